Source: an optimization exercise on an open RTL-to-GDS flow (aim: small area, a short achievable clock period and few clock cycles). Production flows keep margins and buffers that such runs may drop. At most, simulation tests tie the RTL to the original design; equivalence was not proved. Order is by start time. A run may have started before the one above it ended, and the first run may already hold edits. Some runs may be left out. An edit can pass the tests and still lose a function that they never use. Only the layout flow was run in runs 2 and 3; the RTL was not checked for function there. Power and IR drop assume default switching activity.

$ cat design/flow/run.sh
#!/bin/bash
# synth_recipe.tcl (not shown) runs the flow's synth.tcl, then flattens the netlist and writes it again
# the make line also repeats each setting of config.mk as NAME=value (left out here)
make -C /OpenROAD-flow-scripts/flow DESIGN_CONFIG=/design/flow/config.mk WORK_HOME=/design/flow/orfs CLKGATE_MAP_FILE= SYNTH_SCRIPT=/design/flow/synth_recipe.tcl finish
$ cat design/flow/config.mk
export PLATFORM = sky130hd
export DESIGN_NAME = TPU
export DESIGN_NICKNAME = TPU
export VERILOG_FILES = /design/flow/design.v
export SDC_FILE = /design/flow/constraint.sdc
export NUM_CORES = 4
export LEC_CHECK = 0
export CAP_MARGIN = 20
export CORE_MARGIN = 2
export CORE_UTILIZATION = 40
export SLEW_MARGIN = 20
$ cat design/flow/constraint.sdc
create_clock -name core_clock -period 10.0 [get_ports {clk}]
set_input_delay 2.0000 -clock core_clock [delete_from_list [all_inputs] [get_ports {clk}]]
set_output_delay 2.0000 -clock core_clock [all_outputs]
set_load 0.01 [all_outputs]
$ cat design/flow/design.v
module PE (
    input  wire        clk,
    input  wire        rst_n,
    input  wire        clr_acc,    
    input  wire        vld,        
    input  wire [7:0]  a_in,
    input  wire [8:0]  b_in,
    output reg  [7:0]  a_out,
    output reg  [8:0]  b_out,
    output reg signed [31:0] acc
  );
  wire signed [17:0] prod = $signed(a_in) * $signed(b_in);
  always @(posedge clk or negedge rst_n)
  begin
    if (!rst_n)
    begin
      a_out <= 0;
      b_out <= 0;
      acc <= 0;
    end
    else
    begin
      a_out <= a_in;
      b_out <= b_in;
      if (clr_acc)
        acc <= 0;
      else if (vld)
        acc <= acc + $signed(prod);
    end
  end
endmodule
module systolic_array_4x4 (
  input  wire        clk,
  input  wire        rst_n,
  input  wire        start,        
  input  wire        vld,          
  input  wire [31:0] a_bus,        
  input  wire [35:0] b_bus,        
  output wire [511:0] c_bus
  );
  wire [7:0] a_r0_t0, a_r0_t1, a_r0_t2, a_r0_t3, a_r0_t4;
  wire [7:0] a_r1_t0, a_r1_t1, a_r1_t2, a_r1_t3, a_r1_t4;
  wire [7:0] a_r2_t0, a_r2_t1, a_r2_t2, a_r2_t3, a_r2_t4;
  wire [7:0] a_r3_t0, a_r3_t1, a_r3_t2, a_r3_t3, a_r3_t4;
  reg [7:0] a1_d0;
  reg [7:0] a2_d1, a2_d2;
  reg [7:0] a3_d1, a3_d2, a3_d3;
  always @(posedge clk or negedge rst_n)
  begin
    if (!rst_n)
    begin
      a1_d0 <= 8'd0;
      a2_d1 <= 8'd0;
      a2_d2 <= 8'd0;
      a3_d1 <= 8'd0;
      a3_d2 <= 8'd0;
      a3_d3 <= 8'd0;
    end
    else if (start)
    begin
      a1_d0 <= 8'd0;
      a2_d1 <= 8'd0;
      a2_d2 <= 8'd0;
      a3_d1 <= 8'd0;
      a3_d2 <= 8'd0;
      a3_d3 <= 8'd0;
    end
    else if (vld)
    begin
      a1_d0 <= a_bus[23:16];                  
      a2_d1 <= a_bus[15:8 ];
      a2_d2 <= a2_d1;  
      a3_d1 <= a_bus[7 :0 ];
      a3_d2 <= a3_d1;
      a3_d3 <= a3_d2;  
    end
  end
  assign a_r0_t0 = a_bus[31:24];  
  assign a_r1_t0 = a1_d0;
  assign a_r2_t0 = a2_d2;
  assign a_r3_t0 = a3_d3;
  wire [8:0] b_t0_c0, b_t1_c0, b_t2_c0, b_t3_c0, b_t4_c0;
  wire [8:0] b_t0_c1, b_t1_c1, b_t2_c1, b_t3_c1, b_t4_c1;
  wire [8:0] b_t0_c2, b_t1_c2, b_t2_c2, b_t3_c2, b_t4_c2;
  wire [8:0] b_t0_c3, b_t1_c3, b_t2_c3, b_t3_c3, b_t4_c3;
  reg [8:0] b1_d0;
  reg [8:0] b2_d1, b2_d2;
  reg [8:0] b3_d1, b3_d2, b3_d3;
  always @(posedge clk or negedge rst_n)
  begin
    if (!rst_n)
    begin
      b1_d0 <= 9'd0;
      b2_d1 <= 9'd0;
      b2_d2 <= 9'd0;
      b3_d1 <= 9'd0;
      b3_d2 <= 9'd0;
      b3_d3 <= 9'd0;
    end
    else if (start)
    begin
      b1_d0 <= 9'd0;
      b2_d1 <= 9'd0;
      b2_d2 <= 9'd0;
      b3_d1 <= 9'd0;
      b3_d2 <= 9'd0;
      b3_d3 <= 9'd0;
    end
    else if (vld)
    begin
      b1_d0 <= b_bus[26:18];                  
      b2_d1 <= b_bus[17:9 ];
      b2_d2 <= b2_d1;  
      b3_d1 <= b_bus[8 :0 ];
      b3_d2 <= b3_d1;
      b3_d3 <= b3_d2;  
    end
  end
  assign b_t0_c0 = b_bus[35:27];  
  assign b_t0_c1 = b1_d0;
  assign b_t0_c2 = b2_d2;
  assign b_t0_c3 = b3_d3;
  wire [31:0] c00, c01, c02, c03;
  wire [31:0] c10, c11, c12, c13;
  wire [31:0] c20, c21, c22, c23;
  wire [31:0] c30, c31, c32, c33;
  PE pe00 (.clk(clk), .rst_n(rst_n), .clr_acc(start), .vld(vld),
           .a_in(a_r0_t0), .b_in(b_t0_c0), .a_out(a_r0_t1), .b_out(b_t1_c0), .acc(c00));
  PE pe01 (.clk(clk), .rst_n(rst_n), .clr_acc(start), .vld(vld),
           .a_in(a_r0_t1), .b_in(b_t0_c1), .a_out(a_r0_t2), .b_out(b_t1_c1), .acc(c01));
  PE pe02 (.clk(clk), .rst_n(rst_n), .clr_acc(start), .vld(vld),
           .a_in(a_r0_t2), .b_in(b_t0_c2), .a_out(a_r0_t3), .b_out(b_t1_c2), .acc(c02));
  PE pe03 (.clk(clk), .rst_n(rst_n), .clr_acc(start), .vld(vld),
           .a_in(a_r0_t3), .b_in(b_t0_c3), .a_out(a_r0_t4), .b_out(b_t1_c3), .acc(c03));
  PE pe10 (.clk(clk), .rst_n(rst_n), .clr_acc(start), .vld(vld),
           .a_in(a_r1_t0), .b_in(b_t1_c0), .a_out(a_r1_t1), .b_out(b_t2_c0), .acc(c10));
  PE pe11 (.clk(clk), .rst_n(rst_n), .clr_acc(start), .vld(vld),
           .a_in(a_r1_t1), .b_in(b_t1_c1), .a_out(a_r1_t2), .b_out(b_t2_c1), .acc(c11));
  PE pe12 (.clk(clk), .rst_n(rst_n), .clr_acc(start), .vld(vld),
           .a_in(a_r1_t2), .b_in(b_t1_c2), .a_out(a_r1_t3), .b_out(b_t2_c2), .acc(c12));
  PE pe13 (.clk(clk), .rst_n(rst_n), .clr_acc(start), .vld(vld),
           .a_in(a_r1_t3), .b_in(b_t1_c3), .a_out(a_r1_t4), .b_out(b_t2_c3), .acc(c13));
  PE pe20 (.clk(clk), .rst_n(rst_n), .clr_acc(start), .vld(vld),
           .a_in(a_r2_t0), .b_in(b_t2_c0), .a_out(a_r2_t1), .b_out(b_t3_c0), .acc(c20));
  PE pe21 (.clk(clk), .rst_n(rst_n), .clr_acc(start), .vld(vld),
           .a_in(a_r2_t1), .b_in(b_t2_c1), .a_out(a_r2_t2), .b_out(b_t3_c1), .acc(c21));
  PE pe22 (.clk(clk), .rst_n(rst_n), .clr_acc(start), .vld(vld),
           .a_in(a_r2_t2), .b_in(b_t2_c2), .a_out(a_r2_t3), .b_out(b_t3_c2), .acc(c22));
  PE pe23 (.clk(clk), .rst_n(rst_n), .clr_acc(start), .vld(vld),
           .a_in(a_r2_t3), .b_in(b_t2_c3), .a_out(a_r2_t4), .b_out(b_t3_c3), .acc(c23));
  PE pe30 (.clk(clk), .rst_n(rst_n), .clr_acc(start), .vld(vld),
           .a_in(a_r3_t0), .b_in(b_t3_c0), .a_out(a_r3_t1), .b_out(b_t4_c0), .acc(c30));
  PE pe31 (.clk(clk), .rst_n(rst_n), .clr_acc(start), .vld(vld),
           .a_in(a_r3_t1), .b_in(b_t3_c1), .a_out(a_r3_t2), .b_out(b_t4_c1), .acc(c31));
  PE pe32 (.clk(clk), .rst_n(rst_n), .clr_acc(start), .vld(vld),
           .a_in(a_r3_t2), .b_in(b_t3_c2), .a_out(a_r3_t3), .b_out(b_t4_c2), .acc(c32));
  PE pe33 (.clk(clk), .rst_n(rst_n), .clr_acc(start), .vld(vld),
           .a_in(a_r3_t3), .b_in(b_t3_c3), .a_out(a_r3_t4), .b_out(b_t4_c3), .acc(c33));
  assign c_bus = { c33, c32, c31, c30,
                   c23, c22, c21, c20,
                   c13, c12, c11, c10,
                   c03, c02, c01, c00 };
endmodule
module TPU(
    input         clk,
    input         rst_n,
    input         in_valid,
    input  [15:0] K,
    input  [7:0]  M,
    input  [7:0]  N,
    output reg    busy,
    output        A_wr_en,
    output [15:0] A_index,
    output [31:0] A_data_in,
    input  [31:0] A_data_out,
    output        B_wr_en,
    output [15:0] B_index0,
    output [15:0] B_index1,
    output [31:0] B_data_in,
    input  [31:0] B_data_out0,
    input  [31:0] B_data_out1,
    output        C_wr_en,
    output [15:0] C_index,
    output [127:0] C_data_in,
    input  [127:0] C_data_out
  );
  reg         c_wr_en_r;
  reg  [15:0] a_idx_r, b_idx_r0, b_idx_r1, c_idx_r;
  reg  [127:0] c_din_r;
  assign A_wr_en   = 1'b0;
  assign B_wr_en   = 1'b0;
  assign A_data_in = 32'd0;
  assign B_data_in = 32'd0;
  assign A_index   = a_idx_r;
  assign B_index0  = b_idx_r0;
  assign B_index1  = b_idx_r1;
  assign C_wr_en   = c_wr_en_r;
  assign C_index   = c_idx_r;
  assign C_data_in = c_din_r;
  localparam S_IDLE  = 4'd0;
  localparam S_RD0   = 4'd1;  
  localparam S_LD0   = 4'd2;  
  localparam S_RUN   = 4'd3;  
  localparam S_FLUSH = 4'd4;  
  localparam S_WR    = 4'd5;  
  reg [3:0] state, state_nxt;
  reg [7:0] M_tot, N_tot;
  reg [15:0] K_tot;      
  reg [7:0] blkM, blkN;               
  reg [7:0] ib, jb;                   
  reg [7:0] m_q, n_q, n_q2;
  reg [15:0] k_q;
  reg        has_second_block;
  reg        start_pending;
  reg [7:0]  M_req, N_req;
  reg [15:0] K_req;
  reg        in_valid_d;
  wire       idle        = (state == S_IDLE);
  wire [7:0] M_sane      = (M==0)?8'd1:M;
  wire [7:0] N_sane      = (N==0)?8'd1:N;
  wire [15:0] K_sane     = (K==0)?16'd1:K;
  wire       start_pulse = in_valid && !in_valid_d;
  wire       start_fire_live = idle && in_valid;
  wire       start_fire_pend = idle && !in_valid && start_pending;
  wire       start_fire  = start_fire_live || start_fire_pend;
  wire       use_pending = start_fire_pend;
  wire [7:0] start_M     = use_pending ? M_req : M_sane;
  wire [7:0] start_N     = use_pending ? N_req : N_sane;
  wire [15:0] start_K    = use_pending ? K_req : K_sane;
  reg [31:0] a_word_cur, b_word_cur0, b_word_cur1;
  function [7:0] pick8;
    input [31:0] w;
    input [1:0] idx;
    begin
      case (idx)
        2'd0:
          pick8 = w[31:24];
        2'd1:
          pick8 = w[23:16];
        2'd2:
          pick8 = w[15:8 ];
        default:
          pick8 = w[7:0];
      endcase
    end
  endfunction
  function [8:0] pick8_signed;
    input [31:0] w;
    input [1:0] idx;
    reg [7:0] val;
    begin
      case (idx)
        2'd0:
          val = w[31:24];
        2'd1:
          val = w[23:16];
        2'd2:
          val = w[15:8 ];
        default:
          val = w[7:0];
      endcase
      pick8_signed = {val[7], val};
    end
  endfunction
  wire       sa_start = (state == S_LD0);
  wire       sa_vld   = (state == S_RUN) || (state == S_FLUSH);
  reg  [7:0] sa_a0, sa_a1, sa_a2, sa_a3;
  reg  [8:0] sa0_b0, sa0_b1, sa0_b2, sa0_b3;
  reg  [8:0] sa1_b0, sa1_b1, sa1_b2, sa1_b3;
  wire [31:0] c00_0, c01_0, c02_0, c03_0;
  wire [31:0] c10_0, c11_0, c12_0, c13_0;
  wire [31:0] c20_0, c21_0, c22_0, c23_0;
  wire [31:0] c30_0, c31_0, c32_0, c33_0;
  wire [31:0] c00_1, c01_1, c02_1, c03_1;
  wire [31:0] c10_1, c11_1, c12_1, c13_1;
  wire [31:0] c20_1, c21_1, c22_1, c23_1;
  wire [31:0] c30_1, c31_1, c32_1, c33_1;
  wire [31:0]  sa_a_bus = { sa_a0, sa_a1, sa_a2, sa_a3 };
  wire [35:0]  sa_b_bus0 = { sa0_b0, sa0_b1, sa0_b2, sa0_b3 };
  wire [35:0]  sa_b_bus1 = { sa1_b0, sa1_b1, sa1_b2, sa1_b3 };
  wire [511:0] sa_c_bus0;
  wire [511:0] sa_c_bus1;
  systolic_array_4x4 SA4_0 (
                         .clk  (clk),
                         .rst_n(rst_n),
                         .start(sa_start),
                         .vld  (sa_vld),
                         .a_bus(sa_a_bus),
                         .b_bus(sa_b_bus0),
                         .c_bus(sa_c_bus0)
                       );
  systolic_array_4x4 SA4_1 (
                         .clk  (clk),
                         .rst_n(rst_n),
                         .start(sa_start),
                         .vld  (sa_vld),
                         .a_bus(sa_a_bus),
                         .b_bus(sa_b_bus1),
                         .c_bus(sa_c_bus1)
                       );
  assign c00_0 = sa_c_bus0[ 31:  0];
  assign c01_0 = sa_c_bus0[ 63: 32];
  assign c02_0 = sa_c_bus0[ 95: 64];
  assign c03_0 = sa_c_bus0[127: 96];
  assign c10_0 = sa_c_bus0[159:128];
  assign c11_0 = sa_c_bus0[191:160];
  assign c12_0 = sa_c_bus0[223:192];
  assign c13_0 = sa_c_bus0[255:224];
  assign c20_0 = sa_c_bus0[287:256];
  assign c21_0 = sa_c_bus0[319:288];
  assign c22_0 = sa_c_bus0[351:320];
  assign c23_0 = sa_c_bus0[383:352];
  assign c30_0 = sa_c_bus0[415:384];
  assign c31_0 = sa_c_bus0[447:416];
  assign c32_0 = sa_c_bus0[479:448];
  assign c33_0 = sa_c_bus0[511:480];
  assign c00_1 = sa_c_bus1[ 31:  0];
  assign c01_1 = sa_c_bus1[ 63: 32];
  assign c02_1 = sa_c_bus1[ 95: 64];
  assign c03_1 = sa_c_bus1[127: 96];
  assign c10_1 = sa_c_bus1[159:128];
  assign c11_1 = sa_c_bus1[191:160];
  assign c12_1 = sa_c_bus1[223:192];
  assign c13_1 = sa_c_bus1[255:224];
  assign c20_1 = sa_c_bus1[287:256];
  assign c21_1 = sa_c_bus1[319:288];
  assign c22_1 = sa_c_bus1[351:320];
  assign c23_1 = sa_c_bus1[383:352];
  assign c30_1 = sa_c_bus1[415:384];
  assign c31_1 = sa_c_bus1[447:416];
  assign c32_1 = sa_c_bus1[479:448];
  assign c33_1 = sa_c_bus1[511:480];
  reg [15:0] k_cnt;                    
  reg [2:0] flush_cnt, flush_need;    
  reg [1:0] row_cnt;                  
  reg       write_half;
  wire      row_write_done = (!has_second_block) || write_half;
  always @*
  begin
    sa_a0 = 8'd0;
    sa_a1 = 8'd0;
    sa_a2 = 8'd0;
    sa_a3 = 8'd0;
    sa0_b0 = 9'd0;
    sa0_b1 = 9'd0;
    sa0_b2 = 9'd0;
    sa0_b3 = 9'd0;
    sa1_b0 = 9'd0;
    sa1_b1 = 9'd0;
    sa1_b2 = 9'd0;
    sa1_b3 = 9'd0;
    if (state == S_RUN)
    begin
      if (0 < m_q)
        sa_a0 = pick8(a_word_cur, 2'd0);
      if (1 < m_q)
        sa_a1 = pick8(a_word_cur, 2'd1);
      if (2 < m_q)
        sa_a2 = pick8(a_word_cur, 2'd2);
      if (3 < m_q)
        sa_a3 = pick8(a_word_cur, 2'd3);
      if (0 < n_q)
        sa0_b0 = pick8_signed(b_word_cur0, 2'd0);
      if (1 < n_q)
        sa0_b1 = pick8_signed(b_word_cur0, 2'd1);
      if (2 < n_q)
        sa0_b2 = pick8_signed(b_word_cur0, 2'd2);
      if (3 < n_q)
        sa0_b3 = pick8_signed(b_word_cur0, 2'd3);
      if (0 < n_q2)
        sa1_b0 = pick8_signed(b_word_cur1, 2'd0);
      if (1 < n_q2)
        sa1_b1 = pick8_signed(b_word_cur1, 2'd1);
      if (2 < n_q2)
        sa1_b2 = pick8_signed(b_word_cur1, 2'd2);
      if (3 < n_q2)
        sa1_b3 = pick8_signed(b_word_cur1, 2'd3);
    end
  end
  reg [127:0] c_din_pack0;
  reg [127:0] c_din_pack1;
  always @*
  begin
    case (row_cnt)
      2'd0:
        c_din_pack0 = { (n_q>0)?c00_0:32'd0, (n_q>1)?c01_0:32'd0,
                        (n_q>2)?c02_0:32'd0, (n_q>3)?c03_0:32'd0 };
      2'd1:
        c_din_pack0 = { (n_q>0)?c10_0:32'd0, (n_q>1)?c11_0:32'd0,
                        (n_q>2)?c12_0:32'd0, (n_q>3)?c13_0:32'd0 };
      2'd2:
        c_din_pack0 = { (n_q>0)?c20_0:32'd0, (n_q>1)?c21_0:32'd0,
                        (n_q>2)?c22_0:32'd0, (n_q>3)?c23_0:32'd0 };
      default:
        c_din_pack0 = { (n_q>0)?c30_0:32'd0, (n_q>1)?c31_0:32'd0,
                        (n_q>2)?c32_0:32'd0, (n_q>3)?c33_0:32'd0 };
    endcase
  end
  always @*
  begin
    case (row_cnt)
      2'd0:
        c_din_pack1 = { (n_q2>0)?c00_1:32'd0, (n_q2>1)?c01_1:32'd0,
                        (n_q2>2)?c02_1:32'd0, (n_q2>3)?c03_1:32'd0 };
      2'd1:
        c_din_pack1 = { (n_q2>0)?c10_1:32'd0, (n_q2>1)?c11_1:32'd0,
                        (n_q2>2)?c12_1:32'd0, (n_q2>3)?c13_1:32'd0 };
      2'd2:
        c_din_pack1 = { (n_q2>0)?c20_1:32'd0, (n_q2>1)?c21_1:32'd0,
                        (n_q2>2)?c22_1:32'd0, (n_q2>3)?c23_1:32'd0 };
      default:
        c_din_pack1 = { (n_q2>0)?c30_1:32'd0, (n_q2>1)?c31_1:32'd0,
                        (n_q2>2)?c32_1:32'd0, (n_q2>3)?c33_1:32'd0 };
    endcase
  end
  always @*
  begin
    state_nxt = state;
    case (state)
      S_IDLE :
        state_nxt = (in_valid || start_pending) ? S_RD0 : S_IDLE;
      S_RD0  :
        state_nxt = S_LD0;
      S_LD0  :
        state_nxt = S_RUN;
      S_RUN  :
        state_nxt = (k_cnt == k_q-1) ? S_FLUSH : S_RUN;
      S_FLUSH:
        state_nxt = (flush_need == 0) ? S_WR
                    : ((flush_cnt + 3'd1) >= flush_need) ? S_WR : S_FLUSH;
      S_WR   : begin
        if (!row_write_done) begin
          state_nxt = S_WR;
        end else if (row_cnt == m_q-1) begin
          if (jb + (has_second_block ? 8'd2 : 8'd1) < blkN)
            state_nxt = S_RD0;   
          else if (ib + 8'd1 < blkM)
            state_nxt = S_RD0;   
          else
            state_nxt = S_IDLE;  
        end else begin
          state_nxt = S_WR;
        end
      end
      default:
        state_nxt = S_IDLE;
    endcase
  end
  always @(posedge clk or negedge rst_n)
  begin
    if (!rst_n)
    begin
      state <= S_IDLE;
      busy  <= 1'b0;
      a_idx_r <= 16'd0;
      b_idx_r0 <= 16'd0;
      b_idx_r1 <= 16'd0;
      c_idx_r <= 16'd0;
      c_wr_en_r <= 1'b0;
      c_din_r <= 128'd0;
      M_tot <= 0;
      N_tot <= 0;
      K_tot <= 0;
      blkM  <= 0;
      blkN  <= 0;
      ib <= 0;
      jb <= 0;
      m_q <= 0;
      n_q <= 0;
      n_q2 <= 0;
      has_second_block <= 1'b0;
      k_q <= 0;
      a_word_cur <= 32'd0;
      b_word_cur0 <= 32'd0;
      b_word_cur1 <= 32'd0;
      start_pending <= 1'b0;
      in_valid_d <= 1'b0;
      M_req <= 8'd0;
      N_req <= 8'd0;
      K_req <= 8'd0;
      k_cnt <= 0;
      flush_cnt <= 0;
      flush_need <= 0;
      row_cnt <= 0;
      write_half <= 1'b0;
      c_wr_en_r <= 1'b0;
    end
    else
    begin
      state <= state_nxt;
      c_wr_en_r <= 1'b0;
      in_valid_d <= in_valid;
      if (start_pulse && !idle)
      begin
        start_pending <= 1'b1;
        M_req <= M_sane;
        N_req <= N_sane;
        K_req <= K_sane;
      end
      else if (start_fire_pend)
      begin
        start_pending <= 1'b0;
      end
      case (state)
        S_IDLE:
        begin
          if (in_valid || start_pending)
            busy <= 1'b1;
          else
            busy <= 1'b0;
          if (start_fire)
          begin
            M_tot <= start_M;
            N_tot <= start_N;
            K_tot <= start_K;
            k_q   <= start_K;
            blkM  <= (start_M + 8'd3) >> 2;  
            blkN  <= (start_N + 8'd3) >> 2;  
            ib <= 8'd0;
            jb <= 8'd0;
          end
        end
        S_RD0:
        begin
          begin : _tile_sizes
            reg [8:0] M9, N9, start_row, start_col0, start_col1;
            reg [8:0] remM, remN0, remN1;
            reg [7:0] m_q_next, n_q_next, n_q2_next, max_n_q;
            reg       second_block;
            M9        = {1'b0, M_tot};
            N9        = {1'b0, N_tot};
            start_row = ({1'b0, ib} << 2);    
            start_col0 = ({1'b0, jb} << 2);    
            start_col1 = ({1'b0, (jb + 8'd1)} << 2);   
            remM      = (M9 > start_row) ? (M9 - start_row) : 9'd0;
            remN0     = (N9 > start_col0) ? (N9 - start_col0) : 9'd0;
            remN1     = (N9 > start_col1) ? (N9 - start_col1) : 9'd0;
            m_q_next  = (remM > 9'd4) ? 8'd4 : remM[7:0];
            n_q_next  = (remN0 > 9'd4) ? 8'd4 : remN0[7:0];
            second_block = (jb + 8'd1 < blkN);
            n_q2_next = second_block ? ((remN1 > 9'd4) ? 8'd4 : remN1[7:0]) : 8'd0;
            max_n_q   = (n_q2_next > n_q_next) ? n_q2_next : n_q_next;
            m_q       <= m_q_next;
            n_q       <= n_q_next;
            n_q2      <= n_q2_next;
            has_second_block <= second_block;
            flush_cnt <= 3'd0;
            flush_need <= (m_q_next - 8'd1) + (max_n_q - 8'd1);
          end
          k_cnt   <= 8'd0;
          row_cnt <= 2'd0;
          write_half <= 1'b0;
          begin : _ab_base
            reg [15:0] a_blk_base;
            reg [15:0] b_blk_base0;
            reg [15:0] b_blk_base1;
            reg        second_block;
            a_blk_base = {8'd0, ib} * {8'd0, K_tot};
            b_blk_base0 = {8'd0, jb} * {8'd0, K_tot};
            second_block = (jb + 8'd1 < blkN);
            if (second_block)
              b_blk_base1 = {8'd0, (jb + 8'd1)} * {8'd0, K_tot};
            else
              b_blk_base1 = b_blk_base0;
            a_idx_r   <= a_blk_base;
            b_idx_r0  <= b_blk_base0;
            b_idx_r1  <= b_blk_base1;
          end
        end
        S_LD0:
        begin
          a_word_cur <= A_data_out;   
          b_word_cur0 <= B_data_out0;
          if (has_second_block)
            b_word_cur1 <= B_data_out1;
          else
            b_word_cur1 <= 32'd0;
          if (k_q > 8'd1)
          begin
            a_idx_r <= a_idx_r + 16'd1;  
            b_idx_r0 <= b_idx_r0 + 16'd1;
            if (has_second_block)
              b_idx_r1 <= b_idx_r1 + 16'd1;
          end
        end
        S_RUN:
        begin
          if (k_cnt < k_q-1)
          begin
            a_word_cur <= A_data_out;   
            b_word_cur0 <= B_data_out0;
            if (has_second_block)
              b_word_cur1 <= B_data_out1;
            else
              b_word_cur1 <= 32'd0;
          end
          if (k_cnt + 8'd1 < k_q-1)
          begin
            a_idx_r <= a_idx_r + 16'd1;
            b_idx_r0 <= b_idx_r0 + 16'd1;
            if (has_second_block)
              b_idx_r1 <= b_idx_r1 + 16'd1;
          end
          if (k_cnt != k_q-1)
            k_cnt <= k_cnt + 8'd1;
        end
        S_FLUSH:
        begin
          if (flush_need != 0 && flush_cnt < flush_need)
            flush_cnt <= flush_cnt + 3'd1;
        end
        S_WR:
        begin
          c_wr_en_r <= 1'b1;
          begin : _cidx
            reg [15:0] ib4, row_glb;
            reg [15:0] n_blocks;   
            reg [1:0]  row_for_idx;
            reg [7:0]  col_block;
            row_for_idx = row_cnt;
            ib4          = ({8'd0, ib} << 2);                   
            row_glb      = ib4 + {14'd0, row_for_idx};          
            n_blocks     = ({8'd0, N_tot} + 8'd3) >> 2;         
            col_block    = jb + ((has_second_block && write_half) ? 8'd1 : 8'd0);
            c_idx_r      <= row_glb * n_blocks + {14'd0, 2'd0, col_block};   
          end
          if (has_second_block && write_half)
            c_din_r   <= c_din_pack1;
          else
            c_din_r   <= c_din_pack0;
          c_wr_en_r <= 1'b1;
          if (has_second_block && !write_half) begin
            write_half <= 1'b1;
          end else begin
            write_half <= 1'b0;
            if (row_cnt != (m_q-1))
            begin
              row_cnt <= row_cnt + 2'd1;
            end
            else
            begin
              if (jb + (has_second_block ? 8'd2 : 8'd1) < blkN)
              begin
                jb <= jb + (has_second_block ? 8'd2 : 8'd1);          
              end
              else if (ib + 8'd1 < blkM)
              begin
                ib <= ib + 8'd1;          
                jb <= 8'd0;
              end
              row_cnt <= 2'd0;
            end
          end
        end
      endcase
    end
  end
endmodule
==> results of run 1 <==
routing by layer:
layer	GRT usage	up-vias
met2	0.369	4460
li1	-	88200
met1	0.306	99000
met3	0.0318	981
met5	0	-
met4	0.0761	20
critical path, delay by kind of cell, from the launching register on:
family	cells	cell delay, ns
buffers and inverters	4	0.42
DFF	1	0.37
adders and majority gates	7	2.59
and+or+nand+nor	6	2.47
xor gates and xnor gates	1	0.18
AOI/OAI and AO/OA	9	2.47
stage by stage:
stage / cell area (um2) / setup slack [ns]
after floorplan: 267000 / 0.352
after global placement: 280000 / 1.48
after detailed placement: 280000 / 1.48
after CTS: 290000 / 1.37
after global routing: 290000 / 0.884
final: 290000 / 1.34
Yosys cell counts, types with 131 or more instances:
| library cell | n |
|---|---|
| clkbuf_1 | 835 |
| a21oi_1 | 864 |
| a22o_1 | 360 |
| a221oi_1 | 144 |
| nor3_1 | 163 |
| o21ai_0 | 1629 |
| xnor2_1 | 661 |
| inv_1 | 6178 |
| and2_1 | 997 |
| nand2b_1 | 386 |
| nor2_1 | 886 |
| nand3_1 | 423 |
| o21a_1 | 131 |
| dfrtp_1 | 1893 |
| a21o_1 | 386 |
| nand2_1 | 2696 |
| xor2_1 | 470 |
| a222oi_1 | 256 |
| ha_1 | 2452 |
| fa_1 | 4582 |
worst max-delay path by stage:
stage,endpoint,cells after the start
2_1_floorplan,SA4_0.pe00.acc[25],24
6_report,SA4_0.pe00.acc[24],27
3_3_place_gp,SA4_0.pe00.acc[24],27
4_1_cts,SA4_0.pe00.acc[24],27
5_1_grt,SA4_0.pe00.acc[24],27
3_5_place_dp,SA4_0.pe00.acc[24],27
cell type report:
| class | count | area (um2) |
|---|---|---|
| Clock inverter | 125 | 1820 |
| Antenna cell | 16 | 40.0 |
| Sequential cell | 1893 | 47400 |
| Timing Repair Buffer | 663 | 6140 |
| Tap cell | 8879 | 11100 |
| Multi-Input combinational cell | 19000 | 192000 |
| Clock buffer | 356 | 7720 |
| Inverter | 6181 | 23200 |
| Fill cell | 64000 | 373000 |
kinds of logic after synthesis:
| logic type | count (synthesis) |
|---|---|
| buffers and inverters | 7150 |
| adders and majority gates | 7034 |
| and+or+nand+nor | 6017 |
| AOI/OAI and AO/OA | 4631 |
| DFF | 1893 |
| xor gates and xnor gates | 1131 |
| muxes | 94 |
| other | 2 |
==> key figures, run 1 <==
Clock tree
  • Post-CTS Resized: 0
  • Clock Pin Slew Worst Setup and Hold Paths: 0.06 ns
  • CTS root buf: clkbuf_16
  • Setup bufs post-CTS: 0
  • H-tree depth: 5
  • Num CTS Buffers: 271
  • CTS Sinks: 1,893
  • Clock buffer depth: 4
  • Hold Buf Count CTS: 0
  • Worst-skew pair later-pin latency: 1.01 ns
  • TritonCTS clock tree: yes

Setup path
  • Kind of critical path: register to register
  • Worst Path Required: 10.81 ns
  • R2R depth: 27
  • Crit-path slowest cell: o21ai_0
  • CP endpoint kind: register
  • Worst Setup SP: m_q[7]
  • Crit Reg-Reg Startpoint: m_q[7]
  • Reg-to-reg slack, setup: 1.34 ns
  • Crit path launch type: register
  • Worst path max stage delay: 0.59 ns
  • Crit path max fanout: 20
  • Reg2Reg Capture Point: SA4_0.pe00.acc[24]
  • Arr. time, crit path: 9.47 ns

Outcome
  • Status: complete, no violations

Finish
  • Commonest non-fill, non-tap cell in the layout: inv_1
  • Syn-to-layout area delta: 8.79%
  • Max reg flops: 128
  • Final core utilization: 0.437
  • Non-Filler Instances: 37,100
  • Layout cells sized above 1: 0.0340
  • Nets@finish: 35,300
  • Most frequent cells in the layout: inv_1 (6,170), fa_1 (4,576), nand2_1 (2,682)
  • Top reg by flops: c_din_r

Synth
  • Mean post-synth cell area: 9.53 um2
  • Netlist Area Pre-Place: 266,000 um2
  • Compound-cell area share of the yosys netlist: 0.114
  • Area leader, netlist: fa_1
  • Sequential fraction of the synthesis area: 0.178
  • Yosys top cell area share: 0.344
  • Yosys warning count: 3
  • XOR/XNOR share of the synthesized area: 0.0372
  • Dominant cells by area after synthesis: fa_1 (34%), dfrtp_1 (18%), ha_1 (12%), inv_1 (8.7%), nand2_1 (3.8%)
  • Synth Area in Simple Gates: 0.106
  • Main synth FF type: dfrtp_1
  • Netlist cell types: 100
  • Synthesized flop and latch total: 1,893
  • Largest family of logic cells by synthesized area: adder cells
  • Post-synthesis mux area share: 0.00372
  • Async SR Flop Fraction: 1.00
  • Synth Area in Adders: 0.459
  • Synth Instances: 28,000
  • EDFF count, synth: 0

Routing
  • Post-route ant nets: 0
  • DRT Pass-1 Iters: 8
  • Top routing layer in use: met5
  • Wirelength per Cell: 20.0 um
  • Routed metal-1 wire length: 323 mm
  • Drt drc: 0
  • Vias: 193,000
  • Avg Vias per Cell: 5.20
  • Wire length on met3: 41.5 mm
  • Post-Route WL: 743 mm
  • Met2 routed WL: 347 mm
  • 1st-iter DRT viols: 12,700

Timing
  • Setup TNS: 0 ns
  • Final period utilization: 0.866
  • Worst-margin pin slew: 1.25 ns
  • Post-Route Skew: 0.0936 ns
  • Fin. Hold Viols: 0
  • Unrepaired setup endpoints after global routing: no
  • Final setup vio count: 0
  • Hold WS: 0.365 ns
  • Final min period: 8.66 ns
  • Slew headroom: 0.164
  • FMAX: 0.115 GHz
  • Final Slew Violations: 0

Hold path
  • Hold WC Path Type: register to register
  • Hold path endpoint: SA4_1.pe30.a_out[3]
  • Hold wc startpoint: SA4_1.a3_d3[3]
  • Hold Path Depth: 0

Global routing
  • Largest net degree at the start of global routing: 193
  • Grt ovf: 0
  • Global-route wire length before repair: 1190 mm
  • Initial antenna violation count: 49
  • GR Util All Layers: 0.225
  • Vias in the first global route: 206,000

Placement
  • IO Port Bufs: 324
  • Dpl cells: 36,600
  • Placer congestion estimate: 0.906
  • HPWL after detailed placement: 592 mm

Die
  • Cell Rows: 299
  • Starting Density: 0.402
  • CORE AREA: 663,000 um2
  • Chip height: 820 um
  • Chip width: 820 um
  • Die area: 673,000 um2
  • # IOs: 519

Job
  • Max-cap viol count: 0
Testbench counts, summed over its fixed seeds: cycles 638,763.
Power of run 1 is not shown: the default activity estimate is doubtful for this run.
==> run 2: changes to the inputs <==
==> design/flow/design.v (replaced) <==
module PE (
    input  wire        clk,
    input  wire        first,      
    input  wire [7:0]  a,
    input  wire [7:0]  b,
    output reg  [31:0] acc
  );
  reg signed [15:0] prod;
  always @(posedge clk)
  begin
    prod <= $signed(a) * $signed(b);
    acc  <= (first ? 32'd0 : acc) + {{16{prod[15]}}, prod};
  end
endmodule
module systolic_array_4x8 (
  input  wire         clk,
  input  wire         first,
  input  wire [31:0]  a_bus,    
  input  wire [63:0]  b_bus,    
  input  wire [2:0]   wsel,     
  output reg  [127:0] c_row
  );
  wire [31:0] acc [0:31];
  genvar r, c;
  generate
    for (r = 0; r < 4; r = r + 1) begin : g_row
      for (c = 0; c < 8; c = c + 1) begin : g_col
        PE pe (.clk(clk), .first(first),
               .a(a_bus[31-8*r -: 8]), .b(b_bus[63-8*c -: 8]),
               .acc(acc[r*8+c]));
      end
    end
  endgenerate
  always @*
  begin
    c_row = { acc[{wsel, 2'd0}], acc[{wsel, 2'd1}], acc[{wsel, 2'd2}], acc[{wsel, 2'd3}] };
  end
endmodule
module TPU(
    input         clk,
    input         rst_n,
    input         in_valid,
    input  [15:0] K,
    input  [7:0]  M,
    input  [7:0]  N,
    output reg    busy,
    output        A_wr_en,
    output [15:0] A_index,
    output [31:0] A_data_in,
    input  [31:0] A_data_out,
    output        B_wr_en,
    output [15:0] B_index0,
    output [15:0] B_index1,
    output [31:0] B_data_in,
    input  [31:0] B_data_out0,
    input  [31:0] B_data_out1,
    output        C_wr_en,
    output [15:0] C_index,
    output [127:0] C_data_in,
    input  [127:0] C_data_out
  );
  assign A_wr_en   = 1'b0;
  assign B_wr_en   = 1'b0;
  assign A_data_in = 32'd0;
  assign B_data_in = 32'd0;
  wire [7:0]  M_s = {M[7:1], M[0] | ~|M[7:1]};
  wire [7:0]  N_s = {N[7:1], N[0] | ~|N[7:1]};
  wire [15:0] K_s = {K[15:1], K[0] | ~|K[15:1]};
  reg [7:0]  Mr, Nr;
  reg [15:0] Kr;
  reg [7:0]  blkN;         
  reg [15:0] Kp1, K1m;     
  reg        run;          
  reg [15:0] krem;         
  reg [2:0]  bub;          
  reg        tfirst;       
  reg        jfirst;       
  reg        newcol;       
  reg [7:0]  i_rm, i_cn;   
  reg [15:0] a_idx, b_idx0, b_idx1;
  reg        v0, f0, l0;
  reg [7:0]  mask0;
  assign A_index  = a_idx;
  assign B_index0 = b_idx0;
  assign B_index1 = b_idx1;
  wire [2:0] i_mq1 = (i_rm >= 8'd4) ? 3'd3 : (i_rm[2:0] - 3'd1);    
  wire       i_h2  = (i_cn > 8'd4);
  wire [2:0] i_w1  = i_h2 ? {i_mq1[1:0], 1'b1} : i_mq1;              
  wire [7:0] i_mask;
  genvar gi;
  generate
    for (gi = 0; gi < 8; gi = gi + 1) begin : g_mask
      assign i_mask[7-gi] = (i_cn > gi);
    end
  endgenerate
  wire        slot    = run && (bub == 3'd0);
  wire        lastk   = (krem == 16'd1);
  wire [15:0] b_step  = tfirst ? (newcol ? Kp1 : K1m) : 16'd1;
  always @(posedge clk)
  begin
    if (slot)
    begin
      if (jfirst)
      begin
        a_idx  <= 16'd0;
        b_idx0 <= 16'd0;
        b_idx1 <= Kr;
      end
      else
      begin
        a_idx  <= (tfirst && newcol) ? 16'd0 : a_idx + 16'd1;
        b_idx0 <= b_idx0 + b_step;
        b_idx1 <= b_idx1 + b_step;
      end
      mask0 <= i_mask;
    end
  end
  always @(posedge clk or negedge rst_n)
  begin
    if (!rst_n)
    begin
      run <= 1'b0;
      krem <= 16'd0;
      bub <= 3'd0;
      tfirst <= 1'b0;
      jfirst <= 1'b0;
      newcol <= 1'b0;
      i_rm <= 8'd0;
      i_cn <= 8'd0;
      v0 <= 1'b0;
      f0 <= 1'b0;
      l0 <= 1'b0;
    end
    else
    begin
      v0 <= slot;
      f0 <= slot && tfirst;
      l0 <= slot && lastk;
      if (in_valid && !busy)
      begin
        run    <= 1'b1;
        krem   <= K_s;
        bub    <= 3'd0;
        tfirst <= 1'b1;
        jfirst <= 1'b1;
        newcol <= 1'b1;
        i_rm   <= M_s;
        i_cn   <= N_s;
      end
      else if (run)
      begin
        if (bub != 3'd0)
          bub <= bub - 3'd1;
        else
        begin
          tfirst <= 1'b0;
          jfirst <= 1'b0;
          if (lastk)
          begin
            krem   <= Kr;
            tfirst <= 1'b1;
            bub    <= i_w1;
            if (i_rm > 8'd4)
            begin
              i_rm   <= i_rm - 8'd4;
              newcol <= 1'b0;
            end
            else
            begin
              i_rm   <= Mr;
              i_cn   <= i_cn - 8'd8;
              newcol <= 1'b1;
              if (i_cn <= 8'd8)
                run <= 1'b0;
            end
          end
          else
            krem <= krem - 16'd1;
        end
      end
    end
  end
  reg [31:0] a_reg;
  reg [63:0] b_reg;
  reg        f1, l1, f2, l2;
  integer j;
  always @(posedge clk)
  begin
    a_reg <= A_data_out;
    for (j = 0; j < 4; j = j + 1)
    begin
      b_reg[63-8*j -: 8] <= (v0 && mask0[7-j]) ? B_data_out0[31-8*j -: 8] : 8'd0;
      b_reg[31-8*j -: 8] <= (v0 && mask0[3-j]) ? B_data_out1[31-8*j -: 8] : 8'd0;
    end
  end
  always @(posedge clk or negedge rst_n)
  begin
    if (!rst_n)
    begin
      f1 <= 1'b0;
      l1 <= 1'b0;
      f2 <= 1'b0;
      l2 <= 1'b0;
    end
    else
    begin
      f1 <= f0;
      l1 <= l0;
      f2 <= f1;
      l2 <= l1;
    end
  end
  reg  [2:0]   wsel;
  wire [127:0] c_row;
  systolic_array_4x8 SA (
    .clk  (clk),
    .first(f2),
    .a_bus(a_reg),
    .b_bus(b_reg),
    .wsel (wsel),
    .c_row(c_row)
  );
  reg         w_act;        
  reg  [1:0]  w_r;
  reg         w_h;
  reg  [15:0] w_ptr;        
  reg  [7:0]  w_colbase;    
  reg  [7:0]  w_rm, w_cn;
  reg         fin;
  reg         c_wr_en_r;
  reg  [15:0] c_idx_r;
  reg  [127:0] c_din_r;
  assign C_wr_en   = c_wr_en_r;
  assign C_index   = c_idx_r;
  assign C_data_in = c_din_r;
  wire w_h2     = (w_cn > 8'd4);
  wire w_rowend = !w_h2 || w_h;
  wire w_last_r = (w_r == 2'd3) || ((w_rm <= 8'd4) && ({6'd0, w_r} + 8'd1 == w_rm));
  always @*
    wsel = {w_r, w_h};
  always @(posedge clk)
  begin
    c_din_r <= c_row;
    c_idx_r <= w_ptr + {15'd0, w_h};
  end
  always @(posedge clk or negedge rst_n)
  begin
    if (!rst_n)
    begin
      busy <= 1'b0;
      Mr <= 8'd0;
      Nr <= 8'd0;
      Kr <= 16'd0;
      blkN <= 8'd0;
      Kp1 <= 16'd0;
      K1m <= 16'd0;
      w_act <= 1'b0;
      w_r <= 2'd0;
      w_h <= 1'b0;
      w_ptr <= 16'd0;
      w_colbase <= 8'd0;
      w_rm <= 8'd0;
      w_cn <= 8'd0;
      fin <= 1'b0;
      c_wr_en_r <= 1'b0;
    end
    else
    begin
      blkN <= (Nr + 8'd3) >> 2;
      Kp1  <= Kr + 16'd1;
      K1m  <= 16'd1 - Kr;
      c_wr_en_r <= w_act;
      fin <= 1'b0;
      if (in_valid && !busy)
      begin
        busy <= 1'b1;
        Mr <= M_s;
        Nr <= N_s;
        Kr <= K_s;
        w_ptr <= 16'd0;
        w_colbase <= 8'd0;
        w_rm <= M_s;
        w_cn <= N_s;
      end
      else if (fin)
        busy <= 1'b0;
      if (w_act)
      begin
        if (!w_rowend)
          w_h <= 1'b1;
        else
        begin
          w_h <= 1'b0;
          if (!w_last_r)
          begin
            w_r   <= w_r + 2'd1;
            w_ptr <= w_ptr + {8'd0, blkN};
          end
          else
          begin
            w_act <= 1'b0;
            if (w_rm > 8'd4)
            begin
              w_rm  <= w_rm - 8'd4;
              w_ptr <= w_ptr + {8'd0, blkN};
            end
            else
            begin
              w_rm <= Mr;
              w_cn <= w_cn - 8'd8;
              w_colbase <= w_colbase + 8'd2;
              w_ptr <= {8'd0, w_colbase} + 16'd2;
              if (w_cn <= 8'd8)
                fin <= 1'b1;
            end
          end
        end
      end
      if (l2)
      begin
        w_act <= 1'b1;
        w_r   <= 2'd0;
        w_h   <= 1'b0;
      end
    end
  end
endmodule
==> run 2 against run 1 <==
  * Design area is 28% lower
  * Fmax is 38% higher
  * Area after synthesis shrank 29%
  * Worst setup slack better by 2.4 ns
  * Count of clock-buffer cells in the layout up 4
  * Critical path depth down 8
  * Global-route usage rose by 0.11 points
  * Wire length decreased by 26%
  * Hold slack worse by 0.022 ns
  * Clock skew fell by 0.019 ns
  * Sequential cell count rose by 101
  * Sequential share of layout area rose by 3.5 points
==> key figures, run 2 <==
Synth
  • Most instantiated cells after synthesis: inv_1 (3,086), ha_1 (1,976), fa_1 (1,795)
  • Synthesized flop and latch total: 1,994 (+5.3%)
  • Main synth FF type: dfxtp_1
  • Netlist Area Pre-Place: 190,000 um2 (-29%)
  • Sequential fraction of the synthesis area: 0.217 (+0.0394)
  • Async SR Flop Fraction: 0.0812 (-0.919)
  • Mean post-synth cell area: 8.91 um2 (-6.5%)
  • EDFF count, synth: 56 (+56)
  • Area leader, netlist: fa_1
  • Netlist cell types: 103 (+3.0%)
  • Top-count cell post-synth: inv_1
  • Yosys top cell area share: 0.189 (-0.155)
  • Synth Instances: 21,300 (-24%)
  • Yosys warning count: 3 (unchanged)
  • Dominant cells by area after synthesis: fa_1 (19%), dfxtp_1 (19%), ha_1 (13%), inv_1 (6.1%), xnor2_1 (5.4%)

Finish
  • Layout cells sized above 1: 0.0433 (+0.00926)
  • Commonest non-fill, non-tap cell in the layout: inv_1
  • Most frequent cells in the layout: inv_1 (3,083), ha_1 (1,976), fa_1 (1,795)
  • Nets@finish: 25,300 (-28%)
  • # fillers: 46,300 (-28%)
  • Non-Filler Instances: 27,800 (-25%)
  • Syn-to-layout area delta: 9.67%
  • Top reg by flops: SA.g_row.g_col.pe.acc
  • Biggest regs: SA.g_row.g_col.pe.acc (1024), SA.g_row.g_col.pe.prod (512), c_din_r (128)
  • Max reg flops: 1,024 (+700%)

Timing
  • Final setup vio count: 0 (unchanged)
  • Setup TNS: 0 ns (unchanged)
  • Fin. Hold Viols: 0 (unchanged)
  • Worst-margin pin slew: 1.13 ns (-0.126 ns)
  • Final Slew Violations: 0 (unchanged)
  • Unrepaired setup endpoints after global routing: no
  • Final period utilization: 0.630 (-0.236)
  • Final min period: 6.30 ns (-2.36 ns)
  • Post-Route Skew: 0.0744 ns (-0.0193 ns)
  • Setup WS post-layout: 3.70 ns (+2.36 ns)
  • Slew headroom: 0.249 (+0.0842)
  • Hold WS: 0.343 ns (-0.0223 ns)
  • FMAX: 0.159 GHz (+38%)

Clock tree
  • H-tree depth: 5 (unchanged)
  • CTS Sinks: 1,994 (+5.3%)
  • Hold Buf Count CTS: 0 (unchanged)
  • Setup bufs post-CTS: 0 (unchanged)
  • Num CTS Buffers: 266 (-1.8%)
  • Clock buffer depth: 4 (unchanged)
  • Worst-skew pair later-pin latency: 0.98 ns (-0.03 ns)
  • Clock Pin Slew Worst Setup and Hold Paths: 0.06 ns (about the same)
  • CTS root buf: clkbuf_16
  • Post-CTS Resized: 0 (unchanged)
  • TritonCTS clock tree: yes

Power
  • Clk pwr share: 0.196
  • Net switching power: 0.0215 W
  • Sequential Power Share: 0.274
  • P per Cell Area: 244 nW/um2
  • Internal: 0.0294 W
  • P_leak: 101 nW
  • Combinational power share: 0.530
  • Design Power: 0.0509 W
  • Sw Ratio: 0.422
  • VDD IR max: 0.149 mV

Routing
  • Vias: 143,000 (-26%)
  • DRT Pass-1 Iters: 7 (-1)
  • Drt drc: 0 (unchanged)
  • Avg Vias per Cell: 5.16 (-0.67%)
  • 1st-iter DRT viols: 9,176 (-28%)
  • Post-route ant nets: 0 (unchanged)
  • Wirelength per Cell: 19.8 um (-1.2%)
  • Post-Route WL: 549 mm (-26%)

Setup path
  • CP endpoint: SA.g_row[0].g_col[3].pe.prod[15]
  • Kind of critical path: register to register
  • Reg-to-reg slack, setup: 3.70 ns (+2.36 ns)
  • Crit path buf inv count: 5 (+1)
  • Worst path max stage delay: 0.82 ns (+0.23 ns)
  • Crit Reg-Reg Startpoint: a_reg[28]
  • Arr. time, crit path: 7.07 ns (-2.40 ns)
  • Worst Setup SP: a_reg[28]
  • Worst path top cell family by delay: adder cells
  • R2R depth: 19 (-30%)
  • Logic depth of the worst setup path including buffers: 19 (-30%)
  • Worst Path Required: 10.78 ns (-0.03 ns)
  • Crit path launch type: register
  • Crit-path slowest cell: dfxtp_4
  • Crit path max fanout: 40 (+100%)
  • Reg2Reg Capture Point: SA.g_row[0].g_col[3].pe.prod[15]
  • Cell Chain, Critical Path: buf_4 -> nand2_1 -> fa_1 -> fa_1 -> inv_1 -> fa_1 -> inv_1 -> fa_1 -> inv_1 -> ha_1 -> inv_1 -> o21ai_0 -> a21oi_1 -> o21ai_0 -> a21oi_1 -> o21ai_0 -> nor4_1 -> nor3_1 -> xnor2_1
  • CP endpoint kind: register

Placement
  • Pre-CTS setup slack: 3.80 ns (+2.32 ns)
  • Placer congestion estimate: 0.905 (-0.18%)
  • HPWL after detailed placement: 413 mm (-30%)
  • IO Port Bufs: 324 (unchanged)
  • Dpl cells: 27,300 (-26%)

Global routing
  • Vias in the first global route: 142,000 (-31%)
  • Global-route wire length before repair: 843 mm (-29%)
  • Initial antenna violation count: 105 (+110%)
  • GR Util All Layers: 0.226 (+0.00108)
  • Grt ovf: 0 (unchanged)
  • Largest net degree at the start of global routing: 181 (-6.2%)

Die
  • Starting Density: 0.401 (-0.000530)
  • CORE AREA: 474,000 um2 (-29%)
  • Chip width: 693 um (-15%)
  • Cell Rows: 253 (-15%)
  • Chip height: 693 um (-15%)
  • # IOs: 519 (unchanged)
  • Die area: 481,000 um2 (-29%)

Outcome
  • Status: complete, no violations

Job
  • Max-cap viol count: 0 (unchanged)

Hold path
  • Hold Path Depth: 0 (unchanged)
  • Hold WC Path Type: register to register
[run 2: worst min path at each step]
| stage | start | to | slack (ns) |
|---|---|---|---|
| 6_report | f0 | f1 | 0.34 |
| 5_1_grt | f0 | f1 | 0.35 |
| 4_1_cts | f0 | f1 | 0.34 |
| 3_5_place_dp | f1 | f2 | 0.34 |
| 3_3_place_gp | f0 | f1 | 0.33 |
| 2_1_floorplan | f0 | f1 | 0.33 |
[run 2: cell type report]
| type | count | area, um2 | area share |
|---|---|---|---|
| antenna | 24 | 60.1 | 0.000288 |
| timing repair buffer | 474 | 4470 | 0.0214 |
| sequential | 1994 | 41400 | 0.199 |
| tap | 6247 | 7820 | 0.0375 |
| inverter | 3088 | 11600 | 0.0556 |
| clock inverter | 119 | 1490 | 0.00714 |
| clock buffer | 360 | 7520 | 0.0361 |
| multi-input combinational | 15500 | 134000 | 0.643 |
[run 2: stage by stage]
stage	utilization	cell area (um2)
after detailed placement	0.421	199000
after global routing	0.440	208000
after floorplan	-	190000
final	0.440	208000
after CTS	0.440	208000
after global placement	0.421	199000
[run 2: cell families after synthesis]
logic type | after synthesis | share of synthesized area
AOI/OAI and AO/OA | 3670 | 0.123
muxes | 295 | 0.0234
DFF | 1994 | 0.217
adders and majority gates | 3771 | 0.319
xor gates and xnor gates | 1471 | 0.0678
buffers and inverters | 3950 | 0.0794
other | 1 | 0.0000197
and+or+nand+nor | 6186 | 0.170
[run 2: layer usage]
layer | vias up | global-route usage | share of wire
li1 | 69400 | - | -
met1 | 69800 | 0.309 | 0.46
met2 | 3289 | 0.367 | 0.45
met3 | 760 | 0.0358 | 0.058
met4 | 78 | 0.0662 | 0.033
met5 | - | 0 | 0.00090
[run 2: power groups by stage]
stage               registers, W  logic, W  clock network (W)
finish                    0.0139    0.0270            0.00996
global route              0.0142    0.0303             0.0105
CTS                       0.0140    0.0269             0.0102
detailed placement        0.0141    0.0267                  0
global placement          0.0141    0.0263                  0
floorplan                 0.0127    0.0209                  0
==> run 3: changes to the inputs <==
--- a/design/flow/design.v
+++ b/design/flow/design.v
@@ -2,12 +2,288 @@
     input  wire        clk,
-    input  wire        first,      
+    input  wire        first,
     input  wire [7:0]  a,
     input  wire [7:0]  b,
-    output reg  [31:0] acc
+    output reg  [15:0] S,
+    output reg  [15:0] C,
+    output reg  [15:0] H,
+    output reg  [1:0]  Q
   );
-  reg signed [15:0] prod;
+  wire pp_0_0 = (a[0] & b[0]);
+  wire pp_0_1 = (a[0] & b[1]);
+  wire pp_0_2 = (a[0] & b[2]);
+  wire pp_0_3 = (a[0] & b[3]);
+  wire pp_0_4 = (a[0] & b[4]);
+  wire pp_0_5 = (a[0] & b[5]);
+  wire pp_0_6 = (a[0] & b[6]);
+  wire pp_0_7 = ~(a[0] & b[7]);
+  wire pp_1_0 = (a[1] & b[0]);
+  wire pp_1_1 = (a[1] & b[1]);
+  wire pp_1_2 = (a[1] & b[2]);
+  wire pp_1_3 = (a[1] & b[3]);
+  wire pp_1_4 = (a[1] & b[4]);
+  wire pp_1_5 = (a[1] & b[5]);
+  wire pp_1_6 = (a[1] & b[6]);
+  wire pp_1_7 = ~(a[1] & b[7]);
+  wire pp_2_0 = (a[2] & b[0]);
+  wire pp_2_1 = (a[2] & b[1]);
+  wire pp_2_2 = (a[2] & b[2]);
+  wire pp_2_3 = (a[2] & b[3]);
+  wire pp_2_4 = (a[2] & b[4]);
+  wire pp_2_5 = (a[2] & b[5]);
+  wire pp_2_6 = (a[2] & b[6]);
+  wire pp_2_7 = ~(a[2] & b[7]);
+  wire pp_3_0 = (a[3] & b[0]);
+  wire pp_3_1 = (a[3] & b[1]);
+  wire pp_3_2 = (a[3] & b[2]);
+  wire pp_3_3 = (a[3] & b[3]);
+  wire pp_3_4 = (a[3] & b[4]);
+  wire pp_3_5 = (a[3] & b[5]);
+  wire pp_3_6 = (a[3] & b[6]);
+  wire pp_3_7 = ~(a[3] & b[7]);
+  wire pp_4_0 = (a[4] & b[0]);
+  wire pp_4_1 = (a[4] & b[1]);
+  wire pp_4_2 = (a[4] & b[2]);
+  wire pp_4_3 = (a[4] & b[3]);
+  wire pp_4_4 = (a[4] & b[4]);
+  wire pp_4_5 = (a[4] & b[5]);
+  wire pp_4_6 = (a[4] & b[6]);
+  wire pp_4_7 = ~(a[4] & b[7]);
+  wire pp_5_0 = (a[5] & b[0]);
+  wire pp_5_1 = (a[5] & b[1]);
+  wire pp_5_2 = (a[5] & b[2]);
+  wire pp_5_3 = (a[5] & b[3]);
+  wire pp_5_4 = (a[5] & b[4]);
+  wire pp_5_5 = (a[5] & b[5]);
+  wire pp_5_6 = (a[5] & b[6]);
+  wire pp_5_7 = ~(a[5] & b[7]);
+  wire pp_6_0 = (a[6] & b[0]);
+  wire pp_6_1 = (a[6] & b[1]);
+  wire pp_6_2 = (a[6] & b[2]);
+  wire pp_6_3 = (a[6] & b[3]);
+  wire pp_6_4 = (a[6] & b[4]);
+  wire pp_6_5 = (a[6] & b[5]);
+  wire pp_6_6 = (a[6] & b[6]);
+  wire pp_6_7 = ~(a[6] & b[7]);
+  wire pp_7_0 = ~(a[7] & b[0]);
+  wire pp_7_1 = ~(a[7] & b[1]);
+  wire pp_7_2 = ~(a[7] & b[2]);
+  wire pp_7_3 = ~(a[7] & b[3]);
+  wire pp_7_4 = ~(a[7] & b[4]);
+  wire pp_7_5 = ~(a[7] & b[5]);
+  wire pp_7_6 = ~(a[7] & b[6]);
+  wire pp_7_7 = (a[7] & b[7]);
+  wire sg_0 = S[0] & ~first;
+  wire cg_0 = C[0] & ~first;
+  wire sg_1 = S[1] & ~first;
+  wire cg_1 = C[1] & ~first;
+  wire sg_2 = S[2] & ~first;
+  wire cg_2 = C[2] & ~first;
+  wire sg_3 = S[3] & ~first;
+  wire cg_3 = C[3] & ~first;
+  wire sg_4 = S[4] & ~first;
+  wire cg_4 = C[4] & ~first;
+  wire sg_5 = S[5] & ~first;
+  wire cg_5 = C[5] & ~first;
+  wire sg_6 = S[6] & ~first;
+  wire cg_6 = C[6] & ~first;
+  wire sg_7 = S[7] & ~first;
+  wire cg_7 = C[7] & ~first;
+  wire sg_8 = S[8] & ~first;
+  wire cg_8 = C[8] & ~first;
+  wire sg_9 = S[9] & ~first;
+  wire cg_9 = C[9] & ~first;
+  wire sg_10 = S[10] & ~first;
+  wire cg_10 = C[10] & ~first;
+  wire sg_11 = S[11] & ~first;
+  wire cg_11 = C[11] & ~first;
+  wire sg_12 = S[12] & ~first;
+  wire cg_12 = C[12] & ~first;
+  wire sg_13 = S[13] & ~first;
+  wire cg_13 = C[13] & ~first;
+  wire sg_14 = S[14] & ~first;
+  wire cg_14 = C[14] & ~first;
+  wire sg_15 = S[15] & ~first;
+  wire cg_15 = C[15] & ~first;
+  wire hs_1 = pp_0_7 ^ pp_1_6;
+  wire hc_1 = pp_0_7 & pp_1_6;
+  wire fs_2 = pp_1_7 ^ pp_2_6 ^ pp_3_5;
+  wire fc_2 = (pp_1_7 & pp_2_6) | (pp_1_7 & pp_3_5) | (pp_2_6 & pp_3_5);
+  wire hs_3 = pp_0_4 ^ pp_1_3;
+  wire hc_3 = pp_0_4 & pp_1_3;
+  wire fs_4 = pp_0_5 ^ pp_1_4 ^ pp_2_3;
+  wire fc_4 = (pp_0_5 & pp_1_4) | (pp_0_5 & pp_2_3) | (pp_1_4 & pp_2_3);
+  wire hs_5 = pp_3_2 ^ pp_4_1;
+  wire hc_5 = pp_3_2 & pp_4_1;
+  wire fs_6 = pp_0_6 ^ pp_1_5 ^ pp_2_4;
+  wire fc_6 = (pp_0_6 & pp_1_5) | (pp_0_6 & pp_2_4) | (pp_1_5 & pp_2_4);
+  wire fs_7 = pp_3_3 ^ pp_4_2 ^ pp_5_1;
+  wire fc_7 = (pp_3_3 & pp_4_2) | (pp_3_3 & pp_5_1) | (pp_4_2 & pp_5_1);
+  wire hs_8 = pp_6_0 ^ sg_6;
+  wire hc_8 = pp_6_0 & sg_6;
+  wire fs_9 = hs_1 ^ pp_2_5 ^ pp_3_4;
+  wire fc_9 = (hs_1 & pp_2_5) | (hs_1 & pp_3_4) | (pp_2_5 & pp_3_4);
+  wire fs_10 = pp_4_3 ^ pp_5_2 ^ pp_6_1;
+  wire fc_10 = (pp_4_3 & pp_5_2) | (pp_4_3 & pp_6_1) | (pp_5_2 & pp_6_1);
+  wire fs_11 = pp_7_0 ^ sg_7 ^ cg_7;
+  wire fc_11 = (pp_7_0 & sg_7) | (pp_7_0 & cg_7) | (sg_7 & cg_7);
+  wire fs_12 = fs_2 ^ pp_4_4 ^ pp_5_3;
+  wire fc_12 = (fs_2 & pp_4_4) | (fs_2 & pp_5_3) | (pp_4_4 & pp_5_3);
+  wire fs_13 = pp_6_2 ^ pp_7_1 ^ 1'b1;
+  wire fc_13 = (pp_6_2 & pp_7_1) | (pp_6_2 & 1'b1) | (pp_7_1 & 1'b1);
+  wire fs_14 = sg_8 ^ cg_8 ^ hc_1;
+  wire fc_14 = (sg_8 & cg_8) | (sg_8 & hc_1) | (cg_8 & hc_1);
+  wire fs_15 = pp_2_7 ^ pp_3_6 ^ pp_4_5;
+  wire fc_15 = (pp_2_7 & pp_3_6) | (pp_2_7 & pp_4_5) | (pp_3_6 & pp_4_5);
+  wire fs_16 = pp_5_4 ^ pp_6_3 ^ pp_7_2;
+  wire fc_16 = (pp_5_4 & pp_6_3) | (pp_5_4 & pp_7_2) | (pp_6_3 & pp_7_2);
+  wire fs_17 = sg_9 ^ cg_9 ^ fc_2;
+  wire fc_17 = (sg_9 & cg_9) | (sg_9 & fc_2) | (cg_9 & fc_2);
+  wire fs_18 = pp_3_7 ^ pp_4_6 ^ pp_5_5;
+  wire fc_18 = (pp_3_7 & pp_4_6) | (pp_3_7 & pp_5_5) | (pp_4_6 & pp_5_5);
+  wire fs_19 = pp_6_4 ^ pp_7_3 ^ sg_10;
+  wire fc_19 = (pp_6_4 & pp_7_3) | (pp_6_4 & sg_10) | (pp_7_3 & sg_10);
+  wire fs_20 = pp_4_7 ^ pp_5_6 ^ pp_6_5;
+  wire fc_20 = (pp_4_7 & pp_5_6) | (pp_4_7 & pp_6_5) | (pp_5_6 & pp_6_5);
+  wire hs_21 = pp_0_2 ^ pp_1_1;
+  wire hc_21 = pp_0_2 & pp_1_1;
+  wire fs_22 = pp_0_3 ^ pp_1_2 ^ pp_2_1;
+  wire fc_22 = (pp_0_3 & pp_1_2) | (pp_0_3 & pp_2_1) | (pp_1_2 & pp_2_1);
+  wire hs_23 = pp_3_0 ^ sg_3;
+  wire hc_23 = pp_3_0 & sg_3;
+  wire fs_24 = hs_3 ^ pp_2_2 ^ pp_3_1;
+  wire fc_24 = (hs_3 & pp_2_2) | (hs_3 & pp_3_1) | (pp_2_2 & pp_3_1);
+  wire fs_25 = pp_4_0 ^ sg_4 ^ cg_4;
+  wire fc_25 = (pp_4_0 & sg_4) | (pp_4_0 & cg_4) | (sg_4 & cg_4);
+  wire fs_26 = fs_4 ^ hs_5 ^ pp_5_0;
+  wire fc_26 = (fs_4 & hs_5) | (fs_4 & pp_5_0) | (hs_5 & pp_5_0);
+  wire fs_27 = sg_5 ^ cg_5 ^ hc_3;
+  wire fc_27 = (sg_5 & cg_5) | (sg_5 & hc_3) | (cg_5 & hc_3);
+  wire fs_28 = fs_6 ^ fs_7 ^ hs_8;
+  wire fc_28 = (fs_6 & fs_7) | (fs_6 & hs_8) | (fs_7 & hs_8);
+  wire fs_29 = cg_6 ^ fc_4 ^ hc_5;
+  wire fc_29 = (cg_6 & fc_4) | (cg_6 & hc_5) | (fc_4 & hc_5);
+  wire fs_30 = fs_9 ^ fs_10 ^ fs_11;
+  wire fc_30 = (fs_9 & fs_10) | (fs_9 & fs_11) | (fs_10 & fs_11);
+  wire fs_31 = fc_6 ^ fc_7 ^ hc_8;
+  wire fc_31 = (fc_6 & fc_7) | (fc_6 & hc_8) | (fc_7 & hc_8);
+  wire fs_32 = fs_12 ^ fs_13 ^ fs_14;
+  wire fc_32 = (fs_12 & fs_13) | (fs_12 & fs_14) | (fs_13 & fs_14);
+  wire fs_33 = fc_9 ^ fc_10 ^ fc_11;
+  wire fc_33 = (fc_9 & fc_10) | (fc_9 & fc_11) | (fc_10 & fc_11);
+  wire fs_34 = fs_15 ^ fs_16 ^ fs_17;
+  wire fc_34 = (fs_15 & fs_16) | (fs_15 & fs_17) | (fs_16 & fs_17);
+  wire fs_35 = fc_12 ^ fc_13 ^ fc_14;
+  wire fc_35 = (fc_12 & fc_13) | (fc_12 & fc_14) | (fc_13 & fc_14);
+  wire fs_36 = fs_18 ^ fs_19 ^ cg_10;
+  wire fc_36 = (fs_18 & fs_19) | (fs_18 & cg_10) | (fs_19 & cg_10);
+  wire fs_37 = fc_15 ^ fc_16 ^ fc_17;
+  wire fc_37 = (fc_15 & fc_16) | (fc_15 & fc_17) | (fc_16 & fc_17);
+  wire fs_38 = fs_20 ^ pp_7_4 ^ sg_11;
+  wire fc_38 = (fs_20 & pp_7_4) | (fs_20 & sg_11) | (pp_7_4 & sg_11);
+  wire fs_39 = cg_11 ^ fc_18 ^ fc_19;
+  wire fc_39 = (cg_11 & fc_18) | (cg_11 & fc_19) | (fc_18 & fc_19);
+  wire fs_40 = pp_5_7 ^ pp_6_6 ^ pp_7_5;
+  wire fc_40 = (pp_5_7 & pp_6_6) | (pp_5_7 & pp_7_5) | (pp_6_6 & pp_7_5);
+  wire fs_41 = sg_12 ^ cg_12 ^ fc_20;
+  wire fc_41 = (sg_12 & cg_12) | (sg_12 & fc_20) | (cg_12 & fc_20);
+  wire fs_42 = pp_6_7 ^ pp_7_6 ^ sg_13;
+  wire fc_42 = (pp_6_7 & pp_7_6) | (pp_6_7 & sg_13) | (pp_7_6 & sg_13);
+  wire hs_43 = pp_0_1 ^ pp_1_0;
+  wire hc_43 = pp_0_1 & pp_1_0;
+  wire fs_44 = hs_21 ^ pp_2_0 ^ sg_2;
+  wire fc_44 = (hs_21 & pp_2_0) | (hs_21 & sg_2) | (pp_2_0 & sg_2);
+  wire fs_45 = fs_22 ^ hs_23 ^ cg_3;
+  wire fc_45 = (fs_22 & hs_23) | (fs_22 & cg_3) | (hs_23 & cg_3);
+  wire fs_46 = fs_24 ^ fs_25 ^ fc_22;
+  wire fc_46 = (fs_24 & fs_25) | (fs_24 & fc_22) | (fs_25 & fc_22);
+  wire fs_47 = fs_26 ^ fs_27 ^ fc_24;
+  wire fc_47 = (fs_26 & fs_27) | (fs_26 & fc_24) | (fs_27 & fc_24);
+  wire fs_48 = fs_28 ^ fs_29 ^ fc_26;
+  wire fc_48 = (fs_28 & fs_29) | (fs_28 & fc_26) | (fs_29 & fc_26);
+  wire fs_49 = fs_30 ^ fs_31 ^ fc_28;
+  wire fc_49 = (fs_30 & fs_31) | (fs_30 & fc_28) | (fs_31 & fc_28);
+  wire fs_50 = fs_32 ^ fs_33 ^ fc_30;
+  wire fc_50 = (fs_32 & fs_33) | (fs_32 & fc_30) | (fs_33 & fc_30);
+  wire fs_51 = fs_34 ^ fs_35 ^ fc_32;
+  wire fc_51 = (fs_34 & fs_35) | (fs_34 & fc_32) | (fs_35 & fc_32);
+  wire fs_52 = fs_36 ^ fs_37 ^ fc_34;
+  wire fc_52 = (fs_36 & fs_37) | (fs_36 & fc_34) | (fs_37 & fc_34);
+  wire fs_53 = fs_38 ^ fs_39 ^ fc_36;
+  wire fc_53 = (fs_38 & fs_39) | (fs_38 & fc_36) | (fs_39 & fc_36);
+  wire fs_54 = fs_40 ^ fs_41 ^ fc_38;
+  wire fc_54 = (fs_40 & fs_41) | (fs_40 & fc_38) | (fs_41 & fc_38);
+  wire fs_55 = fs_42 ^ cg_13 ^ fc_40;
+  wire fc_55 = (fs_42 & cg_13) | (fs_42 & fc_40) | (cg_13 & fc_40);
+  wire fs_56 = pp_7_7 ^ sg_14 ^ cg_14;
+  wire fc_56 = (pp_7_7 & sg_14) | (pp_7_7 & cg_14) | (sg_14 & cg_14);
+  wire hs_57 = 1'b1 ^ sg_15;
+  wire hc_57 = 1'b1 & sg_15;
+  wire hs_58 = pp_0_0 ^ sg_0;
+  wire hc_58 = pp_0_0 & sg_0;
+  wire fs_59 = hs_43 ^ sg_1 ^ cg_1;
+  wire fc_59 = (hs_43 & sg_1) | (hs_43 & cg_1) | (sg_1 & cg_1);
+  wire fs_60 = fs_44 ^ cg_2 ^ hc_43;
+  wire fc_60 = (fs_44 & cg_2) | (fs_44 & hc_43) | (cg_2 & hc_43);
+  wire fs_61 = fs_45 ^ hc_21 ^ fc_44;
+  wire fc_61 = (fs_45 & hc_21) | (fs_45 & fc_44) | (hc_21 & fc_44);
+  wire fs_62 = fs_46 ^ hc_23 ^ fc_45;
+  wire fc_62 = (fs_46 & hc_23) | (fs_46 & fc_45) | (hc_23 & fc_45);
+  wire fs_63 = fs_47 ^ fc_25 ^ fc_46;
+  wire fc_63 = (fs_47 & fc_25) | (fs_47 & fc_46) | (fc_25 & fc_46);
+  wire fs_64 = fs_48 ^ fc_27 ^ fc_47;
+  wire fc_64 = (fs_48 & fc_27) | (fs_48 & fc_47) | (fc_27 & fc_47);
+  wire fs_65 = fs_49 ^ fc_29 ^ fc_48;
+  wire fc_65 = (fs_49 & fc_29) | (fs_49 & fc_48) | (fc_29 & fc_48);
+  wire fs_66 = fs_50 ^ fc_31 ^ fc_49;
+  wire fc_66 = (fs_50 & fc_31) | (fs_50 & fc_49) | (fc_31 & fc_49);
+  wire fs_67 = fs_51 ^ fc_33 ^ fc_50;
+  wire fc_67 = (fs_51 & fc_33) | (fs_51 & fc_50) | (fc_33 & fc_50);
+  wire fs_68 = fs_52 ^ fc_35 ^ fc_51;
+  wire fc_68 = (fs_52 & fc_35) | (fs_52 & fc_51) | (fc_35 & fc_51);
+  wire fs_69 = fs_53 ^ fc_37 ^ fc_52;
+  wire fc_69 = (fs_53 & fc_37) | (fs_53 & fc_52) | (fc_37 & fc_52);
+  wire fs_70 = fs_54 ^ fc_39 ^ fc_53;
+  wire fc_70 = (fs_54 & fc_39) | (fs_54 & fc_53) | (fc_39 & fc_53);
+  wire fs_71 = fs_55 ^ fc_41 ^ fc_54;
+  wire fc_71 = (fs_55 & fc_41) | (fs_55 & fc_54) | (fc_41 & fc_54);
+  wire fs_72 = fs_56 ^ fc_42 ^ fc_55;
+  wire fc_72 = (fs_56 & fc_42) | (fs_56 & fc_55) | (fc_42 & fc_55);
+  wire fs_73 = hs_57 ^ cg_15 ^ fc_56;
+  wire fc_73 = (hs_57 & cg_15) | (hs_57 & fc_56) | (cg_15 & fc_56);
   always @(posedge clk)
   begin
-    prod <= $signed(a) * $signed(b);
-    acc  <= (first ? 32'd0 : acc) + {{16{prod[15]}}, prod};
+    S[0] <= hs_58;
+    C[0] <= cg_0;
+    S[1] <= fs_59;
+    C[1] <= hc_58;
+    S[2] <= fs_60;
+    C[2] <= fc_59;
+    S[3] <= fs_61;
+    C[3] <= fc_60;
+    S[4] <= fs_62;
+    C[4] <= fc_61;
+    S[5] <= fs_63;
+    C[5] <= fc_62;
+    S[6] <= fs_64;
+    C[6] <= fc_63;
+    S[7] <= fs_65;
+    C[7] <= fc_64;
+    S[8] <= fs_66;
+    C[8] <= fc_65;
+    S[9] <= fs_67;
+    C[9] <= fc_66;
+    S[10] <= fs_68;
+    C[10] <= fc_67;
+    S[11] <= fs_69;
+    C[11] <= fc_68;
+    S[12] <= fs_70;
+    C[12] <= fc_69;
+    S[13] <= fs_71;
+    C[13] <= fc_70;
+    S[14] <= fs_72;
+    C[14] <= fc_71;
+    S[15] <= fs_73;
+    C[15] <= fc_72;
+    Q <= {fc_73, hc_57};
+    H <= first ? 16'd0 : H + {15'd0, Q[0]} + {15'd0, Q[1]} - 16'd1;
   end
@@ -22,3 +298,6 @@
   );
-  wire [31:0] acc [0:31];
+  wire [15:0] S [0:31];
+  wire [15:0] C [0:31];
+  wire [15:0] H [0:31];
+  wire [1:0]  Q [0:31];
   genvar r, c;
@@ -29,3 +308,3 @@
                .a(a_bus[31-8*r -: 8]), .b(b_bus[63-8*c -: 8]),
-               .acc(acc[r*8+c]));
+               .S(S[r*8+c]), .C(C[r*8+c]), .H(H[r*8+c]), .Q(Q[r*8+c]));
       end
@@ -33,5 +312,14 @@
   endgenerate
+  integer j;
+  reg [4:0]  n;
+  reg [15:0] hq;
   always @*
   begin
-    c_row = { acc[{wsel, 2'd0}], acc[{wsel, 2'd1}], acc[{wsel, 2'd2}], acc[{wsel, 2'd3}] };
+    c_row = 128'd0;
+    for (j = 0; j < 4; j = j + 1)
+    begin
+      n  = {wsel, j[1:0]};
+      hq = {15'd0, Q[n][0]} + {15'd0, Q[n][1]} - 16'd1;
+      c_row[127-32*j -: 32] = {H[n], S[n]} + {16'd0, C[n]} + {hq, 16'd0};
+    end
   end
@@ -184,3 +472,3 @@
   reg [63:0] b_reg;
-  reg        f1, l1, f2, l2;
+  reg        f1, l1;
   integer j;
@@ -201,4 +489,2 @@
       l1 <= 1'b0;
-      f2 <= 1'b0;
-      l2 <= 1'b0;
     end
@@ -208,4 +494,2 @@
       l1 <= l0;
-      f2 <= f1;
-      l2 <= l1;
     end
@@ -216,3 +500,3 @@
     .clk  (clk),
-    .first(f2),
+    .first(f1),
     .a_bus(a_reg),
@@ -318,3 +602,3 @@
       end
-      if (l2)
+      if (l1)
       begin
==> run 3 against run 2 <==
  * Hold slack gained 0.0047 ns
  * Global-route usage grew 2.2 points
  * Count of clock-buffer cells in the layout grew 15
==> key figures, run 3 <==
Placement
  • Pre-CTS setup slack: 2.97 ns (-0.827 ns)
  • HPWL after detailed placement: 354 mm (-14%)
  • IO Port Bufs: 324 (unchanged)
  • Placer congestion estimate: 0.888 (-1.8%)

Hold path
  • Hold WC Path Type: register to register

Clock tree
  • Clock Pin Slew Worst Setup and Hold Paths: 0.06 ns (about the same)
  • CTS root buf: clkbuf_16
  • Clock buffer depth: 4 (unchanged)
  • CTS Sinks: 2,056 (+3.1%)
  • Hold Buf Count CTS: 0 (unchanged)
  • H-tree depth: 5 (unchanged)
  • Worst-skew pair later-pin latency: 0.95 ns (-0.03 ns)
  • Setup bufs post-CTS: 0 (unchanged)
  • TritonCTS clock tree: yes
  • Num CTS Buffers: 274 (+3.0%)
  • Post-CTS Resized: 0 (unchanged)

Routing
  • Post-Route WL: 505 mm (-8.0%)
  • DRT Pass-1 Iters: 6 (-1)
  • Post-route ant nets: 0 (unchanged)
  • 1st-iter DRT viols: 8,646 (-5.8%)
  • Drt drc: 0 (unchanged)
  • Vias: 118,000 (-18%)
  • Wirelength per Cell: 22.5 um (+14%)
  • Avg Vias per Cell: 5.24 (+1.6%)

Timing
  • Final min period: 7.32 ns (+1.02 ns)
  • FMAX: 0.137 GHz (-14%)
  • Unrepaired setup endpoints after global routing: no
  • Slew headroom: 0.156 (-0.0929)
  • Fin. Hold Viols: 0 (unchanged)
  • Setup TNS: 0 ns (unchanged)
  • Final setup vio count: 0 (unchanged)
  • Post-Route Skew: 0.0691 ns (-0.00521 ns)
  • Hold WS: 0.347 ns (+0.00469 ns)
  • Worst-margin pin slew: 1.26 ns (+0.130 ns)
  • Setup WS post-layout: 2.68 ns (-1.02 ns)
  • Final period utilization: 0.732 (+0.102)
  • Final Slew Violations: 0 (unchanged)

Setup path
  • Crit path launch type: register
  • Arr. time, crit path: 8.14 ns (+1.07 ns)
  • Worst path max stage delay: 1.00 ns (+0.18 ns)
  • Crit-path slowest cell: a311oi_1
  • Cell Chain, Critical Path: nand2_1 -> nor2_4 -> buf_4 -> a22oi_1 -> o21ai_0 -> o22ai_1 -> ha_1 -> inv_1 -> ha_1 -> nand2_1 -> nor2_1 -> o211ai_1 -> a311oi_1 -> o21ai_1 -> a311oi_2 -> a211o_1 -> a21oi_1 -> xnor2_1
  • Kind of critical path: register to register
  • Crit path max fanout: 31 (-23%)
  • CP endpoint kind: register
  • Worst Path Required: 10.82 ns (+0.04 ns)

Die
  • CORE AREA: 402,000 um2 (-15%)
  • Cell Rows: 233 (-7.9%)
  • Starting Density: 0.401 (about the same)
  • # IOs: 519 (unchanged)
  • Die area: 408,000 um2 (-15%)
  • Chip width: 639 um (-7.9%)
  • Chip height: 639 um (-7.9%)

Synth
  • Netlist cell types: 91 (-12%)
  • Sequential fraction of the synthesis area: 0.264 (+0.0468)
  • Area leader, netlist: fa_1
  • Main synth FF type: dfxtp_1
  • Most instantiated cells after synthesis: inv_1 (2,410), fa_1 (2,055), dfxtp_1 (1,840)
  • Synth Instances: 17,100 (-20%)
  • Top-count cell post-synth: inv_1
  • Yosys top cell area share: 0.255 (+0.0664)
  • Synthesized flop and latch total: 2,056 (+3.1%)
  • Async SR Flop Fraction: 0.0778 (-0.00342)
  • Netlist Area Pre-Place: 161,000 um2 (-15%)
  • Mean post-synth cell area: 9.43 um2 (+5.9%)
  • Yosys warning count: 3 (unchanged)
  • Dominant cells by area after synthesis: fa_1 (26%), dfxtp_1 (23%), ha_1 (7.6%), inv_1 (5.6%), and2_1 (5.1%)
  • EDFF count, synth: 56 (unchanged)

Outcome
  • Status: complete, no violations

Global routing
  • Global route hottest layer: met2
  • Grt ovf: 0 (unchanged)
  • Vias in the first global route: 122,000 (-14%)
  • Global-route wire length before repair: 766 mm (-9.1%)
  • GR Util All Layers: 0.248 (+0.0221)
  • Met3 Resource Use GR: 0.0504 (+0.0147)
  • Grt met1 use: 0.333 (+0.0237)
  • Largest net degree at the start of global routing: 209 (+15%)
  • Initial antenna violation count: 52 (-50%)
  • Met2 usage: 0.390 (+0.0230)

Finish
  • Syn-to-layout area delta: 10.8%
  • Sequential cell area: 42,700 um2 (+3.0%)
  • # fillers: 38,600 (-17%)
  • Area of the multi-input gates: 106,000 um2 (-21%)
  • Final core utilization: 0.444 (+0.00425)
  • Nets@finish: 20,300 (-20%)
  • Layout cells sized above 1: 0.0556 (+0.0123)
  • Commonest non-fill, non-tap cell in the layout: inv_1
  • Most frequent cells in the layout: inv_1 (2,408), fa_1 (2,055), dfxtp_1 (1,777)
  • Biggest regs: SA.g_row.g_col.pe.C (512), SA.g_row.g_col.pe.H (512), SA.g_row.g_col.pe.S (512)

Power
  • P_leak: 82.2 nW (-18%)
  • VDD IR max: 0.163 mV (+9.0%)
  • Design Power: 0.0599 W (+18%)
  • P per Cell Area: 336 nW/um2 (+38%)

Job
  • Max-cap viol count: 0 (unchanged)
[run 3: metal layers]
layer | routed length, um | part of all wire
met3 | 39300 | 0.078
met1 | 216000 | 0.43
met2 | 226000 | 0.45
met4 | 23400 | 0.046
met5 | 234 | 0.00046
[run 3: final timing paths]
check	startpoint	endpoint	slack [ns]	depth (start not counted)
worst max register to register	w_r[0]	c_din_r[95]	2.68	18
worst min-delay path	l0	l1	0.35	0
worst max-delay path	w_r[0]	c_din_r[95]	2.68	18
min in group asynchronous	rst_n	Mr[5]	1.13	1
worst min register to register	l0	l1	0.35	0
max in group asynchronous	rst_n	w_h	7.38	2
[run 3: power by group]
part | total, W | switching [W] | internal (W)
sequential | 0.0151 | 0.00277 | 0.0124
clock | 0.0103 | 0.00420 | 0.00607
combinational | 0.0345 | 0.0191 | 0.0154
total | 0.0599 | 0.0261 | 0.0338
[run 3: cells by family (layout without fill, tap and decap cells)]
group | count (synthesis) | count (layout) | synth area share
multiplexers | 322 | 322 | 0.0261
other | 1 | 102 | 0.0000233
XOR/XNOR | 543 | 543 | 0.0295
AND/OR/NAND/NOR | 5521 | 5521 | 0.178
buffers and inverters | 3371 | 3401 | 0.0803
flip-flops | 2056 | 2056 | 0.264
adder cells (fa/ha/maj) | 3039 | 3039 | 0.332
AO/OA/AOI/OAI | 2218 | 2218 | 0.0901
[run 3: layout make-up]
class	instances	share of cell area
timing repair buffer	506	0.0266
multi-input combinational	11700	0.594
sequential	2056	0.239
clock buffer	375	0.0444
inverter	2412	0.0508
clock inverter	108	0.00717
tap	5287	0.0371
antenna	36	0.000505
[run 3: critical path, delay by kind of cell, from the launching register on]
| kind | cells | cell delay (ns) |
|---|---|---|
| AOI/OAI and AO/OA | 9 | 2.74 |
| adders and majority gates | 2 | 0.63 |
| and+or+nand+nor | 4 | 2.02 |
| DFF | 1 | 0.85 |
| xor gates and xnor gates | 1 | 0.12 |
| buffers and inverters | 2 | 0.76 |
[run 3: metrics by stage]
step | area, um2 | std cells
after floorplan | 161000 | 17100
after global placement | 169000 | 22000
after detailed placement | 169000 | 22000
after CTS | 178000 | 22500
after global routing | 178000 | 22500
final | 178000 | 22500
==> run 4: changes to the inputs <==
--- a/design/flow/design.v
+++ b/design/flow/design.v
@@ -312,4 +312,17 @@
   endgenerate
+  reg [15:0] rS [0:3];
+  reg [15:0] rC [0:3];
+  reg [15:0] rH [0:3];
+  reg [1:0]  rQ [0:3];
   integer j;
-  reg [4:0]  n;
+  always @(posedge clk)
+  begin
+    for (j = 0; j < 4; j = j + 1)
+    begin
+      rS[j] <= S[{wsel, j[1:0]}];
+      rC[j] <= C[{wsel, j[1:0]}];
+      rH[j] <= H[{wsel, j[1:0]}];
+      rQ[j] <= Q[{wsel, j[1:0]}];
+    end
+  end
   reg [15:0] hq;
@@ -320,5 +333,4 @@
     begin
-      n  = {wsel, j[1:0]};
-      hq = {15'd0, Q[n][0]} + {15'd0, Q[n][1]} - 16'd1;
-      c_row[127-32*j -: 32] = {H[n], S[n]} + {16'd0, C[n]} + {hq, 16'd0};
+      hq = {15'd0, rQ[j][0]} + {15'd0, rQ[j][1]} - 16'd1;
+      c_row[127-32*j -: 32] = {rH[j], rS[j]} + {16'd0, rC[j]} + {hq, 16'd0};
     end
@@ -506,2 +518,5 @@
   );
+  reg  [7:0]  t_rm, t_cn;   
+  reg  [15:0] t_base;       
+  reg  [7:0]  t_colbase;    
   reg         w_act;        
@@ -509,6 +524,9 @@
   reg         w_h;
+  reg  [2:0]  w_left;       
+  reg         w_H;          
+  reg         w_final;      
   reg  [15:0] w_ptr;        
-  reg  [7:0]  w_colbase;    
-  reg  [7:0]  w_rm, w_cn;
-  reg         fin;
+  reg         fin, fin_d;
+  reg         w_act_d;
+  reg  [15:0] w_idx_d;
   reg         c_wr_en_r;
@@ -519,5 +537,6 @@
   assign C_data_in = c_din_r;
-  wire w_h2     = (w_cn > 8'd4);
-  wire w_rowend = !w_h2 || w_h;
-  wire w_last_r = (w_r == 2'd3) || ((w_rm <= 8'd4) && ({6'd0, w_r} + 8'd1 == w_rm));
+  wire       t_lrb = (t_rm <= 8'd4);        
+  wire       t_lcp = (t_cn <= 8'd8);        
+  wire       t_H   = (t_cn > 8'd4);
+  wire [2:0] t_mq  = t_lrb ? t_rm[2:0] : 3'd4;
   always @*
@@ -527,3 +546,4 @@
     c_din_r <= c_row;
-    c_idx_r <= w_ptr + {15'd0, w_h};
+    w_idx_d <= w_ptr + {15'd0, w_h};
+    c_idx_r <= w_idx_d;
   end
@@ -540,2 +560,6 @@
       K1m <= 16'd0;
+      t_rm <= 8'd0;
+      t_cn <= 8'd0;
+      t_base <= 16'd0;
+      t_colbase <= 8'd0;
       w_act <= 1'b0;
@@ -543,7 +567,9 @@
       w_h <= 1'b0;
+      w_left <= 3'd0;
+      w_H <= 1'b0;
+      w_final <= 1'b0;
       w_ptr <= 16'd0;
-      w_colbase <= 8'd0;
-      w_rm <= 8'd0;
-      w_cn <= 8'd0;
       fin <= 1'b0;
+      fin_d <= 1'b0;
+      w_act_d <= 1'b0;
       c_wr_en_r <= 1'b0;
@@ -555,4 +581,6 @@
       K1m  <= 16'd1 - Kr;
-      c_wr_en_r <= w_act;
+      w_act_d <= w_act;
+      c_wr_en_r <= w_act_d;
       fin <= 1'b0;
+      fin_d <= fin;
       if (in_valid && !busy)
@@ -563,8 +591,8 @@
         Kr <= K_s;
-        w_ptr <= 16'd0;
-        w_colbase <= 8'd0;
-        w_rm <= M_s;
-        w_cn <= N_s;
+        t_rm <= M_s;
+        t_cn <= N_s;
+        t_base <= 16'd0;
+        t_colbase <= 8'd0;
       end
-      else if (fin)
+      else if (fin_d)
         busy <= 1'b0;
@@ -572,3 +600,10 @@
       begin
-        if (!w_rowend)
+        if (w_left == 3'd1)
+        begin
+          w_act <= 1'b0;
+          if (w_final)
+            fin <= 1'b1;
+        end
+        w_left <= w_left - 3'd1;
+        if (w_H && !w_h)
           w_h <= 1'b1;
@@ -576,26 +611,5 @@
         begin
-          w_h <= 1'b0;
-          if (!w_last_r)
-          begin
-            w_r   <= w_r + 2'd1;
-            w_ptr <= w_ptr + {8'd0, blkN};
-          end
-          else
-          begin
-            w_act <= 1'b0;
-            if (w_rm > 8'd4)
-            begin
-              w_rm  <= w_rm - 8'd4;
-              w_ptr <= w_ptr + {8'd0, blkN};
-            end
-            else
-            begin
-              w_rm <= Mr;
-              w_cn <= w_cn - 8'd8;
-              w_colbase <= w_colbase + 8'd2;
-              w_ptr <= {8'd0, w_colbase} + 16'd2;
-              if (w_cn <= 8'd8)
-                fin <= 1'b1;
-            end
-          end
+          w_h   <= 1'b0;
+          w_r   <= w_r + 2'd1;
+          w_ptr <= w_ptr + {8'd0, blkN};
         end
@@ -604,5 +618,21 @@
       begin
-        w_act <= 1'b1;
-        w_r   <= 2'd0;
-        w_h   <= 1'b0;
+        w_act   <= 1'b1;
+        w_r     <= 2'd0;
+        w_h     <= 1'b0;
+        w_left  <= t_H ? {t_mq[1:0], 1'b0} : t_mq;
+        w_H     <= t_H;
+        w_final <= t_lrb && t_lcp;
+        w_ptr   <= t_base;
+        if (t_lrb)
+        begin
+          t_rm      <= Mr;
+          t_cn      <= t_cn - 8'd8;
+          t_colbase <= t_colbase + 8'd2;
+          t_base    <= {8'd0, t_colbase} + 16'd2;
+        end
+        else
+        begin
+          t_rm   <= t_rm - 8'd4;
+          t_base <= t_base + {6'd0, blkN, 2'b00};
+        end
       end
==> run 4 against run 3 <==
  * Fmax is 54% higher
  * Design area is 3.4% higher
  * Area after synthesis is 3.1% higher
  * Utilization is 0.26 points higher
  * Clock skew is 0.014 ns lower
  * Non-clock buffer count is 4 lower
  * Via count is 2.3% higher
  * Hold slack worse by 0.023 ns
  * Synthesized cell count is 3.2% higher
  * Worst setup slack better by 2.6 ns
  * Critical endpoint is now SA.rC[2][10]
==> key figures, run 4 <==
Synth
  • Sequential fraction of the synthesis area: 0.286 (+0.0216)
  • Synth Instances: 17,600 (+3.2%)
  • Area leader, netlist: dfxtp_1
  • Netlist Area Pre-Place: 166,000 um2 (+3.1%)
  • EDFF count, synth: 56 (unchanged)
  • Yosys warning count: 11 (+8)
  • Yosys top cell area share: 0.248 (-0.00756)
  • Most instantiated cells after synthesis: inv_1 (2,609), dfxtp_1 (2,056), fa_1 (2,056)
  • Main synth FF type: dfxtp_1
  • Synthesized flop and latch total: 2,295 (+12%)
  • Async SR Flop Fraction: 0.0797 (+0.00192)
  • Top-count cell post-synth: inv_1
  • Dominant cells by area after synthesis: dfxtp_1 (25%), fa_1 (25%), ha_1 (7.5%), inv_1 (5.9%), and2_1 (4.4%)
  • Netlist cell types: 85 (-6.6%)
  • Mean post-synth cell area: 9.43 um2 (about the same)

Setup path
  • Worst Path Required: 10.84 ns (+0.02 ns)
  • Crit path launch type: register
  • CP endpoint kind: register
  • Worst path max stage delay: 0.71 ns (-0.29 ns)
  • Cell Chain, Critical Path: inv_8 -> buf_4 -> nand2_2 -> buf_4 -> nor2_4 -> buf_4 -> a22o_1 -> a221oi_1 -> a31oi_1
  • Crit path max fanout: 32 (+3.2%)
  • Crit-path slowest cell: buf_4
  • Arr. time, crit path: 5.58 ns (-2.56 ns)
  • R2R depth: 9 (-9)
  • Worst path most repeated cell: buf_4
  • Logic depth of the worst setup path including buffers: 9 (-9)
  • Crit path buf inv count: 4 (+2)
  • Crit Reg-Reg Startpoint: w_h
  • Reg2Reg Capture Point: SA.rC[2][10]
  • Kind of critical path: register to register
  • Reg-to-reg slack, setup: 5.26 ns (+2.57 ns)
  • Worst path top cell family by delay: buffers and inverters

Die
  • CORE AREA: 413,000 um2 (+2.8%)
  • Chip height: 648 um (+1.5%)
  • Die area: 420,000 um2 (+3.1%)
  • # IOs: 519 (unchanged)
  • Cell Rows: 236 (+1.3%)
  • Chip width: 648 um (+1.5%)
  • Starting Density: 0.402 (+0.00104)

Clock tree
  • Num CTS Buffers: 293 (+6.9%)
  • Hold Buf Count CTS: 0 (unchanged)
  • TritonCTS clock tree: yes
  • Clock Pin Slew Worst Setup and Hold Paths: 0.06 ns (about the same)
  • CTS Sinks: 2,295 (+12%)
  • H-tree depth: 5 (unchanged)
  • Worst-skew pair later-pin latency: 0.98 ns (+0.03 ns)
  • Setup bufs post-CTS: 0 (unchanged)
  • Post-CTS Resized: 0 (unchanged)
  • Clock buffer depth: 4 (unchanged)
  • CTS root buf: clkbuf_16

Timing
  • Slew headroom: 0.114 (-0.0418)
  • Setup TNS: 0 ns (unchanged)
  • Post-Route Skew: 0.0554 ns (-0.0137 ns)
  • Final min period: 4.74 ns (-2.57 ns)
  • Final setup vio count: 0 (unchanged)
  • Unrepaired setup endpoints after global routing: no
  • Worst-margin pin slew: 1.32 ns (+0.0623 ns)
  • Final period utilization: 0.474 (-0.257)
  • FMAX: 0.211 GHz (+54%)
  • Final Slew Violations: 0 (unchanged)
  • Fin. Hold Viols: 0 (unchanged)

Global routing
  • Vias in the first global route: 123,000 (+1.3%)
  • GR Util All Layers: 0.248 (about the same)
  • Initial antenna violation count: 52 (unchanged)
  • Largest net degree at the start of global routing: 218 (+4.3%)
  • Grt ovf: 0 (unchanged)
  • Global-route wire length before repair: 785 mm (+2.5%)

Routing
  • Avg Vias per Cell: 5.18 (-1.2%)
  • Post-route ant nets: 0 (unchanged)
  • Wirelength per Cell: 22.4 um (-0.37%)
  • Vias: 121,000 (+2.3%)
  • Post-Route WL: 521 mm (+3.1%)
  • Drt drc: 0 (unchanged)
  • 1st-iter DRT viols: 9,278 (+7.3%)
  • DRT Pass-1 Iters: 6 (unchanged)

Placement
  • Placer congestion estimate: 0.876 (-1.3%)
  • HPWL after detailed placement: 357 mm (+0.81%)
  • IO Port Bufs: 324 (unchanged)

Finish
  • Biggest regs: SA.g_row.g_col.pe.C (512), SA.g_row.g_col.pe.H (512), SA.g_row.g_col.pe.S (512)
  • Layout cells sized above 1: 0.0507 (-0.00485)
  • Nets@finish: 20,800 (+2.8%)
  • Syn-to-layout area delta: 11.1%
  • Most frequent cells in the layout: inv_1 (2,608), fa_1 (2,056), dfxtp_1 (2,005)
  • Final core utilization: 0.447 (+0.00259)
  • Commonest non-fill, non-tap cell in the layout: inv_1

Hold path
  • Hold wc startpoint: w_idx_d[2]
  • Hold Path Depth: 0 (unchanged)
  • Hold WC Path Type: register to register
  • Hold path endpoint: c_idx_r[2]

Outcome
  • Status: complete, no violations

Power
  • P per Cell Area: 336 nW/um2 (+0.11%)
  • P_leak: 83.8 nW (+1.9%)
  • VDD IR max: 0.141 mV (-13%)

Job
  • Max-cap viol count: 0 (unchanged)
-- run 4: how the worst max path moves through the flow --
stage | start | end | slack, ns
after floorplan | newcol | b_idx1[15] | 6.34
after global placement | w_h | SA.rC[2][10] | 5.44
after detailed placement | w_h | SA.rC[2][10] | 5.44
after CTS | w_h | SA.rC[2][10] | 5.42
after global routing | f1 | SA.g_row[0].g_col[0].pe.S[11] | 5.21
final | w_h | SA.rC[2][10] | 5.26
-- run 4: through the flow --
step	power (W)	hold slack (ns)	cell area, um2	cells	worst slack (ns)
global route	0.0684	0.331	185000	23300	5.21
detailed placement	0.0507	0.312	174000	22700	5.44
CTS	0.0624	0.320	184000	23200	5.42
global placement	0.0498	0.311	174000	22700	5.44
finish	0.0620	0.325	185000	23300	5.26
floorplan	0.0411	0.310	166000	17700	6.34
-- run 4: where the power goes --
part | internal, W | switching, W
Clock | 0.00669 | 0.00453
Sequential | 0.0137 | 0.00259
Combinational | 0.0150 | 0.0195
-- run 4: worst reg2reg max path: cells and delay by family, from the launching register on --
kind	cells	cell delay, ns
AO/OA/AOI/OAI	3	0.71
buffers and inverters	4	2.25
flip-flops	1	0.70
AND/OR/NAND/NOR	2	0.99
-- run 4: cell families after synthesis --
family                     Yosys count  share of synthesized area
AOI/OAI and AO/OA                 2299                     0.0886
xor gates and xnor gates           622                     0.0328
adders and majority gates         3051                      0.323
buffers and inverters             3577                     0.0824
DFF                               2295                      0.286
muxes                              298                     0.0215
other                                1                  0.0000226
and+or+nand+nor                   5471                      0.166
-- run 4: layout make-up --
class | instances | area [um2]
fill | 39700 | 229000
multi-input combinational | 11800 | 105000
sequential | 2295 | 47600
inverter | 2612 | 9820
clock buffer | 403 | 8530
tap | 5474 | 6850
timing repair buffer | 502 | 4720
clock inverter | 124 | 1520
antenna | 61 | 153
-- run 4: metal layers --
metal,wire length [um],GRT usage
met4,20600,0.0866
met3,44300,0.0554
met2,233000,0.391
met1,223000,0.334
met5,203,0
Testbench counts for the RTL of run 4, summed over its fixed seeds: cycles 577,824.
==> run 5: changes to the inputs <==
==> design/flow/design.v (replaced) <==
module PE (
    input  wire        clk,
    input  wire        first,
    input  wire [3:0]  one,    
    input  wire [3:0]  two,    
    input  wire [3:0]  neg,    
    input  wire [7:0]  b,
    output reg  [15:0] S,
    output reg  [15:0] C,
    output reg  [15:0] H,
    output reg  [1:0]  Q
  );
  wire pp_0_0 = (one[0] & b[0]) ^ neg[0];
  wire pp_0_1 = ((one[0] & b[1]) | (two[0] & b[0])) ^ neg[0];
  wire pp_0_2 = ((one[0] & b[2]) | (two[0] & b[1])) ^ neg[0];
  wire pp_0_3 = ((one[0] & b[3]) | (two[0] & b[2])) ^ neg[0];
  wire pp_0_4 = ((one[0] & b[4]) | (two[0] & b[3])) ^ neg[0];
  wire pp_0_5 = ((one[0] & b[5]) | (two[0] & b[4])) ^ neg[0];
  wire pp_0_6 = ((one[0] & b[6]) | (two[0] & b[5])) ^ neg[0];
  wire pp_0_7 = ((one[0] & b[7]) | (two[0] & b[6])) ^ neg[0];
  wire pp_0_8 = ~(((one[0] & b[7]) | (two[0] & b[7])) ^ neg[0]);
  wire pp_1_0 = (one[1] & b[0]) ^ neg[1];
  wire pp_1_1 = ((one[1] & b[1]) | (two[1] & b[0])) ^ neg[1];
  wire pp_1_2 = ((one[1] & b[2]) | (two[1] & b[1])) ^ neg[1];
  wire pp_1_3 = ((one[1] & b[3]) | (two[1] & b[2])) ^ neg[1];
  wire pp_1_4 = ((one[1] & b[4]) | (two[1] & b[3])) ^ neg[1];
  wire pp_1_5 = ((one[1] & b[5]) | (two[1] & b[4])) ^ neg[1];
  wire pp_1_6 = ((one[1] & b[6]) | (two[1] & b[5])) ^ neg[1];
  wire pp_1_7 = ((one[1] & b[7]) | (two[1] & b[6])) ^ neg[1];
  wire pp_1_8 = ~(((one[1] & b[7]) | (two[1] & b[7])) ^ neg[1]);
  wire pp_2_0 = (one[2] & b[0]) ^ neg[2];
  wire pp_2_1 = ((one[2] & b[1]) | (two[2] & b[0])) ^ neg[2];
  wire pp_2_2 = ((one[2] & b[2]) | (two[2] & b[1])) ^ neg[2];
  wire pp_2_3 = ((one[2] & b[3]) | (two[2] & b[2])) ^ neg[2];
  wire pp_2_4 = ((one[2] & b[4]) | (two[2] & b[3])) ^ neg[2];
  wire pp_2_5 = ((one[2] & b[5]) | (two[2] & b[4])) ^ neg[2];
  wire pp_2_6 = ((one[2] & b[6]) | (two[2] & b[5])) ^ neg[2];
  wire pp_2_7 = ((one[2] & b[7]) | (two[2] & b[6])) ^ neg[2];
  wire pp_2_8 = ~(((one[2] & b[7]) | (two[2] & b[7])) ^ neg[2]);
  wire pp_3_0 = (one[3] & b[0]) ^ neg[3];
  wire pp_3_1 = ((one[3] & b[1]) | (two[3] & b[0])) ^ neg[3];
  wire pp_3_2 = ((one[3] & b[2]) | (two[3] & b[1])) ^ neg[3];
  wire pp_3_3 = ((one[3] & b[3]) | (two[3] & b[2])) ^ neg[3];
  wire pp_3_4 = ((one[3] & b[4]) | (two[3] & b[3])) ^ neg[3];
  wire pp_3_5 = ((one[3] & b[5]) | (two[3] & b[4])) ^ neg[3];
  wire pp_3_6 = ((one[3] & b[6]) | (two[3] & b[5])) ^ neg[3];
  wire pp_3_7 = ((one[3] & b[7]) | (two[3] & b[6])) ^ neg[3];
  wire pp_3_8 = ~(((one[3] & b[7]) | (two[3] & b[7])) ^ neg[3]);
  wire sg_0 = S[0] & ~first;
  wire cg_0 = C[0] & ~first;
  wire sg_1 = S[1] & ~first;
  wire cg_1 = C[1] & ~first;
  wire sg_2 = S[2] & ~first;
  wire cg_2 = C[2] & ~first;
  wire sg_3 = S[3] & ~first;
  wire cg_3 = C[3] & ~first;
  wire sg_4 = S[4] & ~first;
  wire cg_4 = C[4] & ~first;
  wire sg_5 = S[5] & ~first;
  wire cg_5 = C[5] & ~first;
  wire sg_6 = S[6] & ~first;
  wire cg_6 = C[6] & ~first;
  wire sg_7 = S[7] & ~first;
  wire cg_7 = C[7] & ~first;
  wire sg_8 = S[8] & ~first;
  wire cg_8 = C[8] & ~first;
  wire sg_9 = S[9] & ~first;
  wire cg_9 = C[9] & ~first;
  wire sg_10 = S[10] & ~first;
  wire cg_10 = C[10] & ~first;
  wire sg_11 = S[11] & ~first;
  wire cg_11 = C[11] & ~first;
  wire sg_12 = S[12] & ~first;
  wire cg_12 = C[12] & ~first;
  wire sg_13 = S[13] & ~first;
  wire cg_13 = C[13] & ~first;
  wire sg_14 = S[14] & ~first;
  wire cg_14 = C[14] & ~first;
  wire sg_15 = S[15] & ~first;
  wire cg_15 = C[15] & ~first;
  wire hs_1 = pp_0_6 ^ pp_1_4;
  wire hc_1 = pp_0_6 & pp_1_4;
  wire hs_2 = pp_0_7 ^ pp_1_5;
  wire hc_2 = pp_0_7 & pp_1_5;
  wire fs_3 = pp_0_8 ^ pp_1_6 ^ pp_2_4;
  wire fc_3 = (pp_0_8 & pp_1_6) | (pp_0_8 & pp_2_4) | (pp_1_6 & pp_2_4);
  wire hs_4 = pp_1_7 ^ pp_2_5;
  wire hc_4 = pp_1_7 & pp_2_5;
  wire hs_5 = pp_0_2 ^ pp_1_0;
  wire hc_5 = pp_0_2 & pp_1_0;
  wire hs_6 = pp_0_3 ^ pp_1_1;
  wire hc_6 = pp_0_3 & pp_1_1;
  wire fs_7 = pp_0_4 ^ pp_1_2 ^ pp_2_0;
  wire fc_7 = (pp_0_4 & pp_1_2) | (pp_0_4 & pp_2_0) | (pp_1_2 & pp_2_0);
  wire hs_8 = neg[2] ^ sg_4;
  wire hc_8 = neg[2] & sg_4;
  wire fs_9 = pp_0_5 ^ pp_1_3 ^ pp_2_1;
  wire fc_9 = (pp_0_5 & pp_1_3) | (pp_0_5 & pp_2_1) | (pp_1_3 & pp_2_1);
  wire hs_10 = sg_5 ^ cg_5;
  wire hc_10 = sg_5 & cg_5;
  wire fs_11 = hs_1 ^ pp_2_2 ^ pp_3_0;
  wire fc_11 = (hs_1 & pp_2_2) | (hs_1 & pp_3_0) | (pp_2_2 & pp_3_0);
  wire fs_12 = neg[3] ^ sg_6 ^ cg_6;
  wire fc_12 = (neg[3] & sg_6) | (neg[3] & cg_6) | (sg_6 & cg_6);
  wire fs_13 = hs_2 ^ pp_2_3 ^ pp_3_1;
  wire fc_13 = (hs_2 & pp_2_3) | (hs_2 & pp_3_1) | (pp_2_3 & pp_3_1);
  wire fs_14 = sg_7 ^ cg_7 ^ hc_1;
  wire fc_14 = (sg_7 & cg_7) | (sg_7 & hc_1) | (cg_7 & hc_1);
  wire fs_15 = fs_3 ^ pp_3_2 ^ 1'b1;
  wire fc_15 = (fs_3 & pp_3_2) | (fs_3 & 1'b1) | (pp_3_2 & 1'b1);
  wire fs_16 = sg_8 ^ cg_8 ^ hc_2;
  wire fc_16 = (sg_8 & cg_8) | (sg_8 & hc_2) | (cg_8 & hc_2);
  wire fs_17 = hs_4 ^ pp_3_3 ^ 1'b1;
  wire fc_17 = (hs_4 & pp_3_3) | (hs_4 & 1'b1) | (pp_3_3 & 1'b1);
  wire fs_18 = sg_9 ^ cg_9 ^ fc_3;
  wire fc_18 = (sg_9 & cg_9) | (sg_9 & fc_3) | (cg_9 & fc_3);
  wire fs_19 = pp_1_8 ^ pp_2_6 ^ pp_3_4;
  wire fc_19 = (pp_1_8 & pp_2_6) | (pp_1_8 & pp_3_4) | (pp_2_6 & pp_3_4);
  wire fs_20 = sg_10 ^ cg_10 ^ hc_4;
  wire fc_20 = (sg_10 & cg_10) | (sg_10 & hc_4) | (cg_10 & hc_4);
  wire fs_21 = pp_2_7 ^ pp_3_5 ^ 1'b1;
  wire fc_21 = (pp_2_7 & pp_3_5) | (pp_2_7 & 1'b1) | (pp_3_5 & 1'b1);
  wire hs_22 = sg_11 ^ cg_11;
  wire hc_22 = sg_11 & cg_11;
  wire fs_23 = pp_2_8 ^ pp_3_6 ^ sg_12;
  wire fc_23 = (pp_2_8 & pp_3_6) | (pp_2_8 & sg_12) | (pp_3_6 & sg_12);
  wire hs_24 = pp_3_7 ^ 1'b1;
  wire hc_24 = pp_3_7 & 1'b1;
  wire hs_25 = pp_0_0 ^ neg[0];
  wire hc_25 = pp_0_0 & neg[0];
  wire hs_26 = pp_0_1 ^ sg_1;
  wire hc_26 = pp_0_1 & sg_1;
  wire fs_27 = hs_5 ^ neg[1] ^ sg_2;
  wire fc_27 = (hs_5 & neg[1]) | (hs_5 & sg_2) | (neg[1] & sg_2);
  wire fs_28 = hs_6 ^ sg_3 ^ cg_3;
  wire fc_28 = (hs_6 & sg_3) | (hs_6 & cg_3) | (sg_3 & cg_3);
  wire fs_29 = fs_7 ^ hs_8 ^ cg_4;
  wire fc_29 = (fs_7 & hs_8) | (fs_7 & cg_4) | (hs_8 & cg_4);
  wire fs_30 = fs_9 ^ hs_10 ^ fc_7;
  wire fc_30 = (fs_9 & hs_10) | (fs_9 & fc_7) | (hs_10 & fc_7);
  wire fs_31 = fs_11 ^ fs_12 ^ fc_9;
  wire fc_31 = (fs_11 & fs_12) | (fs_11 & fc_9) | (fs_12 & fc_9);
  wire fs_32 = fs_13 ^ fs_14 ^ fc_11;
  wire fc_32 = (fs_13 & fs_14) | (fs_13 & fc_11) | (fs_14 & fc_11);
  wire fs_33 = fs_15 ^ fs_16 ^ fc_13;
  wire fc_33 = (fs_15 & fs_16) | (fs_15 & fc_13) | (fs_16 & fc_13);
  wire fs_34 = fs_17 ^ fs_18 ^ fc_15;
  wire fc_34 = (fs_17 & fs_18) | (fs_17 & fc_15) | (fs_18 & fc_15);
  wire fs_35 = fs_19 ^ fs_20 ^ fc_17;
  wire fc_35 = (fs_19 & fs_20) | (fs_19 & fc_17) | (fs_20 & fc_17);
  wire fs_36 = fs_21 ^ hs_22 ^ fc_19;
  wire fc_36 = (fs_21 & hs_22) | (fs_21 & fc_19) | (hs_22 & fc_19);
  wire fs_37 = fs_23 ^ cg_12 ^ fc_21;
  wire fc_37 = (fs_23 & cg_12) | (fs_23 & fc_21) | (cg_12 & fc_21);
  wire fs_38 = hs_24 ^ sg_13 ^ cg_13;
  wire fc_38 = (hs_24 & sg_13) | (hs_24 & cg_13) | (sg_13 & cg_13);
  wire fs_39 = pp_3_8 ^ sg_14 ^ cg_14;
  wire fc_39 = (pp_3_8 & sg_14) | (pp_3_8 & cg_14) | (sg_14 & cg_14);
  wire hs_40 = 1'b1 ^ sg_15;
  wire hc_40 = 1'b1 & sg_15;
  wire hs_41 = hs_25 ^ sg_0;
  wire hc_41 = hs_25 & sg_0;
  wire fs_42 = hs_26 ^ cg_1 ^ hc_25;
  wire fc_42 = (hs_26 & cg_1) | (hs_26 & hc_25) | (cg_1 & hc_25);
  wire fs_43 = fs_27 ^ cg_2 ^ hc_26;
  wire fc_43 = (fs_27 & cg_2) | (fs_27 & hc_26) | (cg_2 & hc_26);
  wire fs_44 = fs_28 ^ hc_5 ^ fc_27;
  wire fc_44 = (fs_28 & hc_5) | (fs_28 & fc_27) | (hc_5 & fc_27);
  wire fs_45 = fs_29 ^ hc_6 ^ fc_28;
  wire fc_45 = (fs_29 & hc_6) | (fs_29 & fc_28) | (hc_6 & fc_28);
  wire fs_46 = fs_30 ^ hc_8 ^ fc_29;
  wire fc_46 = (fs_30 & hc_8) | (fs_30 & fc_29) | (hc_8 & fc_29);
  wire fs_47 = fs_31 ^ hc_10 ^ fc_30;
  wire fc_47 = (fs_31 & hc_10) | (fs_31 & fc_30) | (hc_10 & fc_30);
  wire fs_48 = fs_32 ^ fc_12 ^ fc_31;
  wire fc_48 = (fs_32 & fc_12) | (fs_32 & fc_31) | (fc_12 & fc_31);
  wire fs_49 = fs_33 ^ fc_14 ^ fc_32;
  wire fc_49 = (fs_33 & fc_14) | (fs_33 & fc_32) | (fc_14 & fc_32);
  wire fs_50 = fs_34 ^ fc_16 ^ fc_33;
  wire fc_50 = (fs_34 & fc_16) | (fs_34 & fc_33) | (fc_16 & fc_33);
  wire fs_51 = fs_35 ^ fc_18 ^ fc_34;
  wire fc_51 = (fs_35 & fc_18) | (fs_35 & fc_34) | (fc_18 & fc_34);
  wire fs_52 = fs_36 ^ fc_20 ^ fc_35;
  wire fc_52 = (fs_36 & fc_20) | (fs_36 & fc_35) | (fc_20 & fc_35);
  wire fs_53 = fs_37 ^ hc_22 ^ fc_36;
  wire fc_53 = (fs_37 & hc_22) | (fs_37 & fc_36) | (hc_22 & fc_36);
  wire fs_54 = fs_38 ^ fc_23 ^ fc_37;
  wire fc_54 = (fs_38 & fc_23) | (fs_38 & fc_37) | (fc_23 & fc_37);
  wire fs_55 = fs_39 ^ hc_24 ^ fc_38;
  wire fc_55 = (fs_39 & hc_24) | (fs_39 & fc_38) | (hc_24 & fc_38);
  wire fs_56 = hs_40 ^ cg_15 ^ fc_39;
  wire fc_56 = (hs_40 & cg_15) | (hs_40 & fc_39) | (cg_15 & fc_39);
  always @(posedge clk)
  begin
    S[0] <= hs_41;
    C[0] <= cg_0;
    S[1] <= fs_42;
    C[1] <= hc_41;
    S[2] <= fs_43;
    C[2] <= fc_42;
    S[3] <= fs_44;
    C[3] <= fc_43;
    S[4] <= fs_45;
    C[4] <= fc_44;
    S[5] <= fs_46;
    C[5] <= fc_45;
    S[6] <= fs_47;
    C[6] <= fc_46;
    S[7] <= fs_48;
    C[7] <= fc_47;
    S[8] <= fs_49;
    C[8] <= fc_48;
    S[9] <= fs_50;
    C[9] <= fc_49;
    S[10] <= fs_51;
    C[10] <= fc_50;
    S[11] <= fs_52;
    C[11] <= fc_51;
    S[12] <= fs_53;
    C[12] <= fc_52;
    S[13] <= fs_54;
    C[13] <= fc_53;
    S[14] <= fs_55;
    C[14] <= fc_54;
    S[15] <= fs_56;
    C[15] <= fc_55;
    Q <= {fc_56, hc_40};
    H <= first ? 16'd0 : H + {15'd0, Q[0]} + {15'd0, Q[1]} - 16'd1;
  end
endmodule
module systolic_array_4x8 (
  input  wire         clk,
  input  wire         first,
  input  wire [47:0]  a_enc,    
  input  wire [63:0]  b_bus,    
  input  wire [2:0]   wsel,     
  output reg  [127:0] c_row
  );
  wire [15:0] S [0:31];
  wire [15:0] C [0:31];
  wire [15:0] H [0:31];
  wire [1:0]  Q [0:31];
  genvar r, c;
  generate
    for (r = 0; r < 4; r = r + 1) begin : g_row
      for (c = 0; c < 8; c = c + 1) begin : g_col
        PE pe (.clk(clk), .first(first),
               .one(a_enc[47-12*r -: 4]), .two(a_enc[43-12*r -: 4]), .neg(a_enc[39-12*r -: 4]),
               .b(b_bus[63-8*c -: 8]),
               .S(S[r*8+c]), .C(C[r*8+c]), .H(H[r*8+c]), .Q(Q[r*8+c]));
      end
    end
  endgenerate
  reg [15:0] rS [0:3];
  reg [15:0] rC [0:3];
  reg [15:0] rH [0:3];
  reg [1:0]  rQ [0:3];
  integer j;
  always @(posedge clk)
  begin
    for (j = 0; j < 4; j = j + 1)
    begin
      rS[j] <= S[{wsel, j[1:0]}];
      rC[j] <= C[{wsel, j[1:0]}];
      rH[j] <= H[{wsel, j[1:0]}];
      rQ[j] <= Q[{wsel, j[1:0]}];
    end
  end
  reg [15:0] hq;
  always @*
  begin
    c_row = 128'd0;
    for (j = 0; j < 4; j = j + 1)
    begin
      hq = {15'd0, rQ[j][0]} + {15'd0, rQ[j][1]} - 16'd1;
      c_row[127-32*j -: 32] = {rH[j], rS[j]} + {16'd0, rC[j]} + {hq, 16'd0};
    end
  end
endmodule
module TPU(
    input         clk,
    input         rst_n,
    input         in_valid,
    input  [15:0] K,
    input  [7:0]  M,
    input  [7:0]  N,
    output reg    busy,
    output        A_wr_en,
    output [15:0] A_index,
    output [31:0] A_data_in,
    input  [31:0] A_data_out,
    output        B_wr_en,
    output [15:0] B_index0,
    output [15:0] B_index1,
    output [31:0] B_data_in,
    input  [31:0] B_data_out0,
    input  [31:0] B_data_out1,
    output        C_wr_en,
    output [15:0] C_index,
    output [127:0] C_data_in,
    input  [127:0] C_data_out
  );
  assign A_wr_en   = 1'b0;
  assign B_wr_en   = 1'b0;
  assign A_data_in = 32'd0;
  assign B_data_in = 32'd0;
  wire [7:0]  M_s = {M[7:1], M[0] | ~|M[7:1]};
  wire [7:0]  N_s = {N[7:1], N[0] | ~|N[7:1]};
  wire [15:0] K_s = {K[15:1], K[0] | ~|K[15:1]};
  reg [7:0]  Mr, Nr;
  reg [15:0] Kr;
  reg [7:0]  blkN;         
  reg [15:0] Kp1, K1m;     
  reg        run;          
  reg [15:0] krem;         
  reg [2:0]  bub;          
  reg        tfirst;       
  reg        jfirst;       
  reg        newcol;       
  reg [7:0]  i_rm, i_cn;   
  reg [15:0] a_idx, b_idx0, b_idx1;
  reg        v0, f0, l0;
  reg [7:0]  mask0;
  assign A_index  = a_idx;
  assign B_index0 = b_idx0;
  assign B_index1 = b_idx1;
  wire [2:0] i_mq1 = (i_rm >= 8'd4) ? 3'd3 : (i_rm[2:0] - 3'd1);    
  wire       i_h2  = (i_cn > 8'd4);
  wire [2:0] i_w1  = i_h2 ? {i_mq1[1:0], 1'b1} : i_mq1;              
  wire [7:0] i_mask;
  genvar gi;
  generate
    for (gi = 0; gi < 8; gi = gi + 1) begin : g_mask
      assign i_mask[7-gi] = (i_cn > gi);
    end
  endgenerate
  wire        slot    = run && (bub == 3'd0);
  wire        lastk   = (krem == 16'd1);
  wire [15:0] b_step  = tfirst ? (newcol ? Kp1 : K1m) : 16'd1;
  always @(posedge clk)
  begin
    if (slot)
    begin
      if (jfirst)
      begin
        a_idx  <= 16'd0;
        b_idx0 <= 16'd0;
        b_idx1 <= Kr;
      end
      else
      begin
        a_idx  <= (tfirst && newcol) ? 16'd0 : a_idx + 16'd1;
        b_idx0 <= b_idx0 + b_step;
        b_idx1 <= b_idx1 + b_step;
      end
      mask0 <= i_mask;
    end
  end
  always @(posedge clk or negedge rst_n)
  begin
    if (!rst_n)
    begin
      run <= 1'b0;
      krem <= 16'd0;
      bub <= 3'd0;
      tfirst <= 1'b0;
      jfirst <= 1'b0;
      newcol <= 1'b0;
      i_rm <= 8'd0;
      i_cn <= 8'd0;
      v0 <= 1'b0;
      f0 <= 1'b0;
      l0 <= 1'b0;
    end
    else
    begin
      v0 <= slot;
      f0 <= slot && tfirst;
      l0 <= slot && lastk;
      if (in_valid && !busy)
      begin
        run    <= 1'b1;
        krem   <= K_s;
        bub    <= 3'd0;
        tfirst <= 1'b1;
        jfirst <= 1'b1;
        newcol <= 1'b1;
        i_rm   <= M_s;
        i_cn   <= N_s;
      end
      else if (run)
      begin
        if (bub != 3'd0)
          bub <= bub - 3'd1;
        else
        begin
          tfirst <= 1'b0;
          jfirst <= 1'b0;
          if (lastk)
          begin
            krem   <= Kr;
            tfirst <= 1'b1;
            bub    <= i_w1;
            if (i_rm > 8'd4)
            begin
              i_rm   <= i_rm - 8'd4;
              newcol <= 1'b0;
            end
            else
            begin
              i_rm   <= Mr;
              i_cn   <= i_cn - 8'd8;
              newcol <= 1'b1;
              if (i_cn <= 8'd8)
                run <= 1'b0;
            end
          end
          else
            krem <= krem - 16'd1;
        end
      end
    end
  end
  reg [47:0] a_enc;        
  function [11:0] booth8;
    input [7:0] x;
    integer k;
    reg [8:0] y;
    begin
      y = {x, 1'b0};
      for (k = 0; k < 4; k = k + 1)
      begin
        booth8[8+k] = y[2*k+1] ^ y[2*k];
        booth8[4+k]  = (y[2*k+2] & ~y[2*k+1] & ~y[2*k]) | (~y[2*k+2] & y[2*k+1] & y[2*k]);
        booth8[k]    = y[2*k+2];
      end
    end
  endfunction
  reg [63:0] b_reg;
  reg        f1, l1;
  integer j;
  always @(posedge clk)
  begin
    for (j = 0; j < 4; j = j + 1)
      a_enc[47-12*j -: 12] <= booth8(A_data_out[31-8*j -: 8]);
    for (j = 0; j < 4; j = j + 1)
    begin
      b_reg[63-8*j -: 8] <= (v0 && mask0[7-j]) ? B_data_out0[31-8*j -: 8] : 8'd0;
      b_reg[31-8*j -: 8] <= (v0 && mask0[3-j]) ? B_data_out1[31-8*j -: 8] : 8'd0;
    end
  end
  always @(posedge clk or negedge rst_n)
  begin
    if (!rst_n)
    begin
      f1 <= 1'b0;
      l1 <= 1'b0;
    end
    else
    begin
      f1 <= f0;
      l1 <= l0;
    end
  end
  reg  [2:0]   wsel;
  wire [127:0] c_row;
  systolic_array_4x8 SA (
    .clk  (clk),
    .first(f1),
    .a_enc(a_enc),
    .b_bus(b_reg),
    .wsel (wsel),
    .c_row(c_row)
  );
  reg  [7:0]  t_rm, t_cn;   
  reg  [15:0] t_base;       
  reg  [7:0]  t_colbase;    
  reg         w_act;        
  reg  [1:0]  w_r;
  reg         w_h;
  reg  [2:0]  w_left;       
  reg         w_H;          
  reg         w_final;      
  reg  [15:0] w_ptr;        
  reg         fin, fin_d;
  reg         w_act_d;
  reg  [15:0] w_idx_d;
  reg         c_wr_en_r;
  reg  [15:0] c_idx_r;
  reg  [127:0] c_din_r;
  assign C_wr_en   = c_wr_en_r;
  assign C_index   = c_idx_r;
  assign C_data_in = c_din_r;
  wire       t_lrb = (t_rm <= 8'd4);        
  wire       t_lcp = (t_cn <= 8'd8);        
  wire       t_H   = (t_cn > 8'd4);
  wire [2:0] t_mq  = t_lrb ? t_rm[2:0] : 3'd4;
  always @*
    wsel = {w_r, w_h};
  always @(posedge clk)
  begin
    c_din_r <= c_row;
    w_idx_d <= w_ptr + {15'd0, w_h};
    c_idx_r <= w_idx_d;
  end
  always @(posedge clk or negedge rst_n)
  begin
    if (!rst_n)
    begin
      busy <= 1'b0;
      Mr <= 8'd0;
      Nr <= 8'd0;
      Kr <= 16'd0;
      blkN <= 8'd0;
      Kp1 <= 16'd0;
      K1m <= 16'd0;
      t_rm <= 8'd0;
      t_cn <= 8'd0;
      t_base <= 16'd0;
      t_colbase <= 8'd0;
      w_act <= 1'b0;
      w_r <= 2'd0;
      w_h <= 1'b0;
      w_left <= 3'd0;
      w_H <= 1'b0;
      w_final <= 1'b0;
      w_ptr <= 16'd0;
      fin <= 1'b0;
      fin_d <= 1'b0;
      w_act_d <= 1'b0;
      c_wr_en_r <= 1'b0;
    end
    else
    begin
      blkN <= (Nr + 8'd3) >> 2;
      Kp1  <= Kr + 16'd1;
      K1m  <= 16'd1 - Kr;
      w_act_d <= w_act;
      c_wr_en_r <= w_act_d;
      fin <= 1'b0;
      fin_d <= fin;
      if (in_valid && !busy)
      begin
        busy <= 1'b1;
        Mr <= M_s;
        Nr <= N_s;
        Kr <= K_s;
        t_rm <= M_s;
        t_cn <= N_s;
        t_base <= 16'd0;
        t_colbase <= 8'd0;
      end
      else if (fin_d)
        busy <= 1'b0;
      if (w_act)
      begin
        if (w_left == 3'd1)
        begin
          w_act <= 1'b0;
          if (w_final)
            fin <= 1'b1;
        end
        w_left <= w_left - 3'd1;
        if (w_H && !w_h)
          w_h <= 1'b1;
        else
        begin
          w_h   <= 1'b0;
          w_r   <= w_r + 2'd1;
          w_ptr <= w_ptr + {8'd0, blkN};
        end
      end
      if (l1)
      begin
        w_act   <= 1'b1;
        w_r     <= 2'd0;
        w_h     <= 1'b0;
        w_left  <= t_H ? {t_mq[1:0], 1'b0} : t_mq;
        w_H     <= t_H;
        w_final <= t_lrb && t_lcp;
        w_ptr   <= t_base;
        if (t_lrb)
        begin
          t_rm      <= Mr;
          t_cn      <= t_cn - 8'd8;
          t_colbase <= t_colbase + 8'd2;
          t_base    <= {8'd0, t_colbase} + 16'd2;
        end
        else
        begin
          t_rm   <= t_rm - 8'd4;
          t_base <= t_base + {6'd0, blkN, 2'b00};
        end
      end
    end
  end
endmodule
==> design/flow/flow/run.sh (new file) <==
#!/bin/bash
# Layout flow: the standard ORFS flow (standard synthesis unchanged), with
# timing repair (floorplan, CTS, global route) aiming for SETUP_MARGIN ns of
# setup slack at the design's clock period, so that the layout is repaired
# towards a shorter achieved period. Everything else is standard.sh.
set -euo pipefail
SETUP_MARGIN=6.4
bash standard.sh SETUP_SLACK_MARGIN=$SETUP_MARGIN finish > make_finish.log 2>&1
==> design/flow/standard.sh (new file) <==
#!/bin/bash
# synth_recipe.tcl (not shown) runs the flow's synth.tcl, then flattens the netlist and writes it again
# the make line also repeats each setting of config.mk as NAME=value (left out here)
make -C /OpenROAD-flow-scripts/flow DESIGN_CONFIG=/design/flow/config.mk WORK_HOME=/design/flow/orfs CLKGATE_MAP_FILE= SYNTH_SCRIPT=/design/flow/synth_recipe.tcl "${@:-finish}"
removed: design/flow/run.sh
==> run 5 against run 4 <==
  * Still clean on timing, DRC and antenna
  * Worst setup slack improved by 1.1 ns
  * Area after synthesis decreased by 2.5%
  * Synthesized cell count decreased by 1.5%
  * Critical endpoint is now B_index1[15]
  * Count of clock-buffer cells in the layout increased by 15
  * Via count increased by 3.3%
  * Non-clock buffer count increased by 148
  * Combinational power increased by 16%
  * Fmax increased by 31%
==> key figures, run 5 <==
Clock tree
  • Num CTS Buffers: 291 (-0.68%)
  • Clock Pin Slew Worst Setup and Hold Paths: 0.06 ns (about the same)
  • H-tree depth: 5 (unchanged)
  • CTS Sinks: 2,311 (+0.70%)
  • Clock buffer depth: 4 (unchanged)
  • Worst-skew pair later-pin latency: 0.96 ns (-0.02 ns)
  • TritonCTS clock tree: yes
  • CTS root buf: clkbuf_16

Timing
  • Setup TNS: 0 ns (unchanged)
  • Hold WS: 0.323 ns (-0.00162 ns)
  • Worst-margin pin slew: 1.20 ns (-0.123 ns)
  • Final Slew Violations: 0 (unchanged)
  • Slew headroom: 0.202 (+0.0882)
  • Setup WS post-layout: 6.38 ns (+1.13 ns)
  • Post-Route Skew: 0.0435 ns (-0.0119 ns)
  • Final period utilization: 0.362 (-0.113)
  • FMAX: 0.277 GHz (+31%)
  • Final min period: 3.62 ns (-1.13 ns)
  • Final setup vio count: 0 (unchanged)
  • Fin. Hold Viols: 0 (unchanged)
  • Unrepaired setup endpoints after global routing: yes

Routing
  • Avg Vias per Cell: 5.43 (+4.8%)
  • Wirelength per Cell: 24.0 um (+7.1%)
  • 1st-iter DRT viols: 11,000 (+19%)
  • Met2 routed WL: 240 mm (+3.0%)
  • Routed metal-1 wire length: 223 mm (+0.40%)
  • DRT Pass-1 Iters: 10 (+4)
  • Post-Route WL: 550 mm (+5.5%)
  • Vias: 125,000 (+3.3%)
  • Wire length on met3: 55.9 mm (+26%)
  • Top routing layer in use: met5
  • Drt drc: 0 (unchanged)
  • Post-route ant nets: 0 (unchanged)

Synth
  • Async SR Flop Fraction: 0.0792 (-0.000552)
  • EDFF count, synth: 56 (unchanged)
  • Post-synthesis mux area share: 0.0274 (+0.00599)
  • Main synth FF type: dfxtp_1
  • Synth Area in Simple Gates: 0.114 (-0.0525)
  • Yosys warning count: 11 (unchanged)
  • Dominant cells by area after synthesis: dfxtp_1 (26%), fa_1 (16%), ha_1 (8.7%), xnor2_1 (5.8%), inv_1 (5.7%)
  • Sequential fraction of the synthesis area: 0.295 (+0.00923)
  • Mean post-synth cell area: 9.34 um2 (-0.97%)
  • Yosys top cell area share: 0.256 (+0.00828)
  • Largest family of logic cells by synthesized area: adder cells
  • Synth Area in Adders: 0.250 (-0.0726)
  • Most instantiated cells after synthesis: inv_1 (2,449), dfxtp_1 (2,072), fa_1 (1,318)
  • Top-count cell post-synth: inv_1
  • Synthesized flop and latch total: 2,311 (+0.70%)
  • Compound-cell area share of the yosys netlist: 0.132 (+0.0438)
  • XOR/XNOR share of the synthesized area: 0.0977 (+0.0649)
  • Area leader, netlist: dfxtp_1
  • Netlist Area Pre-Place: 162,000 um2 (-2.5%)
  • Synth Instances: 17,300 (-1.5%)
  • Netlist cell types: 94 (+11%)

Finish
  • Post-route design area: 182,000 um2 (-1.4%)
  • Commonest non-fill, non-tap cell in the layout: inv_1
  • Syn-to-layout area delta: 12.4%
  • # fillers: 38,700 (-2.4%)
  • Area of the multi-input gates: 101,000 um2 (-3.9%)
  • Sequential cell area: 47,900 um2 (+0.74%)
  • Nets@finish: 20,000 (-4.0%)
  • Layout cells sized above 1: 0.0691 (+0.0184)
  • Biggest regs: SA.g_row.g_col.pe.C (512), SA.g_row.g_col.pe.H (512), SA.g_row.g_col.pe.S (512)
  • Most frequent cells in the layout: inv_1 (2,447), dfxtp_1 (2,015), fa_1 (1,318)

Placement
  • Pre-CTS setup slack: 5.11 ns (-0.328 ns)
  • Placer congestion estimate: 0.892 (+1.8%)
  • HPWL after detailed placement: 356 mm (-0.20%)
  • Placed Area: 170,000 um2 (-2.6%)
  • IO Port Bufs: 324 (unchanged)

Setup path
  • CP endpoint kind: output port
  • Reg-to-reg slack, setup: 6.41 ns (+1.15 ns)
  • Reg2Reg Capture Point: SA.rS[0][6]
  • Arr. time, crit path: 1.62 ns (-3.96 ns)
  • Cell Chain, Critical Path: buf_2
  • Crit Reg-Reg Startpoint: w_h
  • Worst path top cell family by delay: flip-flops
  • Kind of critical path: register to output port
  • Crit path max fanout: 2 (-94%)
  • Logic depth of the worst setup path including buffers: 1 (-8)
  • Crit path buf inv count: 1 (-3)
  • CP endpoint: B_index1[15]
  • Worst Path Required: 8.00 ns (-2.84 ns)
  • Worst path max stage delay: 0.48 ns (-0.23 ns)
  • R2R depth: 8 (-1)
  • Worst Setup SP: b_idx1[15]
  • Crit path launch type: register
  • Crit-path slowest cell: edfxtp_1

Power
  • P_leak: 81.0 nW (-3.3%)
  • Net switching power: 0.0303 W (+14%)
  • Sw Ratio: 0.443 (+0.0131)
  • Sequential Power Share: 0.253 (-0.009)
  • Internal: 0.0382 W (+7.9%)
  • P per Cell Area: 376 nW/um2 (+12%)
  • VDD IR max: 0.170 mV (+21%)
  • Combinational power share: 0.585 (+0.028)
  • Clk pwr share: 0.161 (-0.020)

Die
  • Die area: 410,000 um2 (-2.5%)
  • Starting Density: 0.402 (about the same)
  • Cell Rows: 233 (-1.3%)
  • # IOs: 519 (unchanged)
  • Chip width: 640 um (-1.2%)
  • Chip height: 640 um (-1.2%)
  • CORE AREA: 403,000 um2 (-2.5%)

Global routing
  • Largest net degree at the start of global routing: 96 (-56%)
  • GR Util All Layers: 0.263 (+0.0153)
  • Vias in the first global route: 125,000 (+1.7%)
  • Grt ovf: 0 (unchanged)
  • Global-route wire length before repair: 812 mm (+3.3%)
  • Initial antenna violation count: 73 (+40%)

Job
  • Max-cap viol count: 0 (unchanged)

Hold path
  • Hold WC Path Type: register to register

Outcome
  • Status: complete, no violations
## run 5: power by group through the flow
| stage | Sequential, W | Clock, W | Combinational [W] |
|---|---|---|---|
| finish | 0.0173 | 0.0111 | 0.0401 |
| global route | 0.0178 | 0.0116 | 0.0462 |
| CTS | 0.0173 | 0.0113 | 0.0399 |
| detailed placement | 0.0175 | 0 | 0.0395 |
| global placement | 0.0175 | 0 | 0.0385 |
| floorplan | 0.0164 | 0 | 0.0298 |
## run 5: metal layers
layer / GRT usage / vias up
li1: - / 56500
met1: 0.340 / 60900
met2: 0.410 / 5566
met3: 0.0722 / 1539
met4: 0.116 / 92
met5: 0 / -
## run 5: logic make-up after synthesis
logic type / after synthesis
adders and majority gates: 2448
DFF: 2311
AOI/OAI and AO/OA: 3148
buffers and inverters: 3532
other: 1
xor gates and xnor gates: 1807
and+or+nand+nor: 3757
muxes: 341
## run 5: per-stage QoR
step	util	cells	total power [W]
after global routing	0.452	22900	0.0756
after global placement	0.422	22300	0.0560
after detailed placement	0.422	22300	0.0571
final	0.452	22900	0.0685
after CTS	0.450	22900	0.0685
after floorplan	-	17400	0.0461
## run 5: cell type report
cell class / instances / share of cell area
repair buffers: 650 / 0.0376
clock inverters: 108 / 0.00706
flip-flops and latches: 2311 / 0.263
clock buffers: 418 / 0.0473
well taps: 5405 / 0.0372
inverters: 2451 / 0.0506
diodes: 26 / 0.000358
multi-input cells: 11600 / 0.556
## run 5: worst min-delay path by stage
stage / startpoint / end / slack [ns] / depth (start not counted)
after floorplan: w_idx_d[0] / c_idx_r[0] / 0.31 / 0
after global placement: w_idx_d[1] / c_idx_r[1] / 0.31 / 0
after detailed placement: w_idx_d[10] / c_idx_r[10] / 0.31 / 0
after CTS: w_idx_d[12] / c_idx_r[12] / 0.33 / 0
after global routing: w_idx_d[1] / c_idx_r[1] / 0.34 / 0
final: w_idx_d[1] / c_idx_r[1] / 0.32 / 0
## run 5: repair_timing
action / 4_1_cts / 5_1_grt
setup endpoints to repair: 1095 / 215
hold buffers: 0 / 0
resized for setup: 638 / 67
pin swaps: 9 / 2
gates cloned: 9 / 2
buffers inserted: 72 / 32
Testbench counts for the RTL of run 5, summed over its fixed seeds: cycles 577,824.
==> run 6: changes to the inputs <==
--- a/design/flow/design.v
+++ b/design/flow/design.v
@@ -227,3 +227,3 @@
     Q <= {fc_56, hc_40};
-    H <= first ? 16'd0 : H + {15'd0, Q[0]} + {15'd0, Q[1]} - 16'd1;
+    H <= first ? 16'd0 : H + {15'd0, Q[0]} + {15'd0, Q[1]};
   end
@@ -236,2 +236,3 @@
   input  wire [2:0]   wsel,     
+  input  wire [15:0]  wn,       
   output reg  [127:0] c_row
@@ -257,2 +258,3 @@
   reg [1:0]  rQ [0:3];
+  reg [15:0] rN;
   integer j;
@@ -260,2 +262,3 @@
   begin
+    rN <= wn;
     for (j = 0; j < 4; j = j + 1)
@@ -268,12 +271,10 @@
   end
-  reg [15:0] hq;
-  always @*
-  begin
-    c_row = 128'd0;
-    for (j = 0; j < 4; j = j + 1)
-    begin
-      hq = {15'd0, rQ[j][0]} + {15'd0, rQ[j][1]} - 16'd1;
-      c_row[127-32*j -: 32] = {rH[j], rS[j]} + {16'd0, rC[j]} + {hq, 16'd0};
+  genvar q;
+  generate
+    for (q = 0; q < 4; q = q + 1) begin : g_out
+      wire [15:0] hq = {15'd0, rQ[q][0]} + {15'd0, rQ[q][1]} - rN;
+      always @*
+        c_row[127-32*q -: 32] = {rH[q], rS[q]} + {16'd0, rC[q]} + {hq, 16'd0};
     end
-  end
+  endgenerate
 endmodule
@@ -465,2 +466,3 @@
   reg  [2:0]   wsel;
+  reg  [15:0]  w_n;         
   wire [127:0] c_row;
@@ -472,2 +474,3 @@
     .wsel (wsel),
+    .wn   (w_n),
     .c_row(c_row)
@@ -524,2 +527,3 @@
       w_left <= 3'd0;
+      w_n <= 16'd0;
       w_H <= 1'b0;
@@ -563,2 +567,3 @@
         w_left <= w_left - 3'd1;
+        w_n    <= w_n + 16'd1;
         if (w_H && !w_h)
@@ -578,2 +583,3 @@
         w_left  <= t_H ? {t_mq[1:0], 1'b0} : t_mq;
+        w_n     <= Kr;
         w_H     <= t_H;
--- a/design/flow/config.mk
+++ b/design/flow/config.mk
@@ -9,3 +9,3 @@
 export CORE_MARGIN = 2
-export CORE_UTILIZATION = 40
+export CORE_UTILIZATION = 60
 export SLEW_MARGIN = 20
==> run 6 against run 5 <==
  * Via count decreased by 4.7%
  * Design area decreased by 7.8%
  * Count of clock-buffer cells in the layout decreased by 18
  * First-iteration DRC count increased by 19%
  * Non-clock buffer count increased by 18
  * Cell count decreased by 17%
  * Utilization increased by 22 points
  * Critical path type is now register to register
  * Largest power group unchanged
  * Highest routed layer unchanged
==> key figures, run 6 <==
Outcome
  • Status: complete, no violations

Clock tree
  • Num CTS Buffers: 286 (-1.7%)
  • Worst-skew pair later-pin latency: 0.96 ns (about the same)
  • CTS Sinks: 2,343 (+1.4%)
  • CTS root buf: clkbuf_16
  • Clock buffer depth: 4 (unchanged)
  • TritonCTS clock tree: yes
  • Hold Buf Count CTS: 0 (unchanged)
  • Clock Pin Slew Worst Setup and Hold Paths: 0.06 ns (about the same)
  • H-tree depth: 5 (unchanged)

Routing
  • Wirelength per Cell: 28.5 um (+19%)
  • Post-Route WL: 542 mm (-1.3%)
  • 1st-iter DRT viols: 13,100 (+19%)
  • Drt drc: 0 (unchanged)
  • DRT Pass-1 Iters: 7 (-3)
  • Avg Vias per Cell: 6.23 (+15%)
  • Vias: 119,000 (-4.7%)
  • Post-route ant nets: 0 (unchanged)

Timing
  • Worst-margin pin slew: 1.21 ns (+0.0138 ns)
  • Unrepaired setup endpoints after global routing: yes
  • Hold WS: 0.326 ns (+0.00280 ns)
  • Fin. Hold Viols: 0 (unchanged)
  • Setup TNS: 0 ns (unchanged)
  • FMAX: 0.266 GHz (-3.8%)
  • Slew headroom: 0.193 (-0.00918)
  • Final setup vio count: 0 (unchanged)
  • Final min period: 3.76 ns (+0.143 ns)
  • Final period utilization: 0.376 (+0.0143)
  • Final Slew Violations: 0 (unchanged)
  • Post-Route Skew: 0.0715 ns (+0.0280 ns)

Setup path
  • Worst path most repeated cell: buf_6
  • Crit path buf inv count: 4 (+3)
  • Worst path max stage delay: 0.74 ns (+0.26 ns)
  • Crit path launch type: register
  • Cell Chain, Critical Path: buf_6 -> inv_8 -> buf_6 -> nor2_4 -> buf_6 -> a22o_1 -> a221oi_1 -> nor2_1
  • Arr. time, crit path: 4.54 ns (+2.92 ns)
  • Worst Path Required: 10.78 ns (+2.78 ns)
  • Kind of critical path: register to register
  • Worst path top cell family by delay: buffers and inverters
  • Reg-to-reg slack, setup: 6.24 ns (-0.17 ns)
  • CP endpoint kind: register
  • Crit path max fanout: 38 (+36)
  • Crit-path slowest cell: a221oi_1

Power
  • P per Cell Area: 328 nW/um2 (-13%)
  • VDD IR max: 0.219 mV (+29%)
  • P_leak: 71.0 nW (-12%)
  • Design Power: 0.0551 W (-20%)

Global routing
  • Global-route wire length before repair: 793 mm (-2.3%)
  • Met3 Resource Use GR: 0.132 (+0.0599)
  • GR Util All Layers: 0.417 (+0.154)
  • Largest net degree at the start of global routing: 218 (+130%)
  • Grt ovf: 0 (unchanged)
  • Initial antenna violation count: 35 (-52%)
  • Global route hottest layer: met2
  • Grt met1 use: 0.534 (+0.194)
  • Met2 usage: 0.615 (+0.205)
  • Vias in the first global route: 121,000 (-3.4%)

Synth
  • Netlist cell types: 95 (+1.1%)
  • Most instantiated cells after synthesis: dfxtp_1 (2,088), inv_1 (1,529), fa_1 (1,324)
  • Dominant cells by area after synthesis: dfxtp_1 (28%), fa_1 (18%), xnor2_1 (6.2%), ha_1 (5.5%), a22oi_1 (5.0%)
  • EDFF count, synth: 56 (unchanged)
  • Synthesized flop and latch total: 2,343 (+1.4%)
  • Main synth FF type: dfxtp_1
  • Area leader, netlist: dfxtp_1
  • Synth Instances: 15,600 (-10%)
  • Async SR Flop Fraction: 0.0849 (+0.00575)
  • Yosys top cell area share: 0.278 (+0.0220)
  • Sequential fraction of the synthesis area: 0.322 (+0.0276)
  • Netlist Area Pre-Place: 150,000 um2 (-7.2%)
  • Yosys warning count: 11 (unchanged)
  • Mean post-synth cell area: 9.64 um2 (+3.2%)
  • Top-count cell post-synth: dfxtp_1

Placement
  • IO Port Bufs: 324 (unchanged)
  • Placed Area: 156,000 um2 (-8.4%)
  • Placer congestion estimate: 0.953 (+6.8%)
  • HPWL after detailed placement: 358 mm (+0.64%)

Finish
  • Biggest regs: SA.g_row.g_col.pe.C (512), SA.g_row.g_col.pe.H (512), SA.g_row.g_col.pe.S (512)
  • Nets@finish: 17,700 (-11%)
  • Final core utilization: 0.674 (+0.222)
  • Most frequent cells in the layout: dfxtp_1 (2,001), inv_1 (1,522), fa_1 (1,321)
  • Commonest non-fill, non-tap cell in the layout: dfxtp_1
  • Syn-to-layout area delta: 11.6%
  • # fillers: 19,900 (-49%)
  • Layout cells sized above 1: 0.0827 (+0.0136)
  • Post-route design area: 168,000 um2 (-7.8%)

Die
  • # IOs: 519 (unchanged)
  • Chip width: 504 um (-21%)
  • Chip height: 504 um (-21%)
  • CORE AREA: 249,000 um2 (-38%)
  • Die area: 255,000 um2 (-38%)
  • Starting Density: 0.604 (+0.202)
  • Cell Rows: 183 (-21%)

Hold path
  • Hold WC Path Type: register to register

Job
  • Max-cap viol count: 0 (unchanged)
run 6: kinds of logic after synthesis:
logic type,after synthesis,synth area share
xor+xnor,1814,0.106
other cells,1,0.0000250
buf+inv,2663,0.0686
simple gates,3898,0.129
flops,2343,0.322
compound gates,2584,0.117
fa+ha+maj,1985,0.231
mux,311,0.0260
run 6: power breakdown:
part           switching, W  internal [W]
combinational        0.0157        0.0112
clock               0.00430       0.00638
sequential          0.00319        0.0143
run 6: metrics by stage:
| step | cells | setup WS (ns) |
|---|---|---|
| global route | 19000 | 6.24 |
| CTS | 19000 | 6.16 |
| detailed placement | 18400 | 5.18 |
| global placement | 18400 | 5.18 |
| floorplan | 15700 | 6.44 |
| finish | 19100 | 6.24 |
run 6: path summary, 6_finish.rpt:
path / start / to / cells past startpoint
setup reg to reg: w_h / SA.rS[2][9] / 8
setup / recovery: w_h / SA.rS[2][9] / 8
hold / removal: w_idx_d[14] / c_idx_r[14] / 0
min in group asynchronous: rst_n / w_n[4] / 1
hold reg to reg: w_idx_d[14] / c_idx_r[14] / 0
max in group asynchronous: rst_n / v0 / 3
run 6: what timing repair did:
item	in CTS	in global routing
cloned	3	2
pin swaps	21	49
resized for setup	697	156
hold endpoints to repair	0	0
setup buffers	79	33
endpoints found under the setup margin	1203	317
run 6: final cells by class:
| type | instances | area (um2) | area share |
|---|---|---|---|
| Inverter | 1534 | 5790 | 0.0345 |
| Multi-Input combinational cell | 10700 | 92800 | 0.553 |
| Antenna cell | 26 | 65.1 | 0.000388 |
| Sequential cell | 2343 | 48700 | 0.290 |
| Timing Repair Buffer | 668 | 6670 | 0.0398 |
| Tap cell | 3330 | 4170 | 0.0248 |
| Clock inverter | 98 | 1150 | 0.00689 |
| Clock buffer | 400 | 8360 | 0.0498 |
run 6: worst reg2reg max path, stage by stage, from the launching register on:
cell,delay [ns]
dfrtp_4,0.65
buf_6,0.30
inv_8,0.32
buf_6,0.50
nor2_4,0.17
buf_6,0.31
a22o_1,0.46
a221oi_1,0.74
nor2_1,0.17
run 6: metal layers:
layer  wire length [um]  up-vias  part of all wire
met2             231000     7289              0.43
met1             205000    58800              0.38
li1                   -    50900                 -
met3              67300     1789              0.12
met4              38400       18             0.071
met5                120        -           0.00022
Testbench counts for the RTL of run 6, summed over its fixed seeds: cycles 577,824.
==> run 7: changes to the inputs <==
--- a/design/flow/design.v
+++ b/design/flow/design.v
@@ -313,3 +313,2 @@
   reg [7:0]  blkN;         
-  reg [15:0] Kp1, K1m;     
   reg        run;          
@@ -339,3 +338,3 @@
   wire        lastk   = (krem == 16'd1);
-  wire [15:0] b_step  = tfirst ? (newcol ? Kp1 : K1m) : 16'd1;
+  wire [15:0] b_step  = tfirst ? (newcol ? Kr + 16'd1 : ~Kr + 16'd2) : 16'd1;
   always @(posedge clk)
@@ -359,2 +358,3 @@
   end
+  wire start = in_valid && !busy;
   always @(posedge clk or negedge rst_n)
@@ -364,9 +364,2 @@
       run <= 1'b0;
-      krem <= 16'd0;
-      bub <= 3'd0;
-      tfirst <= 1'b0;
-      jfirst <= 1'b0;
-      newcol <= 1'b0;
-      i_rm <= 8'd0;
-      i_cn <= 8'd0;
       v0 <= 1'b0;
@@ -380,43 +373,47 @@
       l0 <= slot && lastk;
-      if (in_valid && !busy)
-      begin
-        run    <= 1'b1;
-        krem   <= K_s;
-        bub    <= 3'd0;
-        tfirst <= 1'b1;
-        jfirst <= 1'b1;
-        newcol <= 1'b1;
-        i_rm   <= M_s;
-        i_cn   <= N_s;
-      end
-      else if (run)
+      if (start)
+        run <= 1'b1;
+      else if (slot && lastk && i_rm <= 8'd4 && i_cn <= 8'd8)
+        run <= 1'b0;
+    end
+  end
+  always @(posedge clk)
+  begin
+    if (start)
+    begin
+      krem   <= K_s;
+      bub    <= 3'd0;
+      tfirst <= 1'b1;
+      jfirst <= 1'b1;
+      newcol <= 1'b1;
+      i_rm   <= M_s;
+      i_cn   <= N_s;
+    end
+    else if (run)
+    begin
+      if (bub != 3'd0)
+        bub <= bub - 3'd1;
+      else
       begin
-        if (bub != 3'd0)
-          bub <= bub - 3'd1;
-        else
+        tfirst <= 1'b0;
+        jfirst <= 1'b0;
+        if (lastk)
         begin
-          tfirst <= 1'b0;
-          jfirst <= 1'b0;
-          if (lastk)
+          krem   <= Kr;
+          tfirst <= 1'b1;
+          bub    <= i_w1;
+          if (i_rm > 8'd4)
           begin
-            krem   <= Kr;
-            tfirst <= 1'b1;
-            bub    <= i_w1;
-            if (i_rm > 8'd4)
-            begin
-              i_rm   <= i_rm - 8'd4;
-              newcol <= 1'b0;
-            end
-            else
-            begin
-              i_rm   <= Mr;
-              i_cn   <= i_cn - 8'd8;
-              newcol <= 1'b1;
-              if (i_cn <= 8'd8)
-                run <= 1'b0;
-            end
+            i_rm   <= i_rm - 8'd4;
+            newcol <= 1'b0;
           end
           else
-            krem <= krem - 16'd1;
+          begin
+            i_rm   <= Mr;
+            i_cn   <= i_cn - 8'd8;
+            newcol <= 1'b1;
+          end
         end
+        else
+          krem <= krem - 16'd1;
       end
@@ -513,20 +510,3 @@
       busy <= 1'b0;
-      Mr <= 8'd0;
-      Nr <= 8'd0;
-      Kr <= 16'd0;
-      blkN <= 8'd0;
-      Kp1 <= 16'd0;
-      K1m <= 16'd0;
-      t_rm <= 8'd0;
-      t_cn <= 8'd0;
-      t_base <= 16'd0;
-      t_colbase <= 8'd0;
       w_act <= 1'b0;
-      w_r <= 2'd0;
-      w_h <= 1'b0;
-      w_left <= 3'd0;
-      w_n <= 16'd0;
-      w_H <= 1'b0;
-      w_final <= 1'b0;
-      w_ptr <= 16'd0;
       fin <= 1'b0;
@@ -538,63 +518,62 @@
     begin
-      blkN <= (Nr + 8'd3) >> 2;
-      Kp1  <= Kr + 16'd1;
-      K1m  <= 16'd1 - Kr;
       w_act_d <= w_act;
       c_wr_en_r <= w_act_d;
-      fin <= 1'b0;
+      fin <= w_act && (w_left == 3'd1) && w_final;
       fin_d <= fin;
-      if (in_valid && !busy)
-      begin
+      if (start)
         busy <= 1'b1;
-        Mr <= M_s;
-        Nr <= N_s;
-        Kr <= K_s;
-        t_rm <= M_s;
-        t_cn <= N_s;
-        t_base <= 16'd0;
-        t_colbase <= 8'd0;
-      end
       else if (fin_d)
         busy <= 1'b0;
-      if (w_act)
+      if (l1)
+        w_act <= 1'b1;
+      else if (w_act && (w_left == 3'd1))
+        w_act <= 1'b0;
+    end
+  end
+  always @(posedge clk)
+  begin
+    blkN <= (Nr + 8'd3) >> 2;
+    if (start)
+    begin
+      Mr <= M_s;
+      Nr <= N_s;
+      Kr <= K_s;
+      t_rm <= M_s;
+      t_cn <= N_s;
+      t_base <= 16'd0;
+      t_colbase <= 8'd0;
+    end
+    if (w_act)
+    begin
+      w_left <= w_left - 3'd1;
+      w_n    <= w_n + 16'd1;
+      if (w_H && !w_h)
+        w_h <= 1'b1;
+      else
       begin
-        if (w_left == 3'd1)
-        begin
-          w_act <= 1'b0;
-          if (w_final)
-            fin <= 1'b1;
-        end
-        w_left <= w_left - 3'd1;
-        w_n    <= w_n + 16'd1;
-        if (w_H && !w_h)
-          w_h <= 1'b1;
-        else
-        begin
-          w_h   <= 1'b0;
-          w_r   <= w_r + 2'd1;
-          w_ptr <= w_ptr + {8'd0, blkN};
-        end
+        w_h   <= 1'b0;
+        w_r   <= w_r + 2'd1;
+        w_ptr <= w_ptr + {8'd0, blkN};
       end
-      if (l1)
+    end
+    if (l1)
+    begin
+      w_r     <= 2'd0;
+      w_h     <= 1'b0;
+      w_left  <= t_H ? {t_mq[1:0], 1'b0} : t_mq;
+      w_n     <= Kr;
+      w_H     <= t_H;
+      w_final <= t_lrb && t_lcp;
+      w_ptr   <= t_base;
+      if (t_lrb)
       begin
-        w_act   <= 1'b1;
-        w_r     <= 2'd0;
-        w_h     <= 1'b0;
-        w_left  <= t_H ? {t_mq[1:0], 1'b0} : t_mq;
-        w_n     <= Kr;
-        w_H     <= t_H;
-        w_final <= t_lrb && t_lcp;
-        w_ptr   <= t_base;
-        if (t_lrb)
-        begin
-          t_rm      <= Mr;
-          t_cn      <= t_cn - 8'd8;
-          t_colbase <= t_colbase + 8'd2;
-          t_base    <= {8'd0, t_colbase} + 16'd2;
-        end
-        else
-        begin
-          t_rm   <= t_rm - 8'd4;
-          t_base <= t_base + {6'd0, blkN, 2'b00};
-        end
+        t_rm      <= Mr;
+        t_cn      <= t_cn - 8'd8;
+        t_colbase <= t_colbase + 8'd2;
+        t_base    <= {8'd0, t_colbase} + 16'd2;
+      end
+      else
+      begin
+        t_rm   <= t_rm - 8'd4;
+        t_base <= t_base + {6'd0, blkN, 2'b00};
       end
==> run 7 against run 6 <==
  * Total power down 8.8%
  * First-iteration DRC count grew 0.27%
  * Critical path type unchanged
  * Critical endpoint is now b_idx1[15]
  * Utilization up 0.49 points
  * Design area shrank 0.46%
  * Worst setup slack lost 0.016 ns
  * Register-to-register slack worse by 0.02 ns
  * Area after synthesis is 1.2% lower
  * Hold slack worse by 0.0061 ns
  * Clock power hardly changed
  * Critical path depth grew 10
  * Clock skew increased by 0.010 ns
  * Still clean
==> key figures, run 7 <==
Global routing
  • Initial antenna violation count: 48 (+37%)
  • Largest net degree at the start of global routing: 229 (+5.0%)
  • Grt ovf: 0 (unchanged)
  • Global-route wire length before repair: 779 mm (-1.8%)
  • GR Util All Layers: 0.420 (+0.00241)
  • Vias in the first global route: 120,000 (-0.93%)

Synth
  • Netlist cell types: 96 (+1.1%)
  • Main synth FF type: dfxtp_1
  • Most instantiated cells after synthesis: dfxtp_1 (2,115), inv_1 (1,574), fa_1 (1,324)
  • Netlist Area Pre-Place: 149,000 um2 (-1.2%)
  • Synth Instances: 15,200 (-2.5%)
  • Top-count cell post-synth: dfxtp_1
  • Yosys top cell area share: 0.285 (+0.00695)
  • EDFF count, synth: 185 (+230%)
  • Async SR Flop Fraction: 0.00519 (-0.0797)
  • Mean post-synth cell area: 9.77 um2 (+1.4%)
  • Yosys warning count: 11 (unchanged)
  • Dominant cells by area after synthesis: dfxtp_1 (29%), fa_1 (18%), xnor2_1 (6.2%), ha_1 (5.6%), a22oi_1 (4.7%)
  • Synthesized flop and latch total: 2,312 (-1.3%)
  • Area leader, netlist: dfxtp_1
  • Sequential fraction of the synthesis area: 0.324 (+0.00205)

Clock tree
  • CTS root buf: clkbuf_16
  • Worst-skew pair later-pin latency: 0.96 ns (about the same)
  • Hold Buf Count CTS: 0 (unchanged)
  • CTS Sinks: 2,312 (-1.3%)
  • TritonCTS clock tree: yes
  • H-tree depth: 5 (unchanged)
  • Num CTS Buffers: 282 (-1.4%)
  • Clock Pin Slew Worst Setup and Hold Paths: 0.06 ns (about the same)
  • Clock buffer depth: 4 (unchanged)

Die
  • Chip height: 502 um (-0.58%)
  • Die area: 252,000 um2 (-1.2%)
  • Starting Density: 0.604 (about the same)
  • # IOs: 519 (unchanged)
  • Cell Rows: 182 (-0.55%)
  • Chip width: 502 um (-0.58%)
  • CORE AREA: 246,000 um2 (-1.2%)

Setup path
  • Worst path most repeated cell: ha_1
  • Worst Path Required: 10.74 ns (-0.04 ns)
  • Kind of critical path: register to register
  • Arr. time, crit path: 4.51 ns (-0.03 ns)
  • Cell Chain, Critical Path: buf_6 -> ha_1 -> nand3_1 -> o21ai_1 -> xnor2_1 -> nor2_1 -> ha_1 -> buf_4 -> o21ai_2 -> o21bai_2 -> a21oi_4 -> o221ai_4 -> a211oi_2 -> o32ai_2 -> a311o_1 -> a31oi_2 -> nor4b_2 -> a311oi_1
  • CP endpoint kind: register
  • Crit path launch type: register
  • Crit Reg-Reg Startpoint: Kr[1]
  • Crit path buf inv count: 2 (-2)
  • Worst path top cell family by delay: compound AO/OA/AOI/OAI gates
  • Worst path max stage delay: 0.47 ns (-0.27 ns)
  • Crit path max fanout: 3 (-92%)
  • Worst Setup SP: Kr[1]
  • Crit-path slowest cell: edfxtp_1

Job
  • Max-cap viol count: 0 (unchanged)

Timing
  • Slew headroom: 0.0762 (-0.117)
  • Final setup vio count: 0 (unchanged)
  • Final Slew Violations: 0 (unchanged)
  • Fin. Hold Viols: 0 (unchanged)
  • Final period utilization: 0.377 (+0.00159)
  • FMAX: 0.265 GHz (-0.42%)
  • Final min period: 3.77 ns (+0.0159 ns)
  • Worst-margin pin slew: 1.39 ns (+0.175 ns)
  • Unrepaired setup endpoints after global routing: yes
  • Post-Route Skew: 0.0815 ns (+0.00999 ns)
  • Setup TNS: 0 ns (unchanged)

Power
  • P_leak: 72.4 nW (+2.0%)
  • Design Power: 0.0502 W (-8.8%)
  • VDD IR max: 0.199 mV (-9.1%)
  • P per Cell Area: 301 nW/um2 (-8.3%)

Routing
  • Avg Vias per Cell: 6.25 (+0.31%)
  • 1st-iter DRT viols: 13,200 (+0.27%)
  • Wirelength per Cell: 28.7 um (+0.90%)
  • DRT Pass-1 Iters: 10 (+3)
  • Drt drc: 0 (unchanged)
  • Post-route ant nets: 0 (unchanged)
  • Post-Route WL: 535 mm (-1.4%)
  • Vias: 116,000 (-2.0%)

Finish
  • Final core utilization: 0.679 (+0.00494)
  • Syn-to-layout area delta: 12.4%
  • Nets@finish: 17,400 (-1.8%)
  • Commonest non-fill, non-tap cell in the layout: dfxtp_1
  • Non-Filler Instances: 18,600 (-2.3%)
  • Biggest regs: SA.g_row.g_col.pe.C (512), SA.g_row.g_col.pe.H (512), SA.g_row.g_col.pe.S (512)
  • Most frequent cells in the layout: dfxtp_1 (2,022), inv_1 (1,562), fa_1 (1,319)
  • Layout cells sized above 1: 0.0935 (+0.0107)
  • # fillers: 19,300 (-2.8%)

Placement
  • Placer congestion estimate: 0.925 (-2.9%)
  • HPWL after detailed placement: 346 mm (-3.5%)
  • Dpl cells: 17,900 (-3.0%)
  • IO Port Bufs: 324 (unchanged)

Hold path
  • Hold wc startpoint: w_idx_d[4]
  • Hold WC Path Type: register to register

Outcome
  • Status: complete, no violations
run 7: timing repair:
action | CTS | global route
buffers inserted | 126 | 111
resized for setup | 621 | 239
cloned | 3 | 4
pin swaps | 61 | 101
endpoints found under the setup margin | 1110 | 315
run 7: power breakdown:
group	internal, W	total, W	switching (W)	leakage, nW
combinational	0.0101	0.0241	0.0140	48.4
clock	0.00632	0.0106	0.00424	4.56
sequential	0.0132	0.0156	0.00232	19.5
run 7: cell type report:
| cell class | count | area, um2 | area share |
|---|---|---|---|
| Clock inverter | 94 | 1240 | 0.00744 |
| Inverter | 1582 | 5970 | 0.0358 |
| Timing Repair Buffer | 775 | 7730 | 0.0463 |
| Sequential cell | 2312 | 48500 | 0.290 |
| Tap cell | 3220 | 4030 | 0.0241 |
| Clock buffer | 389 | 8090 | 0.0484 |
| Multi-Input combinational cell | 10200 | 91400 | 0.547 |
| Antenna cell | 24 | 60.1 | 0.000360 |
run 7: logic make-up (layout without fill, tap and decap cells):
kind of cell,Yosys count,count (layout),synth area share
flip-flops,2312,2312,0.324
multiplexers,314,314,0.0291
other,1,90,0.0000252
AO/OA/AOI/OAI,2311,2311,0.107
XOR/XNOR,1840,1840,0.109
AND/OR/NAND/NOR,3705,3706,0.125
adder cells (fa/ha/maj),1986,1986,0.234
buffers and inverters,2739,2840,0.0711
run 7: final timing paths:
kind / slack (ns) / to / depth (start not counted)
worst max-delay path: 6.23 / b_idx1[15] / 18
worst max register to register: 6.23 / b_idx1[15] / 18
max in group asynchronous: 8.01 / f1 / 1
min in group asynchronous: 1.48 / w_act_d / 1
worst min-delay path: 0.32 / c_idx_r[4] / 0
worst min register to register: 0.32 / c_idx_r[4] / 0
run 7: stage by stage:
stage	hold WS [ns]	area, um2	setup WS, ns
2_1_floorplan	0.310	149000	6.46
3_3_place_gp	0.316	153000	4.87
3_5_place_dp	0.312	153000	4.94
4_1_cts	0.323	165000	6.24
5_1_grt	0.330	167000	6.03
6_report	0.320	167000	6.23
run 7: layer usage:
layer	track usage	share of wire	vias up
li1	-	-	49600
met4	0.242	0.067	34
met3	0.133	0.13	1790
met2	0.629	0.43	7088
met1	0.535	0.37	57900
met5	0	0.00044	-
Testbench counts for the RTL of run 7, summed over its fixed seeds: cycles 577,824.
==> run 8: changes to the inputs <==
--- a/design/flow/design.v
+++ b/design/flow/design.v
@@ -274,5 +274,8 @@
     for (q = 0; q < 4; q = q + 1) begin : g_out
-      wire [15:0] hq = {15'd0, rQ[q][0]} + {15'd0, rQ[q][1]} - rN;
+      wire [1:0]  qv = {1'b0, rQ[q][0]} + {1'b0, rQ[q][1]} + 2'd1;
+      wire [15:0] nn = ~rN;
+      wire [15:0] hs = rH[q] ^ nn ^ {14'd0, qv};
+      wire [15:0] hc = (rH[q] & nn) | (rH[q] & {14'd0, qv}) | (nn & {14'd0, qv});
       always @*
-        c_row[127-32*q -: 32] = {rH[q], rS[q]} + {16'd0, rC[q]} + {hq, 16'd0};
+        c_row[127-32*q -: 32] = {hs, rS[q]} + {hc[14:0], 1'b0, rC[q]};
     end
@@ -313,2 +316,3 @@
   reg [7:0]  blkN;         
+  reg [15:0] Kp1, K1m;     
   reg        run;          
@@ -323,5 +327,5 @@
   reg [7:0]  mask0;
-  assign A_index  = a_idx;
-  assign B_index0 = b_idx0;
-  assign B_index1 = b_idx1;
+  assign A_index  = a_out;
+  assign B_index0 = b_out0;
+  assign B_index1 = b_out1;
   wire [2:0] i_mq1 = (i_rm >= 8'd4) ? 3'd3 : (i_rm[2:0] - 3'd1);    
@@ -338,21 +342,20 @@
   wire        lastk   = (krem == 16'd1);
-  wire [15:0] b_step  = tfirst ? (newcol ? Kr + 16'd1 : ~Kr + 16'd2) : 16'd1;
+  wire [15:0] b_step  = tfirst ? (newcol ? Kp1 : K1m) : 16'd1;
+  wire [15:0] a_st  = (jfirst || (tfirst && newcol)) ? 16'd0 : a_idx + 16'd1;
+  wire [15:0] b0_st = jfirst ? 16'd0 : b_idx0 + b_step;
+  wire [15:0] b1_st = jfirst ? Kr    : b_idx1 + b_step;
+  wire [15:0] a_nx  = slot ? a_st  : a_idx;
+  wire [15:0] b0_nx = slot ? b0_st : b_idx0;
+  wire [15:0] b1_nx = slot ? b1_st : b_idx1;
+  reg  [15:0] a_out, b_out0, b_out1;
   always @(posedge clk)
   begin
+    a_idx  <= a_nx;
+    b_idx0 <= b0_nx;
+    b_idx1 <= b1_nx;
+    a_out  <= a_st;
+    b_out0 <= b0_st;
+    b_out1 <= b1_st;
     if (slot)
-    begin
-      if (jfirst)
-      begin
-        a_idx  <= 16'd0;
-        b_idx0 <= 16'd0;
-        b_idx1 <= Kr;
-      end
-      else
-      begin
-        a_idx  <= (tfirst && newcol) ? 16'd0 : a_idx + 16'd1;
-        b_idx0 <= b_idx0 + b_step;
-        b_idx1 <= b_idx1 + b_step;
-      end
       mask0 <= i_mask;
-    end
   end
@@ -535,2 +538,4 @@
     blkN <= (Nr + 8'd3) >> 2;
+    Kp1  <= Kr + 16'd1;
+    K1m  <= 16'd1 - Kr;
     if (start)
==> run 8 against run 7 <==
  * First-iteration DRC count grew 3.0%
  * Critical endpoint is now c_din_r[83]
  * Total power is 3.2% higher
  * Critical path type unchanged
  * Largest power group unchanged
  * Global-route usage is 0.91 points higher
  * Sequential power barely moved
  * Design area increased by 1.4%
  * Highest routed layer unchanged
==> key figures, run 8 <==
Setup path
  • Crit path buf inv count: 0 (-2)
  • Crit path max fanout: 5 (+2)
  • Reg2Reg Capture Point: c_din_r[83]
  • Worst path max stage delay: 0.83 ns (+0.36 ns)
  • CP endpoint kind: register
  • Reg-to-reg slack, setup: 6.12 ns (-0.10 ns)
  • Worst path top cell family by delay: compound AO/OA/AOI/OAI gates
  • Crit-path slowest cell: nor2_1
  • Crit Reg-Reg Startpoint: SA.rC[1][1]
  • Kind of critical path: register to register
  • Arr. time, crit path: 4.63 ns (+0.12 ns)
  • Crit path launch type: register
  • Worst Path Required: 10.76 ns (+0.02 ns)
  • Cell Chain, Critical Path: ha_1 -> a211oi_1 -> nor4_1 -> nor2_1 -> a21boi_0 -> o21ai_0 -> a21oi_1 -> a21oi_1 -> o21ai_0 -> xor2_2
  • R2R depth: 10 (-8)

Synth
  • Mean post-synth cell area: 9.52 um2 (-2.5%)
  • Yosys warning count: 11 (unchanged)
  • Async SR Flop Fraction: 0.00502 (-0.000171)
  • EDFF count, synth: 185 (unchanged)
  • Netlist cell types: 75 (-22%)
  • Area leader, netlist: dfxtp_1
  • Main synth FF type: dfxtp_1
  • Top-count cell post-synth: dfxtp_1
  • Most instantiated cells after synthesis: dfxtp_1 (2,194), inv_1 (1,982), fa_1 (1,328)
  • Dominant cells by area after synthesis: dfxtp_1 (29%), fa_1 (18%), xnor2_1 (6.0%), ha_1 (5.7%), a22oi_1 (5.1%)
  • Synthesized flop and latch total: 2,391 (+3.4%)
  • Sequential fraction of the synthesis area: 0.328 (+0.00331)
  • Yosys top cell area share: 0.289 (+0.00417)
  • Netlist Area Pre-Place: 152,000 um2 (+2.2%)
  • Synth Instances: 15,900 (+4.9%)

Timing
  • FMAX: 0.258 GHz (-2.7%)
  • Final Slew Violations: 0 (unchanged)
  • Final min period: 3.88 ns (+0.103 ns)
  • Worst-margin pin slew: 1.42 ns (+0.0377 ns)
  • Setup TNS: 0 ns (unchanged)
  • Slew headroom: 0.0442 (-0.0320)
  • Post-Route Skew: 0.0708 ns (-0.0107 ns)
  • Final period utilization: 0.388 (+0.0103)
  • Unrepaired setup endpoints after global routing: yes
  • Setup WS post-layout: 6.12 ns (-0.103 ns)
  • Fin. Hold Viols: 0 (unchanged)
  • Final setup vio count: 0 (unchanged)

Power
  • Net switching power: 0.0220 W (+6.7%)
  • P per Cell Area: 306 nW/um2 (+1.8%)
  • Combinational power share: 0.493 (+0.013)
  • Clk pwr share: 0.201 (-0.009)
  • Sequential Power Share: 0.306 (-0.003)
  • P_leak: 75.3 nW (+4.0%)
  • Internal: 0.0299 W (+0.84%)
  • VDD IR max: 0.301 mV (+51%)
  • Sw Ratio: 0.423 (+0.0137)

Placement
  • IO Port Bufs: 324 (unchanged)
  • Placer congestion estimate: 0.968 (+4.6%)
  • HPWL after detailed placement: 368 mm (+6.3%)
  • Pre-CTS setup slack: 5.16 ns (+0.224 ns)

Hold path
  • Hold wc startpoint: w_idx_d[15]
  • Hold Path Depth: 0 (unchanged)
  • Hold path endpoint: c_idx_r[15]
  • Hold WC Path Type: register to register

Routing
  • Post-Route WL: 558 mm (+4.5%)
  • Drt drc: 0 (unchanged)
  • DRT Pass-1 Iters: 10 (unchanged)
  • Vias: 120,000 (+2.8%)
  • Post-route ant nets: 0 (unchanged)
  • 1st-iter DRT viols: 13,600 (+3.0%)
  • Wirelength per Cell: 28.6 um (-0.22%)
  • Avg Vias per Cell: 6.14 (-1.8%)

Die
  • CORE AREA: 252,000 um2 (+2.3%)
  • Starting Density: 0.603 (about the same)
  • Chip height: 507 um (+1.1%)
  • Cell Rows: 184 (+1.1%)
  • # IOs: 519 (unchanged)
  • Die area: 257,000 um2 (+2.2%)
  • Chip width: 507 um (+1.1%)

Clock tree
  • TritonCTS clock tree: yes
  • Worst-skew pair later-pin latency: 0.95 ns (about the same)
  • Hold Buf Count CTS: 0 (unchanged)
  • CTS root buf: clkbuf_16
  • CTS Sinks: 2,391 (+3.4%)
  • Clock buffer depth: 4 (unchanged)
  • Clock Pin Slew Worst Setup and Hold Paths: 0.06 ns (about the same)
  • Num CTS Buffers: 288 (+2.1%)
  • H-tree depth: 5 (unchanged)

Global routing
  • Global-route wire length before repair: 812 mm (+4.2%)
  • Initial antenna violation count: 59 (+23%)
  • Largest net degree at the start of global routing: 229 (unchanged)
  • GR Util All Layers: 0.429 (+0.00907)
  • Vias in the first global route: 122,000 (+1.8%)
  • Grt ovf: 0 (unchanged)

Finish
  • Biggest regs: SA.g_row.g_col.pe.C (512), SA.g_row.g_col.pe.H (512), SA.g_row.g_col.pe.S (512)
  • Syn-to-layout area delta: 11.5%
  • Nets@finish: 18,100 (+4.1%)
  • Layout cells sized above 1: 0.0727 (-0.0208)
  • Commonest non-fill, non-tap cell in the layout: dfxtp_1
  • Most frequent cells in the layout: dfxtp_1 (2,104), inv_1 (1,978), fa_1 (1,326)

Outcome
  • Status: complete, no violations

Job
  • Max-cap viol count: 0 (unchanged)
-- run 8: cell count changes in the layout (fill, tap and decap cells not counted), moves of 61 or more --
cell	delta
o21ai_0	+162
nand2_1	+96
a21oi_1	+81
xor2_1	-75
a22oi_1	+101
a22o_1	-69
dfxtp_1	+82
nor2b_1	-136
ha_1	+65
inv_1	+416
buf_4	-108
diode_2	+61
nand2b_1	+188
-- run 8: power groups by stage --
stage | registers [W] | clock network, W | logic (W)
6_report | 0.0159 | 0.0104 | 0.0256
5_1_grt | 0.0162 | 0.0108 | 0.0289
4_1_cts | 0.0158 | 0.0105 | 0.0251
3_5_place_dp | 0.0160 | 0 | 0.0245
3_3_place_gp | 0.0159 | 0 | 0.0234
2_1_floorplan | 0.0150 | 0 | 0.0166
-- run 8: cell families after synthesis --
kind of cell | after synthesis | share of synthesized area
simple gates | 3778 | 0.124
buf+inv | 3095 | 0.0781
compound gates | 2610 | 0.114
flops | 2391 | 0.328
fa+ha+maj | 2022 | 0.232
xor+xnor | 1751 | 0.101
mux | 300 | 0.0230
other cells | 1 | 0.0000247
-- run 8: layer usage --
metal / global-route usage / vias to the layer above / part of all wire
li1: - / 51500 / -
met1: 0.526 / 59100 / 0.36
met2: 0.638 / 7221 / 0.43
met3: 0.116 / 1909 / 0.11
met4: 0.342 / 10 / 0.094
met5: 0.00296 / - / 0.00045
-- run 8: final cells by class --
class / count / area [um2]
inverter: 1990 / 7510
tap: 3348 / 4190
clock buffer: 410 / 8300
sequential: 2391 / 50000
fill: 20200 / 82300
clock inverter: 79 / 838
timing repair buffer: 662 / 7260
antenna: 85 / 213
multi-input combinational: 10500 / 91000
-- run 8: repair_timing --
action / in CTS / in global routing
setup endpoints to repair: 1099 / 252
buffers inserted: 47 / 54
gates resized for setup: 588 / 85
pin swaps: 12 / 8
gates cloned: 8 / 4
-- run 8: worst register-to-register path, delay by kind of cell, from the launching register on --
| kind | cells | cell delay (ns) |
|---|---|---|
| DFF | 1 | 0.31 |
| xor gates and xnor gates | 1 | 0.59 |
| and+or+nand+nor | 2 | 0.96 |
| adders and majority gates | 1 | 0.32 |
| AOI/OAI and AO/OA | 6 | 1.53 |
-- run 8: stage by stage --
stage | instance area, um2 | power, W | utilization | hold WS, ns | instances
6_report | 169000 | 0.0519 | 0.673 | 0.323 | 19500
3_5_place_dp | 157000 | 0.0405 | 0.625 | 0.312 | 18800
4_1_cts | 168000 | 0.0514 | 0.668 | 0.323 | 19300
3_3_place_gp | 157000 | 0.0393 | 0.625 | 0.314 | 18800
2_1_floorplan | 152000 | 0.0317 | - | 0.310 | 16000
5_1_grt | 169000 | 0.0559 | 0.673 | 0.326 | 19500
-- run 8: worst max path at each step --
stage / depth (start not counted) / slack, ns / start / to
after floorplan: 13 / 6.41 / newcol / b_idx1[15]
after global routing: 10 / 6.15 / SA.rC[1][1] / c_din_r[83]
after global placement: 9 / 5.21 / a_enc[4] / SA.g_row[3].g_col[7].pe.S[8]
after detailed placement: 7 / 5.16 / w_r[0] / SA.rH[1][13]
after CTS: 10 / 6.38 / SA.rN[3] / c_din_r[94]
final: 10 / 6.12 / SA.rC[1][1] / c_din_r[83]
Testbench counts for the RTL of run 8, summed over its fixed seeds: cycles 577,824.
==> run 9: changes to the inputs <==
--- a/design/flow/design.v
+++ b/design/flow/design.v
@@ -278,4 +278,7 @@
       wire [15:0] hc = (rH[q] & nn) | (rH[q] & {14'd0, qv}) | (nn & {14'd0, qv});
+      wire [16:0] lo  = {1'b0, rS[q]} + {1'b0, rC[q]};
+      wire [15:0] hi0 = hs + {hc[14:0], 1'b0};
+      wire [15:0] hi1 = hs + {hc[14:0], 1'b1};
       always @*
-        c_row[127-32*q -: 32] = {hs, rS[q]} + {hc[14:0], 1'b0, rC[q]};
+        c_row[127-32*q -: 32] = {lo[16] ? hi1 : hi0, lo[15:0]};
     end
--- a/design/flow/flow/run.sh
+++ b/design/flow/flow/run.sh
@@ -6,3 +6,3 @@
 set -euo pipefail
-SETUP_MARGIN=6.4
+SETUP_MARGIN=6.5
 bash standard.sh SETUP_SLACK_MARGIN=$SETUP_MARGIN finish > make_finish.log 2>&1
==> run 9 against run 8 <==
  * Clock skew grew 0.029 ns
  * Count of clock-buffer cells in the layout shrank 6
  * Largest power group unchanged
  * Non-clock buffer count grew 30
  * Utilization grew 0.25 points
  * Clock power grew 8%
  * Total power grew 1.1%
==> key figures, run 9 <==
Synth
  • Most instantiated cells after synthesis: dfxtp_1 (2,194), inv_1 (2,000), fa_1 (1,336)
  • Area leader, netlist: dfxtp_1
  • EDFF count, synth: 185 (unchanged)
  • Main synth FF type: dfxtp_1
  • Async SR Flop Fraction: 0.00502 (unchanged)
  • Yosys top cell area share: 0.290 (+0.00120)
  • Synthesized flop and latch total: 2,391 (unchanged)
  • Top-count cell post-synth: dfxtp_1
  • Dominant cells by area after synthesis: dfxtp_1 (29%), fa_1 (18%), xnor2_1 (6.2%), ha_1 (5.7%), inv_1 (5.0%)
  • Yosys warning count: 11 (unchanged)
  • Sequential fraction of the synthesis area: 0.329 (+0.00136)
  • Netlist cell types: 91 (+21%)
  • Synth Instances: 15,600 (-2.2%)
  • Netlist Area Pre-Place: 151,000 um2 (-0.41%)
  • Mean post-synth cell area: 9.70 um2 (+1.9%)

Placement
  • Pre-CTS setup slack: 5.35 ns (+0.189 ns)
  • Placed Area: 157,000 um2 (-0.32%)
  • HPWL after detailed placement: 351 mm (-4.6%)
  • Placer congestion estimate: 0.942 (-2.6%)
  • IO Port Bufs: 324 (unchanged)

Finish
  • Biggest regs: SA.g_row.g_col.pe.C (512), SA.g_row.g_col.pe.H (512), SA.g_row.g_col.pe.S (512)
  • Most frequent cells in the layout: dfxtp_1 (2,112), inv_1 (1,993), fa_1 (1,327)
  • # fillers: 19,800 (-1.9%)
  • Commonest non-fill, non-tap cell in the layout: dfxtp_1
  • Layout cells sized above 1: 0.0919 (+0.0192)
  • Nets@finish: 17,900 (-1.5%)
  • Post-route design area: 169,000 um2 (about the same)
  • Syn-to-layout area delta: 12.0%

Setup path
  • CP endpoint kind: register
  • Worst path max stage delay: 0.70 ns (-0.13 ns)
  • Arr. time, crit path: 4.37 ns (-0.26 ns)
  • Worst Path Required: 10.79 ns (+0.03 ns)
  • Cell Chain, Critical Path: nand2_2 -> buf_4 -> nor2_4 -> buf_4 -> a22oi_1 -> a31oi_1
  • Crit path max fanout: 30 (+25)
  • Worst path most repeated cell: buf_4
  • Crit path buf inv count: 2 (+2)
  • Worst path top cell family by delay: buffers and inverters
  • Crit path launch type: register
  • Kind of critical path: register to register
  • Crit-path slowest cell: buf_4

Timing
  • Final setup vio count: 0 (unchanged)
  • Final period utilization: 0.358 (-0.0295)
  • Final Slew Violations: 0 (unchanged)
  • Setup TNS: 0 ns (unchanged)
  • FMAX: 0.279 GHz (+8.2%)
  • Setup WS post-layout: 6.42 ns (+0.295 ns)
  • Final min period: 3.58 ns (-0.295 ns)
  • Worst-margin pin slew: 1.23 ns (-0.193 ns)
  • Fin. Hold Viols: 0 (unchanged)
  • Slew headroom: 0.180 (+0.136)
  • Post-Route Skew: 0.0999 ns (+0.0291 ns)
  • Unrepaired setup endpoints after global routing: yes

Routing
  • Drt drc: 0 (unchanged)
  • Vias: 118,000 (-1.1%)
  • 1st-iter DRT viols: 12,500 (-7.7%)
  • Wirelength per Cell: 28.7 um (+0.12%)
  • Post-route ant nets: 0 (unchanged)
  • DRT Pass-1 Iters: 8 (-2)
  • Avg Vias per Cell: 6.17 (+0.46%)
  • Post-Route WL: 550 mm (-1.5%)

Global routing
  • Largest net degree at the start of global routing: 196 (-14%)
  • GR Util All Layers: 0.419 (-0.0101)
  • Grt ovf: 0 (unchanged)
  • Vias in the first global route: 122,000 (+0.17%)
  • Initial antenna violation count: 52 (-12%)
  • Global-route wire length before repair: 791 mm (-2.6%)

Power
  • P per Cell Area: 309 nW/um2 (+0.99%)
  • P_leak: 75.0 nW (-0.35%)
  • VDD IR max: 0.235 mV (-22%)

Clock tree
  • Hold Buf Count CTS: 0 (unchanged)
  • Clock Pin Slew Worst Setup and Hold Paths: 0.06 ns (about the same)
  • Clock buffer depth: 4 (unchanged)
  • CTS Sinks: 2,391 (unchanged)
  • Worst-skew pair later-pin latency: 1.01 ns (+0.06 ns)
  • Num CTS Buffers: 291 (+1.0%)
  • H-tree depth: 5 (unchanged)
  • TritonCTS clock tree: yes
  • CTS root buf: clkbuf_16

Die
  • Cell Rows: 184 (unchanged)
  • Chip width: 506 um (-0.21%)
  • Starting Density: 0.603 (-0.000832)
  • Die area: 256,000 um2 (-0.41%)
  • Chip height: 506 um (-0.21%)
  • # IOs: 519 (unchanged)
  • CORE AREA: 251,000 um2 (-0.27%)

Hold path
  • Hold WC Path Type: register to register

Job
  • Max-cap viol count: 0 (unchanged)

Outcome
  • Status: complete, no violations
==> run 9: cell types whose count changed after synthesis, sizes merged, moves of 39 or more <==
cell    change
nand2     -132
o221ai     +57
a221oi     -43
o21ai     -220
mux4       +49
mux2       +39
mux2i      -71
==> run 9: cell families (layout without fill, tap and decap cells) <==
family	after synthesis	in the layout	synth area share
muxes	317	317	0.0287
AOI/OAI and AO/OA	2353	2353	0.106
other	1	117	0.0000248
and+or+nand+nor	3646	3647	0.121
buffers and inverters	3077	3207	0.0780
xor gates and xnor gates	1775	1775	0.103
adders and majority gates	2030	2030	0.234
DFF	2391	2391	0.329
==> run 9: area by class of cell <==
class                           instances  area [um2]  area share
Multi-Input combinational cell      10200       90600       0.534
Sequential cell                      2391       50000       0.295
Clock buffer                          404        8360      0.0493
Inverter                             2007        7590      0.0448
Timing Repair Buffer                  692        6990      0.0413
Tap cell                             3348        4190      0.0247
Clock inverter                        104        1620     0.00955
Antenna cell                           51         128    0.000753
==> run 9: worst reg2reg max path: stages (launching register included) <==
cell,delay (ns)
dfxtp_4,0.68
nand2_2,0.30
buf_4,0.45
nor2_4,0.42
buf_4,0.70
a22oi_1,0.37
a31oi_1,0.49
==> run 9: final timing paths <==
kind	cells after the start	to	start	slack, ns
max in group asynchronous	1	f1	rst_n	8.11
worst max-delay path	6	SA.rQ[0][0]	w_r[1]	6.42
worst min-delay path	0	c_idx_r[1]	w_idx_d[1]	0.33
worst max register to register	6	SA.rQ[0][0]	w_r[1]	6.42
worst min register to register	0	c_idx_r[1]	w_idx_d[1]	0.33
min in group asynchronous	1	f1	rst_n	1.41
==> run 9: layer usage <==
metal,up-vias,track usage,share of wire
met5,-,0,0.00071
met4,46,0.265,0.073
met3,2037,0.139,0.13
met2,7400,0.624,0.43
met1,58500,0.524,0.37
li1,50400,-,-
==> run 9: report_power, final <==
group	internal [W]	switching (W)
Combinational	0.0104	0.0149
Sequential	0.0136	0.00236
Clock	0.00682	0.00442
==> run 9: per-stage QoR <==
| stage | utilization | hold slack, ns | power (W) | cells |
|---|---|---|---|---|
| after global placement | 0.625 | 0.312 | 0.0391 | 18500 |
| after CTS | 0.670 | 0.326 | 0.0519 | 19100 |
| final | 0.675 | 0.325 | 0.0524 | 19200 |
| after global routing | 0.675 | 0.334 | 0.0566 | 19100 |
| after detailed placement | 0.625 | 0.312 | 0.0403 | 18500 |
| after floorplan | - | 0.310 | 0.0317 | 15700 |
==> run 9: timing repair <==
action,4_1_cts,5_1_grt
setup endpoints to repair,1389,322
pin swaps,21,29
cloned,8,12
resized for setup,1064,116
buffers inserted,73,51
Testbench counts for the RTL of run 9, summed over its fixed seeds: cycles 577,824.
==> run 10: changes to the inputs <==
--- a/design/flow/flow/run.sh
+++ b/design/flow/flow/run.sh
@@ -6,3 +6,3 @@
 set -euo pipefail
-SETUP_MARGIN=6.5
+SETUP_MARGIN=6.4
 bash standard.sh SETUP_SLACK_MARGIN=$SETUP_MARGIN finish > make_finish.log 2>&1
==> run 10 against run 9 <==
  * Still clean on timing, DRC and antenna
  * Clock power is 5% lower
  * Area after synthesis stayed put
  * Fmax is 1.3% lower
  * Critical path depth is 1 higher
  * Non-clock buffer count is 73 lower
  * Hold slack worse by 0.0082 ns
  * Global-route usage is 0.94 points lower
  * Count of clock-buffer cells in the layout is 2 lower
  * Synthesized cell count stayed put
  * Utilization is 0.48 points lower
  * Critical path type unchanged
  * Critical endpoint is now SA.rS[3][10]
  * Largest cell class unchanged
==> key figures, run 10 <==
Clock tree
  • CTS root buf: clkbuf_16
  • Clock Pin Slew Worst Setup and Hold Paths: 0.06 ns (about the same)
  • Worst-skew pair later-pin latency: 0.95 ns (-0.06 ns)
  • Num CTS Buffers: 289 (-0.69%)
  • TritonCTS clock tree: yes
  • Clock buffer depth: 4 (unchanged)
  • CTS Sinks: 2,391 (unchanged)
  • H-tree depth: 5 (unchanged)

Routing
  • Post-Route WL: 532 mm (-3.4%)
  • DRT Pass-1 Iters: 9 (+1)
  • Post-route ant nets: 0 (unchanged)
  • Wirelength per Cell: 27.9 um (-2.9%)
  • Drt drc: 0 (unchanged)
  • Vias: 117,000 (-1.4%)
  • 1st-iter DRT viols: 12,800 (+2.2%)
  • Avg Vias per Cell: 6.12 (-0.87%)

Die
  • Starting Density: 0.603 (unchanged)
  • Chip width: 506 um (unchanged)
  • # IOs: 519 (unchanged)
  • Chip height: 506 um (unchanged)
  • Cell Rows: 184 (unchanged)
  • CORE AREA: 251,000 um2 (unchanged)
  • Die area: 256,000 um2 (unchanged)

Timing
  • Setup WS post-layout: 6.37 ns (-0.0454 ns)
  • Final min period: 3.63 ns (+0.0454 ns)
  • FMAX: 0.276 GHz (-1.3%)
  • Post-Route Skew: 0.0940 ns (-0.00592 ns)
  • Final period utilization: 0.363 (+0.00454)
  • Fin. Hold Viols: 0 (unchanged)
  • Final Slew Violations: 0 (unchanged)
  • Hold WS: 0.317 ns (-0.00821 ns)
  • Unrepaired setup endpoints after global routing: yes
  • Setup TNS: 0 ns (unchanged)
  • Final setup vio count: 0 (unchanged)
  • Worst-margin pin slew: 1.24 ns (+0.00781 ns)
  • Slew headroom: 0.175 (-0.00521)

Finish
  • Most frequent cells in the layout: dfxtp_1 (2,118), inv_1 (1,994), fa_1 (1,332)
  • Biggest regs: SA.g_row.g_col.pe.C (512), SA.g_row.g_col.pe.H (512), SA.g_row.g_col.pe.S (512)
  • Non-Filler Instances: 19,100 (-0.52%)
  • Sequential cell area: 50,000 um2 (about the same)
  • Final core utilization: 0.670 (-0.00479)
  • Syn-to-layout area delta: 11.3%
  • # fillers: 20,100 (+1.2%)
  • Commonest non-fill, non-tap cell in the layout: dfxtp_1
  • Area of the multi-input gates: 90,400 um2 (-0.21%)
  • Layout cells sized above 1: 0.0741 (-0.0178)
  • Nets@finish: 17,800 (-0.43%)

Setup path
  • Cell Chain, Critical Path: buf_4 -> buf_4 -> mux2_2 -> a221oi_1 -> a31oi_1 -> a221oi_1 -> nor2_1
  • Worst path max stage delay: 0.77 ns (+0.07 ns)
  • Arr. time, crit path: 4.41 ns (+0.04 ns)
  • Crit path max fanout: 28 (-6.7%)
  • CP endpoint kind: register
  • Crit path buf inv count: 2 (unchanged)
  • Crit-path slowest cell: dfxtp_4
  • Worst Path Required: 10.79 ns (about the same)
  • Crit path launch type: register
  • Worst path top cell family by delay: compound AO/OA/AOI/OAI gates
  • Reg-to-reg slack, setup: 6.37 ns (-0.05 ns)
  • Kind of critical path: register to register
  • R2R depth: 7 (+1)
  • Logic depth of the worst setup path including buffers: 7 (+1)

Placement
  • Dpl cells: 18,500 (-0.027%)
  • Placer congestion estimate: 0.938 (-0.52%)
  • HPWL after detailed placement: 346 mm (-1.4%)
  • Pre-CTS setup slack: 5.56 ns (+0.209 ns)
  • IO Port Bufs: 324 (unchanged)

Synth
  • Synthesized flop and latch total: 2,391 (unchanged)
  • Synth Instances: 15,600 (unchanged)
  • Main synth FF type: dfxtp_1
  • Async SR Flop Fraction: 0.00502 (unchanged)
  • Mean post-synth cell area: 9.70 um2 (unchanged)
  • EDFF count, synth: 185 (unchanged)
  • Yosys warning count: 11 (unchanged)
  • Dominant cells by area after synthesis: dfxtp_1 (29%), fa_1 (18%), xnor2_1 (6.2%), ha_1 (5.7%), inv_1 (5.0%)
  • Top-count cell post-synth: dfxtp_1
  • Netlist cell types: 91 (unchanged)
  • Netlist Area Pre-Place: 151,000 um2 (unchanged)
  • Area leader, netlist: dfxtp_1
  • Most instantiated cells after synthesis: dfxtp_1 (2,194), inv_1 (2,000), fa_1 (1,336)
  • Sequential fraction of the synthesis area: 0.329 (unchanged)
  • Yosys top cell area share: 0.290 (unchanged)

Power
  • VDD IR max: 0.217 mV (-7.6%)
  • P per Cell Area: 307 nW/um2 (-0.71%)
  • P_leak: 74.5 nW (-0.74%)

Hold path
  • Hold Path Depth: 0 (unchanged)
  • Hold WC Path Type: register to register

Global routing
  • Initial antenna violation count: 43 (-17%)
  • Global-route wire length before repair: 779 mm (-1.5%)
  • Grt ovf: 0 (unchanged)
  • Vias in the first global route: 121,000 (-0.98%)
  • GR Util All Layers: 0.409 (-0.00944)
  • Largest net degree at the start of global routing: 247 (+26%)

Outcome
  • Status: complete, no violations

Job
  • Max-cap viol count: 0 (unchanged)
[run 10: cell count changes in the layout (fill, tap and decap cells not counted), sizes merged, moves of 10 or more]
cell / change
buf: -245
clkdlybuf4s15: +15
bufinv: -17
clkinvlp: -17
dlygate4sd2: +169
clkinv: +17
clkbuf: -10
[run 10: final cells by class]
| cell class | count | share of cell area |
|---|---|---|
| Antenna cell | 42 | 0.000625 |
| Clock buffer | 402 | 0.0492 |
| Clock inverter | 90 | 0.00643 |
| Inverter | 2007 | 0.0450 |
| Multi-Input combinational cell | 10200 | 0.537 |
| Sequential cell | 2391 | 0.297 |
| Tap cell | 3348 | 0.0249 |
| Timing Repair Buffer | 619 | 0.0396 |
[run 10: per-layer routing]
layer / track usage / vias to the layer above / part of all wire / wire length, um
met1: 0.524 / 57700 / 0.38 / 201000
met2: 0.610 / 6925 / 0.43 / 228000
li1: - / 50200 / - / -
met4: 0.237 / 34 / 0.067 / 35900
met3: 0.130 / 1800 / 0.13 / 66700
met5: 0 / - / 0.00044 / 232
[run 10: logic make-up (layout without fill, tap and decap cells)]
kind of cell | Yosys count | after routing | share of synthesized area
flip-flops | 2391 | 2391 | 0.329
XOR/XNOR | 1775 | 1775 | 0.103
other | 1 | 108 | 0.0000248
buffers and inverters | 3077 | 3118 | 0.0780
multiplexers | 317 | 317 | 0.0287
AND/OR/NAND/NOR | 3646 | 3646 | 0.121
adder cells (fa/ha/maj) | 2030 | 2030 | 0.234
AO/OA/AOI/OAI | 2353 | 2353 | 0.106
[run 10: report_power, final]
| part | total (W) | leakage (nW) | internal (W) | switching [W] |
|---|---|---|---|---|
| logic | 0.0251 | 49.7 | 0.0103 | 0.0148 |
| clock network | 0.0106 | 4.62 | 0.00630 | 0.00433 |
| registers | 0.0159 | 20.2 | 0.0136 | 0.00234 |
| total | 0.0517 | 74.5 | 0.0302 | 0.0215 |
[run 10: stage by stage]
stage               total power [W]  instance area, um2
floorplan                    0.0317              151000
global placement             0.0391              157000
detailed placement           0.0403              157000
CTS                          0.0512              167000
global route                 0.0559              168000
finish                       0.0517              168000
[run 10: timing repair]
| action | 4_1_cts | 5_1_grt |
|---|---|---|
| gates resized for setup | 459 | 96 |
| endpoints found under the setup margin | 1167 | 224 |
| hold endpoints to repair | 0 | 0 |
| pin swaps | 11 | 16 |
| gates cloned | 3 | 4 |
| hold buffers | 0 | 0 |
| buffers inserted | 40 | 27 |
[run 10: final timing paths]
path	from	to
max reg2reg	w_r[1]	SA.rS[3][10]
max	w_r[1]	SA.rS[3][10]
max in group asynchronous	rst_n	f1
min reg2reg	w_idx_d[9]	c_idx_r[9]
min in group asynchronous	rst_n	c_wr_en_r
min	w_idx_d[9]	c_idx_r[9]
[run 10: worst register-to-register path, stage by stage, from the launching register on]
cell and delay, ns:
dfxtp_4 0.77, buf_4 0.65, buf_4 0.48, mux2_2 0.42
a221oi_1 0.33, a31oi_1 0.11, a221oi_1 0.62, nor2_1 0.11
==> run 11: changes to the inputs <==
--- a/design/flow/design.v
+++ b/design/flow/design.v
@@ -235,3 +235,3 @@
   input  wire [63:0]  b_bus,    
-  input  wire [2:0]   wsel,     
+  input  wire [7:0]   wsel,     
   input  wire [15:0]  wn,       
@@ -259,3 +259,24 @@
   reg [15:0] rN;
-  integer j;
+  integer j, m;
+  reg [15:0] pS [0:3];
+  reg [15:0] pC [0:3];
+  reg [15:0] pH [0:3];
+  reg [1:0]  pQ [0:3];
+  always @*
+  begin
+    for (j = 0; j < 4; j = j + 1)
+    begin
+      pS[j] = 16'd0;
+      pC[j] = 16'd0;
+      pH[j] = 16'd0;
+      pQ[j] = 2'd0;
+      for (m = 0; m < 8; m = m + 1)
+      begin
+        pS[j] = pS[j] | (S[4*m+j] & {16{wsel[m]}});
+        pC[j] = pC[j] | (C[4*m+j] & {16{wsel[m]}});
+        pH[j] = pH[j] | (H[4*m+j] & {16{wsel[m]}});
+        pQ[j] = pQ[j] | (Q[4*m+j] & {2{wsel[m]}});
+      end
+    end
+  end
   always @(posedge clk)
@@ -265,6 +286,6 @@
     begin
-      rS[j] <= S[{wsel, j[1:0]}];
-      rC[j] <= C[{wsel, j[1:0]}];
-      rH[j] <= H[{wsel, j[1:0]}];
-      rQ[j] <= Q[{wsel, j[1:0]}];
+      rS[j] <= pS[j];
+      rC[j] <= pC[j];
+      rH[j] <= pH[j];
+      rQ[j] <= pQ[j];
     end
@@ -468,3 +489,3 @@
   end
-  reg  [2:0]   wsel;
+  reg  [7:0]   wsel;        
   reg  [15:0]  w_n;         
@@ -503,4 +524,6 @@
   wire [2:0] t_mq  = t_lrb ? t_rm[2:0] : 3'd4;
-  always @*
-    wsel = {w_r, w_h};
+  wire       w_h_nx = l1 ? 1'b0 : (w_act ? (w_H && !w_h) : w_h);
+  wire [1:0] w_r_nx = l1 ? 2'd0 : ((w_act && !(w_H && !w_h)) ? w_r + 2'd1 : w_r);
+  always @(posedge clk)
+    wsel <= 8'd1 << {w_r_nx, w_h_nx};
   always @(posedge clk)
--- a/design/flow/flow/run.sh
+++ b/design/flow/flow/run.sh
@@ -6,3 +6,3 @@
 set -euo pipefail
-SETUP_MARGIN=6.4
+SETUP_MARGIN=6.5
 bash standard.sh SETUP_SLACK_MARGIN=$SETUP_MARGIN finish > make_finish.log 2>&1
==> run 11 against run 10 <==
  * Critical path type is now register to output port
  * Still clean
  * Sequential power about the same
  * Die area is 1.9% lower
  * Count of clock-buffer cells in the layout fell by 8
  * Largest power group unchanged
  * Non-clock buffer count down 40
==> key figures, run 11 <==
Routing
  • Wirelength per Cell: 26.6 um (-4.5%)
  • DRT Pass-1 Iters: 6 (-3)
  • Avg Vias per Cell: 6.14 (+0.43%)
  • Post-route ant nets: 0 (unchanged)
  • Vias: 114,000 (-2.7%)
  • 1st-iter DRT viols: 12,400 (-3.2%)
  • Post-Route WL: 492 mm (-7.5%)
  • Drt drc: 0 (unchanged)

Timing
  • FMAX: 0.282 GHz (+2.3%)
  • Final period utilization: 0.355 (-0.00815)
  • Final min period: 3.55 ns (-0.0815 ns)
  • Unrepaired setup endpoints after global routing: yes
  • Final setup vio count: 0 (unchanged)
  • Final Slew Violations: 0 (unchanged)
  • Setup WS post-layout: 6.45 ns (+0.0815 ns)
  • Post-Route Skew: 0.0927 ns (-0.00122 ns)
  • Slew headroom: 0.216 (+0.0419)
  • Setup TNS: 0 ns (unchanged)
  • Worst-margin pin slew: 1.18 ns (-0.0628 ns)
  • Fin. Hold Viols: 0 (unchanged)

Setup path
  • Worst path max stage delay: 0.44 ns (-0.33 ns)
  • Arr. time, crit path: 1.55 ns (-2.86 ns)
  • CP endpoint kind: output port
  • Worst Setup SP: c_wr_en_r
  • Kind of critical path: register to output port
  • Worst path top cell family by delay: flip-flops
  • Crit-path slowest cell: dfrtp_1
  • Worst Path Required: 8.00 ns (-2.79 ns)
  • Cell Chain, Critical Path: buf_2
  • Crit path max fanout: 1 (-96%)
  • Crit path buf inv count: 1 (-1)
  • Crit Reg-Reg Startpoint: a_enc[12]
  • Crit path launch type: register

Synth
  • Dominant cells by area after synthesis: dfxtp_1 (30%), fa_1 (18%), a22oi_1 (8.6%), xnor2_1 (6.1%), ha_1 (5.9%)
  • Top-count cell post-synth: dfxtp_1
  • Synthesized flop and latch total: 2,399 (+0.33%)
  • EDFF count, synth: 185 (unchanged)
  • XOR/XNOR share of the synthesized area: 0.104 (+0.00143)
  • Most instantiated cells after synthesis: dfxtp_1 (2,202), inv_1 (1,971), a22oi_1 (1,696)
  • Post-synthesis mux area share: 0.00279 (-0.0259)
  • Area leader, netlist: dfxtp_1
  • Netlist cell types: 94 (+3.3%)
  • Sequential fraction of the synthesis area: 0.337 (+0.00756)
  • Synth Instances: 15,200 (-2.7%)
  • Yosys top cell area share: 0.297 (+0.00680)
  • Main synth FF type: dfxtp_1
  • Yosys warning count: 19 (+8)
  • Netlist Area Pre-Place: 148,000 um2 (-1.9%)
  • Async SR Flop Fraction: 0.00500 (-0.0000167)
  • Synth Area in Adders: 0.239 (+0.00461)
  • Synth Area in Simple Gates: 0.124 (+0.00311)
  • Largest family of logic cells by synthesized area: adder cells
  • Compound-cell area share of the yosys netlist: 0.115 (+0.00893)
  • Mean post-synth cell area: 9.78 um2 (+0.78%)

Finish
  • Layout cells sized above 1: 0.0728 (-0.00127)
  • Nets@finish: 17,300 (-2.5%)
  • Biggest regs: SA.g_row.g_col.pe.C (512), SA.g_row.g_col.pe.H (512), SA.g_row.g_col.pe.S (512)
  • Syn-to-layout area delta: 10.9%
  • Most frequent cells in the layout: dfxtp_1 (2,086), inv_1 (1,967), a22oi_1 (1,696)
  • Commonest non-fill, non-tap cell in the layout: dfxtp_1
  • Final core utilization: 0.669 (-0.00184)
  • Post-route design area: 164,000 um2 (-2.3%)

Power
  • P per Cell Area: 305 nW/um2 (-0.71%)
  • P_leak: 71.8 nW (-3.6%)
  • Clk pwr share: 0.211 (+0.005)
  • Net switching power: 0.0206 W (-4.3%)
  • Combinational power share: 0.467 (-0.019)
  • Internal: 0.0296 W (-2.0%)
  • VDD IR max: 0.190 mV (-13%)
  • Sequential Power Share: 0.322 (+0.014)
  • Sw Ratio: 0.410 (-0.00581)

Global routing
  • Global-route wire length before repair: 730 mm (-6.3%)
  • Grt ovf: 0 (unchanged)
  • Vias in the first global route: 117,000 (-3.1%)
  • Largest net degree at the start of global routing: 232 (-6.1%)
  • Initial antenna violation count: 34 (-21%)
  • GR Util All Layers: 0.385 (-0.0243)

Clock tree
  • CTS root buf: clkbuf_16
  • Worst-skew pair later-pin latency: 0.96 ns (about the same)
  • Clock Pin Slew Worst Setup and Hold Paths: 0.06 ns (about the same)
  • TritonCTS clock tree: yes
  • Num CTS Buffers: 285 (-1.4%)
  • CTS Sinks: 2,399 (+0.33%)
  • H-tree depth: 5 (unchanged)
  • Clock buffer depth: 4 (unchanged)

Die
  • Chip width: 501 um (-0.96%)
  • Die area: 251,000 um2 (-1.9%)
  • CORE AREA: 246,000 um2 (-2.0%)
  • # IOs: 519 (unchanged)
  • Cell Rows: 182 (-1.1%)
  • Starting Density: 0.603 (about the same)
  • Chip height: 501 um (-0.96%)

Placement
  • Placed Area: 153,000 um2 (-2.3%)
  • IO Port Bufs: 324 (unchanged)
  • HPWL after detailed placement: 317 mm (-8.5%)
  • Pre-CTS setup slack: 5.47 ns (-0.0842 ns)
  • Placer congestion estimate: 0.951 (+1.5%)

Hold path
  • Hold WC Path Type: register to register
  • Hold wc startpoint: w_idx_d[10]

Job
  • Max-cap viol count: 0 (unchanged)

Outcome
  • Status: complete, no violations
-- run 11: logic make-up after synthesis --
logic type               count (synthesis)
AO/OA/AOI/OAI                         2407
other                                    1
multiplexers                            39
adder cells (fa/ha/maj)               2030
buffers and inverters                 3025
flip-flops                            2399
XOR/XNOR                              1765
AND/OR/NAND/NOR                       3504
-- run 11: what timing repair did --
| item | 4_1_cts | 5_1_grt |
|---|---|---|
| endpoints found under the setup margin | 1290 | 526 |
| cloned | 3 | 9 |
| hold buffers | 0 | 0 |
| resized for setup | 970 | 111 |
| hold endpoints to repair | 0 | 0 |
| pin swaps | 15 | 9 |
| setup buffers | 62 | 37 |
-- run 11: path summary, 6_finish.rpt --
path / to / slack, ns / cells past startpoint
max in group asynchronous: f1 / 8.02 / 1
min reg2reg: c_idx_r[10] / 0.33 / 0
min in group asynchronous: busy / 1.46 / 1
min: c_idx_r[10] / 0.33 / 0
max reg2reg: SA.g_row[2].g_col[1].pe.S[7] / 6.50 / 8
max: C_wr_en / 6.45 / 1
-- run 11: power groups by stage --
stage	registers, W	clock network [W]	logic (W)
2_1_floorplan	0.0151	0	0.0161
3_3_place_gp	0.0163	0	0.0217
3_5_place_dp	0.0163	0	0.0228
4_1_cts	0.0161	0.0106	0.0232
5_1_grt	0.0165	0.0110	0.0270
6_report	0.0162	0.0106	0.0234
-- run 11: per-layer routing --
layer / wire (um) / vias up / share of wire / global-route usage
met5: 126 / - / 0.00026 / 0
met4: 34600 / 24 / 0.070 / 0.223
met3: 53600 / 1728 / 0.11 / 0.0925
met2: 217000 / 6384 / 0.44 / 0.596
met1: 187000 / 56200 / 0.38 / 0.493
li1: - / 49200 / - / -
-- run 11: area by class of cell --
| type | instances | area, um2 |
|---|---|---|
| Antenna cell | 19 | 47.5 |
| Multi-Input combinational cell | 9811 | 87200 |
| Clock inverter | 95 | 1180 |
| Timing Repair inverter | 1 | 5.00 |
| Tap cell | 3220 | 4030 |
| Sequential cell | 2399 | 50300 |
| Fill cell | 19500 | 81500 |
| Clock buffer | 394 | 8120 |
| Timing Repair Buffer | 579 | 6120 |
| Inverter | 1976 | 7430 |
-- run 11: worst reg2reg max path, stage by stage, from the launching register on --
cell and delay (ns):
dfxtp_4 0.65, buf_6 0.46, xnor2_1 0.21, ha_1 0.34, fa_1 0.55, inv_1 0.06
fa_1 0.53, inv_1 0.06, fa_1 0.47
-- run 11: metrics by stage --
step                cells  power (W)  hold slack [ns]
finish              18500     0.0502            0.325
global route        18500     0.0544            0.326
CTS                 18400     0.0500            0.322
detailed placement  17900     0.0391            0.314
global placement    17900     0.0380            0.317
floorplan           15200     0.0312            0.310
Testbench counts for the RTL of run 11, summed over its fixed seeds: cycles 577,824.
==> run 12: changes to the inputs <==
--- a/design/flow/flow/run.sh
+++ b/design/flow/flow/run.sh
@@ -6,3 +6,3 @@
 set -euo pipefail
-SETUP_MARGIN=6.5
+SETUP_MARGIN=6.6
 bash standard.sh SETUP_SLACK_MARGIN=$SETUP_MARGIN finish > make_finish.log 2>&1
==> run 12 against run 11 <==
  * Critical path type is now register to register
  * Clock skew rose by 0.0047 ns
  * Wire length grew 4.4%
  * Die area unchanged
  * Cell count is 0.39% higher
  * Largest cell class unchanged
  * Global-route usage increased by 1.4 points
  * Total power increased by 0.87%
  * Count of clock-buffer cells in the layout increased by 9
  * Still clean
  * Critical endpoint is now SA.rC[1][12]
==> key figures, run 12 <==
Power
  • Design Power: 0.0506 W (+0.87%)
  • P_leak: 72.8 nW (+1.3%)
  • Combinational power share: 0.467 (about the same)
  • Sequential Power Share: 0.321 (about the same)
  • VDD IR max: 0.215 mV (+13%)
  • Sw Ratio: 0.409 (-0.00119)
  • Net switching power: 0.0207 W (+0.57%)
  • Clk pwr share: 0.212 (about the same)
  • P per Cell Area: 304 nW/um2 (-0.34%)
  • Internal: 0.0299 W (+1.1%)

Finish
  • Nets@finish: 17,400 (+0.40%)
  • Non-Filler Instances: 18,600 (+0.39%)
  • Syn-to-layout area delta: 12.2%
  • Most frequent cells in the layout: dfxtp_1 (2,004), inv_1 (1,968), a22oi_1 (1,696)
  • Layout cells sized above 1: 0.0837 (+0.0109)
  • # fillers: 19,300 (-0.94%)
  • Commonest non-fill, non-tap cell in the layout: dfxtp_1
  • Final core utilization: 0.677 (+0.00813)
  • Biggest regs: SA.g_row.g_col.pe.C (512), SA.g_row.g_col.pe.H (512), SA.g_row.g_col.pe.S (512)

Timing
  • Worst-margin pin slew: 1.17 ns (-0.000385 ns)
  • Final setup vio count: 0 (unchanged)
  • FMAX: 0.287 GHz (+1.6%)
  • Post-Route Skew: 0.0975 ns (+0.00475 ns)
  • Slew headroom: 0.211 (-0.00537)
  • Final min period: 3.49 ns (-0.0572 ns)
  • Final period utilization: 0.349 (-0.00572)
  • Unrepaired setup endpoints after global routing: yes
  • Setup TNS: 0 ns (unchanged)
  • Final Slew Violations: 0 (unchanged)
  • Fin. Hold Viols: 0 (unchanged)

Die
  • Die area: 251,000 um2 (unchanged)
  • Cell Rows: 182 (unchanged)
  • Chip height: 501 um (unchanged)
  • Starting Density: 0.603 (unchanged)
  • CORE AREA: 246,000 um2 (unchanged)
  • # IOs: 519 (unchanged)
  • Chip width: 501 um (unchanged)

Hold path
  • Hold path endpoint: c_idx_r[12]
  • Hold Path Depth: 0 (unchanged)
  • Hold wc startpoint: w_idx_d[12]
  • Hold WC Path Type: register to register

Synth
  • Most instantiated cells after synthesis: dfxtp_1 (2,202), inv_1 (1,971), a22oi_1 (1,696)
  • Async SR Flop Fraction: 0.00500 (unchanged)
  • Sequential fraction of the synthesis area: 0.337 (unchanged)
  • Dominant cells by area after synthesis: dfxtp_1 (30%), fa_1 (18%), a22oi_1 (8.6%), xnor2_1 (6.1%), ha_1 (5.9%)
  • Netlist cell types: 94 (unchanged)
  • Top-count cell post-synth: dfxtp_1
  • Synthesized flop and latch total: 2,399 (unchanged)
  • Yosys top cell area share: 0.297 (unchanged)
  • Yosys warning count: 19 (unchanged)
  • Mean post-synth cell area: 9.78 um2 (unchanged)
  • Main synth FF type: dfxtp_1
  • Synth Instances: 15,200 (unchanged)
  • Area leader, netlist: dfxtp_1
  • EDFF count, synth: 185 (unchanged)
  • Netlist Area Pre-Place: 148,000 um2 (unchanged)

Global routing
  • Grt met1 use: 0.517 (+0.0248)
  • Met2 usage: 0.595 (-0.00171)
  • Global-route wire length before repair: 750 mm (+2.8%)
  • Initial antenna violation count: 21 (-38%)
  • Global route hottest layer: met2
  • Met3 Resource Use GR: 0.122 (+0.0291)
  • GR Util All Layers: 0.399 (+0.0142)
  • Grt ovf: 0 (unchanged)
  • Vias in the first global route: 117,000 (-0.077%)
  • Largest net degree at the start of global routing: 217 (-6.5%)

Routing
  • Post-Route WL: 514 mm (+4.4%)
  • Drt drc: 0 (unchanged)
  • Avg Vias per Cell: 6.14 (about the same)
  • DRT Pass-1 Iters: 6 (unchanged)
  • Vias: 114,000 (+0.44%)
  • Wirelength per Cell: 27.7 um (+4.0%)
  • 1st-iter DRT viols: 12,800 (+3.4%)
  • Post-route ant nets: 0 (unchanged)

Clock tree
  • Hold Buf Count CTS: 0 (unchanged)
  • H-tree depth: 5 (unchanged)
  • TritonCTS clock tree: yes
  • CTS Sinks: 2,399 (unchanged)
  • CTS root buf: clkbuf_16
  • Clock Pin Slew Worst Setup and Hold Paths: 0.06 ns (about the same)
  • Clock buffer depth: 4 (unchanged)
  • Num CTS Buffers: 288 (+1.1%)
  • Worst-skew pair later-pin latency: 0.96 ns (about the same)

Setup path
  • Crit path launch type: register
  • Crit-path slowest cell: dfxtp_4
  • Kind of critical path: register to register
  • Reg2Reg Capture Point: SA.rC[1][12]
  • CP endpoint kind: register
  • Crit path max fanout: 53 (+52)
  • Arr. time, crit path: 4.23 ns (+2.68 ns)
  • Worst path max stage delay: 1.07 ns (+0.63 ns)
  • Crit path buf inv count: 2 (+1)
  • Crit Reg-Reg Startpoint: wsel[4]
  • Worst Path Required: 10.74 ns (+2.74 ns)
  • R2R depth: 4 (-4)
  • Worst path top cell family by delay: buffers and inverters
  • Reg-to-reg slack, setup: 6.51 ns (about the same)
  • Cell Chain, Critical Path: buf_6 -> buf_4 -> a22oi_1 -> nand4_1

Placement
  • IO Port Bufs: 324 (unchanged)
  • Dpl cells: 17,900 (-0.017%)
  • Placer congestion estimate: 0.945 (-0.64%)
  • HPWL after detailed placement: 319 mm (+0.88%)

Job
  • Max-cap viol count: 0 (unchanged)

Outcome
  • Status: complete, no violations
run 12: cell counts after synthesis:
Identical to the previous run, type by type.
run 12: power by group through the flow:
stage / logic, W / registers (W) / clock network [W]
CTS: 0.0233 / 0.0162 / 0.0108
finish: 0.0236 / 0.0162 / 0.0107
global route: 0.0271 / 0.0165 / 0.0112
global placement: 0.0216 / 0.0163 / 0
floorplan: 0.0161 / 0.0151 / 0
detailed placement: 0.0227 / 0.0163 / 0
run 12: area by class of cell:
| cell class | count | area [um2] | area share |
|---|---|---|---|
| well taps | 3220 | 4030 | 0.0242 |
| clock inverters | 95 | 1140 | 0.00687 |
| flip-flops and latches | 2399 | 50400 | 0.303 |
| diodes | 17 | 42.5 | 0.000256 |
| inverters | 1976 | 7430 | 0.0447 |
| clock buffers | 403 | 8370 | 0.0503 |
| multi-input cells | 9811 | 87300 | 0.525 |
| repair buffers | 646 | 7720 | 0.0464 |
run 12: repair_timing:
item / 4_1_cts / 5_1_grt
cloned: 13 / 17
buffers inserted: 94 / 55
setup endpoints to repair: 1120 / 401
pin swaps: 21 / 20
gates resized for setup: 1179 / 166
run 12: cells by family (layout without fill, tap and decap cells):
group,count (synthesis),in the layout,share of synthesized area
XOR/XNOR,1765,1765,0.104
AND/OR/NAND/NOR,3504,3504,0.124
adder cells (fa/ha/maj),2030,2030,0.239
multiplexers,39,39,0.00279
other,1,83,0.0000253
buffers and inverters,3025,3120,0.0783
AO/OA/AOI/OAI,2407,2407,0.115
flip-flops,2399,2399,0.337
run 12: how the worst max path moves through the flow:
stage | slack, ns | endpoint | start | depth (start not counted)
floorplan | 6.49 | SA.g_row[1].g_col[1].pe.S[7] | a_enc[25] | 10
global placement | 5.37 | SA.g_row[3].g_col[7].pe.S[9] | a_enc[4] | 9
detailed placement | 5.32 | SA.g_row[3].g_col[5].pe.S[9] | a_enc[4] | 9
CTS | 6.48 | C_data_in[4] | c_din_r[4] | 1
global route | 6.48 | C_wr_en | c_wr_en_r | 1
finish | 6.51 | SA.rC[1][12] | wsel[4] | 4
run 12: routing by layer:
| metal | part of all wire | vias to the layer above |
|---|---|---|
| met5 | 0.00022 | - |
| met3 | 0.12 | 1679 |
| li1 | - | 49400 |
| met2 | 0.43 | 6821 |
| met1 | 0.38 | 56200 |
| met4 | 0.069 | 12 |
run 12: per-stage QoR:
| step | hold slack [ns] | area [um2] | setup slack (ns) |
|---|---|---|---|
| 2_1_floorplan | 0.310 | 149000 | 6.49 |
| 3_3_place_gp | 0.315 | 153000 | 5.37 |
| 3_5_place_dp | 0.312 | 153000 | 5.32 |
| 4_1_cts | 0.324 | 165000 | 6.48 |
| 5_1_grt | 0.337 | 166000 | 6.48 |
| 6_report | 0.322 | 166000 | 6.51 |

[re-timing with driven ports]
The flow's constraints put no driver on any port. The routed layouts listed below were extracted and timed again, unchanged, in two steps.
Step 1, drivers: a clkbuf_16 drives clk and a buf_2 each remaining input, both assumed.
Step 2 moves the port delays by t, midway between the first and last clock arrival at a register: inputs arrive t later, outputs are due t later. That takes back most of the time a late clock gives input paths.
a / b / c = no drivers / after step 1 / after step 2; a / b = the first two.
run	t (ns)	setup slack, ns	worst setup path after step 2
run 1	1.095	1.342 / 1.342 / 1.342	register to register
run 2	1.057	3.703 / 3.703 / 3.703	register to register
run 3	1.032	2.683 / 2.683 / 2.683	register to register
run 4	1.061	5.256 / 5.256 / 5.256	register to register
run 5	1.050	6.384 / 6.266 / 5.842	input to register
run 6	1.032	6.242 / 6.242 / 5.906	input to register
run 7	1.027	6.226 / 6.226 / 5.777	input to register
run 8	1.036	6.123 / 6.123 / 5.761	input to register
run 9	1.066	6.418 / 6.361 / 5.750	input to register
run 10	1.000	6.372 / 6.350 / 5.691	input to register
run 11	1.024	6.454 / 6.350 / 5.731	input to register
run 12	1.018	6.511 / 6.425 / 5.819	input to register
After both steps setup and hold are still met in every run listed. For run 11, which loses most, drivers alone change the setup slack by -0.104 ns; drivers and shift together by -0.723 ns.
